Source: an optimization exercise on an open RTL-to-GDS flow (aim: small area and a short achievable clock period). Production flows keep margins and buffers that such runs may drop. At most, simulation tests tie the RTL to the original design; equivalence was not proved. Order is by start time. A run may have started before the one above it ended, and the first run may already hold edits. Some runs may be left out. An edit can pass the tests and still lose a function that they never use. For runs 6, 8, 9 and 18, only the layout was checked, not whether the RTL still works.

==> design/flow/design.v <==
module cla_4bit(
    input  [3:0] a, b,
    input        cin,
    output [3:0] sum,
    output       G, P
);
    wire [3:0] g, p, c;
    assign g = a & b;      
    assign p = a ^ b;      
    assign c[0] = cin;
    assign c[1] = g[0] | (p[0] & c[0]);
    assign c[2] = g[1] | (p[1] & c[1]);
    assign c[3] = g[2] | (p[2] & c[2]);
    assign sum = p ^ c[3:0];
    assign G = g[3] | (p[3] & g[2]) | (p[3] & p[2] & g[1]) | (p[3] & p[2] & p[1] & g[0]);
    assign P = p[3] & p[2] & p[1] & p[0];
endmodule
module cla_32bit_adder(
    input  [31:0] a, b,
    input         cin,
    output [31:0] sum,
    output        cout
);
    wire [7:0] gG, gP;       
    wire [8:0] carry;        
    assign carry[0] = cin;
    genvar i;
    generate
        for (i = 0; i < 8; i = i + 1) begin : CLA_BLOCKS
            cla_4bit cla_block (
                .a   (a[i*4 +: 4]),
                .b   (b[i*4 +: 4]),
                .cin (carry[i]),
                .sum (sum[i*4 +: 4]),
                .G   (gG[i]),
                .P   (gP[i])
            );
            assign carry[i+1] = gG[i] | (gP[i] & carry[i]);
        end
    endgenerate
    assign cout = carry[8];
endmodule
module sub( 
    input  [31:0]        a, 
    input  [31: 0]       b,   
    input                   en,     
    input                   bin,    
    output reg [31:0] result,
    output                 bout     
);
    wire [31:0] g, p;         
    wire [32:0] b_chain;      
    assign b_chain[0] = bin;          
    assign g = (~a) & b;               
    assign p = (~a) | b;               
    genvar i;
    generate
        for (i = 0; i < 32; i = i + 1) begin : borrow_block
            assign b_chain[i+1] = g[i] | (p[i] & b_chain[i]);
        end
    endgenerate
    always @(*) begin
        if (en)
            result = a ^ b ^ b_chain[31:0];  
        else
            result = 32'd0;
    end
    assign bout = b_chain[32];
endmodule
module and_gate(
    input [31:0]           a,
    input [31:0]           b,
    input                     en,
    output reg[31:0]    result
);
    always @(*) begin
       result = (a & b) & {32{en}};
    end
endmodule
module not_gate(
    input [31:0]a,
    input en,
    output [31:0]result
);
   assign result = (~a) &  {32{en}};
endmodule
module or_gate(
    input  [31:0] a, b,
    input         en,
    output [31:0] result
);
    assign result = (a | b) & {32{en}};
endmodule
module nor_gate(
    input  [31:0] a, b,
    input         en,
    output [31:0] result
);
    assign result = (~(a | b)) & {32{en}};
endmodule
module nand_gate(
    input [31:0]a,b,
    input en,
    output [31:0]result
);
   assign result = (~(a & b)) &  {32{en}};
endmodule
module xor_gate(
    input [31:0]a,b,
    input en,
    output [31:0]result
);
       assign result = (a ^ b) & {32{en}};
endmodule
module xnor_gate(
    input [31:0]a,b,
    input en,
    output [31:0]result
);
     assign  result = (~(a ^ b))& {32{en}};
endmodule
module b_mul (
    input  [31:0] a,   
    input  [31:0] b,   
    output [63:0] result
);
    reg signed [63:0] A, S;
    reg signed [64:0] P;
    integer i;
    always @(*) begin
        A = { {32{a[31]}}, a };          
        S = { {32{~a[31]}}, (~a + 1'b1) };  
        P = { 32'b0, b, 1'b0 };          
        for (i = 0; i < 32; i = i + 1) begin
            case (P[1:0])
                2'b01: P[64:33] = P[64:33] + A;  
                2'b10: P[64:33] = P[64:33] + S;  
                default: ;  
            endcase
            P = { P[64], P[64:1] };
        end
    end
    assign result = P[64:1];  
endmodule
module nr_div(
    input  [31:0] a,     
    input  [31:0] b,     
    input         en,    
    output reg [31:0] result  
);
    integer i;
    reg [33:0] A;        
    reg [31:0] M;        
    reg [31:0] Q;        
    always @(*) begin
        i = 0;
        A = 34'd0;
        M = 32'd0;
        Q = 32'd0;
        if (en) begin
            if (b == 0) begin
                result = 32'hFFFFFFFF; 
            end else begin
                A = 34'd0;
                Q = a;
                M = b;
                for (i = 0; i < 32; i = i + 1) begin
                    {A, Q} = {A, Q} << 1;
                    if (A[33] == 0)
                        A = A - M;
                    else
                        A = A + M;
                    if (A[33] == 0)
                        Q[0] = 1'b1;
                    else
                        Q[0] = 1'b0;
                end
                if (A[33] == 1)
                    A = A + M;
                result = Q;  
            end
        end else begin
            result = 32'd0;
        end
    end
endmodule
module equal(
    input [31:0]a,b,
    input en,
    output reg[31:0]result
);
    always @(*) begin
        if(en)begin
            result = (a == b) ? 1 : 0;    
        end else begin
            result = 32'd0;  
        end
    end
endmodule
module greater(
    input [31:0]a,b,
    input en,
    output reg[31:0]result
);
    always @(*) begin
        if(en)begin
            result = (a > b) ? 1 : 0;    
        end else begin
            result = 32'd0;  
        end
    end
endmodule
module l_shift(
    input [31:0]a,
    input en,
    output reg[31:0]result
);
    always @(*) begin
        if(en)begin
            result = a << 1;    
        end else begin
            result = 32'd0;  
        end
    end
endmodule
module r_shift(
    input [31:0]a,
    input en,
    output reg[31:0]result
);
    always @(*) begin
        if(en)begin
            result = a >> 1;    
        end else begin
            result = 32'd0;  
        end
    end
endmodule
module flags(
    input [31:0] a, b, result,
    input cout, bout,            
    input [3:0] sel,             
    output zero,
    output sign,
    output parity,
    output overflow,
    output carry
);
    assign zero = (result == 32'b0);
    assign sign = result[31];
    assign parity = ~(^result);
    assign overflow = (sel == 4'b0000) ? 
                        ((a[31] & b[31] & ~result[31]) | (~a[31] & ~b[31] & result[31])) :
                      (sel == 4'b0001) ? 
                        ((a[31] & ~b[31] & ~result[31]) | (~a[31] & b[31] & result[31])) :
                      1'b0;
    assign carry = (sel == 4'b0000) ? cout :
                   (sel == 4'b0001) ? bout :
                   1'b0;
endmodule
module alu(
    input [31:0]         a,b,
    input [3:0]           opcode,
    input                   cin,bin,en,
    output [31:0]       sum,diff,
    output reg [31:0] result,
    output                 cout,bout,
    output                 zero,sign,carry,overflow,parity
);
    wire [31:0] andout,orout,notout,norout,nandout,xorout,xnorout,mul,div,eq,gr,ls,rs ;
    wire [63:0] mul_full;
    cla_32bit_adder             a1(.a(a),.b(b),.cin(cin),.sum(sum),.cout(cout));
    sub                               a2(.a(a),.b(b),.bin(bin),.result(diff),.bout(bout),.en(en));
    and_gate    a4(.a(a),.b(b),.result(andout),.en(en));
    not_gate     a3(.a(a),.result(notout),.en(en));
    or_gate      a5(.a(a),.b(b),.result(orout),.en(en));
    nor_gate    a6(.a(a),.b(b),.result(norout),.en(en));
    nand_gate  a7(.a(a),.b(b),.result(nandout),.en(en));
    xor_gate    a8(.a(a),.b(b),.result(xorout),.en(en));
    xnor_gate  a9(.a(a),.b(b),.result(xnorout),.en(en));
    b_mul       a10(.a(a),.b(b),.result(mul_full));
    assign mul = mul_full[31:0];
    nr_div       q11(.a(a),.b(b),.result(div),.en(en));
    equal        q12(.a(a),.b(b),.result(eq),.en(en));
    greater     q13(.a(a),.b(b),.result(gr),.en(en));
    l_shift       q14(.a(a),.result(ls),.en(en));
    r_shift       q15(.a(a),.result(rs),.en(en));
    flags u_flags(.a(a), .b(b), .result(result), .cout(cout), .bout(bout), .sel(opcode), .zero(zero), .sign(sign), .parity(parity), .overflow(overflow), .carry(carry));
    always@(*) begin
        if (en) begin
            case(opcode)
                4'd0    : result = sum;
                4'd1    : result = diff;
                4'd2    : result = notout;
                4'd3    : result = andout;
                4'd4    : result = orout;
                4'd5    : result = norout;
                4'd6    : result = nandout;
                4'd7    : result = xorout;
                4'd8    : result = xnorout;
                4'd9    : result = mul;
                4'd10    : result = div;
                4'd11    : result = eq;
                4'd12    : result = gr;
                4'd13    : result = ls;
                4'd14    : result = rs;
                default : result = 32'b0;  
            endcase
        end else begin
            result = 32'b0;
        end
    end
endmodule
module alu_top(
    input             clk,
    input      [31:0] a,
    input      [31:0] b,
    input      [3:0]  opcode,
    input             cin,
    input             bin,
    input             en,
    output reg [31:0] sum,
    output reg [31:0] diff,
    output reg [31:0] result,
    output reg        cout,
    output reg        bout,
    output reg        zero,
    output reg        sign,
    output reg        carry,
    output reg        overflow,
    output reg        parity
);
    reg [31:0] a_q, b_q;
    reg [3:0]  opcode_q;
    reg        cin_q, bin_q, en_q;
    wire [31:0] sum_w, diff_w, result_w;
    wire        cout_w, bout_w, zero_w, sign_w, carry_w, overflow_w, parity_w;
    alu u_alu(
        .a(a_q), .b(b_q), .opcode(opcode_q),
        .cin(cin_q), .bin(bin_q), .en(en_q),
        .sum(sum_w), .diff(diff_w), .result(result_w),
        .cout(cout_w), .bout(bout_w),
        .zero(zero_w), .sign(sign_w), .carry(carry_w),
        .overflow(overflow_w), .parity(parity_w)
    );
    always @(posedge clk) begin
        a_q      <= a;
        b_q      <= b;
        opcode_q <= opcode;
        cin_q    <= cin;
        bin_q    <= bin;
        en_q     <= en;
        sum      <= sum_w;
        diff     <= diff_w;
        result   <= result_w;
        cout     <= cout_w;
        bout     <= bout_w;
        zero     <= zero_w;
        sign     <= sign_w;
        carry    <= carry_w;
        overflow <= overflow_w;
        parity   <= parity_w;
    end
endmodule
==> design/flow/run.sh <==
#!/bin/bash
# synth_recipe.tcl (not shown) runs the flow's synth.tcl, then flattens the netlist and writes it again
# the make line also repeats each setting of config.mk as NAME=value (left out here)
make -C /OpenROAD-flow-scripts/flow DESIGN_CONFIG=/design/flow/config.mk WORK_HOME=/design/flow/orfs CLKGATE_MAP_FILE= SYNTH_SCRIPT=/design/flow/synth_recipe.tcl finish
==> design/flow/config.mk <==
export PLATFORM = sky130hd
export DESIGN_NAME = alu_top
export DESIGN_NICKNAME = alu_top
export VERILOG_FILES = /design/flow/design.v
export SDC_FILE = /design/flow/constraint.sdc
export NUM_CORES = 4
export LEC_CHECK = 0
export CAP_MARGIN = 20
export CORE_MARGIN = 2
export CORE_UTILIZATION = 30
export SLEW_MARGIN = 20
==> design/flow/constraint.sdc <==
create_clock -name core_clock -period 125.0 [get_ports {clk}]
set_input_delay 25.0000 -clock core_clock [delete_from_list [all_inputs] [get_ports {clk}]]
set_output_delay 25.0000 -clock core_clock [all_outputs]
set_load 0.01 [all_outputs]
==> results.txt, run 1 <==
* Final ANT Viol Nets at 0
* Pre-CTS WS at -3.264 ns
* Worst setup path start: b_q[3]
* Fillers at 36960
* Critical Path Most Common Cell: a21oi_1
* WHS Path Cells at 3
* Die area at 347600 sq um
* Ys flop type: dfxtp_1
* Worst Hold Endpoint: diff[31]
* Worst setup EP type: flop
* Fmax at roughly 0.0085 GHz
* Clock Tree Buf Depth at 3
* DP Wirelength at between 400 and 500 mm
* Layout cell share with drive strength beyond 1 at under 10%
* Status: complete, no violations
* Yosys cell types at between 100 and 150
* Crit-path slowest cell: fa_1
* DRC Markers at 0
* Reg2reg setup slack at 6.88 ns
* Critical path's top delay family: compound AO/OA/AOI/OAI gates
* Number of global-route vias before repair at ~100k
* Vias per cell at 5.819
* Hold_ws at 0.7885 ns
* CP arrival at approximately 120 ns
* Period utilisation layout at ~94%
* DR vias at roughly 110k
* Finish-stage setup viols at 0
* Critical Path End: parity
* DR WL met2 at between 200 and 250 mm
* Largest net degree at the start of global routing at 52
* Final Hold Viols at 0
* Number of synthesized flops with an enable pin at 0
* Setup Skew at approximately 0.038 ns
* WL/cell at 26.98 um
* Slew Viols, Final at 0
* Initial antenna violation count at 70
* Final min period at roughly 120 ns
* Max cap viols at 0
* Final GP Congestion at 1.072
* I/O Buffers at roughly 170
* Post-synthesis sequential area ratio at 3.367%
* Gr usage total at roughly 29%
* Synthesis-to-finish area growth at 10.70%
* Chip width at between 500 and 600 um
* Avg Inst Size Synth at around 7.0 sq um
* I/O pin total at between 150 and 200
* FF+latch count, synth at 173
* Final core utilization at between 30 and 40%
* Nets at 16570
* Mapped Nets at between 15000 and 20000
* DR top layer: met5
* Post-Route WL at between 500 and 600 mm
* Reg2Reg Depth at 550
* TritonCTS Buffers at 25
* CTS Root Cell: clkbuf_16
* DRT met1 WL at 214.7 mm
* Final worst slack at between 6 and 7 ns
* Worst-Skew Late Latency at roughly 0.57 ns
* Placed Cells at around 19000
* Worst path required time at between 100 and 150 ns
* Initial DRC Count at ~15000
* Starting Density at a little under a third
* Hold wc startpoint: a_q[31]
* Crit path kind: flop to flop
* CTS tree: built
* Vert. Die Dim at 589.5 um
* Clock slew at reported path FFs at 0.08 ns
* Worst setup SP type: flop
* Synth warn at 10
* Clock sink count at around 170
* Slew HR at between 10% and 20%
* Core Footprint at between 300000 and 400000 sq um
* Pre-Repair DR Iteration Count at 7
* Worst-margin pin slew at about 1.3 ns
* Gate count after technology mapping at around 15000
* Non-filler cells, final at approximately 19000
* Async SR Flop Fraction at 0%
* Grt ovf at 0
* Worst hold path class: flop to flop
* Worst Path Buf+Inv at 21
* Met3 WL at roughly 62 mm
* Post-synthesis cell area at slightly above 100000 sq um
* Stages on worst setup path at between 500 and 600
* Htree depth at 4
* Worst stage delay on the critical path at around 0.51 ns
* First-pass GRT wire length at about 730 mm
* Row cnt at 215
* R2R Path Start: b_q[3]
* Worst-path maximum fanout at 18
* R2r endpoint: parity
cell type report:
class | instances | area, sq um | share of cell area (%)
diodes | 127 | 317.8 | 0.2791
clock buffers | 28 | 666.9 | 0.5857
clock inverters | 4 | 48.80 | 0.04285
inverters | 523 | 1963 | 1.724
multi-input cells | 13340 | 96150 | 84.44
flip-flops and latches | 173 | 3495 | 3.069
well taps | 4557 | 5702 | 5.007
repair buffers | 659 | 5523 | 4.850
synth_stat cells, types with 91 or more instances:
library cell | n | area (sq um)
nor2_1 | 1684 | 6321
o21a_1 | 268 | 2012
a21oi_1 | 1124 | 5625
o211ai_1 | 91 | 683.2
nand2_1 | 1541 | 5784
o21bai_1 | 194 | 1456
buf_1 | 101 | 379.1
nand3_1 | 293 | 1466
inv_1 | 482 | 1809
a211oi_1 | 119 | 893.4
xnor2_1 | 2256 | 19760
nor3_1 | 305 | 1526
ha_1 | 1662 | 20790
and3_1 | 116 | 725.7
o21ai_0 | 833 | 4169
a21o_1 | 386 | 2898
nand2b_1 | 179 | 1120
dfxtp_1 | 173 | 3463
and2_1 | 137 | 857.1
clkbuf_1 | 511 | 1918
or3_1 | 146 | 913.4
nor2b_1 | 189 | 1182
fa_1 | 115 | 2302
a31oi_1 | 126 | 788.3
xor2_1 | 348 | 3048
cells in the final DEF (no fill, tap or decap), types with 65 or more instances in the layout:
cell type and instances:
a211oi_1 107, a21o_1 386, a21oi_1 1101, a31oi_1 120
and2_1 133, and3_1 113, buf_4 471, clkdlybuf4s50_1 174
dfxtp_1 150, diode_2 127, fa_1 115, ha_1 1660
inv_1 481, mux2_2 86, nand2_1 1541, nand2b_1 179
nand3_1 292, nand4_1 65, nor2_1 1667, nor2b_1 187
nor3_1 297, o211ai_1 91, o21a_1 268, o21ai_0 792
o21bai_1 192, o31ai_1 77, or3_1 145, xnor2_1 2237
xor2_1 335
worst min path at each step:
stage,slack (ns),endpoint,from
3_3_place_gp,0.78,diff[31],a_q[31]
2_1_floorplan,0.52,diff[0],en_q
stage by stage:
stage / instance area [sq um] / setup TNS (ns)
after floorplan: 102900 / 0
final: 113900 / 0
after CTS: 112700 / 0
after global placement: 111800 / -8.704
after detailed placement: 111800 / -8.921
after global routing: 113700 / -0.3690
logic make-up (layout without fill, tap and decap cells):
group | after synthesis | in the layout | share of synthesized area (%)
AO/OA/AOI/OAI | 3966 | 3966 | 25.06
XOR/XNOR | 2609 | 2609 | 22.28
adder cells (fa/ha/maj) | 1777 | 1777 | 22.45
buffers and inverters | 1163 | 1214 | 4.313
flip-flops | 173 | 173 | 3.367
multiplexers | 119 | 119 | 1.275
other | 0 | 127 | 0
AND/OR/NAND/NOR | 4864 | 4864 | 21.24
flip-flops by register name, indices dropped and copies added, names as in the netlist:
name,cells
a_q,32
b_q,32
diff,32
result,32
sum,32
opcode_q,4
bin_q,1
bout,1
carry,1
cin_q,1
cout,1
en_q,1
overflow,1
parity,1
zero,1
timing repair:
item | CTS | global route
endpoints found under the hold margin | 0 | 0
setup buffers | 6 | 25
gates resized for setup | 31 | 160
hold buffers | 0 | 0
setup endpoints to repair | 4 | 5
pin swaps | 4 | 43
gates cloned | 0 | 1
routing by layer:
metal	up-vias	track usage [%]
met5	-	0.01368
li1	51940	-
met3	1398	6.562
met4	28	18.06
met2	6602	41.26
met1	52960	38.23
Power of run 1 is not shown: the default activity estimate is doubtful for this run.
==> run 2: too many edits to list; what changed since run 1 <==
design/flow/design.v: 364 -> 5278 lines; modules unchanged: 0
  alu_top: edited, 51 -> 5278 lines, shown in part
  removed: cla_4bit, cla_32bit_adder, sub, and_gate, not_gate, or_gate, nor_gate, nand_gate, xor_gate, xnor_gate, b_mul, nr_div, equal, greater, l_shift, r_shift, flags, alu
==> module alu_top, changes in run 2, first 60 of 5303 lines <==
@@ -11,41 +11,5268 @@
     output reg [31:0] result,
     output reg        cout,
     output reg        bout,
-    output reg        zero,
-    output reg        sign,
+    output            zero,
+    output            sign,
     output reg        carry,
     output reg        overflow,
-    output reg        parity
+    output            parity
 );
-    reg [31:0] a_q, b_q;
-    reg [3:0]  opcode_q;
-    reg        cin_q, bin_q, en_q;
-    wire [31:0] sum_w, diff_w, result_w;
-    wire        cout_w, bout_w, zero_w, sign_w, carry_w, overflow_w, parity_w;
-    alu u_alu(
-        .a(a_q), .b(b_q), .opcode(opcode_q),
-        .cin(cin_q), .bin(bin_q), .en(en_q),
-        .sum(sum_w), .diff(diff_w), .result(result_w),
-        .cout(cout_w), .bout(bout_w),
-        .zero(zero_w), .sign(sign_w), .carry(carry_w),
-        .overflow(overflow_w), .parity(parity_w)
-    );
-    always @(posedge clk) begin
-        a_q      <= a;
-        b_q      <= b;
-        opcode_q <= opcode;
-        cin_q    <= cin;
-        bin_q    <= bin;
-        en_q     <= en;
-        sum      <= sum_w;
-        diff     <= diff_w;
-        result   <= result_w;
-        cout     <= cout_w;
-        bout     <= bout_w;
-        zero     <= zero_w;
-        sign     <= sign_w;
-        carry    <= carry_w;
-        overflow <= overflow_w;
-        parity   <= parity_w;
-    end
+  reg [31:0] a_q, b_q;
+  reg [3:0]  op_q;
+  reg        cin_q, bin_q, en_q;
+  reg [11:0] rk_q;
+  reg [11:0] qk_q;
+  wire h1 = ~b[31];
+  wire h2 = h1 & ~b[30];
+  wire h3 = h2 & ~b[29];
+  wire h4 = h3 & ~b[28];
+  wire h5 = h4 & ~b[27];
+  wire h6 = h5 & ~b[26];
+  wire h7 = h6 & ~b[25];
+  wire h8 = h7 & ~b[24];
+  wire h9 = h8 & ~b[23];
+  wire h10 = h9 & ~b[22];
+  wire h11 = h10 & ~b[21];
--- a/design/flow/config.mk
+++ b/design/flow/config.mk
@@ -5,6 +5,7 @@
 export SDC_FILE = /design/flow/constraint.sdc
 export NUM_CORES = 4
 export LEC_CHECK = 0
+export ABC_AREA = 1
 export CAP_MARGIN = 20
 export CORE_MARGIN = 2
 export CORE_UTILIZATION = 30
==> results.txt, run 2 <==
* Post-synthesis sequential area ratio at 9.955%
* Nets at 6796
* Worst setup EP type: flop
* Period utilisation layout at around half
* Yosys cell types at 64
* FF+latch count, synth at a little under 200
* Layout cell share with drive strength beyond 1 at under 10%
* TritonCTS Buffers at 17
* Clock slew at reported path FFs at approximately 0.080 ns
* Largest net degree at the start of global routing at 59
* Worst-Skew Late Latency at between 0.4 and 0.5 ns
* Synth warn at 1
* Max cap viols at 0
* Post-CTS sizing at 0
* DRC Markers at 0
* Final min period at between 60 and 70 ns
* Worst-path maximum fanout at 48
* Clock Tree Buf Depth at 2
* Fmax at between 0.015 and 0.02 GHz
* Gr usage total at between 20% and 30%
* Most frequent cell after synthesis: nand2_1
* Die area at 133600 sq um
* Clock sink count at a little under 200
* Area contributors post-synth: ha_1, nand2_1, o21ai_0, fa_1, dfxtp_1
* CTS Root Cell: clkbuf_16
* Final Hold Viols at 0
* Final ANT Viol Nets at 0
* Ys flop type: dfxtp_1
* Worst path required time at 125.29 ns
* Chip width at roughly 370 um
* Vert. Die Dim at between 300 and 400 um
* Post-Route WL at 163.0 mm
* Crit-path slowest cell: nand2_1
* Finish-stage setup viols at 0
* Htree depth at 4
* Slew HR at 21.35%
* Pre-Repair DR Iteration Count at 6
* Critical Path Most Common Cell: nand2_1
* Initial antenna violation count at 8
* Fillers at 13970
* CP arrival at roughly 61 ns
* Leading cell type in the layout, fill and taps excluded: nand2_1
* Post-synthesis cell area at slightly below 40000 sq um
* Gate count after technology mapping at slightly below 6000
* Row cnt at around 130
* Initial DRC Count at roughly 3900
* Post-CTS Setup Bufs at 0
* CTS Hold Buffers Added at 0
* Leading area contributor after synthesis: ha_1
* Status: complete, no violations
* Crit path kind: flop to flop
* CTS tree: built
* Vias per cell at roughly 5.4
* RSZ-0062 raised after global routing: false
* Slew Viols, Final at 0
* DR vias at 42110
* WL/cell at 21.09 um
* Commonest non-fill, non-tap cells in the layout: nand2_1, o21ai_0, inv_1, ha_1, a21oi_1
* I/O pin total at about 180
* DP Wirelength at around 130 mm
* Avg Inst Size Synth at between 6 and 7 sq um
* Final GP Congestion at roughly 1.0
* Fin Setup TNS at 0 ns
* Synth top area share at between 15 and 20%
* Mapped Nets at between 6000 and 7000
* First-pass GRT wire length at approximately 250 mm
* Worst hold path class: flop to flop
* Grt ovf at 0
* Async SR Flop Fraction at 0%
* Worst setup SP type: flop
* Number of synthesized flops with an enable pin at 0
* I/O Buffers at roughly 170
* Worst-margin pin slew at 1.167 ns
* Worst stage delay on the critical path at slightly below 0.9 ns
* Core Footprint at between 100000 and 150000 sq um
* Setup Skew at roughly 0.034 ns
* Starting Density at between 30% and 40%
* Number of global-route vias before repair at roughly 40000
* Most instantiated cells after synthesis: nand2_1, o21ai_0, inv_1, ha_1, a21oi_1
* Synthesis-to-finish area growth at 10.31%
## run 2: final timing paths
kind / from / endpoint / slack, ns / depth (start not counted)
worst max-delay path: op_q[3] / result[23] / 64.12 / 321
worst min-delay path: qk_q[1] / result[21] / 0.60 / 2
worst max register to register: op_q[3] / result[23] / 64.12 / 321
worst min register to register: qk_q[1] / result[21] / 0.60 / 2
## run 2: metal layers
layer  track usage, %  share of wire (%)  vias up
met2            38.65                 44     2084
met1            31.96                 42    19730
met5                0              0.017        -
met3            2.873                8.9      434
met4            10.13                5.0        4
li1                 -                  -    19850
## run 2: metrics by stage
step,utilization (%),setup WS [ns],cell area (sq um),hold WS (ns),std cells
global placement,32.88,66.36,42630,0.5354,7696
detailed placement,32.89,65.26,42640,0.5538,7696
global route,33.36,57.58,43250,0.6488,7728
CTS,33.36,65.05,43250,0.5893,7728
floorplan,-,77.96,39210,0.4443,5952
finish,33.36,64.12,43260,0.5983,7730
## run 2: critical path: cells and delay by family, from the launching register on
kind,cells,cell delay [ns]
simple gates,188,21.33
xor+xnor,1,0.18
flops,1,0.38
buf+inv,28,10.68
fa+ha+maj,23,8.30
compound gates,81,19.63
## run 2: final cells by class
class	instances	area, sq um	area share (%)
Timing Repair Buffer	249	2305	5.328
Clock inverter	14	183.9	0.4252
Inverter	767	2884	6.667
Clock buffer	18	429.2	0.9921
Multi-Input combinational cell	4743	31370	72.51
Antenna cell	2	5.005	0.01157
Sequential cell	195	3904	9.025
Tap cell	1742	2180	5.039
## run 2: logic make-up after synthesis
logic type,share of synthesized area (%)
AOI/OAI and AO/OA,21.22
xor gates and xnor gates,6.075
adders and majority gates,27.93
buffers and inverters,10.18
DFF,9.955
muxes,0.2138
and+or+nand+nor,24.44
Power of run 2 is not shown: the default activity estimate is doubtful for this run.
==> run 3: too many edits to list; what changed since run 2 <==
design/flow/design.v: 5278 -> 3711 lines; modules unchanged: 0
  alu_top: edited, 5278 -> 3711 lines, shown in part
==> module alu_top, changes in run 3, first 55 of 8791 lines <==
@@ -55,5185 +55,3618 @@
   wire h31 = h30 & ~b[1];
   wire mp32 = opcode == 4'd9;
   wire nm33 = ~mp32;
-  wire nbd34 = ~b[0] & nm33;
-  wire nbd35 = ~b[1] & nm33;
-  wire nbd36 = ~b[2] & nm33;
-  wire nbd37 = ~b[3] & nm33;
-  wire nbd38 = ~b[4] & nm33;
-  wire nbd39 = ~b[5] & nm33;
-  wire nbd40 = ~b[6] & nm33;
-  wire nbd41 = ~b[7] & nm33;
-  wire nbd42 = ~b[8] & nm33;
-  wire nbd43 = ~b[9] & nm33;
-  wire nbd44 = ~b[10] & nm33;
-  wire nbd45 = ~b[11] & nm33;
-  wire nbd46 = ~b[12] & nm33;
-  wire nbd47 = ~b[13] & nm33;
-  wire nbd48 = ~b[14] & nm33;
-  wire nbd49 = ~b[15] & nm33;
-  wire nbd50 = ~b[16] & nm33;
-  wire nbd51 = ~b[17] & nm33;
-  wire nbd52 = ~b[18] & nm33;
-  wire nbd53 = ~b[19] & nm33;
-  wire nbd54 = ~b[20] & nm33;
-  wire nbd55 = ~b[21] & nm33;
-  wire nbd56 = ~b[22] & nm33;
-  wire nbd57 = ~b[23] & nm33;
-  wire nbd58 = ~b[24] & nm33;
-  wire nbd59 = ~b[25] & nm33;
-  wire nbd60 = ~b[26] & nm33;
-  wire nbd61 = ~b[27] & nm33;
-  wire nbd62 = ~b[28] & nm33;
-  wire nbd63 = ~b[29] & nm33;
-  wire nbd64 = ~b[30] & nm33;
-  wire nbd65 = ~b[31] & nm33;
+  wire yc34 = mp32 ? a[0] : ~b[0];
+  wire yc35 = mp32 ? a[1] : ~b[1];
+  wire yc36 = mp32 ? a[2] : ~b[2];
+  wire yc37 = mp32 ? a[3] : ~b[3];
+  wire yc38 = mp32 ? a[4] : ~b[4];
+  wire yc39 = mp32 ? a[5] : ~b[5];
+  wire yc40 = mp32 ? a[6] : ~b[6];
+  wire yc41 = mp32 ? a[7] : ~b[7];
+  wire yc42 = mp32 ? a[8] : ~b[8];
+  wire yc43 = mp32 ? a[9] : ~b[9];
+  wire yc44 = mp32 ? a[10] : ~b[10];
+  wire yc45 = mp32 ? a[11] : ~b[11];
+  wire yc46 = mp32 ? a[12] : ~b[12];
+  wire yc47 = mp32 ? a[13] : ~b[13];
+  wire yc48 = mp32 ? a[14] : ~b[14];
+  wire yc49 = mp32 ? a[15] : ~b[15];
+  wire yc50 = mp32 ? a[16] : ~b[16];
+  wire yc51 = mp32 ? a[17] : ~b[17];
+  wire yc52 = mp32 ? a[18] : ~b[18];
removed: design/flow/run.sh
==> design/flow/flow/run.sh (new file) <==
#!/bin/bash
# The standard layout (standard.sh), with one change: synthesis skips the adder-cell
# step (extract_fa + ADDER_MAP_FILE), so ABC maps the adders of the divide/multiply array
# itself. Registers and everything else are as in the standard flow.
set -euo pipefail
bash standard.sh ADDER_MAP_FILE= finish > orfs_make.log 2>&1
==> design/flow/standard.sh (new file) <==
#!/bin/bash
# synth_recipe.tcl (not shown) runs the flow's synth.tcl, then flattens the netlist and writes it again
# the make line also repeats each setting of config.mk as NAME=value (left out here)
make -C /OpenROAD-flow-scripts/flow DESIGN_CONFIG=/design/flow/config.mk WORK_HOME=/design/flow/orfs CLKGATE_MAP_FILE= SYNTH_SCRIPT=/design/flow/synth_recipe.tcl "${@:-finish}"
==> results.txt, run 3 <==
* Final min period at around 51 ns
* TritonCTS Buffers at 17
* Final ANT Viol Nets at 0
* Die area at ~150000 sq um
* DR vias at 49470
* Most frequent cell after synthesis: nand2_1
* Row cnt at 142
* Period utilisation layout at between 40% and 50%
* Worst path required time at 125.36 ns
* Post-synthesis sequential area ratio at 8.594%
* I/O Buffers at ~170
* Worst-path maximum fanout at 21
* Crit path kind: input port to flop
* FF+latch count, synth at just under 200
* Placed Cells at approximately 9800
* Non-filler cells, final at approximately 10000
* Worst stage delay on the critical path at 0.62 ns
* Gate count after technology mapping at 7742
* I/O pin total at between 150 and 200
* Htree depth at 4
* Worst hold path class: flop to flop
* DRC Markers at 0
* Clock sink count at 195
* Largest net degree at the start of global routing at 75
* Post-Route WL at 171.0 mm
* Slew Viols, Final at 0
* Starting Density at a little under a third
* CTS Hold Buffers Added at 0
* Core Footprint at approximately 150000 sq um
* Pre-Repair DR Iteration Count at 9
* Layout cell share with drive strength beyond 1 at 23.95%
* Status: complete, no violations
* Initial DRC Count at a little over 4000
* Max cap viols at 0
* Number of synthesized flops with an enable pin at 0
* Setup Skew at 0.03272 ns
* Worst-margin pin slew at between 1 and 1.5 ns
* Async SR Flop Fraction at 0%
* Slew HR at between 15 and 20%
* Synth top area share at around a fifth
* Area contributors post-synth: nand2_1, dfxtp_1, nand3_1, nand2_2, inv_1
* DP Wirelength at 136.8 mm
* Post-CTS Setup Bufs at 0
* CTS tree: built
* Worst setup EP type: flop
* RSZ-0062 raised after global routing: false
* Crit-path slowest cell: nor4_1
* Post-CTS sizing at 0
* Mapped Nets at about 7800
* Synthesis-to-finish area growth at 6.090%
* Gr usage total at 21.55%
* Post-synthesis cell area at ~45000 sq um
* Final GP Congestion at about 0.97
* Hold_ws at roughly 0.53 ns
* Fin Setup TNS at 0 ns
* Final Hold Viols at 0
* Finish-stage setup viols at 0
* Fillers at between 15000 and 20000
* WL/cell at between 15 and 20 um
* First-pass GRT wire length at around 260 mm
* Most instantiated cells after synthesis: nand2_1, nand3_1, inv_1, nand2_2, nor2_1
* Ys flop type: dfxtp_1
* Grt ovf at 0
* Number of global-route vias before repair at between 40000 and 50000
* Vert. Die Dim at roughly 390 um
* Nets at a little under 8000
* Reg2reg setup slack at ~81 ns
* Clock Tree Buf Depth at 2
* Yosys cell types at 92
* Initial antenna violation count at 2
* Clock slew at reported path FFs at ~0.08 ns
* Vias per cell at around 5.0
* Commonest non-fill, non-tap cells in the layout: nand2_1, nand3_1, inv_1, nand2_2, nor2_1
* Synth warn at 1
* Leading cell type in the layout, fill and taps excluded: nand2_1
* Critical Path Most Common Cell: nand2_1
* Worst-Skew Late Latency at roughly 0.5 ns
* Chip width at 393.1 um
* Avg Inst Size Synth at between 5 and 6 sq um
* Leading area contributor after synthesis: nand2_1
* Fmax at around 0.019 GHz
* Worst setup SP type: input port
* CTS Root Cell: clkbuf_16
* CP arrival at 51.67 ns
[run 3: changes by cell type after synthesis, moves of 191 or more]
cell,previous run,this run
o21ai_0,902,191
nand2_1,1231,2565
nand3_1,250,780
fa_1,207,0
ha_1,544,0
nand2_2,80,579
inv_2,10,201
[run 3: kinds of logic (layout without fill, tap and decap cells)]
family	count (synthesis)	count (layout)	share of synthesized area, %
simple gates	5256	5256	59.69
buf+inv	1224	1294	14.87
compound gates	885	885	13.27
flops	195	195	8.594
xor+xnor	181	181	3.556
fa+ha+maj	1	1	0.02204
other cells	0	2	0
[run 3: worst max-delay path, delay by kind of cell]
| kind | cells | cell delay (ns) |
|---|---|---|
| AND/OR/NAND/NOR | 141 | 17.36 |
| AO/OA/AOI/OAI | 34 | 6.58 |
| buffers and inverters | 19 | 2.27 |
| adder cells (fa/ha/maj) | 1 | 0.35 |
[run 3: worst paths after layout]
kind | start | cells past startpoint | end
worst max-delay path | b[31] | 195 | rk_q[1]
worst max register to register | op_q[3] | 308 | result[17]
worst min-delay path | en_q | 2 | result[31]
worst min register to register | en_q | 2 | result[31]
[run 3: cell type report]
class,instances,area (sq um),share of cell area [%]
sequential,195,3904,8.101
clock buffer,19,452.9,0.9399
clock inverter,13,158.9,0.3297
timing repair buffer,254,2342,4.860
multi-input combinational,6323,34820,72.25
tap,2016,2522,5.234
inverter,1008,3989,8.277
antenna,2,5.005,0.01039
[run 3: stage by stage]
step                worst slack, ns  utilization (%)  cell area, sq um
finish                        73.69            32.10             48190
detailed placement            73.25            31.68             47570
global placement              73.57            31.68             47570
floorplan                     80.59                -             45420
global route                  69.22            32.10             48190
CTS                           73.69            32.09             48180
[run 3: routing by layer]
metal / wire length [um] / global-route usage, % / vias to the layer above
met5: 13 / 0 / -
met4: 6244 / 7.308 / 2
met3: 10980 / 2.809 / 303
met2: 77170 / 35.86 / 1581
met1: 76620 / 28.46 / 22750
li1: - / - / 24830
Power of run 3 is not shown: the default activity estimate is doubtful for this run.
--- run 4: outline of the changes from run 3 ---
design/flow/design.v: 3711 -> 3711 lines; modules unchanged: 0
  alu_top: edited, 3711 -> 3711 lines, shown in part
==> module alu_top as of run 4, first 66 of 3711 lines <==
module alu_top(
    input             clk,
    input      [31:0] a,
    input      [31:0] b,
    input      [3:0]  opcode,
    input             cin,
    input             bin,
    input             en,
    output reg [31:0] sum,
    output reg [31:0] diff,
    output reg [31:0] result,
    output reg        cout,
    output reg        bout,
    output            zero,
    output            sign,
    output reg        carry,
    output reg        overflow,
    output            parity
);
  reg [31:0] a_q, b_q;
  reg [3:0]  op_q;
  reg        cin_q, bin_q, en_q;
  reg [7:0] rk_q;
  reg [7:0] qk_q;
  wire h1 = ~b[31];
  wire h2 = h1 & ~b[30];
  wire h3 = h2 & ~b[29];
  wire h4 = h3 & ~b[28];
  wire h5 = h4 & ~b[27];
  wire h6 = h5 & ~b[26];
  wire h7 = h6 & ~b[25];
  wire h8 = h7 & ~b[24];
  wire h9 = h8 & ~b[23];
  wire h10 = h9 & ~b[22];
  wire h11 = h10 & ~b[21];
  wire h12 = h11 & ~b[20];
  wire h13 = h12 & ~b[19];
  wire h14 = h13 & ~b[18];
  wire h15 = h14 & ~b[17];
  wire h16 = h15 & ~b[16];
  wire h17 = h16 & ~b[15];
  wire h18 = h17 & ~b[14];
  wire h19 = h18 & ~b[13];
  wire h20 = h19 & ~b[12];
  wire h21 = h20 & ~b[11];
  wire h22 = h21 & ~b[10];
  wire h23 = h22 & ~b[9];
  wire h24 = h23 & ~b[8];
  wire h25 = h24 & ~b[7];
  wire h26 = h25 & ~b[6];
  wire h27 = h26 & ~b[5];
  wire h28 = h27 & ~b[4];
  wire h29 = h28 & ~b[3];
  wire h30 = h29 & ~b[2];
  wire h31 = h30 & ~b[1];
  wire mp32 = opcode == 4'd9;
  wire nm33 = ~mp32;
  wire yc34 = mp32 ? a[0] : ~b[0];
  wire yc35 = mp32 ? a[1] : ~b[1];
  wire yc36 = mp32 ? a[2] : ~b[2];
  wire yc37 = mp32 ? a[3] : ~b[3];
  wire yc38 = mp32 ? a[4] : ~b[4];
  wire yc39 = mp32 ? a[5] : ~b[5];
  wire yc40 = mp32 ? a[6] : ~b[6];
  wire yc41 = mp32 ? a[7] : ~b[7];
  wire yc42 = mp32 ? a[8] : ~b[8];
==> design/flow/flow/run.sh (replaced) <==
#!/bin/bash
# The standard layout (standard.sh) with two changes:
#  - synthesis skips the adder-cell step (extract_fa + ADDER_MAP_FILE), so ABC maps the
#    adders of the divide/multiply array itself;
#  - repair_timing aims for SETUP_SLACK_MARGIN ns of setup slack instead of 0, so it
#    sizes and buffers the long divider paths even though they meet the 125 ns clock.
# Registers, constraints and everything else are as in the standard flow.
set -euo pipefail
bash standard.sh ADDER_MAP_FILE= SETUP_SLACK_MARGIN=85 finish > orfs_make.log 2>&1
--- a/design/flow/config.mk
+++ b/design/flow/config.mk
@@ -8,5 +8,5 @@
 export ABC_AREA = 1
 export CAP_MARGIN = 20
 export CORE_MARGIN = 2
-export CORE_UTILIZATION = 30
+export CORE_UTILIZATION = 40
 export SLEW_MARGIN = 20
==> results.txt, run 4 <==
* Clock sink count at around 190
* Layout cell share with drive strength beyond 1 at between 30 and 40%
* Synthesis-to-finish area growth at 29.73%
* Avg Inst Size Synth at 5.881 sq um
* Grt ovf at 0
* Leading area contributor after synthesis: nand2_1
* Ys flop type: dfxtp_1
* Final ANT Viol Nets at 0
* DP Wirelength at between 100 and 150 mm
* Worst-margin pin slew at ~1.5 ns
* Status: complete, but fails checks
* Htree depth at 4
* Worst-Skew Late Latency at approximately 0.50 ns
* Fin area at approximately 60000 sq um
* Worst setup SP type: flop
* Final min period at 39.24 ns
* RSZ-0062 raised after global routing: true
* Crit-path slowest cell: o31ai_4
* Clock Tree Buf Depth at 2
* Final worst slack at between 80 and 90 ns
* R2R Path Start: op_q[0]
* Post-Route WL at a little over 200 mm
* Vias per cell at 5.554
* Row cnt at 124
* Gr usage total at just over 30%
* Post-synthesis cell area at between 40000 and 50000 sq um
* Finish-stage setup viols at 0
* Worst setup path start: op_q[0]
* Slew Viols, Final at 11
* Number of synthesized flops with an enable pin at 0
* Worst hold path class: flop to flop
* Critical Path Most Common Cell: nand2_2
* Hold wc startpoint: cin_q
* Vert. Die Dim at 343.0 um
* Yosys cell types at 94
* Nets at between 8000 and 9000
* Number of global-route vias before repair at between 40000 and 50000
* Pre-Repair DR Iteration Count at 6
* Synth top area share at around a fifth
* I/O Buffers at 174
* Starting Density at about 40%
* Worst-path maximum fanout at 12
* Worst stage delay on the critical path at a little over 0.4 ns
* Synth warn at 1
* ANT cells at 0
* Commonest non-fill, non-tap cells in the layout: nand2_1, nand2_2, nand3_1, inv_1, buf_4
* CTS Hold Buffers Added at 0
* TritonCTS Buffers at 17
* CTS tree: built
* Slew HR at -0.9591%
* Layout Check Fails: max-capacitance violations, max-slew violations
* Crit path kind: flop to flop
* Pre-CTS WS at approximately 80 ns
* Setup Skew at 0.02945 ns
* Most frequent cell after synthesis: nand2_1
* Period utilisation layout at 31.40%
* Die area at approximately 120000 sq um
* WL/cell at between 20 and 25 um
* Worst setup EP type: flop
* DRC Markers at 0
* Fmax at 0.02548 GHz
* Most instantiated cells after synthesis: nand2_1, nand3_1, inv_1, nand2_2, nor2_1
* I/O pin total at between 150 and 200
* First-pass GRT wire length at about 280 mm
* CP arrival at between 30 and 40 ns
* CTS Root Cell: clkbuf_16
* Fillers at ~11000
* Post-synthesis sequential area ratio at about 8%
* Async SR Flop Fraction at 0%
* Clock slew at reported path FFs at 0.10 ns
* Final Hold Viols at 0
* Area contributors post-synth: nand2_1, nand3_1, nand2_2, dfxtp_1, inv_1
* FF+latch count, synth at around 190
* Max cap viols at 2
* Initial antenna violation count at 4
* DR vias at 55770
* Worst path required time at ~130 ns
* Leading cell type in the layout, fill and taps excluded: nand2_1
* Post-DP Area at between 40000 and 50000 sq um
* Chip width at 343.0 um
* Largest net degree at the start of global routing at 64
* Final GP Congestion at 1.008
* Final core utilization at between 50% and 60%
* Core Footprint at 114200 sq um
* Mapped Nets at around 7900
* Fin Setup TNS at 0 ns
* Initial DRC Count at between 5000 and 6000
* Gate count after technology mapping at about 8000
run 4: changes by cell type in the layout (fill, tap and decap cells not counted), sizes merged, moves of 19 or more:
cell	before	now
nand3	1024	1055
nand2	3306	3481
inv	942	970
or2	184	165
buf	80	618
nor2	534	503
a21oi	188	156
run 4: critical path, delay by kind of cell (launching register included):
kind	cells	cell delay, ns
xor gates and xnor gates	2	0.40
DFF	1	0.37
buffers and inverters	51	6.51
and+or+nand+nor	264	26.65
AOI/OAI and AO/OA	24	4.75
run 4: layout make-up:
| cell class | instances | area [sq um] | area share [%] |
|---|---|---|---|
| clock buffer | 17 | 425.4 | 0.7136 |
| clock inverter | 15 | 215.2 | 0.3610 |
| inverter | 1029 | 4297 | 7.207 |
| multi-input combinational | 6472 | 41370 | 69.39 |
| sequential | 187 | 3751 | 6.292 |
| tap | 1512 | 1892 | 3.173 |
| timing repair buffer | 802 | 7592 | 12.74 |
| timing repair inverter | 8 | 77.57 | 0.1301 |
run 4: path summary, 6_finish.rpt:
kind | slack [ns] | depth (start not counted) | end
max | 85.76 | 341 | result[19]
min | 0.48 | 1 | sum[0]
max reg2reg | 85.76 | 341 | result[19]
min reg2reg | 0.48 | 1 | sum[0]
run 4: metrics by stage:
| step | instances | hold WS (ns) |
|---|---|---|
| 2_1_floorplan | 7814 | 0.4471 |
| 3_5_place_dp | 9357 | 0.4702 |
| 4_1_cts | 9501 | 0.4760 |
| 6_report | 10040 | 0.4832 |
| 3_3_place_gp | 9356 | 0.4730 |
| 5_1_grt | 10040 | 0.4844 |
run 4: cells by family after synthesis:
group                    Yosys count  synth area share, %
adder cells (fa/ha/maj)            4              0.08713
flip-flops                       187                8.146
AO/OA/AOI/OAI                    851                12.87
AND/OR/NAND/NOR                 5333                59.72
buffers and inverters           1247                15.45
XOR/XNOR                         192                3.724
run 4: routing by layer:
layer / wire length, um / global-route usage, % / part of all wire [%] / vias to the layer above
met1: 82150 / 41.14 / 40 / 25670
li1: - / - / - / 26470
met4: 14790 / 15.37 / 7.2 / 6
met3: 20320 / 4.688 / 9.9 / 752
met5: 46 / 0 / 0.022 / -
met2: 88430 / 48.61 / 43 / 2879
run 4: timing repair:
action / in CTS / in global routing
endpoints found under the hold margin: 0 / 0
buffers inserted: 61 / 481
pin swaps: 36 / 411
setup endpoints to repair: 33 / 42
cloned: 51 / 60
gates resized for setup: 110 / 1239
Power of run 4 is not shown: the default activity estimate is doubtful for this run.
==> run 5: changes to the inputs <==
==> design/flow/design.v: back to that of run 2 <==
==> design/flow/run.sh (new file) <==
#!/bin/bash
# synth_recipe.tcl (not shown) runs the flow's synth.tcl, then flattens the netlist and writes it again
# the make line also repeats each setting of config.mk as NAME=value (left out here)
make -C /OpenROAD-flow-scripts/flow DESIGN_CONFIG=/design/flow/config.mk WORK_HOME=/design/flow/orfs CLKGATE_MAP_FILE= SYNTH_SCRIPT=/design/flow/synth_recipe.tcl finish
--- a/design/flow/config.mk
+++ b/design/flow/config.mk
@@ -8,5 +8,6 @@
 export ABC_AREA = 1
 export CAP_MARGIN = 20
 export CORE_MARGIN = 2
-export CORE_UTILIZATION = 40
+export CORE_UTILIZATION = 55
+export PLACE_DENSITY = 0.7
 export SLEW_MARGIN = 20
removed: design/flow/flow/run.sh
removed: design/flow/standard.sh
==> results.txt, run 5 <==
* Row cnt at 97
* Number of global-route vias before repair at 39280
* WL/cell at 22.06 um
* Synth warn at 1
* I/O Buffers at about 170
* Worst-path maximum fanout at 72
* Pre-Repair DR Iteration Count at 8
* Critical Path Most Common Cell: nand2_1
* Initial antenna violation count at 7
* DP Wirelength at ~120 mm
* FF+latch count, synth at 195
* WHS Path Cells at 2
* Setup Skew at around 0.014 ns
* Post-Route WL at roughly 150 mm
* Leading area contributor after synthesis: ha_1
* CTS Hold Buffers Added at 0
* Grt ovf at 0
* Post-CTS Setup Bufs at 0
* Area contributors post-synth: ha_1, nand2_1, o21ai_0, fa_1, dfxtp_1
* Htree depth at 4
* Largest net degree at the start of global routing at 73
* Reg2Reg Depth at 324
* Commonest non-fill, non-tap cells in the layout: nand2_1, o21ai_0, inv_1, ha_1, a21oi_1
* TritonCTS Buffers at 17
* Clock Tree Buf Depth at 2
* Most frequent cell after synthesis: nand2_1
* Chip width at ~270 um
* CTS Root Cell: clkbuf_16
* Clock slew at reported path FFs at approximately 0.090 ns
* Worst Hold Endpoint: result[23]
* Crit-path slowest cell: o21ai_0
* Vert. Die Dim at approximately 270 um
* Final Hold Viols at 0
* Hold_ws at approximately 0.59 ns
* Core Footprint at 70270 sq um
* Hold wc startpoint: qk_q[3]
* DRC Markers at 0
* Worst-margin pin slew at 1.100 ns
* Post-synthesis cell area at 39210 sq um
* Crit path kind: flop to flop
* Reg2reg setup slack at between 60 and 70 ns
* Synthesis-to-finish area growth at 7.731%
* First-pass GRT wire length at between 200 and 250 mm
* Finish-stage setup viols at 0
* Clock sink count at just under 200
* Most instantiated cells after synthesis: nand2_1, o21ai_0, inv_1, ha_1, a21oi_1
* Fin Setup TNS at 0 ns
* RSZ-0062 raised after global routing: false
* Mapped Nets at 6775
* Worst stage delay on the critical path at roughly 0.90 ns
* Period utilisation layout at a little under half
* Fmax at 0.01687 GHz
* Final min period at between 50 and 60 ns
* Gr usage total at 40.62%
* Yosys cell types at 64
* Avg Inst Size Synth at approximately 6.6 sq um
* Final ANT Viol Nets at 0
* Vias per cell at 6.119
* Layout cell share with drive strength beyond 1 at 5.233%
* Leading cell type in the layout, fill and taps excluded: nand2_1
* Status: complete, no violations
* Slew Viols, Final at 0
* Worst setup EP type: flop
* Synth top area share at roughly 17%
* Worst setup SP type: flop
* I/O pin total at 175
* Initial DRC Count at 4486
* Max cap viols at 0
* Worst hold path class: flop to flop
* Post-CTS sizing at 0
* Post-synthesis sequential area ratio at 9.955%
* DR vias at about 42000
* R2r endpoint: overflow
* Die area at between 70000 and 80000 sq um
* Number of synthesized flops with an enable pin at 0
* Slew HR at a little over a quarter
* Nets at about 6800
* Gate count after technology mapping at 5952
* Ys flop type: dfxtp_1
* CP arrival at 59.66 ns
* Final GP Congestion at roughly 1
* Starting Density at ~56%
* R2R Path Start: op_q[0]
* Worst path required time at 125.39 ns
* Async SR Flop Fraction at 0%
* CTS tree: built
* Worst-Skew Late Latency at 0.46 ns
==> run 5: metal layers <==
layer | wire length [um] | track usage [%]
met1 | 60260 | 53.52
met4 | 9412 | 21.87
met2 | 64580 | 61.77
met5 | 69 | 0
met3 | 18370 | 8.849
==> run 5: kinds of logic after synthesis <==
logic type,count (synthesis),share of synthesized area (%)
AO/OA/AOI/OAI,1535,21.22
XOR/XNOR,272,6.075
adder cells (fa/ha/maj),751,27.93
buffers and inverters,1014,10.18
flip-flops,195,9.955
multiplexers,8,0.2138
AND/OR/NAND/NOR,2177,24.44
==> run 5: cell type report <==
type	count	area, sq um
multi-input cells	4743	31350
fillers	6770	28030
flip-flops and latches	195	3904
inverters	767	2884
repair buffers	244	2267
well taps	940	1176
clock buffers	17	425.4
clock inverters	15	231.5
diodes	2	5.005
==> run 5: worst max path at each step <==
stage / depth (start not counted) / end / start / slack, ns
2_1_floorplan: 360 / result[23] / op_q[2] / 77.96
3_3_place_gp: 320 / overflow / op_q[3] / 68.49
3_5_place_dp: 324 / overflow / op_q[3] / 67.20
4_1_cts: 325 / overflow / op_q[3] / 66.93
5_1_grt: 324 / overflow / op_q[3] / 58.66
6_report: 324 / overflow / op_q[0] / 65.73
==> run 5: metrics by stage <==
stage	std cells	worst slack (ns)	cell area, sq um	util [%]
2_1_floorplan	5952	77.96	39210	-
3_3_place_gp	6889	68.49	41580	59.17
3_5_place_dp	6889	67.20	41580	59.17
4_1_cts	6921	66.93	42240	60.11
5_1_grt	6921	58.66	42240	60.11
6_report	6923	65.73	42240	60.12
==> run 5: worst max-delay path: cells and delay by family (launching register included) <==
family | cells | cell delay (ns)
and+or+nand+nor | 184 | 20.18
AOI/OAI and AO/OA | 90 | 19.74
buffers and inverters | 28 | 10.94
adders and majority gates | 22 | 7.76
DFF | 1 | 0.36
Power of run 5 is not shown: the default activity estimate is doubtful for this run.
==> run 6: too many edits to list; what changed since run 5 <==
design/flow/design.v: 5278 -> 4751 lines; modules unchanged: 0
  alu_top: edited, 5278 -> 4751 lines, shown in part
==> module alu_top, changes in run 6, first 55 of 9825 lines <==
@@ -55,5185 +55,4658 @@
   wire h31 = h30 & ~b[1];
   wire mp32 = opcode == 4'd9;
   wire nm33 = ~mp32;
-  wire nbd34 = ~b[0] & nm33;
-  wire nbd35 = ~b[1] & nm33;
-  wire nbd36 = ~b[2] & nm33;
-  wire nbd37 = ~b[3] & nm33;
-  wire nbd38 = ~b[4] & nm33;
-  wire nbd39 = ~b[5] & nm33;
-  wire nbd40 = ~b[6] & nm33;
-  wire nbd41 = ~b[7] & nm33;
-  wire nbd42 = ~b[8] & nm33;
-  wire nbd43 = ~b[9] & nm33;
-  wire nbd44 = ~b[10] & nm33;
-  wire nbd45 = ~b[11] & nm33;
-  wire nbd46 = ~b[12] & nm33;
-  wire nbd47 = ~b[13] & nm33;
-  wire nbd48 = ~b[14] & nm33;
-  wire nbd49 = ~b[15] & nm33;
-  wire nbd50 = ~b[16] & nm33;
-  wire nbd51 = ~b[17] & nm33;
-  wire nbd52 = ~b[18] & nm33;
-  wire nbd53 = ~b[19] & nm33;
-  wire nbd54 = ~b[20] & nm33;
-  wire nbd55 = ~b[21] & nm33;
-  wire nbd56 = ~b[22] & nm33;
-  wire nbd57 = ~b[23] & nm33;
-  wire nbd58 = ~b[24] & nm33;
-  wire nbd59 = ~b[25] & nm33;
-  wire nbd60 = ~b[26] & nm33;
-  wire nbd61 = ~b[27] & nm33;
-  wire nbd62 = ~b[28] & nm33;
-  wire nbd63 = ~b[29] & nm33;
-  wire nbd64 = ~b[30] & nm33;
-  wire nbd65 = ~b[31] & nm33;
+  wire yc34 = mp32 ? a[0] : ~b[0];
+  wire yc35 = mp32 ? a[1] : ~b[1];
+  wire yc36 = mp32 ? a[2] : ~b[2];
+  wire yc37 = mp32 ? a[3] : ~b[3];
+  wire yc38 = mp32 ? a[4] : ~b[4];
+  wire yc39 = mp32 ? a[5] : ~b[5];
+  wire yc40 = mp32 ? a[6] : ~b[6];
+  wire yc41 = mp32 ? a[7] : ~b[7];
+  wire yc42 = mp32 ? a[8] : ~b[8];
+  wire yc43 = mp32 ? a[9] : ~b[9];
+  wire yc44 = mp32 ? a[10] : ~b[10];
+  wire yc45 = mp32 ? a[11] : ~b[11];
+  wire yc46 = mp32 ? a[12] : ~b[12];
+  wire yc47 = mp32 ? a[13] : ~b[13];
+  wire yc48 = mp32 ? a[14] : ~b[14];
+  wire yc49 = mp32 ? a[15] : ~b[15];
+  wire yc50 = mp32 ? a[16] : ~b[16];
+  wire yc51 = mp32 ? a[17] : ~b[17];
+  wire yc52 = mp32 ? a[18] : ~b[18];
removed: design/flow/run.sh
==> design/flow/flow/run.sh (new file) <==
#!/bin/bash
# The standard layout (standard.sh), except that up to clock-tree synthesis
# repair_timing aims for SETUP_SLACK_MARGIN ns of setup slack instead of 0, so it sizes the
# long divider paths even though they meet the 125 ns clock. Routing and the rest run as in
# the standard flow.
set -euo pipefail
bash standard.sh SETUP_SLACK_MARGIN=82 cts > orfs_make_cts.log 2>&1
bash standard.sh finish > orfs_make_finish.log 2>&1
==> design/flow/standard.sh (new file) <==
#!/bin/bash
# synth_recipe.tcl (not shown) runs the flow's synth.tcl, then flattens the netlist and writes it again
# the make line also repeats each setting of config.mk as NAME=value (left out here)
make -C /OpenROAD-flow-scripts/flow DESIGN_CONFIG=/design/flow/config.mk WORK_HOME=/design/flow/orfs CLKGATE_MAP_FILE= SYNTH_SCRIPT=/design/flow/synth_recipe.tcl "${@:-finish}"
==> results.txt, run 6 <==
* Number of synthesized flops with an enable pin at 0
* Async SR Flop Fraction at 0%
* Number of global-route vias before repair at around 39000
* CTS tree: built
* I/O pin total at 175
* Max cap viols at 0
* Finish-stage setup viols at 0
* CP arrival at ~58 ns
* Reg2Reg Depth at approximately 490
* WL/cell at around 21 um
* Reg2reg setup slack at about 68 ns
* Initial DRC Count at about 3200
* Fin Setup TNS at 0 ns
* Commonest non-fill, non-tap cells in the layout: nand2_1, inv_1, ha_1, buf_4, nand3_1
* Initial antenna violation count at 11
* Htree depth at 4
* Slew HR at between 20% and 30%
* Status: complete, no violations
* Row cnt at 95
* TritonCTS Buffers at 17
* Worst hold path class: flop to flop
* Synth top area share at between 10% and 20%
* Most frequent cell after synthesis: nand2_1
* Worst setup EP type: flop
* Vias per cell at between 5 and 6
* Final ANT Viol Nets at 0
* Avg Inst Size Synth at 7.190 sq um
* Gr usage total at around two fifths
* Period utilisation layout at a little under half
* R2r endpoint: result[2]
* Worst stage delay on the critical path at around 0.43 ns
* Yosys cell types at 87
* Largest net degree at the start of global routing at 55
* Worst Hold Endpoint: result[31]
* Final Hold Viols at 0
* Layout cell share with drive strength beyond 1 at a little under a quarter
* Crit path kind: flop to flop
* Worst path required time at roughly 130 ns
* CTS Root Cell: clkbuf_16
* Critical Path Most Common Cell: nand2_1
* DR vias at 38620
* Synth warn at 1
* Setup Skew at around 0.021 ns
* Final min period at 57.24 ns
* Crit-path slowest cell: fa_2
* DP Wirelength at a little over 100 mm
* Most instantiated cells after synthesis: nand2_1, inv_1, ha_1, nand3_1, a21oi_1
* Pre-CTS WS at roughly 60 ns
* First-pass GRT wire length at about 220 mm
* Grt ovf at 0
* Leading area contributor after synthesis: ha_1
* Leading cell type in the layout, fill and taps excluded: nand2_1
* Die area at ~70000 sq um
* Slew Viols, Final at 0
* Area contributors post-synth: ha_1, nand2_1, fa_1, dfxtp_1, inv_1
* Final GP Congestion at a little under 1
* CTS Hold Buffers Added at 0
* Mapped Nets at 6022
* Worst-margin pin slew at between 1 and 1.5 ns
* DRC Markers at 0
* Vert. Die Dim at 264.3 um
* Chip width at approximately 260 um
* RSZ-0062 raised after global routing: false
* Ys flop type: dfxtp_1
* Worst-path maximum fanout at 19
* Worst-Skew Late Latency at 0.48 ns
* Post-Route WL at about 140 mm
* Worst setup SP type: flop
* Final worst slack at ~68 ns
* FF+latch count, synth at around 200
* Clock slew at reported path FFs at roughly 0.090 ns
* Clock sink count at just under 200
* Fmax at ~0.017 GHz
* Clock Tree Buf Depth at 2
* Nets at 6523
* Hold wc startpoint: en_q
* Pre-Repair DR Iteration Count at 9
* Core Footprint at 67160 sq um
* WHS Path Cells at 2
* Synthesis-to-finish area growth at 22.01%
* I/O Buffers at about 170
* Post-synthesis sequential area ratio at 10.48%
* R2R Path Start: b_q[31]
* Gate count after technology mapping at between 5000 and 6000
* Starting Density at 55.48%
* Post-synthesis cell area at ~37000 sq um
[run 6: what timing repair did]
item                       in CTS  in global routing
setup buffers                 349                  0
setup endpoints to repair      47                  0
resized for setup             284                  0
[run 6: stage by stage]
step / instance area, sq um / hold slack (ns) / instances / utilization (%)
2_1_floorplan: 38350 / 0.4816 / 5182 / -
5_1_grt: 45450 / 0.5641 / 6569 / 67.68
3_5_place_dp: 40490 / 0.5407 / 6156 / 60.29
4_1_cts: 45450 / 0.5438 / 6569 / 67.67
6_report: 45460 / 0.5420 / 6571 / 67.69
3_3_place_gp: 40490 / 0.5262 / 6156 / 60.29
[run 6: cell type report]
class | instances | area, sq um
Multi-Input combinational cell | 4234 | 31840
Fill cell | 5749 | 21700
Timing Repair Buffer | 605 | 5448
Sequential cell | 195 | 3906
Inverter | 622 | 2489
Tap cell | 873 | 1092
Clock buffer | 19 | 442.9
Clock inverter | 13 | 195.2
Timing Repair inverter | 8 | 42.54
Antenna cell | 2 | 5.005
[run 6: worst max-delay path: cells and delay by family, from the launching register on]
family | cells | cell delay, ns
compound gates | 99 | 13.84
buf+inv | 95 | 11.92
fa+ha+maj | 19 | 6.67
flops | 1 | 0.42
simple gates | 272 | 24.16
[run 6: per-layer routing]
layer	routed length (um)	global-route usage [%]	share of wire [%]
met1	54540	48.65	39
met2	61600	63.71	44
met3	13790	10.06	9.9
met4	9084	22.34	6.5
met5	40	0	0.029
[run 6: worst max-delay path by stage]
stage | endpoint | cells after the start | startpoint | slack (ns)
2_1_floorplan | result[3] | 518 | op_q[3] | 73.13
3_3_place_gp | result[3] | 497 | op_q[1] | 61.48
3_5_place_dp | result[3] | 497 | op_q[2] | 59.24
6_report | result[2] | 485 | b_q[31] | 67.76
[run 6: logic make-up (layout without fill, tap and decap cells)]
family / after synthesis / in the layout / share of synthesized area [%]
and+or+nand+nor: 2319 / 2322 / 28.58
AOI/OAI and AO/OA: 881 / 891 / 15.36
adders and majority gates: 768 / 768 / 30.32
buffers and inverters: 766 / 1267 / 9.198
xor gates and xnor gates: 246 / 246 / 5.783
DFF: 195 / 195 / 10.48
muxes: 7 / 7 / 0.2820
other: 0 / 2 / 0
Power of run 6 is not shown: the default activity estimate is doubtful for this run.
==> run 7: changes to the inputs <==
==> design/flow/design.v: back to that of run 2 <==
--- a/design/flow/flow/run.sh
+++ b/design/flow/flow/run.sh
@@ -4,5 +4,5 @@
 # long divider paths even though they meet the 125 ns clock. Routing and the rest run as in
 # the standard flow.
 set -euo pipefail
-bash standard.sh SETUP_SLACK_MARGIN=82 cts > orfs_make_cts.log 2>&1
+bash standard.sh SETUP_SLACK_MARGIN=86 cts > orfs_make_cts.log 2>&1
 bash standard.sh finish > orfs_make_finish.log 2>&1
==> results.txt, run 7 <==
* Met2 Track Usage GR at 70.20%
* Core Footprint at ~70000 sq um
* CTS Root Cell: clkbuf_16
* Number of synthesized flops with an enable pin at 0
* Area contributors post-synth: ha_1, nand2_1, o21ai_0, fa_1, dfxtp_1
* RSZ-0062 raised after global routing: false
* Fin area at just over 50000 sq um
* Gr busiest metal: met2
* Met1 GRT Util at just under 60%
* Multi-input gate area at approximately 35000 sq um
* Slew HR at between 20% and 30%
* Synth top area share at 17.36%
* Final Hold Viols at 0
* Fin Setup TNS at 0 ns
* FF/Latch Area at between 3000 and 4000 sq um
* Layout cell share with drive strength beyond 1 at between 20% and 30%
* CTS tree: built
* Post-synthesis cell area at slightly below 40000 sq um
* FF+latch count, synth at 195
* Ys flop type: dfxtp_1
* Avg Inst Size Synth at 6.588 sq um
* Vert. Die Dim at between 200 and 300 um
* Crit-path slowest cell: or4_4
* First-pass GRT wire length at ~260 mm
* Die area at ~73000 sq um
* Initial antenna violation count at 14
* Mapped Nets at approximately 6800
* Leading area contributor after synthesis: ha_1
* Post-Route WL at 173.9 mm
* Initial DRC Count at roughly 6000
* Met3 Use GR at between 10 and 15%
* Critical Path Most Common Cell: nand2_1
* Worst-path maximum fanout at 11
* Grt ovf at 0
* Chip width at between 200 and 300 um
* Clock Tree Buf Depth at 2
* Pre-Repair DR Iteration Count at 10
* Number of global-route vias before repair at between 40000 and 50000
* Async SR Flop Fraction at 0%
* Gr usage total at around 46%
* Clock slew at reported path FFs at 0.09 ns
* Fmax at ~0.022 GHz
* Worst-margin pin slew at 1.178 ns
* Worst hold path class: flop to flop
* Worst setup EP type: flop
* Yosys cell types at 64
* WL/cell at 23.37 um
* Post-synthesis sequential area ratio at 9.955%
* Starting Density at ~56%
* DP Wirelength at between 100 and 150 mm
* Final ANT Viol Nets at 0
* Max cap viols at 0
* Fillers at ~6000
* Status: complete, no violations
* CP arrival at approximately 46 ns
* Synth warn at 1
* Largest net degree at the start of global routing at 50
* Gate count after technology mapping at 5952
* Final min period at roughly 45 ns
* Worst stage delay on the critical path at between 0.5 and 0.6 ns
* Row cnt at 97
* Final GP Congestion at 1.037
* DRC Markers at 0
* Crit path kind: input port to flop
* Commonest non-fill, non-tap cells in the layout: nand2_1, inv_1, o21ai_0, buf_4, ha_1
* Synthesis-to-finish area growth at 28.35%
* Most frequent cell after synthesis: nand2_1
* Nets at roughly 7300
* I/O pin total at approximately 180
* I/O Buffers at ~170
* Finish-stage setup viols at 0
* Period utilisation layout at 36.13%
* Slew Viols, Final at 0
* Setup Skew at about 0.022 ns
* Leading cell type in the layout, fill and taps excluded: nand2_1
* TritonCTS Buffers at 17
* Clock sink count at 195
* Most instantiated cells after synthesis: nand2_1, o21ai_0, inv_1, ha_1, a21oi_1
* Vias per cell at about 6.3
* Htree depth at 4
* Worst path required time at approximately 130 ns
* Worst setup SP type: input port
* Worst-Skew Late Latency at between 0.4 and 0.5 ns
* DR vias at approximately 47000
* Post-DP Area at 42520 sq um
## run 7: cell count changes after synthesis, moves of 46 or more
cell      delta
inv_1      +148
clkbuf_1   +142
o21ai_0    +702
nand3_2     -50
o21ai_2     -96
nand3_1    -159
o21ai_1     -48
and2_1      -46
a21oi_1    +118
or2_2      -104
nor2_1     +153
## run 7: cells by family after synthesis
kind of cell | share of synthesized area, %
compound gates | 21.22
buf+inv | 10.18
fa+ha+maj | 27.93
mux | 0.2138
flops | 9.955
xor+xnor | 6.075
simple gates | 24.44
## run 7: per-layer routing
metal,up-vias,part of all wire (%)
met1,21690,37
li1,20970,-
met4,16,7.8
met3,772,13
met5,-,0.066
met2,3063,42
## run 7: path summary, 6_finish.rpt
kind,startpoint,end,slack (ns),cells past startpoint
worst min-delay path,qk_q[1],result[21],0.57,2
worst min register to register,qk_q[1],result[21],0.57,2
worst max register to register,b_q[31],overflow,81.49,333
worst max-delay path,b[17],rk_q[11],79.84,142
## run 7: final cells by class
class / instances / area share, %
repair buffers: 699 / 11.79
flip-flops and latches: 195 / 7.771
clock inverters: 15 / 0.4500
clock buffers: 17 / 0.8452
repair inverters: 35 / 0.8154
diodes: 1 / 0.004972
inverters: 767 / 6.168
multi-input cells: 4769 / 69.82
well taps: 940 / 2.337
## run 7: timing repair
item / in CTS / in global routing
resized for setup: 801 / 0
hold buffers: 0 / 0
setup endpoints to repair: 49 / 0
buffers inserted: 445 / 0
## run 7: worst max-delay path, delay by kind of cell
family / cells / cell delay, ns
adder cells (fa/ha/maj): 14 / 4.49
AND/OR/NAND/NOR: 65 / 7.79
buffers and inverters: 22 / 2.23
AO/OA/AOI/OAI: 40 / 5.72
multiplexers: 1 / 0.30
## run 7: metrics by stage
step	std cells	util [%]	setup slack (ns)	hold WS, ns
5_1_grt	7437	71.62	78.12	0.5943
3_3_place_gp	6894	60.51	76.28	0.5320
4_1_cts	7437	71.62	80.29	0.5686
3_5_place_dp	6894	60.51	75.29	0.5481
2_1_floorplan	5952	-	81.80	0.4445
6_report	7438	71.62	79.84	0.5688
Power of run 7 is not shown: the default activity estimate is doubtful for this run.
--- run 8: outline of the changes from run 7 ---
design/flow/design.v: 5278 -> 6648 lines; modules unchanged: 0
  alu_top: edited, 5278 -> 6648 lines, shown in part
==> module alu_top as of run 8, first 67 of 6648 lines <==
module alu_top(
    input             clk,
    input      [31:0] a,
    input      [31:0] b,
    input      [3:0]  opcode,
    input             cin,
    input             bin,
    input             en,
    output reg [31:0] sum,
    output reg [31:0] diff,
    output reg [31:0] result,
    output reg        cout,
    output reg        bout,
    output            zero,
    output            sign,
    output reg        carry,
    output reg        overflow,
    output            parity
);
  reg [31:0] a_q, b_q;
  reg [3:0]  op_q;
  reg        cin_q, bin_q, en_q;
  reg [11:0] rk_q;
  reg [11:0] qk_q;
  reg [31:0] m3_q;
  wire h1 = ~b[31];
  wire h2 = h1 & ~b[30];
  wire h3 = h2 & ~b[29];
  wire h4 = h3 & ~b[28];
  wire h5 = h4 & ~b[27];
  wire h6 = h5 & ~b[26];
  wire h7 = h6 & ~b[25];
  wire h8 = h7 & ~b[24];
  wire h9 = h8 & ~b[23];
  wire h10 = h9 & ~b[22];
  wire h11 = h10 & ~b[21];
  wire h12 = h11 & ~b[20];
  wire h13 = h12 & ~b[19];
  wire h14 = h13 & ~b[18];
  wire h15 = h14 & ~b[17];
  wire h16 = h15 & ~b[16];
  wire h17 = h16 & ~b[15];
  wire h18 = h17 & ~b[14];
  wire h19 = h18 & ~b[13];
  wire h20 = h19 & ~b[12];
  wire h21 = h20 & ~b[11];
  wire h22 = h21 & ~b[10];
  wire h23 = h22 & ~b[9];
  wire h24 = h23 & ~b[8];
  wire h25 = h24 & ~b[7];
  wire h26 = h25 & ~b[6];
  wire h27 = h26 & ~b[5];
  wire h28 = h27 & ~b[4];
  wire h29 = h28 & ~b[3];
  wire h30 = h29 & ~b[2];
  wire h31 = h30 & ~b[1];
  wire mp32 = opcode == 4'd9;
  wire m33 = mp32 ? a[0] : b[0];
  wire m34 = mp32 ? a[1] : b[1];
  wire m35 = mp32 ? a[2] : b[2];
  wire m36 = mp32 ? a[3] : b[3];
  wire m37 = mp32 ? a[4] : b[4];
  wire m38 = mp32 ? a[5] : b[5];
  wire m39 = mp32 ? a[6] : b[6];
  wire m40 = mp32 ? a[7] : b[7];
  wire m41 = mp32 ? a[8] : b[8];
  wire m42 = mp32 ? a[9] : b[9];
--- a/design/flow/flow/run.sh
+++ b/design/flow/flow/run.sh
@@ -4,5 +4,5 @@
 # long divider paths even though they meet the 125 ns clock. Routing and the rest run as in
 # the standard flow.
 set -euo pipefail
-bash standard.sh SETUP_SLACK_MARGIN=86 cts > orfs_make_cts.log 2>&1
+bash standard.sh SETUP_SLACK_MARGIN=84 cts > orfs_make_cts.log 2>&1
 bash standard.sh finish > orfs_make_finish.log 2>&1
==> results.txt, run 8 <==
* I/O pin total at between 150 and 200
* RSZ-0062 raised after global routing: false
* DP Wirelength at 152.7 mm
* Clock Tree Buf Depth at 3
* DR vias at 50550
* Most frequent cell after synthesis: nand2_1
* Synth warn at 1
* Post-Route WL at about 200 mm
* Crit path kind: flop to flop
* Status: complete, no violations
* Final Hold Viols at 0
* Slew Viols, Final at 0
* CTS tree: built
* Clock slew at reported path FFs at ~0.07 ns
* First-pass GRT wire length at ~290 mm
* Area contributors post-synth: ha_1, nand2_1, fa_1, dfxtp_1, inv_1
* Layout cell share with drive strength beyond 1 at roughly 7%
* DRC Markers at 0
* Worst stage delay on the critical path at 0.47 ns
* Leading area contributor after synthesis: ha_1
* TritonCTS Buffers at 26
* Largest net degree at the start of global routing at 70
* Row cnt at between 100 and 150
* Htree depth at 1
* Worst hold path class: flop to flop
* Number of synthesized flops with an enable pin at 0
* Die area at between 90000 and 100000 sq um
* Most instantiated cells after synthesis: nand2_1, inv_1, ha_1, a21oi_1, nand3_1
* Period utilisation layout at between 30% and 40%
* Worst-margin pin slew at between 1 and 1.5 ns
* Mapped Nets at approximately 8300
* Starting Density at a little under three fifths
* Critical Path Most Common Cell: nand2_1
* CTS Hold Buffers Added at 0
* Worst path required time at 125.47 ns
* Synthesis-to-finish area growth at 9.079%
* Clock sink count at roughly 230
* Grt ovf at 0
* Yosys cell types at 78
* Initial DRC Count at 5878
* Avg Inst Size Synth at between 6 and 7 sq um
* Gate count after technology mapping at a little over 7000
* CP arrival at roughly 42 ns
* Post-synthesis cell area at around 50000 sq um
* Setup Skew at roughly 0.048 ns
* Number of global-route vias before repair at roughly 48000
* Chip width at around 300 um
* Commonest non-fill, non-tap cells in the layout: nand2_1, inv_1, ha_1, a21oi_1, nand3_1
* Slew HR at 19.36%
* Final min period at 41.98 ns
* Gr usage total at between 40% and 50%
* CTS Root Cell: clkbuf_16
* Crit-path slowest cell: buf_6
* Vert. Die Dim at 304.4 um
* Core Footprint at around 90000 sq um
* Nets at approximately 8500
* Final GP Congestion at between 1 and 1.5
* FF+latch count, synth at approximately 230
* Synth top area share at between 10% and 20%
* Worst setup SP type: flop
* Max cap viols at 0
* Post-DP Area at 53010 sq um
* Finish-stage setup viols at 0
* Fin area at ~54000 sq um
* I/O Buffers at 174
* Ys flop type: dfxtp_1
* WL/cell at 23.03 um
* Fillers at between 8000 and 9000
* Vias per cell at approximately 5.9
* Initial antenna violation count at 10
* Post-synthesis sequential area ratio at under 10%
* Pre-Repair DR Iteration Count at 7
* Worst-path maximum fanout at 53
* Worst-Skew Late Latency at 0.60 ns
* Fin Setup TNS at 0 ns
* Leading cell type in the layout, fill and taps excluded: nand2_1
* Worst setup EP type: flop
* Fmax at around 0.024 GHz
* Async SR Flop Fraction at 0%
* Final ANT Viol Nets at 0
==> run 8: kinds of logic after synthesis <==
kind of cell	after synthesis	synth area share, %
AND/OR/NAND/NOR	2794	24.14
AO/OA/AOI/OAI	1415	16.97
buffers and inverters	1197	9.636
adder cells (fa/ha/maj)	1072	31.84
XOR/XNOR	467	8.242
flip-flops	227	9.157
multiplexers	1	0.02017
==> run 8: path summary, 6_finish.rpt <==
kind	from	end	slack [ns]	cells past startpoint
max	op_q[0]	result[24]	83.02	278
min	qk_q[7]	result[27]	0.60	2
max reg2reg	op_q[0]	result[24]	83.02	278
min reg2reg	qk_q[7]	result[27]	0.60	2
==> run 8: critical path: cells and delay by family (launching register included) <==
kind,cells,cell delay (ns)
buf+inv,34,7.59
flops,1,0.38
fa+ha+maj,11,4.12
compound gates,69,12.03
simple gates,164,17.34
==> run 8: area by class of cell <==
cell class	instances	area [sq um]	area share (%)
antenna	3	7.507	0.01387
clock buffer	32	723.2	1.336
clock inverter	16	201.4	0.3721
inverter	1002	3785	6.992
multi-input combinational	5752	40710	75.21
sequential	227	4544	8.395
tap	1176	1471	2.718
timing repair buffer	296	2683	4.955
timing repair inverter	1	5.005	0.009245
==> run 8: metal layers <==
layer  up-vias  track usage, %  part of all wire [%]
met5         -               0                 0.029
met1     23420           54.16                    40
met3       596           8.037                    10
met4        10           23.97                   7.2
li1      23920               -                     -
met2      2602           63.50                    42
==> run 8: timing repair <==
item                                    in CTS  in global routing
gates resized for setup                     35                  0
endpoints found under the setup margin      32                  0
endpoints found under the hold margin        0                  0
buffers inserted                             5                  0
==> run 8: stage by stage <==
stage | instances | util (%) | setup slack [ns] | hold WS, ns
6_report | 8505 | 60.32 | 83.02 | 0.5987
5_1_grt | 8502 | 60.32 | 79.06 | 0.5827
4_1_cts | 8502 | 60.31 | 84.02 | 0.5837
3_5_place_dp | 8445 | 59.07 | 80.65 | 0.5654
3_3_place_gp | 8445 | 59.06 | 81.23 | 0.5628
2_1_floorplan | 7173 | - | 84.50 | 0.4311
Power of run 8 is not shown: the default activity estimate is doubtful for this run.
--- run 9: outline of the changes from run 8 ---
design/flow/design.v: 6648 -> 5271 lines; modules unchanged: 0
  alu_top: edited, 6648 -> 5271 lines, shown in part
==> module alu_top as of run 9, first 68 of 5271 lines <==
module alu_top(
    input             clk,
    input      [31:0] a,
    input      [31:0] b,
    input      [3:0]  opcode,
    input             cin,
    input             bin,
    input             en,
    output reg [31:0] sum,
    output reg [31:0] diff,
    output reg [31:0] result,
    output reg        cout,
    output reg        bout,
    output            zero,
    output            sign,
    output reg        carry,
    output reg        overflow,
    output            parity
);
  reg [31:0] a_q, b_q;
  reg [3:0]  op_q;
  reg        cin_q, bin_q, en_q;
  reg [12:0] rk_q;
  reg [12:0] qk_q;
  wire h1 = ~b[31];
  wire h2 = h1 & ~b[30];
  wire h3 = h2 & ~b[29];
  wire h4 = h3 & ~b[28];
  wire h5 = h4 & ~b[27];
  wire h6 = h5 & ~b[26];
  wire h7 = h6 & ~b[25];
  wire h8 = h7 & ~b[24];
  wire h9 = h8 & ~b[23];
  wire h10 = h9 & ~b[22];
  wire h11 = h10 & ~b[21];
  wire h12 = h11 & ~b[20];
  wire h13 = h12 & ~b[19];
  wire h14 = h13 & ~b[18];
  wire h15 = h14 & ~b[17];
  wire h16 = h15 & ~b[16];
  wire h17 = h16 & ~b[15];
  wire h18 = h17 & ~b[14];
  wire h19 = h18 & ~b[13];
  wire h20 = h19 & ~b[12];
  wire h21 = h20 & ~b[11];
  wire h22 = h21 & ~b[10];
  wire h23 = h22 & ~b[9];
  wire h24 = h23 & ~b[8];
  wire h25 = h24 & ~b[7];
  wire h26 = h25 & ~b[6];
  wire h27 = h26 & ~b[5];
  wire h28 = h27 & ~b[4];
  wire h29 = h28 & ~b[3];
  wire h30 = h29 & ~b[2];
  wire h31 = h30 & ~b[1];
  wire mp32 = opcode == 4'd9;
  wire nm33 = ~mp32;
  wire nbd34 = ~b[0] & nm33;
  wire nbd35 = ~b[1] & nm33;
  wire nbd36 = ~b[2] & nm33;
  wire nbd37 = ~b[3] & nm33;
  wire nbd38 = ~b[4] & nm33;
  wire nbd39 = ~b[5] & nm33;
  wire nbd40 = ~b[6] & nm33;
  wire nbd41 = ~b[7] & nm33;
  wire nbd42 = ~b[8] & nm33;
  wire nbd43 = ~b[9] & nm33;
  wire nbd44 = ~b[10] & nm33;
--- a/design/flow/flow/run.sh
+++ b/design/flow/flow/run.sh
@@ -4,5 +4,5 @@
 # long divider paths even though they meet the 125 ns clock. Routing and the rest run as in
 # the standard flow.
 set -euo pipefail
-bash standard.sh SETUP_SLACK_MARGIN=84 cts > orfs_make_cts.log 2>&1
+bash standard.sh SETUP_SLACK_MARGIN=78 cts > orfs_make_cts.log 2>&1
 bash standard.sh finish > orfs_make_finish.log 2>&1
==> results.txt, run 9 <==
* Initial DRC Count at about 4900
* FF+latch count, synth at just under 200
* Multiplexer share of the synthesized area at less than 1%
* Nets at ~6800
* Die area at roughly 72000 sq um
* Chip width at roughly 270 um
* Layout cell share with drive strength beyond 1 at 10.96%
* Number of synthesized flops with an enable pin at 0
* Worst setup SP type: input port
* Worst-Skew Late Latency at around 0.48 ns
* Max cap viols at 0
* CTS tree: built
* DRC Markers at 0
* DR vias at about 43000
* Status: complete, no violations
* Worst setup EP type: flop
* WL/cell at 22.47 um
* Mapped Nets at 6626
* Final min period at about 48 ns
* TritonCTS Buffers at 17
* Leading area contributor after synthesis: ha_1
* I/O Buffers at around 170
* Slew HR at between 10% and 20%
* WHS Path Cells at 2
* Most instantiated cells after synthesis: nand2_1, o21ai_0, inv_1, ha_1, a21oi_1
* Clock slew at reported path FFs at approximately 0.090 ns
* Worst stage delay on the critical path at about 0.58 ns
* Critical Path Most Common Cell: buf_4
* CP arrival at 48.87 ns
* Avg Inst Size Synth at between 6 and 7 sq um
* Gate count after technology mapping at 5833
* Worst-path maximum fanout at 11
* Post-synthesis compound-gate area fraction at a little over a fifth
* Most frequent cell after synthesis: nand2_1
* CTS Root Cell: clkbuf_16
* Post-Synth Adder-Cell Area at 27.40%
* Setup Skew at 0.01706 ns
* Yosys cell types at 62
* DP Wirelength at between 100 and 150 mm
* Simple-gate share of the synthesized area at ~24%
* Number of global-route vias before repair at ~40000
* First-pass GRT wire length at between 200 and 250 mm
* Worst-margin pin slew at ~1.3 ns
* Worst path required time at approximately 130 ns
* Area contributors post-synth: ha_1, o21ai_0, nand2_1, fa_1, dfxtp_1
* RSZ-0062 raised after global routing: false
* Post-synthesis cell area at a little under 40000 sq um
* Largest family of logic cells by synthesized area: adder cells
* Gr usage total at ~43%
* Pre-Repair DR Iteration Count at 7
* Vert. Die Dim at ~270 um
* Slew Viols, Final at 0
* Clock sink count at between 150 and 200
* Synthesis-to-finish area growth at 13.39%
* Final Hold Viols at 0
* Reg2Reg Depth at around 330
* Ys flop type: dfxtp_1
* Synth top area share at ~17%
* Commonest non-fill, non-tap cells in the layout: nand2_1, o21ai_0, inv_1, ha_1, a21oi_1
* Vias per cell at around 6.1
* CTS Hold Buffers Added at 0
* Final ANT Viol Nets at 0
* Starting Density at around 55%
* Async SR Flop Fraction at 0%
* Largest net degree at the start of global routing at 54
* Hold_ws at 0.4591 ns
* Synth warn at 1
* Clock Tree Buf Depth at 2
* Placed Cells at slightly below 7000
* Core Footprint at roughly 70000 sq um
* Post-synthesis xor/xnor area fraction at 6.165%
* Htree depth at 4
* Grt ovf at 0
* Fin Setup TNS at 0 ns
* Post-synthesis sequential area ratio at about a tenth
* Initial antenna violation count at 10
* I/O pin total at between 150 and 200
* Non-filler cells, final at 6987
* Post-Route WL at between 150 and 200 mm
* Finish-stage setup viols at 0
* Leading cell type in the layout, fill and taps excluded: nand2_1
* Fmax at between 0.02 and 0.025 GHz
* Final GP Congestion at ~1.0
* Crit path kind: input port to flop
* Period utilisation layout at approximately two fifths
* Crit-path slowest cell: or4_4
* Final core utilization at between 60% and 70%
* Worst hold path class: flop to flop
* Row cnt at 97
-- run 9: cell types whose count changed after synthesis, sizes merged, moves of 83 or more --
cell and change:
ha -242, inv -243, o211ai -83, nand3 -190, o21ai +381, nand2 -475
clkbuf +112, fa -109, xnor2 -165
-- run 9: final timing paths --
| check | from | end | slack (ns) |
|---|---|---|---|
| min | qk_q[0] | result[19] | 0.46 |
| max | b[17] | rk_q[5] | 76.51 |
| max reg2reg | op_q[3] | result[30] | 76.90 |
| min reg2reg | qk_q[0] | result[19] | 0.46 |
-- run 9: logic make-up (layout without fill, tap and decap cells) --
| family | after synthesis | count (layout) |
|---|---|---|
| AND/OR/NAND/NOR | 2095 | 2102 |
| AO/OA/AOI/OAI | 1540 | 1540 |
| buffers and inverters | 1003 | 1204 |
| adder cells (fa/ha/maj) | 721 | 721 |
| XOR/XNOR | 272 | 272 |
| flip-flops | 197 | 197 |
| multiplexers | 5 | 5 |
| other | 0 | 6 |
-- run 9: what timing repair did --
action	4_1_cts	5_1_grt
hold endpoints to repair	0	0
setup buffers	145	0
endpoints found under the setup margin	47	0
gates resized for setup	319	0
-- run 9: area by class of cell --
cell class | instances | area (sq um)
Multi-Input combinational cell | 4640 | 31520
Sequential cell | 197 | 3944
Clock inverter | 13 | 182.7
Tap cell | 940 | 1176
Timing Repair inverter | 15 | 113.9
Inverter | 771 | 3010
Timing Repair Buffer | 386 | 3415
Antenna cell | 6 | 15.01
Fill cell | 6519 | 25970
Clock buffer | 19 | 442.9
-- run 9: per-stage QoR --
| step | instance area, sq um | setup WS, ns |
|---|---|---|
| global route | 43800 | 72.27 |
| finish | 43820 | 76.51 |
| CTS | 43800 | 77.62 |
| floorplan | 38740 | 78.00 |
| detailed placement | 41050 | 67.59 |
| global placement | 41050 | 69.19 |
-- run 9: critical path: cells and delay by family --
family | cells | cell delay [ns]
adders and majority gates | 14 | 4.25
and+or+nand+nor | 62 | 7.38
buffers and inverters | 42 | 5.01
AOI/OAI and AO/OA | 43 | 7.09
xor gates and xnor gates | 1 | 0.11
-- run 9: layer usage --
layer / vias to the layer above / global-route usage, % / part of all wire, %
li1: 19770 / - / -
met4: 10 / 26.52 / 7.2
met3: 653 / 11.13 / 13
met2: 2689 / 64.98 / 42
met1: 19650 / 53.91 / 38
met5: - / 0 / 0.047
Power of run 9 is not shown: the default activity estimate is doubtful for this run.
==> run 10: changes to the inputs <==
==> design/flow/design.v: back to that of run 2 <==
==> results.txt, run 10 <==
* Slew HR at between 20% and 30%
* Final ANT Viol Nets at 0
* Async SR Flop Fraction at 0%
* Leading area contributor after synthesis: ha_1
* FF+latch count, synth at 195
* Row cnt at 97
* Worst setup SP type: flop
* Status: complete, no violations
* Grt ovf at 0
* Worst Path Buf+Inv at 30
* Worst-Skew Late Latency at roughly 0.47 ns
* I/O pin total at roughly 180
* DP Wirelength at between 100 and 150 mm
* Initial antenna violation count at 3
* Number of global-route vias before repair at approximately 40000
* Critical Path Most Common Cell: nand2_1
* Chip width at between 200 and 300 um
* Worst path required time at 125.39 ns
* Pre-Repair DR Iteration Count at 8
* Ys flop type: dfxtp_1
* Die area at between 70000 and 80000 sq um
* Vias per cell at around 6.1
* Worst setup EP type: flop
* Worst-path maximum fanout at 45
* Finish-stage setup viols at 0
* Number of synthesized flops with an enable pin at 0
* DR vias at about 43000
* Clock Tree Buf Depth at 2
* Final GP Congestion at 1.006
* Fmax at a little over 0.02 GHz
* Synth top area share at ~17%
* Nets at around 6900
* Mapped Nets at 6775
* Post-synthesis cell area at between 30000 and 40000 sq um
* Most frequent cell after synthesis: nand2_1
* Worst-margin pin slew at around 1.1 ns
* Commonest non-fill, non-tap cells in the layout: nand2_1, o21ai_0, inv_1, ha_1, a21oi_1
* Worst stage delay on the critical path at approximately 0.46 ns
* Gate count after technology mapping at ~6000
* Setup Skew at 0.01812 ns
* Leading cell type in the layout, fill and taps excluded: nand2_1
* CTS Hold Buffers Added at 0
* Yosys cell types at 64
* Largest net degree at the start of global routing at between 40 and 50
* Htree depth at 4
* Gr usage total at around 41%
* Slew Viols, Final at 0
* Worst hold path class: flop to flop
* Synth warn at 1
* Final min period at 48.16 ns
* TritonCTS Buffers at 17
* RSZ-0062 raised after global routing: false
* CTS Root Cell: clkbuf_16
* WL/cell at approximately 22 um
* Clock sink count at between 150 and 200
* Post-synthesis sequential area ratio at 9.955%
* Vert. Die Dim at around 270 um
* Critical path's top delay family: simple AND/OR/NAND/NOR gates
* I/O Buffers at around 170
* Final Hold Viols at 0
* DRC Markers at 0
* CTS tree: built
* Most instantiated cells after synthesis: nand2_1, o21ai_0, inv_1, ha_1, a21oi_1
* Post-Route WL at roughly 160 mm
* Crit-path slowest cell: fa_1
* Initial DRC Count at 5064
* Period utilisation layout at roughly two fifths
* Starting Density at ~56%
* Avg Inst Size Synth at between 6 and 7 sq um
* Clock slew at reported path FFs at approximately 0.090 ns
* Layout cell share with drive strength beyond 1 at under 10%
* Max cap viols at 0
* Core Footprint at around 70000 sq um
* Synthesis-to-finish area growth at 10.64%
* Crit path kind: flop to flop
* CP arrival at 48.55 ns
* First-pass GRT wire length at 236.2 mm
* Fin Setup TNS at 0 ns
* Area contributors post-synth: ha_1, nand2_1, o21ai_0, fa_1, dfxtp_1
run 10: changes by cell type after synthesis, moves of 19 or more:
cell,previous run,this run
nand3_1,230,250
nand3_2,27,5
ha_1,512,544
nand2_1,1163,1231
a2111oi_0,4,26
o22ai_1,30,74
a21oi_1,415,366
nor4_1,16,35
run 10: area by class of cell:
class                      count  area, sq um
sequential                   195         3904
clock inverter                15        234.0
multi-input combinational   4747        31820
timing repair buffer         294         2694
fill                        6776        26890
antenna                        2        5.005
inverter                     767         3032
timing repair inverter        14        96.34
clock buffer                  17        425.4
tap                          940         1176
run 10: cells by family after synthesis:
logic type	synth area share, %
and+or+nand+nor	24.44
AOI/OAI and AO/OA	21.22
buffers and inverters	10.18
adders and majority gates	27.93
xor gates and xnor gates	6.075
DFF	9.955
muxes	0.2138
run 10: stage by stage:
step	util (%)	hold slack, ns	std cells	instance area, sq um	worst slack [ns]
after floorplan	-	0.4443	5952	39210	78.40
after global placement	59.25	0.5510	6897	41640	69.15
after detailed placement	59.25	0.5460	6897	41640	67.61
after CTS	61.73	0.5695	6989	43380	78.02
after global routing	61.73	0.6095	6989	43380	72.03
final	61.74	0.5807	6991	43380	76.84
run 10: repair_timing:
action / CTS / global route
endpoints found under the setup margin: 47 / 0
setup buffers: 42 / 0
gates resized for setup: 223 / 0
run 10: layer usage:
layer / up-vias / part of all wire [%] / GRT usage [%] / routed length [um]
met1: 19950 / 40 / 54.61 / 61640
met5: - / 0 / 0 / 0
li1: 20000 / - / - / -
met3: 542 / 12 / 8.148 / 18140
met4: 0 / 6.2 / 21.52 / 9566
met2: 2491 / 42 / 63.63 / 65960
run 10: worst register-to-register path, delay by kind of cell, from the launching register on:
kind	cells	cell delay [ns]
buffers and inverters	30	4.58
muxes	1	0.39
xor gates and xnor gates	1	0.14
adders and majority gates	22	7.96
and+or+nand+nor	196	20.74
AOI/OAI and AO/OA	77	13.86
DFF	1	0.38
run 10: path summary, 6_finish.rpt:
path	start	endpoint	slack, ns	cells past startpoint
worst min register to register	qk_q[3]	result[23]	0.58	2
worst max-delay path	op_q[3]	overflow	76.84	327
worst max register to register	op_q[3]	overflow	76.84	327
worst min-delay path	qk_q[3]	result[23]	0.58	2
Power of run 10 is not shown: the default activity estimate is doubtful for this run.
==> run 11: changes to the inputs <==
==> design/flow/flow/run.sh (replaced) <==
#!/bin/bash
# The standard layout (standard.sh), except that repair_timing aims for extra setup
# slack (SETUP_SLACK_MARGIN ns instead of 0): 80 ns up to clock-tree synthesis and 72 ns after
# global routing, so it sizes the long divider paths even though they meet the 125 ns clock.
set -euo pipefail
bash standard.sh SETUP_SLACK_MARGIN=80 cts > orfs_make_cts.log 2>&1
bash standard.sh SETUP_SLACK_MARGIN=72 grt > orfs_make_grt.log 2>&1
bash standard.sh finish > orfs_make_finish.log 2>&1
==> results.txt, run 11 <==
* Initial DRC Count at between 5000 and 6000
* Ys flop type: dfxtp_1
* Vias per cell at 6.213
* Fin Setup TNS at 0 ns
* Leading area contributor after synthesis: ha_1
* WL/cell at approximately 23 um
* Most instantiated cells after synthesis: nand2_1, o21ai_0, inv_1, ha_1, a21oi_1
* Number of synthesized flops with an enable pin at 0
* Simple-gate share of the synthesized area at 24.44%
* Vert. Die Dim at between 200 and 300 um
* Synth warn at 1
* Async SR Flop Fraction at 0%
* I/O pin total at 175
* CP arrival at between 40 and 50 ns
* CTS Hold Buffers Added at 0
* Post-Route WL at between 150 and 200 mm
* Chip width at approximately 270 um
* Period utilisation layout at between 30% and 40%
* Fmax at around 0.022 GHz
* Multi-input gate area at roughly 33000 sq um
* Final ANT Viol Nets at 0
* Final core utilization at between 60% and 70%
* Worst-path maximum fanout at 28
* Grt ovf at 0
* TritonCTS Buffers at 17
* Clock sink count at 195
* Most frequent cell after synthesis: nand2_1
* Initial antenna violation count at 9
* Avg Inst Size Synth at approximately 6.6 sq um
* Post-synthesis compound-gate area fraction at between 20% and 30%
* DR vias at approximately 44000
* Largest net degree at the start of global routing at ~50
* Largest family of logic cells by synthesized area: adder cells
* Non-filler cells, final at between 7000 and 8000
* Post-synthesis cell area at 39210 sq um
* Placed Cells at 6888
* Htree depth at 4
* Clock slew at reported path FFs at 0.09 ns
* Worst setup EP type: flop
* Leading cell type in the layout, fill and taps excluded: nand2_1
* Gate count after technology mapping at 5952
* Status: complete, no violations
* Post-synthesis xor/xnor area fraction at under 10%
* Clock Tree Buf Depth at 2
* RSZ-0062 raised after global routing: false
* I/O Buffers at 174
* CTS Root Cell: clkbuf_16
* Setup Skew at ~0.017 ns
* FF/Latch Area at slightly below 4000 sq um
* Post-synthesis sequential area ratio at 9.955%
* Final GP Congestion at roughly 1.0
* Area contributors post-synth: ha_1, nand2_1, o21ai_0, fa_1, dfxtp_1
* Worst hold path class: flop to flop
* Worst-margin pin slew at between 1 and 1.5 ns
* Fillers at between 6000 and 7000
* Slew HR at a little over a quarter
* Hold_ws at ~0.60 ns
* Max cap viols at 0
* Synthesis-to-finish area growth at 15.34%
* Nets at 7000
* Slew Viols, Final at 0
* Pre-Repair DR Iteration Count at 9
* Multiplexer share of the synthesized area at less than 1%
* Crit path kind: flop to flop
* DP Wirelength at ~120 mm
* CTS tree: built
* Row cnt at 97
* Worst-Skew Late Latency at approximately 0.47 ns
* Critical Path Most Common Cell: nand2_1
* Worst path required time at between 100 and 150 ns
* Finish-stage setup viols at 0
* Number of global-route vias before repair at between 40000 and 50000
* Post-Synth Adder-Cell Area at between 20 and 30%
* Commonest non-fill, non-tap cells in the layout: nand2_1, o21ai_0, inv_1, ha_1, a21oi_1
* Starting Density at 55.80%
* Final Hold Viols at 0
* Synth top area share at 17.36%
* First-pass GRT wire length at 244.8 mm
* Die area at about 73000 sq um
* Mapped Nets at 6775
* Crit-path slowest cell: or4_1
* FF+latch count, synth at about 200
* Worst setup SP type: flop
* Final min period at ~46 ns
* DRC Markers at 0
* Gr usage total at between 40 and 50%
* Core Footprint at around 70000 sq um
* Worst stage delay on the critical path at around 0.5 ns
* Yosys cell types at 64
* Layout cell share with drive strength beyond 1 at a little under an eighth
[run 11: metrics by stage]
step | area [sq um] | setup WS (ns)
after global routing | 45220 | 74.01
final | 45230 | 78.73
after floorplan | 39320 | 80.02
after CTS | 45220 | 80.02
after detailed placement | 41630 | 66.92
after global placement | 41630 | 68.06
[run 11: critical path: cells and delay by family, from the launching register on]
family,cells,cell delay [ns]
compound gates,79,13.55
buf+inv,31,4.02
flops,1,0.37
xor+xnor,3,0.48
fa+ha+maj,23,7.63
simple gates,199,20.02
[run 11: worst paths after layout]
kind                 from          to  slack (ns)  cells after the start
hold reg to reg   qk_q[1]  result[21]        0.60                      2
hold / removal    qk_q[1]  result[21]        0.60                      2
setup reg to reg  op_q[0]    overflow       78.73                    335
setup / recovery  op_q[0]    overflow       78.73                    335
[run 11: area by class of cell]
cell class,count,area share (%)
Inverter,767,6.783
Multi-Input combinational cell,4754,72.01
Sequential cell,195,8.631
Timing Repair Buffer,419,8.222
Clock inverter,14,0.3984
Antenna cell,4,0.02213
Timing Repair inverter,23,0.3928
Tap cell,940,2.600
Clock buffer,17,0.9406
[run 11: per-layer routing]
layer / wire, um / part of all wire, % / vias up / global-route usage (%)
met5: 93 / 0.057 / - / 0
met4: 11090 / 6.8 / 10 / 24.86
li1: - / - / 20290 / -
met1: 62120 / 38 / 20500 / 55.65
met3: 20440 / 13 / 645 / 9.355
met2: 68380 / 42 / 2871 / 65.78
[run 11: cells by family after synthesis]
group	after synthesis
flip-flops	195
adder cells (fa/ha/maj)	751
multiplexers	8
AO/OA/AOI/OAI	1535
XOR/XNOR	272
AND/OR/NAND/NOR	2177
buffers and inverters	1014
[run 11: what timing repair did]
action                                  CTS  global route
setup buffers                           174             0
resized for setup                       451             0
endpoints found under the setup margin   47             0
Power of run 11 is not shown: the default activity estimate is doubtful for this run.
==> run 12: changes to the inputs <==
==> design/flow/flow/run.sh (replaced) <==
#!/bin/bash
# The standard layout (standard.sh), except that up to clock-tree synthesis
# repair_timing aims for SETUP_SLACK_MARGIN ns of setup slack instead of 0, so it sizes the
# long divider paths even though they meet the 125 ns clock. Routing and the rest run as in
# the standard flow.
set -euo pipefail
bash standard.sh SETUP_SLACK_MARGIN=81 cts > orfs_make_cts.log 2>&1
bash standard.sh finish > orfs_make_finish.log 2>&1
==> results.txt, run 12 <==
* Status: complete, no violations
* Period utilisation layout at a little over a third
* Fmax at around 0.022 GHz
* Finish-stage setup viols at 0
* Post-DP Area at 41790 sq um
* Final Hold Viols at 0
* CP arrival at 45.88 ns
* Final core utilization at 65.93%
* Worst setup SP type: input port
* Commonest non-fill, non-tap cells in the layout: nand2_1, o21ai_0, inv_1, ha_1, nor2_1
* Final ANT Viol Nets at 0
* Met3 Use GR at between 10% and 20%
* Layout cell share with drive strength beyond 1 at about 14%
* Fin area at about 46000 sq um
* Synthesis-to-finish area growth at 18.15%
* Synth top area share at between 10% and 20%
* Leading area contributor after synthesis: ha_1
* Setup Skew at between 0.015 and 0.02 ns
* Worst-path maximum fanout at 7
* Gr busiest metal: met2
* Final GP Congestion at just over 1
* Worst-Skew Late Latency at 0.47 ns
* Vias per cell at about 6.2
* Chip width at ~270 um
* Gate count after technology mapping at 5952
* Ys flop type: dfxtp_1
* Clock Tree Buf Depth at 2
* R2r endpoint: result[23]
* Met2 Track Usage GR at between 60% and 70%
* Leading cell type in the layout, fill and taps excluded: nand2_1
* Worst Hold Endpoint: result[21]
* Slew HR at about a quarter
* Post-Route WL at ~160 mm
* Pre-Repair DR Iteration Count at 7
* Worst setup EP type: flop
* Most instantiated cells after synthesis: nand2_1, o21ai_0, inv_1, ha_1, a21oi_1
* Pre-CTS WS at 69.43 ns
* First-pass GRT wire length at 247.5 mm
* Crit path kind: input port to flop
* WL/cell at around 23 um
* TritonCTS Buffers at 17
* Starting Density at about 56%
* R2R Path Start: op_q[0]
* Critical Path Most Common Cell: nand2_1
* Slew Viols, Final at 0
* Nets at 7060
* Fin Setup TNS at 0 ns
* Core Footprint at 70270 sq um
* Htree depth at 4
* RSZ-0062 raised after global routing: false
* CTS tree: built
* FF+latch count, synth at 195
* Final min period at 45.53 ns
* Mapped Nets at just under 7000
* Synth warn at 1
* Grt ovf at 0
* Largest net degree at the start of global routing at 48
* Die area at between 70000 and 80000 sq um
* Worst-margin pin slew at 1.124 ns
* I/O Buffers at ~170
* Number of global-route vias before repair at 42160
* Gr usage total at 43.50%
* Worst path required time at roughly 130 ns
* Clock slew at reported path FFs at 0.09 ns
* Post-synthesis sequential area ratio at 9.955%
* Crit-path slowest cell: nor4_4
* Worst stage delay on the critical path at between 0.4 and 0.5 ns
* I/O pin total at 175
* Hold wc startpoint: qk_q[1]
* DRC Markers at 0
* Most frequent cell after synthesis: nand2_1
* Yosys cell types at between 60 and 70
* Vert. Die Dim at 271.0 um
* Row cnt at 97
* Met1 GRT Util at between 50% and 60%
* Area contributors post-synth: ha_1, nand2_1, o21ai_0, fa_1, dfxtp_1
* DR vias at ~45000
* Initial antenna violation count at 7
* CTS Root Cell: clkbuf_16
* Reg2Reg Depth at 330
* Post-synthesis cell area at around 39000 sq um
* Reg2reg setup slack at ~80 ns
* DP Wirelength at between 100 and 150 mm
* Async SR Flop Fraction at 0%
* Worst hold path class: flop to flop
* Number of synthesized flops with an enable pin at 0
* Final worst slack at just under 80 ns
* Initial DRC Count at approximately 5400
* WHS Path Cells at 2
* Max cap viols at 0
* Clock sink count at slightly below 200
* Avg Inst Size Synth at 6.588 sq um
==> run 12: cell count changes in the layout (fill, tap and decap cells not counted), sizes merged <==
| cell | previous run | this run |
|---|---|---|
| diode | 4 | 6 |
| nand2 | 1363 | 1368 |
| buf | 243 | 299 |
| clkinvlp | 17 | 14 |
| nor2 | 360 | 357 |
| bufbuf | 2 | 5 |
| clkinv | 37 | 39 |
==> run 12: worst max path at each step <==
stage                  from  cells after the start         end
finish                b[12]                    145    rk_q[11]
global route        op_q[3]                    347  result[23]
CTS                   b[12]                    148    rk_q[11]
detailed placement  op_q[3]                    321    overflow
global placement    op_q[3]                    319    overflow
floorplan           op_q[0]                    366  result[23]
==> run 12: logic make-up (layout without fill, tap and decap cells) <==
kind of cell / after synthesis / count (layout) / synth area share [%]
simple gates: 2177 / 2190 / 24.44
compound gates: 1535 / 1535 / 21.22
buf+inv: 1014 / 1298 / 10.18
fa+ha+maj: 751 / 751 / 27.93
xor+xnor: 272 / 272 / 6.075
flops: 195 / 195 / 9.955
mux: 8 / 8 / 0.2138
other cells: 0 / 6 / 0
==> run 12: cell type report <==
type                            instances  area (sq um)
Sequential cell                       195          3904
Timing Repair Buffer                  478          4264
Timing Repair inverter                 22         203.9
Clock buffer                           17         425.4
Antenna cell                            6         15.01
Tap cell                              940          1176
Multi-Input combinational cell       4756         33090
Inverter                              767          3064
Clock inverter                         14         182.7
Fill cell                            6384         23940
==> run 12: timing repair <==
item / CTS / global route
endpoints found under the hold margin: 0 / 0
endpoints found under the setup margin: 47 / 0
hold buffers: 0 / 0
buffers inserted: 218 / 0
resized for setup: 542 / 0
==> run 12: worst max-delay path, delay by kind of cell <==
kind	cells	cell delay (ns)
AO/OA/AOI/OAI	39	5.84
adder cells (fa/ha/maj)	14	4.48
buffers and inverters	29	3.13
multiplexers	1	0.30
AND/OR/NAND/NOR	62	7.10
==> run 12: metal layers <==
layer  vias to the layer above  wire [um]
met5                         -         36
met4                         8      11960
met3                       690      21850
met2                      3005      68560
met1                     20590      61780
li1                      20450          -
==> run 12: metrics by stage <==
| step | cells | hold WS, ns |
|---|---|---|
| after floorplan | 5952 | 0.4443 |
| after global placement | 6896 | 0.5357 |
| after detailed placement | 6896 | 0.5517 |
| after CTS | 7189 | 0.5778 |
| after global routing | 7189 | 0.6133 |
| final | 7195 | 0.5830 |
Power of run 12 is not shown: the default activity estimate is doubtful for this run.
==> run 13: changes to the inputs <==
--- a/design/flow/flow/run.sh
+++ b/design/flow/flow/run.sh
@@ -4,5 +4,5 @@
 # long divider paths even though they meet the 125 ns clock. Routing and the rest run as in
 # the standard flow.
 set -euo pipefail
-bash standard.sh SETUP_SLACK_MARGIN=81 cts > orfs_make_cts.log 2>&1
+bash standard.sh SETUP_SLACK_MARGIN=78 cts > orfs_make_cts.log 2>&1
 bash standard.sh finish > orfs_make_finish.log 2>&1
--- a/design/flow/config.mk
+++ b/design/flow/config.mk
@@ -8,6 +8,6 @@
 export ABC_AREA = 1
 export CAP_MARGIN = 20
 export CORE_MARGIN = 2
-export CORE_UTILIZATION = 55
-export PLACE_DENSITY = 0.7
+export CORE_UTILIZATION = 65
+export PLACE_DENSITY = 0.8
 export SLEW_MARGIN = 20
==> results.txt, run 13 <==
* Status: complete, no violations
* Final min period at 48.42 ns
* Worst setup SP type: flop
* Fillers at between 5000 and 6000
* Avg Inst Size Synth at approximately 6.6 sq um
* Worst-Skew Late Latency at approximately 0.47 ns
* Synthesis-to-finish area growth at 9.694%
* First-pass GRT wire length at 232.3 mm
* WHS Path Cells at 2
* Fin Setup TNS at 0 ns
* Worst-margin pin slew at around 1.2 ns
* Final ANT Viol Nets at 0
* Commonest non-fill, non-tap cells in the layout: nand2_1, o21ai_0, inv_1, ha_1, a21oi_1
* Initial antenna violation count at 7
* Crit-path slowest cell: buf_4
* Gr usage total at 47.71%
* Number of synthesized flops with an enable pin at 0
* R2R Path Start: op_q[2]
* Critical path's top delay family: simple AND/OR/NAND/NOR gates
* Slew HR at ~17%
* Leading area contributor after synthesis: ha_1
* Chip width at about 250 um
* Critical Path Most Common Cell: nand2_1
* Gate count after technology mapping at just under 6000
* Vias per cell at around 6.4
* Clock Tree Buf Depth at 2
* Core Footprint at 60020 sq um
* Worst path required time at 125.40 ns
* Layout cell share with drive strength beyond 1 at roughly 7.3%
* Mapped Nets at slightly below 7000
* Grt ovf at 0
* Fin area at about 43000 sq um
* Synth top area share at 17.36%
* Die area at between 60000 and 70000 sq um
* Fmax at 0.02065 GHz
* Post-synthesis cell area at 39210 sq um
* Max cap viols at 0
* Worst setup EP type: flop
* Final Hold Viols at 0
* DR top layer: met5
* DR WL met2 at 62.17 mm
* Post-synthesis sequential area ratio at about a tenth
* Vert. Die Dim at 249.6 um
* Setup Skew at ~0.02 ns
* Most frequent cell after synthesis: nand2_1
* WL/cell at ~22 um
* Reg2Reg Depth at roughly 330
* Worst-path maximum fanout at 46
* Post-Route WL at 152.2 mm
* Worst Path Buf+Inv at 28
* CTS tree: built
* Worst Hold Endpoint: result[18]
* R2r endpoint: overflow
* Synth warn at 1
* Period utilisation layout at 38.73%
* RSZ-0062 raised after global routing: false
* Hold wc startpoint: en_q
* Crit path kind: flop to flop
* I/O Buffers at 174
* FF+latch count, synth at around 200
* Worst stage delay on the critical path at between 0.5 and 0.6 ns
* Final GP Congestion at 1.049
* Worst hold path class: flop to flop
* Leading cell type in the layout, fill and taps excluded: nand2_1
* Async SR Flop Fraction at 0%
* Most instantiated cells after synthesis: nand2_1, o21ai_0, inv_1, ha_1, a21oi_1
* Nets at 6833
* Row cnt at 90
* Initial DRC Count at between 5000 and 6000
* Reg2reg setup slack at approximately 77 ns
* Largest net degree at the start of global routing at slightly above 60
* Number of global-route vias before repair at 41060
* Pre-Repair DR Iteration Count at 7
* DRT met1 WL at 55.50 mm
* DRC Markers at 0
* Htree depth at 4
* Clock sink count at between 150 and 200
* CTS Root Cell: clkbuf_16
* Slew Viols, Final at 0
* Met3 WL at 21.57 mm
* Clock slew at reported path FFs at approximately 0.090 ns
* Finish-stage setup viols at 0
* I/O pin total at between 150 and 200
* Yosys cell types at 64
* DR vias at about 44000
* CP arrival at around 49 ns
* Starting Density at 65.33%
* TritonCTS Buffers at 17
* Ys flop type: dfxtp_1
* Area contributors post-synth: ha_1, nand2_1, o21ai_0, fa_1, dfxtp_1
* DP Wirelength at 113.7 mm
* Post-DP Area at between 40000 and 50000 sq um
[run 13: worst min-delay path: stages (launching register included)]
cell	delay, ns
dfxtp_1	0.36
nand2_1	0.08
inv_1	0.03
[run 13: routing by layer]
metal | track usage (%) | up-vias
met3 | 12.64 | 812
met1 | 60.08 | 19820
met4 | 32.98 | 10
li1 | - | 19950
met2 | 71.22 | 2989
met5 | 0 | -
[run 13: stage by stage]
stage          hold WS [ns]  utilization (%)  cells  setup slack [ns]
2_1_floorplan        0.4443                -   5952             78.40
3_3_place_gp         0.5061            68.93   6729             69.22
3_5_place_dp         0.5004            68.93   6729             67.58
4_1_cts              0.5119            71.66   6805             78.03
5_1_grt              0.5404            71.66   6805             71.54
6_report             0.5086            71.67   6807             76.59
[run 13: logic make-up (layout without fill, tap and decap cells)]
kind of cell	count (synthesis)	in the layout	share of synthesized area, %
AND/OR/NAND/NOR	2177	2181	24.44
AO/OA/AOI/OAI	1535	1535	21.22
buffers and inverters	1014	1081	10.18
adder cells (fa/ha/maj)	751	751	27.93
XOR/XNOR	272	272	6.075
flip-flops	195	195	9.955
multiplexers	8	8	0.2138
other	0	2	0
[run 13: worst max-delay path by stage]
stage / startpoint / endpoint / slack [ns] / cells past startpoint
3_3_place_gp: op_q[3] / overflow / 69.22 / 317
5_1_grt: op_q[0] / overflow / 71.54 / 337
3_5_place_dp: op_q[3] / result[23] / 67.58 / 323
4_1_cts: b[12] / rk_q[11] / 78.03 / 143
6_report: op_q[2] / overflow / 76.59 / 332
2_1_floorplan: op_q[0] / result[23] / 78.40 / 362
[run 13: area by class of cell]
cell class	instances	area, sq um	share of cell area [%]
repair inverters	11	80.08	0.1862
clock inverters	15	224.0	0.5207
diodes	2	5.005	0.01164
multi-input cells	4747	31810	73.94
flip-flops and latches	195	3904	9.076
inverters	767	3002	6.978
clock buffers	17	425.4	0.9890
well taps	782	978.4	2.275
repair buffers	271	2590	6.021
[run 13: repair_timing]
item,in CTS,in global routing
hold buffers,0,0
endpoints found under the setup margin,47,0
resized for setup,225,0
setup buffers,26,0
Power of run 13 is not shown: the default activity estimate is doubtful for this run.
==> run 14: too many edits to list; what changed since run 13 <==
design/flow/design.v: 5278 -> 3703 lines; modules unchanged: 0
  alu_top: edited, 5278 -> 3703 lines, shown in part
==> module alu_top, changes in run 14, first 59 of 8846 lines <==
@@ -20,8 +20,8 @@
   reg [31:0] a_q, b_q;
   reg [3:0]  op_q;
   reg        cin_q, bin_q, en_q;
-  reg [11:0] rk_q;
-  reg [11:0] qk_q;
+  reg [9:0] rk_q;
+  reg [9:0] qk_q;
   wire h1 = ~b[31];
   wire h2 = h1 & ~b[30];
   wire h3 = h2 & ~b[29];
@@ -55,5213 +55,3638 @@
   wire h31 = h30 & ~b[1];
   wire mp32 = opcode == 4'd9;
   wire nm33 = ~mp32;
-  wire nbd34 = ~b[0] & nm33;
-  wire nbd35 = ~b[1] & nm33;
-  wire nbd36 = ~b[2] & nm33;
-  wire nbd37 = ~b[3] & nm33;
-  wire nbd38 = ~b[4] & nm33;
-  wire nbd39 = ~b[5] & nm33;
-  wire nbd40 = ~b[6] & nm33;
-  wire nbd41 = ~b[7] & nm33;
-  wire nbd42 = ~b[8] & nm33;
-  wire nbd43 = ~b[9] & nm33;
-  wire nbd44 = ~b[10] & nm33;
-  wire nbd45 = ~b[11] & nm33;
-  wire nbd46 = ~b[12] & nm33;
-  wire nbd47 = ~b[13] & nm33;
-  wire nbd48 = ~b[14] & nm33;
-  wire nbd49 = ~b[15] & nm33;
-  wire nbd50 = ~b[16] & nm33;
-  wire nbd51 = ~b[17] & nm33;
-  wire nbd52 = ~b[18] & nm33;
-  wire nbd53 = ~b[19] & nm33;
-  wire nbd54 = ~b[20] & nm33;
-  wire nbd55 = ~b[21] & nm33;
-  wire nbd56 = ~b[22] & nm33;
-  wire nbd57 = ~b[23] & nm33;
-  wire nbd58 = ~b[24] & nm33;
-  wire nbd59 = ~b[25] & nm33;
-  wire nbd60 = ~b[26] & nm33;
-  wire nbd61 = ~b[27] & nm33;
-  wire nbd62 = ~b[28] & nm33;
-  wire nbd63 = ~b[29] & nm33;
-  wire nbd64 = ~b[30] & nm33;
-  wire nbd65 = ~b[31] & nm33;
+  wire yc34 = mp32 ? a[0] : ~b[0];
+  wire yc35 = mp32 ? a[1] : ~b[1];
+  wire yc36 = mp32 ? a[2] : ~b[2];
+  wire yc37 = mp32 ? a[3] : ~b[3];
+  wire yc38 = mp32 ? a[4] : ~b[4];
+  wire yc39 = mp32 ? a[5] : ~b[5];
+  wire yc40 = mp32 ? a[6] : ~b[6];
+  wire yc41 = mp32 ? a[7] : ~b[7];
+  wire yc42 = mp32 ? a[8] : ~b[8];
+  wire yc43 = mp32 ? a[9] : ~b[9];
+  wire yc44 = mp32 ? a[10] : ~b[10];
+  wire yc45 = mp32 ? a[11] : ~b[11];
==> design/flow/flow/run.sh (replaced) <==
#!/bin/bash
# The standard layout (standard.sh) with two changes:
#  - synthesis skips the adder-cell step (extract_fa + ADDER_MAP_FILE), so ABC maps the
#    adders of the divide/multiply array itself;
#  - up to clock-tree synthesis, repair_timing aims for SETUP_SLACK_MARGIN ns of setup slack
#    instead of 0, so it sizes the long divider paths even though they meet the 125 ns clock.
# Routing and the rest run as in the standard flow.
set -euo pipefail
bash standard.sh ADDER_MAP_FILE= SETUP_SLACK_MARGIN=80 cts > orfs_make_cts.log 2>&1
bash standard.sh ADDER_MAP_FILE= finish > orfs_make_finish.log 2>&1
--- a/design/flow/config.mk
+++ b/design/flow/config.mk
@@ -8,6 +8,6 @@
 export ABC_AREA = 1
 export CAP_MARGIN = 20
 export CORE_MARGIN = 2
-export CORE_UTILIZATION = 65
-export PLACE_DENSITY = 0.8
+export CORE_UTILIZATION = 55
+export PLACE_DENSITY = 0.7
 export SLEW_MARGIN = 20
==> results.txt, run 14 <==
* CP arrival at around 46 ns
* Largest family of logic cells by synthesized area: simple AND/OR/NAND/NOR gates
* Final Hold Viols at 0
* Leading cell type in the layout, fill and taps excluded: nand2_1
* Ys flop type: dfxtp_1
* Reg2Reg Depth at ~350
* DP Wirelength at between 100 and 150 mm
* Placed Cells at 8755
* Post-Route WL at 156.5 mm
* Post-synthesis xor/xnor area fraction at approximately 3.5%
* Simple-gate share of the synthesized area at 61.45%
* Clock sink count at approximately 190
* Die area at 85070 sq um
* Clock Tree Buf Depth at 2
* Fin Setup TNS at 0 ns
* Grt ovf at 0
* Worst-Skew Late Latency at around 0.48 ns
* Status: complete, no violations
* CTS tree: built
* R2r endpoint: result[20]
* Final ANT Viol Nets at 0
* Core Footprint at just over 80000 sq um
* Initial DRC Count at roughly 3900
* Most instantiated cells after synthesis: nand2_1, nand3_1, nand2_2, inv_1, nor2_1
* Worst stage delay on the critical path at around 0.63 ns
* Vias per cell at 5.568
* Starting Density at between 50% and 60%
* I/O pin total at around 180
* Number of synthesized flops with an enable pin at 0
* WL/cell at 17.81 um
* Final min period at roughly 45 ns
* Synth warn at 1
* Final GP Congestion at 0.9797
* Post-synthesis compound-gate area fraction at 11.72%
* FF+latch count, synth at between 150 and 200
* Async SR Flop Fraction at 0%
* Max cap viols at 0
* Worst Hold Endpoint: sum[0]
* Chip width at between 200 and 300 um
* R2R Path Start: op_q[2]
* Row cnt at ~110
* Number of global-route vias before repair at ~44000
* DR vias at between 40000 and 50000
* First-pass GRT wire length at between 200 and 250 mm
* Crit-path slowest cell: buf_4
* Setup Skew at ~0.023 ns
* Layout cell share with drive strength beyond 1 at 25.45%
* Avg Inst Size Synth at about 5.9 sq um
* RSZ-0062 raised after global routing: false
* Clock slew at reported path FFs at approximately 0.080 ns
* Final core utilization at ~57%
* Post-synthesis cell area at 45510 sq um
* Slew Viols, Final at 0
* Post-CTS sizing at 3
* Post-Synth Adder-Cell Area at less than 1%
* Synth top area share at 21.05%
* CTS Hold Buffers Added at 0
* TritonCTS Buffers at 17
* I/O Buffers at approximately 170
* Htree depth at 4
* Hold_ws at approximately 0.58 ns
* Worst path required time at approximately 130 ns
* Post-synthesis sequential area ratio at between 8 and 9%
* Worst-margin pin slew at 1.134 ns
* Reg2reg setup slack at around 80 ns
* Worst setup SP type: flop
* CTS Root Cell: clkbuf_16
* Post-CTS Setup Bufs at 0
* Non-filler cells, final at between 8000 and 9000
* Critical Path Most Common Cell: nand2_2
* Slew HR at 24.21%
* Commonest non-fill, non-tap cells in the layout: nand2_1, nand3_1, nand2_2, inv_1, nor2_1
* Worst setup EP type: flop
* Fillers at ~8500
* Yosys cell types at 96
* Vert. Die Dim at around 290 um
* WHS Path Cells at 2
* Largest net degree at the start of global routing at 64
* Worst-path maximum fanout at 63
* Multiplexer share of the synthesized area at 0%
* Pre-Repair DR Iteration Count at 6
* Synthesis-to-finish area growth at 3.054%
* Gate count after technology mapping at 7656
* Gr usage total at 35.98%
* Area contributors post-synth: nand2_1, nand2_2, nand3_1, dfxtp_1, inv_1
* Mapped Nets at approximately 7700
* Hold wc startpoint: cin_q
* Period utilisation layout at between 30% and 40%
* DRC Markers at 0
* Finish-stage setup viols at 0
* Crit path kind: flop to flop
* Fmax at approximately 0.022 GHz
* Leading area contributor after synthesis: nand2_1
* Worst hold path class: flop to flop
* Nets at slightly below 8000
* Most frequent cell after synthesis: nand2_1
* Initial antenna violation count at 4
run 14: layout make-up:
cell class	instances	area [sq um]	share of cell area [%]
Clock inverter	12	118.9	0.2534
Antenna cell	3	7.507	0.01601
Clock buffer	19	442.9	0.9444
Inverter	935	3866	8.243
Multi-Input combinational cell	6312	35010	74.65
Sequential cell	191	3825	8.155
Tap cell	1070	1339	2.854
Timing Repair Buffer	247	2290	4.882
run 14: worst max-delay path, delay by kind of cell (launching register included):
family / cells / cell delay (ns)
and+or+nand+nor: 309 / 36.09
DFF: 1 / 0.53
AOI/OAI and AO/OA: 8 / 1.19
buffers and inverters: 31 / 6.34
run 14: kinds of logic after synthesis:
logic type / count (synthesis)
AND/OR/NAND/NOR: 5359
buffers and inverters: 1153
AO/OA/AOI/OAI: 772
flip-flops: 191
XOR/XNOR: 176
adder cells (fa/ha/maj): 5
run 14: worst max-delay path by stage:
stage	startpoint	to	slack (ns)	cells past startpoint
floorplan	b[30]	rk_q[1]	83.24	145
CTS	b[10]	rk_q[7]	80.05	143
global route	op_q[2]	result[20]	75.81	356
finish	op_q[2]	result[20]	79.57	348
global placement	b[13]	rk_q[7]	79.62	143
detailed placement	b[13]	rk_q[1]	79.09	143
run 14: through the flow:
stage,instance area [sq um],setup slack [ns]
finish,46900,79.57
detailed placement,46310,79.09
CTS,46900,80.05
floorplan,45510,83.24
global route,46900,75.81
global placement,46310,79.62
run 14: per-layer routing:
| metal | wire, um | global-route usage (%) |
|---|---|---|
| met4 | 6635 | 13.84 |
| met5 | 24 | 0 |
| met1 | 67940 | 47.42 |
| met2 | 68680 | 58.65 |
| met3 | 13240 | 5.823 |
Power of run 14 is not shown: the default activity estimate is doubtful for this run.
==> run 15: changes to the inputs <==
--- a/design/flow/flow/run.sh
+++ b/design/flow/flow/run.sh
@@ -6,5 +6,5 @@
 #    instead of 0, so it sizes the long divider paths even though they meet the 125 ns clock.
 # Routing and the rest run as in the standard flow.
 set -euo pipefail
-bash standard.sh ADDER_MAP_FILE= SETUP_SLACK_MARGIN=80 cts > orfs_make_cts.log 2>&1
+bash standard.sh ADDER_MAP_FILE= SETUP_SLACK_MARGIN=92 cts > orfs_make_cts.log 2>&1
 bash standard.sh ADDER_MAP_FILE= finish > orfs_make_finish.log 2>&1
==> results.txt, run 15 <==
* Final min period at roughly 43 ns
* RSZ-0062 raised after global routing: false
* WL/cell at ~21 um
* Worst-Skew Late Latency at 0.49 ns
* TritonCTS Buffers at 17
* Synth top area share at roughly a fifth
* FF+latch count, synth at around 190
* Area contributors post-synth: nand2_1, nand2_2, nand3_1, dfxtp_1, inv_1
* Layout cell share with drive strength beyond 1 at around two fifths
* Synth warn at 1
* Setup Skew at ~0.026 ns
* Die area at between 80000 and 90000 sq um
* Fmax at roughly 0.023 GHz
* Commonest non-fill, non-tap cells in the layout: nand2_1, nand2_2, nand3_1, inv_1, buf_4
* Mapped Nets at between 7000 and 8000
* Worst-path maximum fanout at 10
* Critical Path Most Common Cell: nand2_1
* Worst-margin pin slew at roughly 1.2 ns
* Starting Density at a little under three fifths
* Pre-Repair DR Iteration Count at 7
* Slew Viols, Final at 0
* Largest net degree at the start of global routing at 45
* I/O Buffers at approximately 170
* DRC Markers at 0
* Gr usage total at between 40 and 50%
* CTS tree: built
* I/O pin total at approximately 180
* Initial DRC Count at around 6400
* Most instantiated cells after synthesis: nand2_1, nand3_1, nand2_2, inv_1, nor2_1
* Post-synthesis sequential area ratio at ~8.4%
* CTS Hold Buffers Added at 0
* Worst setup SP type: input port
* Post-synthesis cell area at around 46000 sq um
* Core Footprint at 81980 sq um
* Vias per cell at about 6
* Worst path required time at roughly 130 ns
* Chip width at a little under 300 um
* Avg Inst Size Synth at roughly 5.9 sq um
* Worst stage delay on the critical path at approximately 0.61 ns
* Crit-path slowest cell: nor4_4
* Synthesis-to-finish area growth at 26.49%
* Number of global-route vias before repair at ~55000
* Leading area contributor after synthesis: nand2_1
* Clock Tree Buf Depth at 2
* Hold_ws at ~0.5 ns
* Leading cell type in the layout, fill and taps excluded: nand2_1
* Final core utilization at between 70% and 80%
* DR vias at around 57000
* Grt ovf at 0
* Clock sink count at roughly 190
* Initial antenna violation count at 14
* Final GP Congestion at around 1.0
* Reg2Reg Depth at 340
* WHS Path Cells at 2
* Crit path kind: input port to flop
* Worst setup EP type: flop
* Yosys cell types at 96
* Number of synthesized flops with an enable pin at 0
* Gate count after technology mapping at around 7700
* Status: complete, no violations
* Htree depth at 4
* Fin Setup TNS at 0 ns
* Max cap viols at 0
* DP Wirelength at roughly 130 mm
* Vert. Die Dim at approximately 300 um
* Finish-stage setup viols at 0
* Reg2reg setup slack at 87.89 ns
* Period utilisation layout at 34.19%
* Final ANT Viol Nets at 0
* Post-Route WL at 200.0 mm
* CTS Root Cell: clkbuf_16
* Final Hold Viols at 0
* First-pass GRT wire length at 307.0 mm
* Most frequent cell after synthesis: nand2_1
* Nets at 8479
* Worst hold path class: flop to flop
* Clock slew at reported path FFs at roughly 0.08 ns
* Slew HR at between 10% and 20%
* CP arrival at roughly 43 ns
* Async SR Flop Fraction at 0%
* Row cnt at between 100 and 150
* Ys flop type: dfxtp_1
[run 15: layer usage]
layer	global-route usage (%)	share of wire, %	up-vias
li1	-	-	26060
met1	53.80	36	25790
met2	70.87	42	3664
met3	11.86	12	1232
met4	34.89	9.0	16
met5	0	0.052	-
[run 15: layout make-up]
cell class                      count  area (sq um)
Clock buffer                       18         429.2
Timing Repair inverter              7         66.31
Inverter                          935          4019
Sequential cell                   191          3834
Tap cell                         1070          1339
Fill cell                        6834         24410
Multi-Input combinational cell   6387         39720
Clock inverter                     14         148.9
Antenna cell                        1         2.502
Timing Repair Buffer              868          8011
[run 15: logic make-up after synthesis]
logic type / synth area share, %
AND/OR/NAND/NOR: 61.45
AO/OA/AOI/OAI: 11.72
flip-flops: 8.401
adder cells (fa/ha/maj): 0.1100
buffers and inverters: 14.86
XOR/XNOR: 3.453
[run 15: path summary, 6_finish.rpt]
check | start | endpoint
worst min register to register | cin_q | sum[0]
worst max-delay path | b[10] | rk_q[9]
worst min-delay path | cin_q | sum[0]
worst max register to register | op_q[3] | result[11]
[run 15: timing repair]
action | CTS | global route
setup buffers | 609 | 0
resized for setup | 1016 | 0
endpoints found under the hold margin | 0 | 0
endpoints found under the setup margin | 47 | 0
[run 15: metrics by stage]
| step | instance area, sq um | cells | setup WS (ns) |
|---|---|---|---|
| global route | 57570 | 9490 | 80.43 |
| global placement | 46510 | 8755 | 80.52 |
| floorplan | 45740 | 7656 | 84.60 |
| CTS | 57550 | 9490 | 82.51 |
| finish | 57570 | 9491 | 82.26 |
| detailed placement | 46510 | 8755 | 80.33 |
[run 15: critical path: cells and delay by family]
kind                     cells  cell delay (ns)
AND/OR/NAND/NOR             94            10.37
AO/OA/AOI/OAI               31             4.21
buffers and inverters       17             2.00
adder cells (fa/ha/maj)      5             1.47
Power of run 15 is not shown: the default activity estimate is doubtful for this run.
==> run 16: changes to the inputs <==
--- a/design/flow/flow/run.sh
+++ b/design/flow/flow/run.sh
@@ -6,5 +6,5 @@
 #    instead of 0, so it sizes the long divider paths even though they meet the 125 ns clock.
 # Routing and the rest run as in the standard flow.
 set -euo pipefail
-bash standard.sh ADDER_MAP_FILE= SETUP_SLACK_MARGIN=92 cts > orfs_make_cts.log 2>&1
+bash standard.sh ADDER_MAP_FILE= SETUP_SLACK_MARGIN=88 cts > orfs_make_cts.log 2>&1
 bash standard.sh ADDER_MAP_FILE= finish > orfs_make_finish.log 2>&1
==> results.txt, run 16 <==
* Number of global-route vias before repair at 47500
* R2R Path Start: op_q[0]
* First-pass GRT wire length at 269.2 mm
* Area contributors post-synth: nand2_1, nand2_2, nand3_1, dfxtp_1, inv_1
* DRC Markers at 0
* Initial DRC Count at 4961
* I/O pin total at approximately 180
* Starting Density at 55.52%
* Leading area contributor after synthesis: nand2_1
* DR vias at about 50000
* Worst hold path class: flop to flop
* Status: complete, no violations
* Layout cell share with drive strength beyond 1 at 27.66%
* Row cnt at approximately 110
* Post-synthesis sequential area ratio at 8.401%
* Worst setup EP type: flop
* Htree depth at 4
* Fmax at about 0.023 GHz
* Final ANT Viol Nets at 0
* ANT cells at 0
* Fin area at just under 50000 sq um
* TritonCTS Buffers at 17
* Period utilisation layout at approximately a third
* CP arrival at about 43 ns
* CTS tree: built
* Max cap viols at 0
* Commonest non-fill, non-tap cells in the layout: nand2_1, nand3_1, nand2_2, inv_1, nor2_1
* Reg2reg setup slack at approximately 87 ns
* Synth top area share at about a fifth
* I/O Buffers at between 150 and 200
* Final min period at ~43 ns
* Synth warn at 1
* Crit path kind: input port to flop
* Mapped Nets at a little under 8000
* WHS Path Cells at 2
* Fin Setup TNS at 0 ns
* Critical Path Most Common Cell: nand2_1
* Worst stage delay on the critical path at 0.62 ns
* Worst Hold Endpoint: sum[0]
* Gr usage total at roughly two fifths
* Synthesis-to-finish area growth at 8.258%
* CTS Hold Buffers Added at 0
* Clock slew at reported path FFs at 0.08 ns
* Gate count after technology mapping at ~7700
* Vert. Die Dim at approximately 300 um
* DP Wirelength at between 100 and 150 mm
* Nets at 7919
* Clock sink count at between 150 and 200
* Slew Viols, Final at 0
* Core Footprint at just over 80000 sq um
* Most frequent cell after synthesis: nand2_1
* Vias per cell at ~5.8
* Hold wc startpoint: cin_q
* Post-DP Area at ~47000 sq um
* Die area at between 80000 and 90000 sq um
* Finish-stage setup viols at 0
* Grt ovf at 0
* Ys flop type: dfxtp_1
* Async SR Flop Fraction at 0%
* Final GP Congestion at roughly 1
* WL/cell at between 15 and 20 um
* Final Hold Viols at 0
* Worst-margin pin slew at between 1 and 1.5 ns
* RSZ-0062 raised after global routing: false
* Worst path required time at roughly 130 ns
* Post-Route WL at about 180 mm
* Largest net degree at the start of global routing at 45
* CTS Root Cell: clkbuf_16
* Non-filler cells, final at about 8900
* Worst-path maximum fanout at 10
* Slew HR at between 10% and 20%
* Post-synthesis cell area at roughly 46000 sq um
* FF+latch count, synth at between 150 and 200
* Chip width at a little under 300 um
* Crit-path slowest cell: nor4_4
* Setup Skew at 0.02634 ns
* Worst setup SP type: input port
* R2r endpoint: result[31]
* Worst-Skew Late Latency at approximately 0.49 ns
* Placed Cells at 8755
* Number of synthesized flops with an enable pin at 0
* Clock Tree Buf Depth at 2
* Yosys cell types at between 90 and 100
* Initial antenna violation count at 6
* Leading cell type in the layout, fill and taps excluded: nand2_1
* Avg Inst Size Synth at just under 6 sq um
* Pre-Repair DR Iteration Count at 6
* Most instantiated cells after synthesis: nand2_1, nand3_1, nand2_2, inv_1, nor2_1
* Reg2Reg Depth at 336
## run 16: cell counts after synthesis
No cell type changed its count.
## run 16: logic make-up (layout without fill, tap and decap cells)
kind of cell | Yosys count | count (layout) | synth area share, %
buffers and inverters | 1153 | 1309 | 14.86
flip-flops | 191 | 191 | 8.401
AO/OA/AOI/OAI | 772 | 772 | 11.72
XOR/XNOR | 176 | 176 | 3.453
adder cells (fa/ha/maj) | 5 | 5 | 0.1100
AND/OR/NAND/NOR | 5359 | 5407 | 61.45
## run 16: worst max-delay path by stage
stage	startpoint	end	slack (ns)	depth (start not counted)
6_report	b[10]	rk_q[9]	82.31	147
5_1_grt	b[10]	rk_q[9]	80.42	147
4_1_cts	b[10]	rk_q[9]	82.51	147
3_5_place_dp	b[13]	rk_q[7]	80.33	146
3_3_place_gp	b[13]	rk_q[0]	80.52	146
2_1_floorplan	b[30]	rk_q[1]	84.60	146
## run 16: stage by stage
stage                     hold WS [ns]  utilization (%)  setup WS [ns]
after floorplan                 0.4663                -          84.60
after global placement          0.5066            56.74          80.52
after detailed placement        0.5067            56.74          80.33
after CTS                       0.5175            60.09          82.51
after global routing            0.5373            60.10          80.42
final                           0.5176            60.10          82.31
## run 16: critical path: cells and delay by family
kind | cells | cell delay [ns]
buf+inv | 17 | 2.00
fa+ha+maj | 5 | 1.47
simple gates | 94 | 10.36
compound gates | 31 | 4.19
## run 16: layout make-up
cell class                 count  area, sq um
clock buffer                  18        429.2
timing repair buffer         342         3342
fill                        8160        32710
multi-input combinational   6360        36280
sequential                   191         3826
clock inverter                14        148.9
inverter                     935         3901
tap                         1070         1339
## run 16: timing repair
item	4_1_cts	5_1_grt
setup buffers	89	0
resized for setup	118	0
setup endpoints to repair	45	0
## run 16: layer usage
metal | vias to the layer above | wire length (um) | track usage, % | part of all wire [%]
li1 | 24850 | - | - | -
met2 | 2568 | 75510 | 63.38 | 43
met3 | 645 | 17800 | 6.957 | 10
met1 | 23310 | 70340 | 51.02 | 40
met5 | - | 36 | 0 | 0.021
met4 | 6 | 11880 | 23.80 | 6.8
Power of run 16 is not shown: the default activity estimate is doubtful for this run.
==> run 17: changes to the inputs <==
--- a/design/flow/flow/run.sh
+++ b/design/flow/flow/run.sh
@@ -6,5 +6,5 @@
 #    instead of 0, so it sizes the long divider paths even though they meet the 125 ns clock.
 # Routing and the rest run as in the standard flow.
 set -euo pipefail
-bash standard.sh ADDER_MAP_FILE= SETUP_SLACK_MARGIN=88 cts > orfs_make_cts.log 2>&1
+bash standard.sh ADDER_MAP_FILE= SETUP_SLACK_MARGIN=84 cts > orfs_make_cts.log 2>&1
 bash standard.sh ADDER_MAP_FILE= finish > orfs_make_finish.log 2>&1
==> results.txt, run 17 <==
* Number of synthesized flops with an enable pin at 0
* Post-Route WL at between 150 and 200 mm
* Async SR Flop Fraction at 0%
* Largest net degree at the start of global routing at 48
* Htree depth at 4
* Most frequent cell after synthesis: nand2_1
* Clock slew at reported path FFs at approximately 0.070 ns
* Fillers at 8384
* Layout cell share with drive strength beyond 1 at a little over a quarter
* Area contributors post-synth: nand2_1, nand2_2, nand3_1, dfxtp_1, inv_1
* Final min period at 42.68 ns
* Worst-path maximum fanout at 8
* Worst setup SP type: input port
* Worst-Skew Late Latency at about 0.47 ns
* Vias per cell at about 5.6
* Worst Hold Endpoint: sum[0]
* Slew Viols, Final at 0
* Synth top area share at 21.05%
* Clock sink count at around 190
* Finish-stage setup viols at 0
* TritonCTS Buffers at 17
* Worst path required time at around 130 ns
* R2r endpoint: result[20]
* Ys flop type: dfxtp_1
* CTS Hold Buffers Added at 0
* Max cap viols at 0
* DR WL met2 at 71.36 mm
* First-pass GRT wire length at 252.2 mm
* Pre-Repair DR Iteration Count at 8
* R2R Path Start: op_q[0]
* DP Wirelength at between 100 and 150 mm
* DRT met1 WL at 68.82 mm
* Fmax at roughly 0.023 GHz
* Worst Path Buf+Inv at 17
* Most instantiated cells after synthesis: nand2_1, nand3_1, nand2_2, inv_1, nor2_1
* CP arrival at about 43 ns
* Mapped Nets at a little under 8000
* Worst stage delay on the critical path at roughly 0.51 ns
* Post-synthesis cell area at about 46000 sq um
* I/O Buffers at 174
* CTS Root Cell: clkbuf_16
* Critical Path Most Common Cell: nand2_1
* Row cnt at between 100 and 150
* Grt ovf at 0
* WL/cell at 18.26 um
* Worst hold path class: flop to flop
* Reg2reg setup slack at between 80 and 90 ns
* Synthesis-to-finish area growth at 5.729%
* Gate count after technology mapping at ~7700
* Slew HR at ~17%
* Chip width at about 290 um
* I/O pin total at roughly 180
* Worst-margin pin slew at 1.229 ns
* FF+latch count, synth at about 190
* Initial antenna violation count at 8
* DR vias at between 40000 and 50000
* Core Footprint at 81980 sq um
* Status: complete, no violations
* Starting Density at a little under three fifths
* Yosys cell types at between 90 and 100
* Final Hold Viols at 0
* DR top layer: met5
* Commonest non-fill, non-tap cells in the layout: nand2_1, nand3_1, nand2_2, inv_1, nor2_1
* Reg2Reg Depth at roughly 360
* Critical path's top delay family: simple AND/OR/NAND/NOR gates
* Gr usage total at a little under two fifths
* Clock Tree Buf Depth at 2
* RSZ-0062 raised after global routing: false
* Period utilisation layout at 34.15%
* Worst setup EP type: flop
* CTS tree: built
* Hold wc startpoint: cin_q
* Number of global-route vias before repair at approximately 46000
* Initial DRC Count at approximately 4400
* Fin Setup TNS at 0 ns
* DRC Markers at 0
* Vert. Die Dim at slightly below 300 um
* Nets at 7879
* Avg Inst Size Synth at between 5 and 6 sq um
* Crit path kind: input port to flop
* WHS Path Cells at 2
* Synth warn at 1
* Final GP Congestion at 0.9861
* Die area at 85070 sq um
* Met3 WL at 13.89 mm
* Leading area contributor after synthesis: nand2_1
* Crit-path slowest cell: clkdlybuf4s50_1
* Post-synthesis sequential area ratio at around 8.4%
* Setup Skew at 0.01937 ns
* Leading cell type in the layout, fill and taps excluded: nand2_1
* Final ANT Viol Nets at 0
[run 17: cell counts after synthesis]
Identical to the previous run, type by type.
[run 17: what timing repair did]
| item | CTS | global route |
|---|---|---|
| resized for setup | 80 | 0 |
| setup endpoints to repair | 43 | 0 |
| setup buffers | 86 | 0 |
[run 17: logic make-up after synthesis]
kind of cell / Yosys count / share of synthesized area, %
XOR/XNOR: 176 / 3.453
flip-flops: 191 / 8.401
AO/OA/AOI/OAI: 772 / 11.72
AND/OR/NAND/NOR: 5359 / 61.45
adder cells (fa/ha/maj): 5 / 0.1100
buffers and inverters: 1153 / 14.86
[run 17: area by class of cell]
cell class	count	area, sq um	share of cell area (%)
diodes	2	5.005	0.01040
repair inverters	1	7.507	0.01560
clock inverters	13	168.9	0.3510
well taps	1070	1339	2.782
flip-flops and latches	191	3825	7.949
inverters	935	3876	8.055
multi-input cells	6328	35500	73.78
clock buffers	18	439.2	0.9127
repair buffers	333	2958	6.147
[run 17: layer usage]
metal | track usage [%] | vias up
met1 | 48.47 | 22840
met5 | 0 | -
met3 | 5.397 | 409
li1 | - | 24730
met2 | 60.51 | 1984
met4 | 17.17 | 4
[run 17: stage by stage]
stage	worst slack, ns	instance area, sq um	cells	utilization, %	hold WS (ns)
after floorplan	84.06	45590	7656	-	0.4663
after global placement	80.77	46370	8755	56.56	0.5075
after detailed placement	80.10	46370	8755	56.56	0.5084
after CTS	82.91	48110	8889	58.69	0.5189
after global routing	79.93	48110	8889	58.69	0.5476
final	82.32	48120	8891	58.70	0.5221
[run 17: how the worst max path moves through the flow]
stage	from	end	slack (ns)	cells past startpoint
floorplan	b[30]	rk_q[1]	84.06	145
global placement	b[13]	rk_q[7]	80.77	146
detailed placement	b[13]	rk_q[1]	80.10	146
CTS	b[10]	rk_q[0]	82.91	148
global route	op_q[0]	result[20]	79.93	343
finish	b[25]	rk_q[2]	82.32	146
[run 17: worst register-to-register path: cells and delay by family (launching register included)]
family	cells	cell delay, ns
AND/OR/NAND/NOR	324	36.33
AO/OA/AOI/OAI	5	0.83
buffers and inverters	26	4.13
flip-flops	1	0.36
Power of run 17 is not shown: the default activity estimate is doubtful for this run.
--- run 18: outline of the changes from run 17 ---
design/flow/design.v: 3703 -> 3391 lines; modules unchanged: 0
  alu_top: edited, 3703 -> 3391 lines, shown in part
==> module alu_top as of run 18, first 66 of 3391 lines <==
module alu_top(
    input             clk,
    input      [31:0] a,
    input      [31:0] b,
    input      [3:0]  opcode,
    input             cin,
    input             bin,
    input             en,
    output reg [31:0] sum,
    output reg [31:0] diff,
    output reg [31:0] result,
    output reg        cout,
    output reg        bout,
    output            zero,
    output            sign,
    output reg        carry,
    output reg        overflow,
    output            parity
);
  reg [31:0] a_q, b_q;
  reg [3:0]  op_q;
  reg        cin_q, bin_q, en_q;
  reg [9:0] rk_q;
  reg [9:0] qk_q;
  wire h1 = ~b[31];
  wire h2 = h1 & ~b[30];
  wire h3 = h2 & ~b[29];
  wire h4 = h3 & ~b[28];
  wire h5 = h4 & ~b[27];
  wire h6 = h5 & ~b[26];
  wire h7 = h6 & ~b[25];
  wire h8 = h7 & ~b[24];
  wire h9 = h8 & ~b[23];
  wire h10 = h9 & ~b[22];
  wire h11 = h10 & ~b[21];
  wire h12 = h11 & ~b[20];
  wire h13 = h12 & ~b[19];
  wire h14 = h13 & ~b[18];
  wire h15 = h14 & ~b[17];
  wire h16 = h15 & ~b[16];
  wire h17 = h16 & ~b[15];
  wire h18 = h17 & ~b[14];
  wire h19 = h18 & ~b[13];
  wire h20 = h19 & ~b[12];
  wire h21 = h20 & ~b[11];
  wire h22 = h21 & ~b[10];
  wire h23 = h22 & ~b[9];
  wire h24 = h23 & ~b[8];
  wire h25 = h24 & ~b[7];
  wire h26 = h25 & ~b[6];
  wire h27 = h26 & ~b[5];
  wire h28 = h27 & ~b[4];
  wire h29 = h28 & ~b[3];
  wire h30 = h29 & ~b[2];
  wire h31 = h30 & ~b[1];
  wire mp32 = opcode == 4'd9;
  wire nm33 = ~mp32;
  wire yc34 = mp32 ? a[0] : ~b[0];
  wire yc35 = mp32 ? a[1] : ~b[1];
  wire yc36 = mp32 ? a[2] : ~b[2];
  wire yc37 = mp32 ? a[3] : ~b[3];
  wire yc38 = mp32 ? a[4] : ~b[4];
  wire yc39 = mp32 ? a[5] : ~b[5];
  wire yc40 = mp32 ? a[6] : ~b[6];
  wire yc41 = mp32 ? a[7] : ~b[7];
  wire yc42 = mp32 ? a[8] : ~b[8];
==> results.txt, run 18 <==
* Multiplexer share of the synthesized area at less than 1%
* Post-synthesis cell area at between 40000 and 50000 sq um
* Post-Synth Adder-Cell Area at less than 1%
* Slew HR at roughly 16%
* Worst-margin pin slew at between 1 and 1.5 ns
* DRC Markers at 0
* R2r endpoint: result[23]
* Final GP Congestion at approximately 1.0
* CP arrival at roughly 44 ns
* Largest family of logic cells by synthesized area: simple AND/OR/NAND/NOR gates
* Placed Cells at about 8400
* WHS Path Cells at 1
* I/O Buffers at roughly 170
* CTS Root Cell: clkbuf_16
* Finish-stage setup viols at 0
* Synthesis-to-finish area growth at 18.06%
* Gate count after technology mapping at between 7000 and 8000
* Gr usage total at between 40 and 50%
* Starting Density at between 50% and 60%
* Most frequent cell after synthesis: nand2_1
* Critical Path Most Common Cell: nand3_2
* Reg2reg setup slack at 82.48 ns
* Worst-path maximum fanout at 11
* Number of global-route vias before repair at approximately 48000
* CTS tree: built
* Chip width at about 270 um
* Pre-Repair DR Iteration Count at 7
* Ys flop type: dfxtp_1
* Crit path kind: input port to flop
* Vert. Die Dim at between 200 and 300 um
* Avg Inst Size Synth at 5.418 sq um
* Fmax at 0.02296 GHz
* Layout cell share with drive strength beyond 1 at 24.74%
* Worst Path Buf+Inv at 20
* Crit-path slowest cell: clkdlybuf4s50_1
* Setup Skew at 0.01807 ns
* Initial antenna violation count at 10
* Worst Hold Endpoint: sum[0]
* Worst setup SP type: input port
* Leading cell type in the layout, fill and taps excluded: nand2_1
* CTS Hold Buffers Added at 0
* Hold wc startpoint: cin_q
* Slew Viols, Final at 0
* Final ANT Viol Nets at 0
* I/O pin total at between 150 and 200
* Area contributors post-synth: nand2_1, nand3_1, dfxtp_1, nand2_2, inv_1
* Worst path required time at ~130 ns
* Fin Setup TNS at 0 ns
* Worst stage delay on the critical path at ~0.42 ns
* Reg2Reg Depth at ~470
* Worst setup EP type: flop
* Critical path's top delay family: simple AND/OR/NAND/NOR gates
* Post-synthesis sequential area ratio at a little under a tenth
* Non-filler cells, final at between 8000 and 9000
* Commonest non-fill, non-tap cells in the layout: nand2_1, nand3_1, inv_1, nand2_2, nor2_1
* First-pass GRT wire length at between 200 and 300 mm
* Final min period at 43.56 ns
* TritonCTS Buffers at 17
* DP Wirelength at roughly 130 mm
* R2R Path Start: b_q[30]
* Number of synthesized flops with an enable pin at 0
* Leading area contributor after synthesis: nand2_1
* Yosys cell types at 82
* Status: complete, no violations
* DR vias at about 52000
* Row cnt at a little under 100
* Vias per cell at between 5 and 6
* FF+latch count, synth at between 150 and 200
* Hold_ws at about 0.56 ns
* Post-Route WL at around 180 mm
* WL/cell at roughly 20 um
* Worst hold path class: flop to flop
* Most instantiated cells after synthesis: nand2_1, nand3_1, inv_1, nand2_2, nor2_1
* Initial DRC Count at 5999
* RSZ-0062 raised after global routing: false
* Final Hold Viols at 0
* Grt ovf at 0
* Period utilisation layout at a little over a third
* Async SR Flop Fraction at 0%
* Die area at around 75000 sq um
* Mapped Nets at roughly 7500
* Clock Tree Buf Depth at 2
* Htree depth at 4
* Final core utilization at approximately two thirds
* Max cap viols at 0
* Post-synthesis compound-gate area fraction at a little under an eighth
* Clock sink count at between 150 and 200
* Synth warn at 1
* Stages on worst setup path at 152
* Clock slew at reported path FFs at about 0.07 ns
* Core Footprint at 71730 sq um
* Worst-Skew Late Latency at between 0.4 and 0.5 ns
* Largest net degree at the start of global routing at 50
* Synth top area share at 25.50%
* Simple-gate share of the synthesized area at between 50% and 60%
* Nets at 7893
* Post-synthesis xor/xnor area fraction at ~3.1%
[run 18: changes by cell type after synthesis, moves of 39 or more]
cell | before | now
nand2_2 | 665 | 410
nand3_1 | 812 | 1044
nand2_1 | 2552 | 2718
nand2_4 | 184 | 45
o21ai_2 | 184 | 112
nand3_2 | 183 | 114
o21ai_1 | 54 | 122
nand3_4 | 62 | 11
clkbuf_8 | 85 | 39
nor2_2 | 58 | 19
[run 18: worst register-to-register path, delay by kind of cell (launching register included)]
| family | cells | cell delay [ns] |
|---|---|---|
| buffers and inverters | 18 | 1.73 |
| flip-flops | 1 | 0.37 |
| AND/OR/NAND/NOR | 444 | 38.81 |
| XOR/XNOR | 1 | 0.15 |
| AO/OA/AOI/OAI | 8 | 1.37 |
[run 18: what timing repair did]
action                                  CTS  global route
gates resized for setup                 494             0
endpoints found under the setup margin   44             0
setup buffers                           346             0
[run 18: routing by layer]
layer	track usage [%]	part of all wire, %
met1	55.91	38
met2	71.13	42
met3	11.04	12
met4	33.12	8.6
met5	0	0.049
[run 18: final cells by class]
cell class | count | area (sq um)
diodes | 2 | 5.005
clock buffers | 18 | 429.2
clock inverters | 13 | 130.1
fillers | 6951 | 24500
inverters | 972 | 4253
multi-input cells | 6046 | 32110
flip-flops and latches | 191 | 3836
well taps | 950 | 1189
repair buffers | 590 | 5251
repair inverters | 3 | 25.02
[run 18: metrics by stage]
stage | worst slack, ns | area [sq um]
final | 81.44 | 47230
after global routing | 77.94 | 47230
after detailed placement | 75.36 | 41270
after CTS | 83.69 | 47230
after floorplan | 84.07 | 40010
after global placement | 76.91 | 41270
[run 18: worst max path at each step]
| stage | to | slack [ns] | from |
|---|---|---|---|
| 4_1_cts | rk_q[9] | 83.69 | b[21] |
| 3_3_place_gp | result[31] | 76.91 | op_q[2] |
| 6_report | rk_q[6] | 81.44 | b[21] |
| 3_5_place_dp | result[31] | 75.36 | op_q[2] |
| 2_1_floorplan | rk_q[0] | 84.07 | b[30] |
| 5_1_grt | result[0] | 77.94 | op_q[3] |
[run 18: cells by family after synthesis]
| family | count (synthesis) |
|---|---|
| buffers and inverters | 1192 |
| xor gates and xnor gates | 142 |
| adders and majority gates | 2 |
| and+or+nand+nor | 5124 |
| DFF | 191 |
| muxes | 1 |
| AOI/OAI and AO/OA | 732 |
Power of run 18 is not shown: the default activity estimate is doubtful for this run.

-- re-timing with driven ports --
Ports are ideal in the flow. The routed layouts listed here were re-timed in OpenROAD.
Step 1: set_driving_cell puts a clkbuf_16 on clk and a buf_2 on each other input, an assumption about the parent block.
Step 2 times the ports against the registers' clock, not the clock port: input delays grow and output delays shrink by t, the midpoint of the rising clock arrivals with the driver on.
a / b / c = ideal ports / drivers / drivers and shift; a / b = the first two.
run	t, ns	setup WS [ns]	worst hold slack (ns)	worst setup path after step 2	worst register clock-pin slew, ns
run 1	0.607	6.881 / 6.881 / 6.881	0.789 / 0.789 / 0.789	register to register	0.09 / 0.09
run 2	0.490	64.116 / 64.116 / 64.116	0.598 / 0.598 / 0.598	register to register	0.10 / 0.10
run 3	0.557	73.690 / 73.728 / 73.171	0.531 / 0.531 / 0.531	input to register	0.10 / 0.10
run 4	0.549	85.756 / 85.756 / 85.756	0.483 / 0.483 / 0.483	register to register	0.10 / 0.10
run 5	0.503	65.731 / 65.731 / 65.731	0.595 / 0.595 / 0.595	register to register	0.09 / 0.09
run 6	0.532	67.758 / 67.758 / 67.758	0.542 / 0.542 / 0.542	register to register	0.10 / 0.10
run 7	0.514	79.835 / 79.846 / 79.332	0.569 / 0.569 / 0.569	input to register	0.10 / 0.10
run 8	0.639	83.021 / 83.021 / 83.021	0.599 / 0.599 / 0.599	register to register	0.08 / 0.08
run 9	0.520	76.509 / 76.521 / 76.000	0.459 / 0.459 / 0.459	input to register	0.09 / 0.09
run 10	0.506	76.842 / 76.842 / 76.842	0.581 / 0.581 / 0.581	register to register	0.09 / 0.09
run 11	0.518	78.730 / 78.730 / 78.701	0.600 / 0.600 / 0.600	input to register	0.09 / 0.09
run 12	0.506	79.471 / 79.496 / 78.990	0.583 / 0.583 / 0.583	input to register	0.09 / 0.09
run 13	0.512	76.585 / 76.585 / 76.585	0.509 / 0.509 / 0.509	register to register	0.09 / 0.09
run 14	0.534	79.569 / 79.568 / 79.325	0.576 / 0.576 / 0.576	input to register	0.09 / 0.09
run 15	0.548	82.261 / 82.302 / 81.755	0.513 / 0.513 / 0.513	input to register	0.09 / 0.09
run 16	0.538	82.307 / 82.346 / 81.808	0.518 / 0.518 / 0.518	input to register	0.09 / 0.09
run 17	0.528	82.316 / 82.358 / 81.830	0.522 / 0.522 / 0.522	input to register	0.09 / 0.09
run 18	0.504	81.443 / 81.480 / 80.976	0.564 / 0.564 / 0.564	input to register	0.09 / 0.09
For run 3, which loses most, drivers alone change the setup slack by +0.038 ns; drivers and shift together by -0.519 ns.
